From an optimization exercise on the open Yosys and OpenROAD flow, aimed at small area; shortcuts taken in it are not production practice. Where RTL was checked, it was by simulation tests only, not by an equivalence proof against the original. The runs stand in the order in which they began. Some may have run side by side, so a run need not build on the results above it, and the first need not be the original design. Not every run is shown, and edits may drop behaviour that the tests do not exercise. The RTL of runs 6 to 8, 11 and 13 to 15 was laid out without a check of its function. The clock cells of runs 10 to 17 and 19 come from the design's own scripts or RTL, not from TritonCTS. The clock input has no modelled driver; a real chip could not lean on it and would need a root buffer or a full tree.

==> design/flow/run.sh <==
#!/bin/bash
# synth_recipe.tcl (not shown) runs the flow's synth.tcl, then flattens the netlist and writes it again
# the make line also repeats each setting of config.mk as NAME=value (left out here)
make -C /OpenROAD-flow-scripts/flow DESIGN_CONFIG=/design/flow/config.mk WORK_HOME=/design/flow/orfs CLKGATE_MAP_FILE= SYNTH_SCRIPT=/design/flow/synth_recipe.tcl finish
==> design/flow/config.mk <==
export PLATFORM = sky130hd
export DESIGN_NAME = servo_driver
export DESIGN_NICKNAME = servo_driver
export VERILOG_FILES = /design/flow/design.v
export SDC_FILE = /design/flow/constraint.sdc
export NUM_CORES = 4
export LEC_CHECK = 0
export CAP_MARGIN = 20
export CORE_MARGIN = 2
export CORE_UTILIZATION = 40
export SLEW_MARGIN = 20
==> design/flow/constraint.sdc <==
create_clock -name core_clock -period 25.0 [get_ports {clk}]
set_input_delay 5.0000 -clock core_clock [delete_from_list [all_inputs] [get_ports {clk}]]
set_output_delay 5.0000 -clock core_clock [all_outputs]
set_load 0.01 [all_outputs]
==> design/flow/design.v <==
module bit_scaler(
clk,
rst,
rdy_in,
akn_out,
rdy_out,
akn_in,
request,
time_output
);
input       clk               ;
input       rst               ; 
input       rdy_in            ;
input       akn_in            ;
input       [7:0]request      ; 
output reg  rdy_out           ;
output reg  akn_out           ;
output reg  [31:0]time_output ; 
reg         [1:0] state       ; 
reg         [31:0]data        ;
localparam WAIT = 2'b00, SAVE = 2'b01, MULTIPLY = 2'b10, SEND = 2'b11;
parameter NUMERATOR = 32'HABE0, DENOMINATOR = 32'hFF, OFFSET = 32'HD0FC;
always@(posedge clk)begin
  if(rst)begin
    state <= WAIT               ;
    data <= 32'b0              ;
    rdy_out <= 1'b0            ;
    akn_out <= 1'b0            ;
    time_output <= 32'b0       ;
  end else begin
  case(state)
    WAIT: begin
      if(rdy_in)begin
        data[7:0] <= request;
        state <= SAVE;
        time_output <= 32'b0;
        akn_out <= 1'b1; 
      end
    end
    SAVE: begin
       akn_out <= 1'b1;
      if(~rdy_in)begin
        akn_out <= 1'b0;
        state <= MULTIPLY;
      end
    end
    MULTIPLY: begin
      time_output <= NUMERATOR * data / DENOMINATOR  + OFFSET;
      state <= SEND;
    end
    SEND: begin
      rdy_out <= 1'b1;
      if(akn_in)begin
        rdy_out <= 1'b0;
        state <= WAIT;
      end
    end
    default begin
      state <= WAIT;
    end
  endcase
  end
end
endmodule
module pwm_signal(
clk,
rst,
pulse_request,
pwm_out,
new_data_ready,
data_recieved,
tap
);
input           clk                       ; 
input           rst                       ; 
input     [31:0]pulse_request             ; 
input           new_data_ready            ; 
output reg      pwm_out                   ; 
output reg      data_recieved             ; 
output reg      [7:0]tap                  ;
reg       [31:0]pulse_length              ;
reg       [31:0]_time                     ; 
wire      [31:0]_time_next                ; 
parameter MIN_PULSE_LENGTH = 32'HD0FC, MAX_PULSE_LENGTH = 32'h17CDC,  FRAME = 32'h10C8E0; 
always@(posedge clk)begin
  if(rst)begin
    pulse_length      <= MIN_PULSE_LENGTH    ;
    data_recieved     <= 1'b0                ;
    tap               <= MIN_PULSE_LENGTH    ;
  end else if(new_data_ready)begin
    if(pulse_request >= MAX_PULSE_LENGTH) begin
      pulse_length <= MAX_PULSE_LENGTH;	
    end else if(pulse_request < MIN_PULSE_LENGTH) begin
      pulse_length <= MIN_PULSE_LENGTH;	
    end else begin
      pulse_length <= pulse_request;	
    end
    data_recieved  <= 1'b1;
	 tap            <= pulse_length[7:0];
  end else begin
    data_recieved  <= 1'b0; 
  end
end
assign _time_next = _time + 1'b1;
always@(posedge clk)begin
  if(rst)begin
    pwm_out           <= 1'b0                ; 
    _time             <= 32'h0               ; 
  end else if(_time_next >= FRAME)begin
    _time    <= 31'h0;
    pwm_out  <= 1'b1;
  end else begin
    _time    <= _time_next;
    if(_time_next >= pulse_length) begin
      pwm_out <= 1'b0;
    end
  end
end
endmodule
module servo_driver(
clk,
rst,
pulse_request,
pwm_out,
rdy_in,
akn_in_out,
addr,
tap
);
input           clk                          ; 
input           rst                          ; 
input      [7:0]pulse_request                ; 
input           rdy_in                       ; 
input      [7:0]addr                         ;
output          pwm_out                      ; 
output          akn_in_out                   ; 
output     [7:0]tap                          ;
reg               go                         ;
reg               bs_rdy                     ;
wire              bs_akn                     ;
reg          [1:0]state                      ;
reg               local_akn                  ;
wire              pwm_rdy                    ;
wire              pwm_akn                    ;
wire        [31:0]data                       ;
localparam WAIT = 2'H0, SEND_DATA = 2'H1, SEND_AKN = 2'H2;
parameter LOCAL_ADDR = 8'H1          ;
parameter MIN_PULSE_LENGTH = 32'HD0FC, MAX_PULSE_LENGTH = 32'h17CDC,  FRAME = 32'h10C8E0;
parameter NUMERATOR = (MAX_PULSE_LENGTH - MIN_PULSE_LENGTH), DENOMINATOR = 32'hFF, OFFSET = MIN_PULSE_LENGTH;
assign akn_in_out = local_akn;
bit_scaler #(.NUMERATOR(NUMERATOR),.DENOMINATOR(DENOMINATOR),.OFFSET(OFFSET)) bs (
clk,
rst,
bs_rdy, 	
bs_akn,	
pwm_rdy,        
pwm_akn,         
pulse_request,        
data    
);
pwm_signal #(.MIN_PULSE_LENGTH(MIN_PULSE_LENGTH), .MAX_PULSE_LENGTH(MAX_PULSE_LENGTH), .FRAME(FRAME)) PWM1(
clk,
rst,
data,  
pwm_out,        
pwm_rdy, 
pwm_akn,
tap  
);
always@(posedge clk)begin
  if(rst)begin
    local_akn      <= 1'B0                    ;
    bs_rdy         <= 1'B0                    ;
    state          <= WAIT;
  end else
  case(state)
    WAIT:begin
      if(rdy_in && (addr == LOCAL_ADDR))begin
        bs_rdy <= 1'B1;
        state <= SEND_DATA;
      end
    end SEND_DATA: begin
      if(bs_akn && ~ local_akn)begin
        bs_rdy <= 1'B0;
        local_akn <= 1'B1;
        state <= SEND_AKN;
      end
    end SEND_AKN: begin
      if(~rdy_in && local_akn)begin
        state <= WAIT;
        local_akn <= 1'B0;
      end
    end default begin
      state <= WAIT;
    end
  endcase
end
endmodule 
==> results of run 1 <==
-- cell usage in the layout, fill, tap and decap left out, drive strengths merged, types with 13 or more instances in the layout --
cell	count
a211oi	42
or3	23
or2	17
a21o	25
nor3	59
inv	119
o31ai	22
and4	13
o211ai	22
nor2	173
xor2	31
a211o	21
o21a	15
nand2b	29
a22oi	14
nand3	81
ha	80
xnor2	61
a31o	14
nor4	34
fa	25
o21ai	98
nand4	26
clkdlybuf4s50	27
nand2	143
nor2b	19
mux2i	22
a21oi	117
and3	28
and2	34
a31oi	36
dfxtp	94
-- state kept, by name, summed over array words and instances, names as in the netlist --
name / count
PWM1._time: 32
PWM1.pulse_length: 18
bs.time_output: 18
PWM1.tap: 8
bs.data: 8
bs.state: 2
state: 2
PWM1.data_recieved: 1
PWM1.pwm_out: 1
bs.akn_out: 1
bs.rdy_out: 1
bs_rdy: 1
local_akn: 1
-- through the flow --
| stage | area, sq um | setup slack (ns) | util, % | hold WS [ns] | cells |
|---|---|---|---|---|---|
| 6_report | 14400 | 3.11 | 43.1 | 0.452 | 2238 |
| 5_1_grt | 14400 | 1.57 | 43.1 | 0.466 | 2238 |
| 4_1_cts | 14400 | 3.49 | 43.1 | 0.454 | 2238 |
| 3_5_place_dp | 14100 | 3.59 | 42.2 | 0.444 | 2222 |
| 3_3_place_gp | 14100 | 3.88 | 42.2 | 0.437 | 2222 |
| 2_1_floorplan | 13600 | 6.84 | - | 0.422 | 1800 |
-- cells by family (layout without fill, tap and decap cells) --
family / count (synthesis) / count (layout) / synth area share (%)
adder cells (fa/ha/maj): 106 / 106 / 11.2
flip-flops: 94 / 94 / 13.9
buffers and inverters: 178 / 168 / 5.72
multiplexers: 29 / 29 / 2.24
other: 1 / 11 / 0.0277
AO/OA/AOI/OAI: 577 / 577 / 32.5
XOR/XNOR: 94 / 94 / 6.40
AND/OR/NAND/NOR: 711 / 711 / 28.0
-- area by class of cell --
cell class | count | area [sq um]
Fill cell | 3445 | 19000
Multi-Input combinational cell | 1528 | 10900
Sequential cell | 94 | 1880
Tap cell | 448 | 561
Inverter | 117 | 439
Timing Repair Buffer | 35 | 328
Clock buffer | 9 | 225
Clock inverter | 7 | 78.8
-- worst min-delay path by stage --
stage	to
2_1_floorplan	PWM1.pulse_length[17]
3_5_place_dp	PWM1.pulse_length[17]
4_1_cts	bs.time_output[1]
3_3_place_gp	PWM1.pulse_length[17]
6_report	PWM1.pulse_length[17]
5_1_grt	bs.time_output[1]
-- critical path: cells and delay by family (launching register included) --
family	cells	cell delay (ns)
AOI/OAI and AO/OA	29	8.99
DFF	1	0.79
muxes	3	1.47
adders and majority gates	8	2.81
buffers and inverters	4	0.44
and+or+nand+nor	21	6.95
xor gates and xnor gates	1	0.27
-- metal layers --
metal | vias up | GRT usage [%] | routed length, um
met2 | 462 | 38.5 | 19000
li1 | 6711 | - | -
met3 | 107 | 2.43 | 2000
met5 | - | 0 | 0
met1 | 6617 | 32.4 | 19800
met4 | 0 | 8.18 | 1390
==> reports/results.ini, run 1 <==
[clocking]
cts_tree=built
postCtsResizedCells=0
clk_pin_slew_ns=0.07
clock-sinks=94
clockBufferDepth=2
cts_root_buffer=clkbuf_16
post_cts_buffers=0
clkLatencyLatePin_ns=0.36
cts_buffers=9
cts.hold.buffers_added=0
htree_levels=3

[synthesis]
avgSynthCellArea_sq_um=7.56
mappedNetlistArea_sq_um=13500
ys_warn_count=3
ys_async_sr_fraction_pct=0
ys_ff_latch=94
yosysTopAreaCell=dfxtp_1
synth_cells=1790
yosysSeqAreaShare_pct=13.9
synthDistinctLibCells=128
ys.flop_type=dfxtp_1
synth_edf_count=0
synth.most_common_cell=nor2_1
synthTopCellsByArea=dfxtp_1, ha_1, nor2_1, a21oi_1, xnor2_1
synth_top_cells_by_count=nor2_1, nand2_1, inv_1
synth.top_cell.area_share_pct=13.9

[run_status]
status=timing/DRC/antenna clean

[timing]
relSlewSlack_pct=24.8
final_hold_viol_count=0
setup_viol_count_final=0
skew_ns=0.00915
worst_slew_pin_slew_ns=1.12
max_freq_mhz=45.7
fin_crit_sh_pct=87.5
rsz0062_at_grt=no
finalSetupTns_ns=0
slew_violations=0
finalCriticalPeriod_ns=21.89

[critical_path]
rr_worst_depth=66
critPathKind=register to register
slowest_delay_ns=0.84
r2r_start=bs.data[0]
cp.arrival_ns=22.11
r2r_end=bs.time_output[16]
worstPathRequired_ns=25.22
cp_slowest_cell=a221oi_1
regToRegSetupSlack_ns=3.11
cp-end-kind=register
crit_start=bs.data[0]
path_max_fanout=19
startpoint_type=register
path_common_cell=ha_1
critical_path.endpoint=bs.time_output[16]

[final_layout]
drive_gt1_share_pct=8.10
synthToLayoutAreaGrowth_pct=6.62
nets=1909
antenna_cells=0

[detailed_routing]
routed_wirelength_um=42200
drt_iter0_drc=1113
vias=13900
first_pass_iters=5
routed_via_density=6.21
drcViolationCount=0
ant_nets=0
wl_per_cell_um=18.8

[floorplan]
die_x_um=188
pin_count=29
initial_utilization_pct=40.4
core_area_sq_um=33400
die_area_sq_um=35300
fp.dieH_um=188
placementRows=67

[flow_run]
cap_violations=0

[placed_design]
hpwl_um=33900
portBuffers=28
gp_congestion=0.978

[global_routing]
grt_start_max_net_pins=51
grt_pass1_vias=13000
grt_pass1_wl_um=69400
track_usage_pct=23.6
grt.overflow.total=0
antenna_found_initial=0

[min_path]
hold_class=register to register
hold_depth=2
min-delay-start=PWM1.pulse_length[17]

Power of run 1 is not shown: the default activity estimate is doubtful for this run.
==> inputs of run 2 (changes only) <==
==> design/flow/design.v (replaced) <==
module bit_scaler(
d,
y
);
input      [7:0]d;
output    [16:0]y;
wire      [27:0]p = d * 20'd706761;
assign y = p[27:12] + 17'd53500;
endmodule
module pwm_signal(
clk,
rst,
position,
load,
pwm_out,
tap
);
input           clk;
input           rst;
input      [7:0]position;
input           load;
output reg      pwm_out;
output reg [7:0]tap;
localparam [20:0] FRAME_LAST = 21'h10C8DF;  
reg        [7:0]pos;             
reg       [20:0]_time;           
wire      [21:0]_time_next = _time + 1'b1;
wire      [16:0]pulse_length;
wire            wrap = &(_time | ~FRAME_LAST);
bit_scaler bs(.d(pos), .y(pulse_length));
always @(posedge clk) begin
  if (rst) begin
    pos <= 8'd0;
    tap <= 8'hFC;
  end else begin
    if (load) pos <= position;
    tap <= pulse_length[7:0];
  end
end
always @(posedge clk) begin
  if (rst || wrap) _time <= 21'd0;
  else             _time <= _time_next[20:0];
end
always @(posedge clk) begin
  if (rst)                                pwm_out <= 1'b0;
  else if (wrap)                          pwm_out <= 1'b1;
  else if (_time_next >= pulse_length)    pwm_out <= 1'b0;
end
endmodule
module servo_driver(
clk,
rst,
pulse_request,
pwm_out,
rdy_in,
akn_in_out,
addr,
tap
);
input           clk;
input           rst;             
input      [7:0]pulse_request;
input           rdy_in;
input      [7:0]addr;
output          pwm_out;
output          akn_in_out;
output     [7:0]tap;
parameter LOCAL_ADDR = 8'H1;
localparam WAIT = 2'd0, SEND_DATA = 2'd1, SEND_AKN = 2'd2;
reg        [1:0]state;           
reg        [2:0]seq;             
reg        [7:0]data;            
wire            take = (seq == 3'd0) && (state == SEND_DATA);
assign akn_in_out = (state == SEND_AKN);
always @(posedge clk) begin
  if (rst) begin
    state <= WAIT;
    seq   <= 3'd0;
  end else begin
    case (state)
      WAIT:      if (rdy_in && (addr == LOCAL_ADDR)) state <= SEND_DATA;
      SEND_DATA: if (seq == 3'd1) state <= SEND_AKN;
      default:   if (~rdy_in) state <= WAIT;
    endcase
    if (seq == 3'd0) begin
      if (state == SEND_DATA) seq <= 3'd1;
    end else if (seq == 3'd6) begin
      seq <= 3'd0;
    end else begin
      seq <= seq + 3'd1;
    end
  end
end
always @(posedge clk) begin
  if (take) data <= pulse_request;
end
pwm_signal PWM1(
  .clk(clk),
  .rst(rst),
  .position(data),
  .load(seq == 3'd5),
  .pwm_out(pwm_out),
  .tap(tap)
);
endmodule
==> reports/results.ini, run 2 <==
[run_status]
status=timing/DRC/antenna clean

[clocking]
htree_levels=2  ; -1
clkLatencyLatePin_ns=0.30  ; -0.06 ns
cts_tree=built
cts.hold.buffers_added=0  ; unchanged
post_cts_buffers=0  ; unchanged
cts_buffers=5  ; -4
cts_root_buffer=clkbuf_16
clock-sinks=51  ; -46%
clockBufferDepth=2  ; unchanged
clk_pin_slew_ns=0.06  ; about the same
postCtsResizedCells=0  ; unchanged

[synthesis]
yosysSeqAreaShare_pct=22.1  ; +8.2 points
synthTopCellsByArea=ha_1, dfxtp_1, fa_1, edfxtp_1, inv_1
synth_cells=556  ; -69%
synth.most_common_cell=ha_1
ys_warn_count=2  ; -1
ys_ff_latch=51  ; -46%
synth_top_cells_by_count=ha_1, inv_1, nand2_1
avgSynthCellArea_sq_um=8.96  ; +19%
mappedNetlistArea_sq_um=4980  ; -63%
synth_edf_count=8  ; +8
yosysTopAreaCell=ha_1
synth.top_cell.area_share_pct=20.1  ; +6.2 points
ys.flop_type=dfxtp_1
ys_async_sr_fraction_pct=0  ; unchanged
synthDistinctLibCells=72  ; -44%

[final_layout]
top_register=PWM1._time
final_common_cell=ha_1
largest_register_ffs=21  ; -34%
synthToLayoutAreaGrowth_pct=11.4
drive_gt1_share_pct=6.22  ; -1.9 points
final_cell_mix=ha_1, inv_1, nand2_1
antenna_cells=0  ; unchanged
nets=700  ; -63%

[floorplan]
fp.dieH_um=116  ; -38%
initial_utilization_pct=41.3  ; +0.87 points
die_x_um=116  ; -38%
placementRows=40  ; -40%
die_area_sq_um=13400  ; -62%
pin_count=29  ; unchanged
core_area_sq_um=12100  ; -64%

[timing]
skew_ns=0.00443  ; -0.00472 ns
setup_viol_count_final=0  ; unchanged
max_freq_mhz=156  ; +240%
finalCriticalPeriod_ns=6.41  ; -15.48 ns
holdWs_ns=0.480  ; +0.0282 ns
worst_slack_ns=18.59  ; +15.48 ns
final_hold_viol_count=0  ; unchanged
finalSetupTns_ns=0  ; unchanged
relSlewSlack_pct=52.0  ; +27 points
slew_violations=0  ; unchanged
rsz0062_at_grt=no
worst_slew_pin_slew_ns=0.720  ; -0.399 ns
fin_crit_sh_pct=25.6  ; -62 points

[placed_design]
gp_congestion=0.842  ; -14%
hpwl_um=8070  ; -76%
dp_slack_ns=18.38  ; +14.78 ns
portBuffers=28  ; unchanged

[critical_path]
path_max_fanout=5  ; -14
r2r_start=PWM1.pos[4]
worstPathRequired_ns=20.00  ; -5.22 ns
crit_start=state[1]
cp-end-kind=output port
cp.arrival_ns=1.41  ; -20.70 ns
critPathKind=register to output port
startpoint_type=register

[min_path]
min-delay-start=seq[0]
hold_class=register to register

[flow_run]
cap_violations=0  ; unchanged

[global_routing]
antenna_found_initial=0  ; unchanged
grt.overflow.total=0  ; unchanged
grt_pass1_vias=3917  ; -70%
grt_pass1_wl_um=17400  ; -75%
track_usage_pct=15.9  ; -7.7 points
grt_start_max_net_pins=26  ; -49%

[detailed_routing]
routed_wirelength_um=9770  ; -77%
vias=3842  ; -72%
routed_via_density=5.14  ; -17%
drt_iter0_drc=131  ; -88%
first_pass_iters=4  ; -1
ant_nets=0  ; unchanged
wl_per_cell_um=13.1  ; -31%
drcViolationCount=0  ; unchanged

-- run 2: changes by cell type after synthesis, sizes merged, moves of 49 or more --
cell / before / now
nor3: 59 / 10
nor2: 173 / 32
dfxtp: 94 / 43
nand3: 81 / 28
o21ai: 98 / 16
inv: 116 / 50
a21oi: 117 / 32
nand2: 143 / 49
-- run 2: worst paths after layout --
check                  to  slack [ns]  cells past startpoint
min reg2reg        seq[0]        0.48                      1
max reg2reg  PWM1.pwm_out       19.05                     21
max            akn_in_out       18.59                      2
min                seq[0]        0.48                      1
-- run 2: cell families after synthesis --
kind of cell / after synthesis / share of synthesized area [%]
compound gates: 86 / 11.7
mux: 5 / 1.08
simple gates: 205 / 22.9
fa+ha+maj: 103 / 29.3
xor+xnor: 42 / 7.68
flops: 51 / 22.1
buf+inv: 64 / 5.20
-- run 2: final cells by class --
class	instances	area [sq um]
timing repair buffer	29	288
multi-input combinational	441	3620
clock buffer	5	125
tap	168	210
sequential	51	1100
inverter	50	188
fill	1195	6510
clock inverter	3	17.5
-- run 2: per-layer routing --
| layer | global-route usage, % | routed length, um |
|---|---|---|
| met5 | 0 | 0 |
| met4 | 4.02 | 144 |
| met3 | 3.03 | 290 |
| met2 | 27.8 | 4690 |
| met1 | 20.1 | 4650 |
-- run 2: per-stage QoR --
step / area, sq um / std cells / util, %
3_3_place_gp: 5410 / 739 / 44.8
6_report: 5550 / 747 / 46.0
5_1_grt: 5550 / 747 / 46.0
2_1_floorplan: 4980 / 556 / -
3_5_place_dp: 5410 / 739 / 44.8
4_1_cts: 5550 / 747 / 46.0
-- run 2: worst max-delay path, cell delays in order (launching register included) --
cell	delay, ns
dfxtp_1	0.38
nor2b_1	0.17
clkdlybuf4s50_1	0.56
Power of run 2 is not shown: the default activity estimate is doubtful for this run.
==> inputs of run 3 (changes only) <==
--- a/design/flow/design.v
+++ b/design/flow/design.v
@@ -6,4 +6,15 @@
 output    [16:0]y;
-wire      [27:0]p = d * 20'd706761;
-assign y = p[27:12] + 17'd53500;
+wire     [335:0]ta = {21'd662586, 21'd618413, 21'd574242, 21'd530069, 21'd485896, 21'd441723, 21'd397553, 21'd353379, 21'd309206, 21'd265033, 21'd220860, 21'd176689, 21'd132516, 21'd88343, 21'd44170, 21'd0};
+wire     [335:0]tb = {21'd897414, 21'd894652, 21'd891892, 21'd889131, 21'd886371, 21'd883609, 21'd880847, 21'd878088, 21'd875326, 21'd872567, 21'd869805, 21'd867045, 21'd864284, 21'd861524, 21'd858762, 21'd856000};
+wire      [20:0]a = ta[d[7:4]*21 +: 21];
+wire      [20:0]b = tb[d[3:0]*21 +: 21];
+wire      [21:0]c;
+wire      [20:0]s;
+assign c[0] = 1'b0;
+genvar i;
+generate for (i = 0; i < 21; i = i + 1) begin : rc
+  assign s[i]   = a[i] ^ b[i] ^ c[i];
+  assign c[i+1] = (a[i] & b[i]) | (c[i] & (a[i] ^ b[i]));
+end endgenerate
+assign y = s[20:4];
 endmodule
==> design/flow/flow/run.sh (new file) <==
#!/bin/bash
# Layout flow: the standard synthesis, then the combinational logic of its
# netlist is mapped again for area (the registers are kept as they are), then
# the standard ORFS flow from floorplan to finish.
set -euo pipefail
WORK=$(pwd)
FLOW=$WORK/flow
R=$WORK/orfs/results/$FLOW_PLATFORM/servo_driver/base

bash standard.sh synth > $WORK/std_synth.log 2>&1

cp $R/1_2_yosys.v $WORK/std_netlist.v
bash $FLOW/resynth.sh $WORK/std_netlist.v $WORK/resynth.v > $WORK/resynth.log 2>&1

cp $WORK/resynth.v $R/1_2_yosys.v
touch $R/1_2_yosys.v $R/1_2_yosys.sdc
rm -f $R/1_synth.odb $R/1_synth.sdc

bash standard.sh \
  "BUFFER_PORTS_ARGS=-buffer_cell sky130_fd_sc_hd__buf_1" \
  "CTS_ARGS=$(cat $FLOW/cts_args.txt)" \
  finish > $WORK/std_finish.log 2>&1
==> design/flow/flow/abc_1.script (new file) <==
strash; dc2; dch -f; amap; topo
==> design/flow/flow/abc_2.script (new file) <==
strash; dch -f; amap; strash; dch -f; amap; topo
==> design/flow/flow/abc_3.script (new file) <==
strash
&get -n
&deepsyn -T 60 -S 1
&put
dch -f
amap
topo
==> design/flow/flow/cts_args.txt (new file) <==
-sink_clustering_enable -repair_clock_nets -buf_list sky130_fd_sc_hd__clkbuf_8 -root_buf sky130_fd_sc_hd__clkbuf_8 -dont_use_dummy_load
==> design/flow/flow/resynth.sh (new file) <==
#!/bin/bash
# usage: resynth.sh in.v out.v
# Maps the combinational logic of a mapped netlist again for area with a few
# ABC scripts and keeps the smallest result. Flip-flop cells are kept as
# black boxes, so every register keeps its instance name and cell type.
set -euo pipefail
IN=$1; OUT=$2
FLOW=$(cd $(dirname $0) && pwd)
LIB=$FLOW_HOME/platforms/sky130hd/lib/sky130_fd_sc_hd__tt_025C_1v80.lib
TMP=$(dirname $OUT)/resynth_tmp
mkdir -p $TMP
best=""; besta=""
for s in $FLOW/abc_*.script; do
  n=$(basename $s .script)
  cat > $TMP/$n.ys <<EOT
read_liberty -ignore_miss_func $LIB
read_verilog $IN
blackbox sky130_fd_sc_hd__df* sky130_fd_sc_hd__edf* sky130_fd_sc_hd__sdf* sky130_fd_sc_hd__sedf* sky130_fd_sc_hd__dl*
hierarchy -top $FLOW_TOP
flatten
opt_clean
techmap
opt -fast -purge
abc -liberty $LIB -dont_use *probe* -dont_use *lpflow* -script $s
opt_clean -purge
hilomap -singleton -hicell sky130_fd_sc_hd__conb_1 HI -locell sky130_fd_sc_hd__conb_1 LO
splitnets
opt_clean -purge
tee -o $TMP/$n.stat stat -liberty $LIB
write_verilog -noattr -noexpr -nohex -nodec $TMP/$n.v
EOT
  if yosys -l $TMP/$n.log -q $TMP/$n.ys > /dev/null 2>&1; then
    a=$(grep "Chip area for module" $TMP/$n.stat | tail -1 | awk '{print $NF}')
    echo "$n: $a"
    if [[ -z "$besta" ]] || python3 -c "import sys; sys.exit(0 if $a < $besta else 1)"; then
      best=$n; besta=$a
    fi
  else
    echo "$n: failed"
  fi
done
echo "best: $best $besta"
cp $TMP/$best.v $OUT
==> design/flow/standard.sh (new file) <==
#!/bin/bash
# synth_recipe.tcl (not shown) runs the flow's synth.tcl, then flattens the netlist and writes it again
# the make line also repeats each setting of config.mk as NAME=value (left out here)
make -C /OpenROAD-flow-scripts/flow DESIGN_CONFIG=/design/flow/config.mk WORK_HOME=/design/flow/orfs CLKGATE_MAP_FILE= SYNTH_SCRIPT=/design/flow/synth_recipe.tcl "${@:-finish}"
removed: design/flow/run.sh
==> reports/results.ini, run 3 <==
[placed_design]
portBuffers=28  ; unchanged
hpwl_um=4900  ; -39%
gp_congestion=0.962  ; +14%
dp_cells=500  ; -32%

[clocking]
post_cts_buffers=0  ; unchanged
htree_levels=2  ; unchanged
cts_tree=built
clkLatencyLatePin_ns=0.30  ; about the same
clk_pin_slew_ns=0.09  ; +0.03 ns
cts.hold.buffers_added=0  ; unchanged
cts_root_buffer=clkbuf_8
cts_buffers=5  ; unchanged
clockBufferDepth=2  ; unchanged
clock-sinks=51  ; unchanged
postCtsResizedCells=0  ; unchanged

[global_routing]
grt_pass1_vias=2365  ; -40%
track_usage_pct=18.2  ; +2.3 points
grt_pass1_wl_um=11000  ; -37%
antenna_found_initial=0  ; unchanged
grt_start_max_net_pins=16  ; -38%
grt.overflow.total=0  ; unchanged

[timing]
slew_violations=0  ; unchanged
worst_slew_pin_slew_ns=0.650  ; -0.0695 ns
final_hold_viol_count=0  ; unchanged
skew_ns=0.0175  ; +0.0131 ns
setup_viol_count_final=0  ; unchanged
finalCriticalPeriod_ns=7.05  ; +0.644 ns
max_freq_mhz=142  ; -9.1%
finalSetupTns_ns=0  ; unchanged
holdWs_ns=0.459  ; -0.0210 ns
fin_crit_sh_pct=28.2  ; +2.6 points
relSlewSlack_pct=55.5  ; +3.5 points
rsz0062_at_grt=no

[floorplan]
die_x_um=86.7  ; -25%
die_area_sq_um=7510  ; -44%
placementRows=30  ; -25%
fp.dieH_um=86.7  ; -25%
initial_utilization_pct=40.7  ; -0.64 points
pin_count=29  ; unchanged
core_area_sq_um=6720  ; -44%

[detailed_routing]
wl_per_cell_um=12.4  ; -5.4%
first_pass_iters=5  ; +1
vias=2677  ; -30%
ant_nets=0  ; unchanged
drt_iter0_drc=216  ; +65%
drcViolationCount=0  ; unchanged
routed_wirelength_um=6250  ; -36%
routed_via_density=5.30  ; +3.1%

[final_layout]
largest_register_ffs=21  ; unchanged
final-seq-area_sq_um=1100  ; unchanged
final_cells=505  ; -32%
multi_input_area_sq_um=1450  ; -60%
top_register=PWM1._time
final_cell_mix=nor2_1, clkinv_1, nand2_1
fill_cells=670  ; -44%
antenna_cells=0  ; unchanged
synthToLayoutAreaGrowth_pct=10.0
drive_gt1_share_pct=1.18  ; -5.0 points
nets=446  ; -36%
final_common_cell=nor2_1

[critical_path]
r2r_start=PWM1.pos[7]
slowest_delay_ns=0.64  ; +0.08 ns
critPathKind=register to register
cp-end-kind=register
r2r_end=PWM1.pwm_out
cp_slowest_cell=a2111oi_0
cp_num_buf_inv=4  ; +3
worstSetupPathDepth=38  ; +36
critical_path.endpoint=PWM1.pwm_out
cp.arrival_ns=7.27  ; +5.86 ns
regToRegSetupSlack_ns=17.95  ; -1.10 ns
crit_start=PWM1.pos[7]
path_common_cell=nor2_1
path_delay_family=compound AO/OA/AOI/OAI gates
worstPathRequired_ns=25.21  ; +5.21 ns
startpoint_type=register
rr_worst_depth=38  ; +81%
path_max_fanout=11  ; +6

[min_path]
hold_class=register to register

[synthesis]
ys_warn_count=2  ; unchanged
mappedNetlistArea_sq_um=2730  ; -45%
synth_cells=392  ; -29%
avgSynthCellArea_sq_um=6.97  ; -22%

[run_status]
status=timing/DRC/antenna clean

[flow_run]
cap_violations=0  ; unchanged

==> run 3: cell type report <==
cell class / instances / share of cell area, %
Multi-Input combinational cell: 292 / 48.1
Sequential cell: 51 / 36.6
Inverter: 49 / 6.12
Timing Repair Buffer: 28 / 3.50
Tap cell: 80 / 3.33
Clock buffer: 5 / 2.29
==> run 3: routing by layer <==
layer	vias up	share of wire (%)	global-route usage [%]
met5	-	0	0
met4	0	1.1	5.11
met3	7	5.2	3.43
met2	60	43	27.8
met1	1176	51	26.3
li1	1434	-	-
==> run 3: stage by stage <==
| step | utilization, % | cell area [sq um] | setup WS (ns) |
|---|---|---|---|
| final | 44.7 | 3010 | 17.95 |
| after global routing | 44.7 | 3010 | 16.95 |
| after CTS | 44.7 | 3010 | 18.06 |
| after detailed placement | 43.7 | 2940 | 18.14 |
| after global placement | 43.7 | 2940 | 18.11 |
| after floorplan | - | 2730 | 19.18 |
==> run 3: how the worst min path moves through the flow <==
stage | start | to | slack (ns) | depth (start not counted)
after floorplan | PWM1._time[0] | PWM1._time[0] | 0.42 | 1
final | PWM1._time[0] | PWM1._time[0] | 0.46 | 1
after global placement | PWM1._time[0] | PWM1._time[0] | 0.44 | 1
after detailed placement | PWM1._time[0] | PWM1._time[0] | 0.45 | 1
after global routing | PWM1._time[0] | PWM1._time[0] | 0.51 | 1
after CTS | PWM1._time[0] | PWM1._time[0] | 0.47 | 1
Power of run 3 is not shown: the default activity estimate is doubtful for this run.
==> inputs of run 4 (changes only) <==
==> design/flow/flow/cts_args.txt (replaced) <==
-sink_clustering_enable -sink_clustering_size 60 -sink_clustering_max_diameter 500 -repair_clock_nets -buf_list sky130_fd_sc_hd__clkbuf_16 -root_buf sky130_fd_sc_hd__clkbuf_16 -dont_use_dummy_load
==> reports/results.ini, run 4 <==
[clocking]
clkLatencyLatePin_ns=0.29  ; about the same
cts_root_buffer=clkbuf_16
post_cts_buffers=0  ; unchanged
clockBufferDepth=2  ; unchanged
clock-sinks=51  ; unchanged
cts_buffers=5  ; unchanged
clk_pin_slew_ns=0.06  ; -0.03 ns
htree_levels=2  ; unchanged
cts.hold.buffers_added=0  ; unchanged
postCtsResizedCells=0  ; unchanged
cts_tree=built

[placed_design]
gp_congestion=0.902  ; -6.2%
portBuffers=28  ; unchanged
dpl_cell_area_sq_um=2950  ; +0.43%
hpwl_um=4910  ; about the same
dp_slack_ns=18.31  ; +0.170 ns

[timing]
finalSetupTns_ns=0  ; unchanged
relSlewSlack_pct=53.3  ; -2.2 points
setup_viol_count_final=0  ; unchanged
worst_slew_pin_slew_ns=0.701  ; +0.0501 ns
worst_slack_ns=18.22  ; +0.278 ns
slew_violations=0  ; unchanged
holdWs_ns=0.453  ; -0.00623 ns
skew_ns=0.00920  ; -0.00828 ns
final_hold_viol_count=0  ; unchanged
rsz0062_at_grt=no
fin_crit_sh_pct=27.1  ; -1.1 points
max_freq_mhz=148  ; +4.1%
finalCriticalPeriod_ns=6.78  ; -0.278 ns

[global_routing]
grt_pass1_wl_um=11100  ; +0.69%
track_usage_pct=18.5  ; +0.29 points
grt_pass1_vias=2397  ; +1.4%
antenna_found_initial=0  ; unchanged
grt.overflow.total=0  ; unchanged
grt_start_max_net_pins=20  ; +4

[detailed_routing]
drt_iter0_drc=274  ; +27%
first_pass_iters=5  ; unchanged
vias=2590  ; -3.2%
routed.top_layer=met4
route.met2.wl_um=2720  ; +1.6%
ant_nets=0  ; unchanged
met3WireLength_um=278  ; -14%
routed_wirelength_um=6270  ; +0.42%
wl_per_cell_um=12.5  ; +0.82%
routed_via_density=5.15  ; -2.9%
drt-met1-wl_um=3190  ; +0.22%
drcViolationCount=0  ; unchanged

[final_layout]
drive_gt1_share_pct=1.18  ; +0.0056 points
postLayoutCellArea_sq_um=3080  ; +2.3%
largest_register_ffs=21  ; unchanged
synthToLayoutAreaGrowth_pct=12.0
top_register=PWM1._time
antenna_cells=0  ; unchanged
final_cell_mix=nor2_1, nand2_1, clkinv_1
nets=444  ; -0.45%
final_common_cell=nor2_1

[synthesis]
mappedNetlistArea_sq_um=2750  ; +0.46%
avgSynthCellArea_sq_um=7.04  ; +0.97%
ys_warn_count=2  ; unchanged
synth_cells=390  ; -0.51%

[min_path]
hold_class=register to register

[critical_path]
cp-end-kind=register
path_max_fanout=7  ; -4
critPathKind=register to register
cp.arrival_ns=7.01  ; -0.26 ns
cp_slowest_cell=dfxtp_1
slowest_delay_ns=0.44  ; -0.20 ns
worstPathRequired_ns=25.23  ; +0.02 ns
startpoint_type=register

[floorplan]
placementRows=30  ; unchanged
pin_count=29  ; unchanged
fp.dieH_um=86.8  ; +0.21%
initial_utilization_pct=40.9  ; +0.19 points
die_x_um=86.8  ; +0.21%
die_area_sq_um=7540  ; +0.43%
core_area_sq_um=6720  ; unchanged

[run_status]
status=timing/DRC/antenna clean

[flow_run]
cap_violations=0  ; unchanged

## run 4: through the flow
step / util [%] / std cells
final: 45.8 / 503
after global routing: 45.8 / 503
after CTS: 45.8 / 503
after detailed placement: 43.9 / 498
after global placement: 43.9 / 498
after floorplan: - / 390
## run 4: routing by layer
layer  up-vias  global-route usage, %
met4         0                   6.11
met2        57                   28.0
met3         7                   4.00
met1      1121                   26.2
met5         -                      0
li1       1405                      -
## run 4: worst max-delay path: cells and delay by family (launching register included)
| kind | cells | cell delay (ns) |
|---|---|---|
| AOI/OAI and AO/OA | 19 | 3.22 |
| buffers and inverters | 4 | 0.52 |
| DFF | 1 | 0.44 |
| and+or+nand+nor | 23 | 2.51 |
## run 4: cell type report
type / count / area [sq um]
Fill cell: 687 / 3640
Multi-Input combinational cell: 290 / 1460
Sequential cell: 51 / 1100
Inverter: 49 / 184
Clock buffer: 5 / 125
Timing Repair Buffer: 28 / 105
Tap cell: 80 / 100
## run 4: final timing paths
path	endpoint	slack, ns	from	cells after the start
hold / removal	PWM1._time[0]	0.45	PWM1._time[0]	1
hold reg to reg	PWM1._time[0]	0.45	PWM1._time[0]	1
setup / recovery	PWM1.pwm_out	18.22	PWM1.pos[4]	46
setup reg to reg	PWM1.pwm_out	18.22	PWM1.pos[4]	46
Power of run 4 is not shown: the default activity estimate is doubtful for this run.
==> inputs of run 5 (changes only) <==
==> design/flow/flow/abc_1.script (replaced) <==
strash; dc2; dch -f; amap; strash; dch -f; amap; topo
==> design/flow/flow/abc_2.script (replaced) <==
strash; balance -l; resub -K 6 -l; rewrite -l; resub -K 6 -N 2 -l; refactor -l; resub -K 8 -l; balance -l; resub -K 8 -N 2 -l; rewrite -l; resub -K 10 -l; rewrite -z -l; resub -K 10 -N 2 -l; balance -l; resub -K 12 -l; refactor -z -l; resub -K 12 -N 2 -l; rewrite -z -l; balance -l; balance -l; resub -K 6 -l; rewrite -l; resub -K 6 -N 2 -l; refactor -l; resub -K 8 -l; balance -l; resub -K 8 -N 2 -l; rewrite -l; resub -K 10 -l; rewrite -z -l; resub -K 10 -N 2 -l; balance -l; resub -K 12 -l; refactor -z -l; resub -K 12 -N 2 -l; rewrite -z -l; balance -l; balance -l; resub -K 6 -l; rewrite -l; resub -K 6 -N 2 -l; refactor -l; resub -K 8 -l; balance -l; resub -K 8 -N 2 -l; rewrite -l; resub -K 10 -l; rewrite -z -l; resub -K 10 -N 2 -l; balance -l; resub -K 12 -l; refactor -z -l; resub -K 12 -N 2 -l; rewrite -z -l; balance -l; dch -f; amap; strash; dch -f; amap; topo
==> design/flow/flow/abc_ds1.script (new file) <==
strash; &get -n; &deepsyn -T 120 -S 1; &put; dch -f; amap; strash; dch -f; amap; topo
==> design/flow/flow/abc_ds2.script (new file) <==
strash; &get -n; &deepsyn -T 120 -S 2; &put; dch -f; amap; strash; dch -f; amap; topo
==> design/flow/flow/abc_ds3.script (new file) <==
strash; &get -n; &deepsyn -T 120 -S 3; &put; dch -f; amap; strash; dch -f; amap; topo
==> design/flow/flow/abc_ds4.script (new file) <==
strash; &get -n; &deepsyn -T 120 -S 4; &put; dch -f; amap; strash; dch -f; amap; topo
==> design/flow/flow/cts_args.txt (replaced) <==
-sink_clustering_enable -repair_clock_nets -buf_list sky130_fd_sc_hd__clkbuf_8 -root_buf sky130_fd_sc_hd__clkbuf_8 -dont_use_dummy_load
--- a/design/flow/flow/resynth.sh
+++ b/design/flow/flow/resynth.sh
@@ -3,5 +3,6 @@
 # Maps the combinational logic of a mapped netlist again for area with a few
-# ABC scripts and keeps the smallest result. Flip-flop cells are kept as
-# black boxes, so every register keeps its instance name and cell type.
-set -euo pipefail
+# ABC scripts (run side by side) and keeps the smallest result. Flip-flop
+# cells are kept as black boxes, so every register keeps its instance name
+# and cell type.
+set -uo pipefail
 IN=$1; OUT=$2
@@ -11,3 +12,2 @@
 mkdir -p $TMP
-best=""; besta=""
 for s in $FLOW/abc_*.script; do
@@ -31,3 +31,9 @@
 EOT
-  if yosys -l $TMP/$n.log -q $TMP/$n.ys > /dev/null 2>&1; then
+  yosys -l $TMP/$n.log -q $TMP/$n.ys > /dev/null 2>&1 &
+done
+wait
+best=""; besta=""
+for s in $FLOW/abc_*.script; do
+  n=$(basename $s .script)
+  if [[ -f $TMP/$n.stat && -f $TMP/$n.v ]]; then
     a=$(grep "Chip area for module" $TMP/$n.stat | tail -1 | awk '{print $NF}')
removed: design/flow/flow/abc_3.script
==> reports/results.ini, run 5 <==
[critical_path]
cp-end-kind=register
regToRegSetupSlack_ns=18.44  ; +0.22 ns
path_max_fanout=7  ; unchanged
slowest_delay_ns=0.44  ; about the same
critPathKind=register to register
worstPathRequired_ns=25.15  ; -0.08 ns
startpoint_type=register
cp_slowest_cell=dfxtp_1
path_common_cell=o21ai_0
cp.arrival_ns=6.72  ; -0.29 ns
rr_worst_depth=45  ; -2.2%

[detailed_routing]
drt_iter0_drc=172  ; -37%
routed_via_density=5.24  ; +1.8%
first_pass_iters=4  ; -1
routed_wirelength_um=6250  ; -0.32%
drcViolationCount=0  ; unchanged
ant_nets=0  ; unchanged
wl_per_cell_um=12.4  ; -0.91%
vias=2653  ; +2.4%

[final_layout]
largest_register_ffs=21  ; unchanged
top_register=PWM1._time
final_cell_mix=nor2_1, nand2_1, o21ai_0
antenna_cells=0  ; unchanged
fill_cells=702  ; +2.2%
postLayoutCellArea_sq_um=2990  ; -2.7%
final_common_cell=nor2_1
nets=447  ; +0.68%
synthToLayoutAreaGrowth_pct=10.1
drive_gt1_share_pct=1.17  ; -0.0083 points

[global_routing]
track_usage_pct=18.1  ; -0.39 points
grt_pass1_wl_um=10800  ; -2.4%
grt_start_max_net_pins=21  ; +5.0%
antenna_found_initial=0  ; unchanged
grt_pass1_vias=2421  ; +1.0%
grt.overflow.total=0  ; unchanged

[clocking]
cts_buffers=5  ; unchanged
clockBufferDepth=2  ; unchanged
clk_pin_slew_ns=0.09  ; +0.03 ns
clock-sinks=51  ; unchanged
post_cts_buffers=0  ; unchanged
postCtsResizedCells=0  ; unchanged
htree_levels=2  ; unchanged
cts.hold.buffers_added=0  ; unchanged
cts_root_buffer=clkbuf_8
clkLatencyLatePin_ns=0.30  ; about the same
cts_tree=built

[placed_design]
hpwl_um=4960  ; +1.1%
portBuffers=28  ; unchanged
gp_congestion=0.902  ; about the same
dpl_cell_area_sq_um=2920  ; -0.89%

[synthesis]
mappedNetlistArea_sq_um=2720  ; -0.96%
synth_cells=393  ; +0.77%
avgSynthCellArea_sq_um=6.92  ; -1.7%
ys_warn_count=2  ; unchanged

[floorplan]
die_area_sq_um=7470  ; -0.91%
pin_count=29  ; unchanged
initial_utilization_pct=40.7  ; -0.16 points
core_area_sq_um=6680  ; -0.56%
placementRows=30  ; unchanged
die_x_um=86.4  ; -0.45%
fp.dieH_um=86.4  ; -0.45%

[timing]
max_freq_mhz=152  ; +3.3%
rsz0062_at_grt=no
skew_ns=0.0191  ; +0.00993 ns
final_hold_viol_count=0  ; unchanged
finalCriticalPeriod_ns=6.56  ; -0.216 ns
slew_violations=0  ; unchanged
fin_crit_sh_pct=26.2  ; -0.86 points
finalSetupTns_ns=0  ; unchanged
setup_viol_count_final=0  ; unchanged
relSlewSlack_pct=49.8  ; -3.5 points
worst_slew_pin_slew_ns=0.745  ; +0.0443 ns

[min_path]
hold_depth=2  ; +1
hold_class=register to register

[flow_run]
cap_violations=0  ; unchanged

[run_status]
status=timing/DRC/antenna clean

==> run 5: final cells by class <==
type / count / area [sq um] / share of cell area, %
clock buffers: 5 / 68.8 / 2.30
inverters: 39 / 146 / 4.89
repair buffers: 28 / 105 / 3.51
flip-flops and latches: 51 / 1100 / 36.8
multi-input cells: 303 / 1470 / 49.2
well taps: 80 / 100 / 3.34
==> run 5: per-stage QoR <==
stage	hold WS, ns	cells	setup WS (ns)	util (%)
after floorplan	0.417	393	19.11	-
after global placement	0.432	501	18.29	43.8
after detailed placement	0.433	501	18.27	43.8
after CTS	0.457	506	18.50	44.8
after global routing	0.473	506	17.35	44.8
final	0.449	506	18.44	44.8
==> run 5: worst max-delay path, delay by kind of cell (launching register included) <==
family                 cells  cell delay (ns)
DFF                        1             0.44
AOI/OAI and AO/OA         23             3.43
and+or+nand+nor           19             2.05
buffers and inverters      3             0.51
==> run 5: routing by layer <==
layer	wire length (um)	up-vias	part of all wire (%)	global-route usage (%)
met5	0	-	0	0
met4	74	0	1.2	4.69
met3	198	6	3.2	2.86
met2	2830	38	45	29.6
met1	3150	1183	50	25.1
li1	-	1426	-	-
==> run 5: worst paths after layout <==
kind / start / endpoint
hold / removal: data[4] / PWM1.pos[4]
setup / recovery: PWM1.pos[7] / PWM1.pwm_out
hold reg to reg: data[4] / PWM1.pos[4]
setup reg to reg: PWM1.pos[7] / PWM1.pwm_out
Power of run 5 is not shown: the default activity estimate is doubtful for this run.
==> inputs of run 6 (changes only) <==
--- a/design/flow/design.v
+++ b/design/flow/design.v
@@ -79,25 +79,28 @@
 parameter LOCAL_ADDR = 8'H1;
-localparam WAIT = 2'd0, SEND_DATA = 2'd1, SEND_AKN = 2'd2;
-reg        [1:0]state;           
+reg             send_data;       
+reg             send_akn;        
 reg        [2:0]seq;             
 reg        [7:0]data;            
-wire            take = (seq == 3'd0) && (state == SEND_DATA);
-assign akn_in_out = (state == SEND_AKN);
+wire            idle  = ~seq[2] & ~seq[0];
+wire            save  = ~seq[1] &  seq[0];
+wire            send2 =  seq[1] & ~seq[0];
+wire            step  = idle ? send_data : (save ? send_akn : 1'b1);
+assign akn_in_out = send_akn;
 always @(posedge clk) begin
   if (rst) begin
-    state <= WAIT;
-    seq   <= 3'd0;
+    send_data <= 1'b0;
+    send_akn  <= 1'b0;
+    seq       <= 3'b000;
   end else begin
-    case (state)
-      WAIT:      if (rdy_in && (addr == LOCAL_ADDR)) state <= SEND_DATA;
-      SEND_DATA: if (seq == 3'd1) state <= SEND_AKN;
-      default:   if (~rdy_in) state <= WAIT;
-    endcase
-    if (seq == 3'd0) begin
-      if (state == SEND_DATA) seq <= 3'd1;
-    end else if (seq == 3'd6) begin
-      seq <= 3'd0;
-    end else begin
-      seq <= seq + 3'd1;
+    if (send_data) begin
+      if (save) begin
+        send_data <= 1'b0;
+        send_akn  <= 1'b1;
+      end
+    end else if (send_akn) begin
+      if (~rdy_in) send_akn <= 1'b0;
+    end else if (rdy_in && (addr == LOCAL_ADDR)) begin
+      send_data <= 1'b1;
     end
+    if (step) seq <= {seq[1:0], ~seq[2]};
   end
@@ -105,3 +108,3 @@
 always @(posedge clk) begin
-  if (take) data <= pulse_request;
+  if (idle) data <= pulse_request;
 end
@@ -111,3 +114,3 @@
   .position(data),
-  .load(seq == 3'd5),
+  .load(send2),
   .pwm_out(pwm_out),
==> design/flow/flow/abc_ds1.script (replaced) <==
strash; &get -n; &deepsyn -I 1 -J 200 -S 1; &put; dch -f; amap; strash; dch -f; amap; strash; dch -f; amap; topo
==> design/flow/flow/abc_ds2.script (replaced) <==
strash; &get -n; &deepsyn -I 1 -J 200 -S 2; &put; dch -f; amap; strash; dch -f; amap; strash; dch -f; amap; topo
==> design/flow/flow/abc_ds3.script (replaced) <==
strash; &get -n; &deepsyn -I 1 -J 200 -S 3; &put; dch -f; amap; strash; dch -f; amap; strash; dch -f; amap; topo
==> design/flow/flow/abc_ds4.script (replaced) <==
strash; &get -n; &deepsyn -I 1 -J 200 -S 4; &put; dch -f; amap; strash; dch -f; amap; strash; dch -f; amap; topo
==> reports/results.ini, run 6 <==
[critical_path]
cp-end-kind=register
worstPathRequired_ns=25.25  ; +0.10 ns
cp_slowest_cell=o21ai_0
critPathKind=register to register
regToRegSetupSlack_ns=18.46  ; +0.02 ns
path_common_cell=nand2_1
startpoint_type=register
path_max_fanout=7  ; unchanged
cp_num_buf_inv=4  ; +1
path_delay_family=compound AO/OA/AOI/OAI gates
cp.arrival_ns=6.80  ; +0.08 ns
slowest_delay_ns=0.65  ; +0.21 ns

[final_layout]
drive_gt1_share_pct=1.18  ; +0.011 points
largest_register_ffs=21  ; unchanged
final_cell_mix=nor2_1, nand2_1, o21ai_0
synthToLayoutAreaGrowth_pct=10.0  ; about the same
top_register=PWM1._time
final_common_cell=nor2_1
antenna_cells=0  ; unchanged
multi_input_area_sq_um=1460  ; -1.0%
fill_cells=663  ; -5.6%
nets=443  ; -0.89%
final-seq-area_sq_um=1100  ; unchanged

[global_routing]
grt_pass1_wl_um=10100  ; -7.1%
grt_start_max_net_pins=20  ; -4.8%
antenna_found_initial=0  ; unchanged
grt_pass1_vias=2210  ; -8.7%
track_usage_pct=16.8  ; -1.3 points
grt.overflow.total=0  ; unchanged

[floorplan]
fp.dieH_um=86.2  ; -0.33%
die_x_um=86.2  ; -0.33%
initial_utilization_pct=42.0  ; +1.3 points
placementRows=29  ; -3.3%
core_area_sq_um=6420  ; -3.9%
die_area_sq_um=7420  ; -0.66%
pin_count=29  ; unchanged

[synthesis]
mappedNetlistArea_sq_um=2700  ; -0.69%
ys_warn_count=2  ; unchanged
avgSynthCellArea_sq_um=6.94  ; +0.33%
synth_cells=389  ; -1.0%

[detailed_routing]
first_pass_iters=4  ; unchanged
wl_per_cell_um=12.2  ; -1.3%
routed_wirelength_um=6090  ; -2.7%
drt_iter0_drc=186  ; +8.1%
drcViolationCount=0  ; unchanged
ant_nets=0  ; unchanged
vias=2613  ; -1.5%
routed_via_density=5.24  ; -0.13%

[timing]
max_freq_mhz=153  ; +0.24%
worst_slew_pin_slew_ns=1.03  ; +0.286 ns
final_hold_viol_count=0  ; unchanged
relSlewSlack_pct=31.3  ; -19 points
rsz0062_at_grt=no
finalCriticalPeriod_ns=6.54  ; -0.0158 ns
skew_ns=0.0267  ; +0.00762 ns
setup_viol_count_final=0  ; unchanged
finalSetupTns_ns=0  ; unchanged
slew_violations=0  ; unchanged
fin_crit_sh_pct=26.2  ; -0.063 points

[min_path]
hold_class=register to register

[clocking]
clk_pin_slew_ns=0.10  ; about the same
post_cts_buffers=0  ; unchanged
clkLatencyLatePin_ns=0.31  ; about the same
clockBufferDepth=2  ; unchanged
clock-sinks=51  ; unchanged
cts_buffers=5  ; unchanged
cts.hold.buffers_added=0  ; unchanged
cts_tree=built
postCtsResizedCells=0  ; unchanged
cts_root_buffer=clkbuf_8
htree_levels=2  ; unchanged

[placed_design]
gp_congestion=0.957  ; +6.2%
hpwl_um=4720  ; -4.8%
portBuffers=28  ; unchanged

[run_status]
status=timing/DRC/antenna clean

[flow_run]
cap_violations=0  ; unchanged

[run 6: final cells by class]
type                    count  share of cell area, %
clock buffers               5                   2.32
flip-flops and latches     51                   37.1
repair buffers             28                   3.54
multi-input cells         300                   49.0
inverters                  38                   4.80
well taps                  77                   3.24
[run 6: path summary, 6_finish.rpt]
check,depth (start not counted),to,from
max reg2reg,39,PWM1.pwm_out,PWM1.pos[6]
max,39,PWM1.pwm_out,PWM1.pos[6]
min reg2reg,2,PWM1.pos[5],data[5]
min,2,PWM1.pos[5],data[5]
[run 6: metal layers]
layer	share of wire (%)	track usage [%]	vias to the layer above	wire length, um
li1	-	-	1422	-
met3	4.3	3.18	6	261
met5	0	0	-	0
met2	43	25.7	63	2650
met1	51	23.9	1122	3110
met4	1.2	5.05	0	72
[run 6: worst register-to-register path, delay by kind of cell, from the launching register on]
family | cells | cell delay, ns
compound gates | 16 | 3.11
buf+inv | 4 | 0.67
flops | 1 | 0.38
simple gates | 19 | 2.36
[run 6: stage by stage]
stage	hold slack (ns)	setup WS [ns]	cell area [sq um]	cells	util, %
after floorplan	0.417	19.14	2700	389	-
after global placement	0.431	18.52	2900	494	45.2
after detailed placement	0.432	18.46	2900	494	45.2
after CTS	0.453	18.52	2970	499	46.2
after global routing	0.468	17.70	2970	499	46.2
final	0.446	18.46	2970	499	46.2
Power of run 6 is not shown: the default activity estimate is doubtful for this run.
==> inputs of run 7 (changes only) <==
--- a/design/flow/design.v
+++ b/design/flow/design.v
@@ -26,3 +26,3 @@
 pwm_out,
-tap
+low_byte
 );
@@ -33,3 +33,3 @@
 output reg      pwm_out;
-output reg [7:0]tap;
+output     [7:0]low_byte;        
 localparam [20:0] FRAME_LAST = 21'h10C8DF;  
@@ -41,10 +41,6 @@
 bit_scaler bs(.d(pos), .y(pulse_length));
+assign low_byte = pulse_length[7:0];
 always @(posedge clk) begin
-  if (rst) begin
-    pos <= 8'd0;
-    tap <= 8'hFC;
-  end else begin
-    if (load) pos <= position;
-    tap <= pulse_length[7:0];
-  end
+  if (rst)       pos <= 8'd0;
+  else if (load) pos <= position;
 end
@@ -79,32 +75,30 @@
 parameter LOCAL_ADDR = 8'H1;
-reg             send_data;       
-reg             send_akn;        
+localparam WAIT = 2'd0, SEND_DATA = 2'd1, SEND_AKN = 2'd2;
+reg        [1:0]state;           
 reg        [2:0]seq;             
 reg        [7:0]data;            
-wire            idle  = ~seq[2] & ~seq[0];
-wire            save  = ~seq[1] &  seq[0];
-wire            send2 =  seq[1] & ~seq[0];
-wire            step  = idle ? send_data : (save ? send_akn : 1'b1);
-assign akn_in_out = send_akn;
+assign akn_in_out = (state == SEND_AKN);
 always @(posedge clk) begin
   if (rst) begin
-    send_data <= 1'b0;
-    send_akn  <= 1'b0;
-    seq       <= 3'b000;
+    state <= WAIT;
+    seq   <= 3'd0;
   end else begin
-    if (send_data) begin
-      if (save) begin
-        send_data <= 1'b0;
-        send_akn  <= 1'b1;
-      end
-    end else if (send_akn) begin
-      if (~rdy_in) send_akn <= 1'b0;
-    end else if (rdy_in && (addr == LOCAL_ADDR)) begin
-      send_data <= 1'b1;
+    case (state)
+      WAIT:      if (rdy_in && (addr == LOCAL_ADDR)) state <= SEND_DATA;
+      SEND_DATA: if (seq == 3'd1) state <= SEND_AKN;
+      default:   if (~rdy_in) state <= WAIT;
+    endcase
+    if (seq == 3'd0) begin
+      if (state == SEND_DATA) seq <= 3'd1;
+    end else if (seq == 3'd6) begin
+      seq <= 3'd0;
+    end else begin
+      seq <= seq + 3'd1;
     end
-    if (step) seq <= {seq[1:0], ~seq[2]};
   end
 end
+wire       [7:0]low_byte;
 always @(posedge clk) begin
-  if (idle) data <= pulse_request;
+  if (seq == 3'd0)      data <= pulse_request;
+  else if (seq == 3'd5) data <= low_byte;
 end
@@ -114,6 +108,7 @@
   .position(data),
-  .load(send2),
+  .load(seq == 3'd5),
   .pwm_out(pwm_out),
-  .tap(tap)
+  .low_byte(low_byte)
 );
+assign tap = (seq == 3'd6) ? data : low_byte;
 endmodule
==> reports/results.ini, run 7 <==
[clocking]
post_cts_buffers=0  ; unchanged
postCtsResizedCells=0  ; unchanged
clk_pin_slew_ns=0.08  ; -0.02 ns
clkLatencyLatePin_ns=0.30  ; about the same
cts.hold.buffers_added=0  ; unchanged
htree_levels=2  ; unchanged
cts_tree=built
cts_buffers=5  ; unchanged
cts_root_buffer=clkbuf_8
clock-sinks=43  ; -16%
clockBufferDepth=2  ; unchanged

[critical_path]
r2r_start=PWM1.pos[4]
cp-end-kind=output port
r2r_end=PWM1.pwm_out
cp.arrival_ns=5.50  ; -1.30 ns
critPathKind=register to output port
rr_worst_depth=44  ; +13%
worstPathRequired_ns=20.00  ; -5.25 ns
regToRegSetupSlack_ns=17.45  ; -1.01 ns
slowest_delay_ns=0.49  ; -0.16 ns
cp_slowest_cell=dfxtp_1
startpoint_type=register
path_max_fanout=9  ; +2

[detailed_routing]
wl_per_cell_um=13.6  ; +11%
routed_wirelength_um=7000  ; +15%
routed_via_density=5.52  ; +5.5%
drcViolationCount=0  ; unchanged
drt_iter0_drc=172  ; -7.5%
first_pass_iters=4  ; unchanged
vias=2845  ; +8.9%
ant_nets=0  ; unchanged

[final_layout]
largest_register_ffs=21  ; unchanged
final_cell_mix=nor2_1, clkinv_1, o21ai_0
final_common_cell=nor2_1
reg_top3=PWM1._time x21, PWM1.pos x8, data x8
top_register=PWM1._time
fill_cells=685  ; +3.3%
drive_gt1_share_pct=1.14  ; -0.043 points
nets=459  ; +3.6%
antenna_cells=0  ; unchanged
synthToLayoutAreaGrowth_pct=10.1  ; about the same

[global_routing]
grt_pass1_wl_um=11800  ; +18%
grt_pass1_vias=2595  ; +17%
grt.overflow.total=0  ; unchanged
track_usage_pct=20.1  ; +3.3 points
antenna_found_initial=0  ; unchanged
grt_start_max_net_pins=20  ; unchanged

[synthesis]
mappedNetlistArea_sq_um=2670  ; -1.1%
synth_cells=405  ; +4.1%
ys_warn_count=2  ; unchanged
avgSynthCellArea_sq_um=6.60  ; -5.0%

[min_path]
min-delay-start=PWM1._time[10]
hold_depth=2  ; unchanged
hold_class=register to register
hold_end=PWM1._time[10]

[timing]
relSlewSlack_pct=51.4  ; +20 points
rsz0062_at_grt=no
fin_crit_sh_pct=42.0  ; +16 points
finalCriticalPeriod_ns=10.50  ; +3.96 ns
max_freq_mhz=95.2  ; -38%
final_hold_viol_count=0  ; unchanged
skew_ns=0.0123  ; -0.0144 ns
worst_slack_ns=14.50  ; -3.96 ns
slew_violations=0  ; unchanged
setup_viol_count_final=0  ; unchanged
worst_slew_pin_slew_ns=0.726  ; -0.305 ns
finalSetupTns_ns=0  ; unchanged

[floorplan]
placementRows=29  ; unchanged
die_x_um=85.7  ; -0.51%
initial_utilization_pct=41.6  ; -0.45 points
core_area_sq_um=6420  ; unchanged
fp.dieH_um=85.7  ; -0.51%
die_area_sq_um=7350  ; -1.0%
pin_count=29  ; unchanged

[flow_run]
cap_violations=0  ; unchanged

[placed_design]
gp_congestion=0.871  ; -9.0%
portBuffers=28  ; unchanged
hpwl_um=5460  ; +16%
dp_slack_ns=14.93  ; -3.53 ns

[run_status]
status=timing/DRC/antenna clean

## run 7: worst max path at each step
| stage | from | end | slack, ns |
|---|---|---|---|
| 2_1_floorplan | PWM1.pos[4] | tap[7] | 15.70 |
| 3_3_place_gp | PWM1.pos[4] | tap[7] | 15.15 |
| 3_5_place_dp | PWM1.pos[4] | tap[7] | 14.93 |
| 4_1_cts | PWM1.pos[4] | tap[7] | 14.57 |
| 5_1_grt | PWM1.pos[4] | tap[7] | 13.80 |
| 6_report | PWM1.pos[4] | tap[7] | 14.50 |
## run 7: worst max-delay path, delay by kind of cell, from the launching register on
kind / cells / cell delay (ns)
AND/OR/NAND/NOR: 9 / 1.27
flip-flops: 1 / 0.49
AO/OA/AOI/OAI: 14 / 2.64
buffers and inverters: 5 / 0.79
## run 7: area by class of cell
class / instances / area (sq um) / area share, %
clock buffers: 5 / 68.8 / 2.34
inverters: 48 / 180 / 6.13
multi-input cells: 314 / 1550 / 52.7
flip-flops and latches: 43 / 941 / 32.0
well taps: 77 / 96.3 / 3.28
repair buffers: 28 / 105 / 3.57
## run 7: per-layer routing
layer	GRT usage [%]	wire length, um	vias up
li1	-	-	1502
met1	27.3	3510	1258
met2	33.1	3090	77
met3	2.89	288	8
met4	6.06	106	0
met5	0	0	-
## run 7: per-stage QoR
stage	cells	utilization (%)	cell area (sq um)	hold slack (ns)
after floorplan	405	-	2670	0.435
after global placement	510	44.7	2870	0.457
after CTS	515	45.8	2940	0.474
after global routing	515	45.8	2940	0.490
after detailed placement	510	44.7	2870	0.459
final	515	45.8	2940	0.467
Power of run 7 is not shown: the default activity estimate is doubtful for this run.
==> inputs of run 8 (changes only) <==
--- a/design/flow/design.v
+++ b/design/flow/design.v
@@ -26,3 +26,3 @@
 pwm_out,
-low_byte
+tap
 );
@@ -33,3 +33,3 @@
 output reg      pwm_out;
-output     [7:0]low_byte;        
+output reg [7:0]tap;
 localparam [20:0] FRAME_LAST = 21'h10C8DF;  
@@ -41,6 +41,10 @@
 bit_scaler bs(.d(pos), .y(pulse_length));
-assign low_byte = pulse_length[7:0];
 always @(posedge clk) begin
-  if (rst)       pos <= 8'd0;
-  else if (load) pos <= position;
+  if (rst) begin
+    pos <= 8'd0;
+    tap <= 8'hFC;
+  end else begin
+    if (load) pos <= position;
+    tap <= pulse_length[7:0];
+  end
 end
@@ -75,30 +79,32 @@
 parameter LOCAL_ADDR = 8'H1;
-localparam WAIT = 2'd0, SEND_DATA = 2'd1, SEND_AKN = 2'd2;
-reg        [1:0]state;           
+reg             send_data;       
+reg             send_akn;        
 reg        [2:0]seq;             
 reg        [7:0]data;            
-assign akn_in_out = (state == SEND_AKN);
+wire            idle  = ~seq[2] & ~seq[0];
+wire            save  = ~seq[1] &  seq[0];
+wire            send2 =  seq[1] & ~seq[0];
+wire            step  = idle ? send_data : (save ? send_akn : 1'b1);
+assign akn_in_out = send_akn;
 always @(posedge clk) begin
   if (rst) begin
-    state <= WAIT;
-    seq   <= 3'd0;
+    send_data <= 1'b0;
+    send_akn  <= 1'b0;
+    seq       <= 3'b000;
   end else begin
-    case (state)
-      WAIT:      if (rdy_in && (addr == LOCAL_ADDR)) state <= SEND_DATA;
-      SEND_DATA: if (seq == 3'd1) state <= SEND_AKN;
-      default:   if (~rdy_in) state <= WAIT;
-    endcase
-    if (seq == 3'd0) begin
-      if (state == SEND_DATA) seq <= 3'd1;
-    end else if (seq == 3'd6) begin
-      seq <= 3'd0;
-    end else begin
-      seq <= seq + 3'd1;
+    if (send_data) begin
+      if (save) begin
+        send_data <= 1'b0;
+        send_akn  <= 1'b1;
+      end
+    end else if (send_akn) begin
+      if (~rdy_in) send_akn <= 1'b0;
+    end else if (rdy_in && (addr == LOCAL_ADDR)) begin
+      send_data <= 1'b1;
     end
+    if (step) seq <= {seq[1:0], ~seq[2]};
   end
 end
-wire       [7:0]low_byte;
 always @(posedge clk) begin
-  if (seq == 3'd0)      data <= pulse_request;
-  else if (seq == 3'd5) data <= low_byte;
+  if (idle) data <= pulse_request;
 end
@@ -108,7 +114,6 @@
   .position(data),
-  .load(seq == 3'd5),
+  .load(send2),
   .pwm_out(pwm_out),
-  .low_byte(low_byte)
+  .tap(tap)
 );
-assign tap = (seq == 3'd6) ? data : low_byte;
 endmodule
==> design/flow/flow/abc_p1_a.script (new file) <==
strash; dc2; dch -f; amap; strash; dch -f; amap; topo
==> design/flow/flow/abc_p1_b.script (new file) <==
strash; balance -l; resub -K 6 -l; rewrite -l; resub -K 6 -N 2 -l; refactor -l; resub -K 8 -l; balance -l; resub -K 8 -N 2 -l; rewrite -l; resub -K 10 -l; rewrite -z -l; resub -K 10 -N 2 -l; balance -l; resub -K 12 -l; refactor -z -l; resub -K 12 -N 2 -l; rewrite -z -l; balance -l; balance -l; resub -K 6 -l; rewrite -l; resub -K 6 -N 2 -l; refactor -l; resub -K 8 -l; balance -l; resub -K 8 -N 2 -l; rewrite -l; resub -K 10 -l; rewrite -z -l; resub -K 10 -N 2 -l; balance -l; resub -K 12 -l; refactor -z -l; resub -K 12 -N 2 -l; rewrite -z -l; balance -l; balance -l; resub -K 6 -l; rewrite -l; resub -K 6 -N 2 -l; refactor -l; resub -K 8 -l; balance -l; resub -K 8 -N 2 -l; rewrite -l; resub -K 10 -l; rewrite -z -l; resub -K 10 -N 2 -l; balance -l; resub -K 12 -l; refactor -z -l; resub -K 12 -N 2 -l; rewrite -z -l; balance -l; dch -f; amap; strash; dch -f; amap; topo
==> design/flow/flow/abc_p1_ds1.script (new file) <==
strash; &get -n; &deepsyn -I 1 -J 200 -S 1; &put; dch -f; amap; strash; dch -f; amap; strash; dch -f; amap; topo
==> design/flow/flow/abc_p1_ds2.script (new file) <==
strash; &get -n; &deepsyn -I 1 -J 200 -S 2; &put; dch -f; amap; strash; dch -f; amap; strash; dch -f; amap; topo
==> design/flow/flow/abc_p1_ds3.script (new file) <==
strash; &get -n; &deepsyn -I 1 -J 200 -S 3; &put; dch -f; amap; strash; dch -f; amap; strash; dch -f; amap; topo
==> design/flow/flow/abc_p1_ds4.script (new file) <==
strash; &get -n; &deepsyn -I 1 -J 200 -S 4; &put; dch -f; amap; strash; dch -f; amap; strash; dch -f; amap; topo
==> design/flow/flow/abc_p2_ds5.script (new file) <==
strash; &get -n; &deepsyn -I 1 -J 200 -S 5; &put; dch -f; amap; strash; dch -f; amap; strash; dch -f; amap; topo
==> design/flow/flow/abc_p2_ds6.script (new file) <==
strash; &get -n; &deepsyn -I 1 -J 200 -S 6; &put; dch -f; amap; strash; dch -f; amap; strash; dch -f; amap; topo
==> design/flow/flow/abc_p2_ds7.script (new file) <==
strash; &get -n; &deepsyn -I 1 -J 200 -S 7; &put; dch -f; amap; strash; dch -f; amap; strash; dch -f; amap; topo
==> design/flow/flow/abc_p2_ds8.script (new file) <==
strash; &get -n; &deepsyn -I 1 -J 200 -S 8; &put; dch -f; amap; strash; dch -f; amap; strash; dch -f; amap; topo
==> design/flow/flow/abc_p3_ds10.script (new file) <==
strash; &get -n; &deepsyn -I 1 -J 200 -S 10; &put; dch -f; amap; strash; dch -f; amap; strash; dch -f; amap; topo
==> design/flow/flow/abc_p3_ds11.script (new file) <==
strash; &get -n; &deepsyn -I 1 -J 200 -S 11; &put; dch -f; amap; strash; dch -f; amap; strash; dch -f; amap; topo
==> design/flow/flow/abc_p3_ds12.script (new file) <==
strash; &get -n; &deepsyn -I 1 -J 200 -S 12; &put; dch -f; amap; strash; dch -f; amap; strash; dch -f; amap; topo
==> design/flow/flow/abc_p3_ds9.script (new file) <==
strash; &get -n; &deepsyn -I 1 -J 200 -S 9; &put; dch -f; amap; strash; dch -f; amap; strash; dch -f; amap; topo
==> design/flow/flow/resynth.sh (replaced) <==
#!/bin/bash
# usage: resynth.sh in.v out.v
# Maps the combinational logic of a mapped netlist again for area. Each pass
# runs its ABC scripts (abc_pN_*.script) side by side on the best netlist so
# far and keeps the smallest result. Flip-flop cells are kept as black
# boxes, so every register keeps its instance name and cell type.
set -uo pipefail
IN=$1; OUT=$2
FLOW=$(cd $(dirname $0) && pwd)
LIB=$FLOW_HOME/platforms/sky130hd/lib/sky130_fd_sc_hd__tt_025C_1v80.lib
TMP=$(dirname $OUT)/resynth_tmp
mkdir -p $TMP
cur=$IN; cura=""
for pass in 1 2 3; do
  for s in $FLOW/abc_p${pass}_*.script; do
    n=$(basename $s .script)
    cat > $TMP/$n.ys <<EOT
read_liberty -ignore_miss_func $LIB
read_verilog $cur
blackbox sky130_fd_sc_hd__df* sky130_fd_sc_hd__edf* sky130_fd_sc_hd__sdf* sky130_fd_sc_hd__sedf* sky130_fd_sc_hd__dl*
hierarchy -top $FLOW_TOP
flatten
opt_clean
techmap
opt -fast -purge
abc -liberty $LIB -dont_use *probe* -dont_use *lpflow* -script $s
opt_clean -purge
hilomap -singleton -hicell sky130_fd_sc_hd__conb_1 HI -locell sky130_fd_sc_hd__conb_1 LO
splitnets
opt_clean -purge
tee -o $TMP/$n.stat stat -liberty $LIB
write_verilog -noattr -noexpr -nohex -nodec $TMP/$n.v
EOT
    yosys -l $TMP/$n.log -q $TMP/$n.ys > /dev/null 2>&1 &
  done
  wait
  for s in $FLOW/abc_p${pass}_*.script; do
    n=$(basename $s .script)
    if [[ -f $TMP/$n.stat && -f $TMP/$n.v ]]; then
      a=$(grep "Chip area for module" $TMP/$n.stat | tail -1 | awk '{print $NF}')
      echo "pass $pass $n: $a"
      if [[ -z "$cura" ]] || python3 -c "import sys; sys.exit(0 if $a < $cura else 1)"; then
        cur=$TMP/$n.v; cura=$a
      fi
    else
      echo "pass $pass $n: failed"
    fi
  done
  echo "after pass $pass: $cur $cura"
done
cp $cur $OUT
removed: design/flow/flow/abc_1.script
removed: design/flow/flow/abc_2.script
removed: design/flow/flow/abc_ds1.script
removed: design/flow/flow/abc_ds2.script
removed: design/flow/flow/abc_ds3.script
removed: design/flow/flow/abc_ds4.script
==> reports/results.ini, run 8 <==
[run_status]
status=timing/DRC/antenna clean

[floorplan]
placementRows=29  ; unchanged
core_area_sq_um=6390  ; -0.57%
initial_utilization_pct=41.5  ; -0.097 points
die_x_um=85.4  ; -0.38%
pin_count=29  ; unchanged
fp.dieH_um=85.4  ; -0.38%
die_area_sq_um=7290  ; -0.76%

[global_routing]
track_usage_pct=17.8  ; -2.3 points
grt_pass1_vias=2335  ; -10%
grt_pass1_wl_um=10500  ; -11%
antenna_found_initial=0  ; unchanged
grt_start_max_net_pins=17  ; -15%
grt.overflow.total=0  ; unchanged

[final_layout]
antenna_cells=0  ; unchanged
largest_register_ffs=21  ; unchanged
nets=434  ; -5.4%
final_cell_mix=nor2_1, nand2_1, o21ai_0
top_register=PWM1._time
drive_gt1_share_pct=1.21  ; +0.069 points
final_common_cell=nor2_1
synthToLayoutAreaGrowth_pct=10.2  ; about the same

[detailed_routing]
ant_nets=0  ; unchanged
wl_per_cell_um=12.4  ; -8.7%
drt_iter0_drc=144  ; -16%
routed_wirelength_um=6080  ; -13%
drcViolationCount=0  ; unchanged
first_pass_iters=4  ; unchanged
vias=2638  ; -7.3%
routed_via_density=5.38  ; -2.5%

[timing]
worst_slew_pin_slew_ns=0.673  ; -0.0529 ns
setup_viol_count_final=0  ; unchanged
finalSetupTns_ns=0  ; unchanged
final_hold_viol_count=0  ; unchanged
slew_violations=0  ; unchanged
skew_ns=0.00331  ; -0.00902 ns
relSlewSlack_pct=54.7  ; +3.3 points
fin_crit_sh_pct=24.8  ; -17 points
finalCriticalPeriod_ns=6.19  ; -4.32 ns
rsz0062_at_grt=no
max_freq_mhz=162  ; +70%

[clocking]
clkLatencyLatePin_ns=0.29  ; about the same
cts_root_buffer=clkbuf_8
postCtsResizedCells=0  ; unchanged
cts_buffers=5  ; unchanged
post_cts_buffers=0  ; unchanged
clockBufferDepth=2  ; unchanged
cts_tree=built
clock-sinks=51  ; +19%
cts.hold.buffers_added=0  ; unchanged
clk_pin_slew_ns=0.08  ; about the same
htree_levels=2  ; unchanged

[placed_design]
gp_congestion=0.923  ; +5.9%
hpwl_um=4740  ; -13%
portBuffers=28  ; unchanged

[synthesis]
ys_warn_count=2  ; unchanged
mappedNetlistArea_sq_um=2650  ; -0.80%
avgSynthCellArea_sq_um=6.97  ; +5.7%
synth_cells=380  ; -6.2%

[critical_path]
path_max_fanout=11  ; +2
startpoint_type=input port
cp.arrival_ns=6.41  ; +0.91 ns
critPathKind=input port to register
worstPathRequired_ns=25.22  ; +5.22 ns
rr_worst_depth=38  ; -14%
cp-end-kind=register

[min_path]
hold_depth=2  ; unchanged
hold_class=register to register

[flow_run]
cap_violations=0  ; unchanged

-- run 8: final timing paths --
| check | start | end | slack [ns] |
|---|---|---|---|
| worst max-delay path | rst | PWM1.pos[2] | 18.81 |
| worst min-delay path | data[5] | PWM1.pos[5] | 0.45 |
| worst max register to register | PWM1.pos[3] | PWM1.pwm_out | 19.00 |
| worst min register to register | data[5] | PWM1.pos[5] | 0.45 |
-- run 8: stage by stage --
| step | setup WS, ns | util [%] | cell area, sq um | std cells | hold slack, ns |
|---|---|---|---|---|---|
| finish | 18.81 | 45.7 | 2920 | 490 | 0.454 |
| global route | 18.19 | 45.7 | 2920 | 490 | 0.480 |
| CTS | 18.77 | 45.7 | 2920 | 490 | 0.460 |
| detailed placement | 18.45 | 44.7 | 2850 | 485 | 0.437 |
| global placement | 18.59 | 44.7 | 2850 | 485 | 0.436 |
| floorplan | 19.14 | - | 2650 | 380 | 0.418 |
-- run 8: critical path, cell delays in order --
cell and delay, ns:
buf_1 0.30, clkinv_1 0.36, nand2_1 0.23, o21ai_0 0.26, o21ai_0 0.25
-- run 8: layout make-up --
class                      instances  area [sq um]
sequential                        51          1100
tap                               77          96.3
fill                             648          3470
timing repair buffer              28           105
multi-input combinational        296          1430
inverter                          33           124
clock buffer                       5          68.8
-- run 8: routing by layer --
metal / vias to the layer above / track usage [%] / routed length [um]
met3: 9 / 3.02 / 357
met5: - / 0 / 0
li1: 1393 / - / -
met4: 0 / 6.20 / 89
met2: 74 / 27.3 / 2600
met1: 1162 / 25.1 / 3030
Power of run 8 is not shown: the default activity estimate is doubtful for this run.
==> inputs of run 9 (changes only) <==
--- a/design/flow/design.v
+++ b/design/flow/design.v
@@ -26,3 +26,3 @@
 pwm_out,
-tap
+low_byte
 );
@@ -33,3 +33,3 @@
 output reg      pwm_out;
-output reg [7:0]tap;
+output     [7:0]low_byte;        
 localparam [20:0] FRAME_LAST = 21'h10C8DF;  
@@ -41,10 +41,6 @@
 bit_scaler bs(.d(pos), .y(pulse_length));
+assign low_byte = pulse_length[7:0];
 always @(posedge clk) begin
-  if (rst) begin
-    pos <= 8'd0;
-    tap <= 8'hFC;
-  end else begin
-    if (load) pos <= position;
-    tap <= pulse_length[7:0];
-  end
+  if (rst)       pos <= 8'd0;
+  else if (load) pos <= position;
 end
@@ -86,2 +82,3 @@
 wire            send2 =  seq[1] & ~seq[0];
+wire            send3 =  seq[2] & ~seq[1];
 wire            step  = idle ? send_data : (save ? send_akn : 1'b1);
@@ -107,4 +104,6 @@
 end
+wire       [7:0]low_byte;
 always @(posedge clk) begin
-  if (idle) data <= pulse_request;
+  if (idle)       data <= pulse_request;
+  else if (send2) data <= low_byte;
 end
@@ -116,4 +115,5 @@
   .pwm_out(pwm_out),
-  .tap(tap)
+  .low_byte(low_byte)
 );
+assign tap = send3 ? data : low_byte;
 endmodule
==> reports/results.ini, run 9 <==
[run_status]
status=timing/DRC/antenna clean

[floorplan]
die_x_um=85.0  ; -0.50%
fp.dieH_um=85.0  ; -0.50%
core_area_sq_um=6350  ; -0.57%
initial_utilization_pct=41.3  ; -0.20 points
die_area_sq_um=7220  ; -0.99%
pin_count=29  ; unchanged
placementRows=29  ; unchanged

[min_path]
hold_class=register to register
min-delay-start=PWM1._time[0]

[clocking]
cts_buffers=5  ; unchanged
clk_pin_slew_ns=0.09  ; about the same
clkLatencyLatePin_ns=0.29  ; about the same
post_cts_buffers=0  ; unchanged
clock-sinks=43  ; -16%
clockBufferDepth=2  ; unchanged
cts.hold.buffers_added=0  ; unchanged
postCtsResizedCells=0  ; unchanged
htree_levels=2  ; unchanged
cts_root_buffer=clkbuf_8
cts_tree=built

[synthesis]
mappedNetlistArea_sq_um=2620  ; -1.0%
avgSynthCellArea_sq_um=6.64  ; -4.8%
synth_cells=395  ; +3.9%
ys_warn_count=2  ; unchanged

[detailed_routing]
ant_nets=0  ; unchanged
routed_wirelength_um=6690  ; +10%
drcViolationCount=0  ; unchanged
vias=2723  ; +3.2%
first_pass_iters=4  ; unchanged
drt_iter0_drc=137  ; -4.9%
wl_per_cell_um=13.3  ; +6.8%
routed_via_density=5.39  ; +0.16%

[final_layout]
synthToLayoutAreaGrowth_pct=10.3  ; about the same
final_cell_mix=nor2_1, clkinv_1, a21oi_1
drive_gt1_share_pct=1.17  ; -0.042 points
final_cells=505  ; +3.1%
nets=449  ; +3.5%
top_register=PWM1._time
antenna_cells=0  ; unchanged
reg_top3=PWM1._time x21, PWM1.pos x8, data x8
final_core_util_pct=45.6  ; -0.17 points
final_common_cell=nor2_1
largest_register_ffs=21  ; unchanged

[timing]
slew_violations=0  ; unchanged
finalSetupTns_ns=0  ; unchanged
final_hold_viol_count=0  ; unchanged
max_freq_mhz=103  ; -36%
skew_ns=0.0165  ; +0.0132 ns
worst_slew_pin_slew_ns=0.681  ; +0.00839 ns
fin_crit_sh_pct=38.8  ; +14 points
rsz0062_at_grt=no
relSlewSlack_pct=54.4  ; -0.25 points
finalCriticalPeriod_ns=9.71  ; +3.52 ns
setup_viol_count_final=0  ; unchanged

[flow_run]
cap_violations=0  ; unchanged

[critical_path]
regToRegSetupSlack_ns=18.31  ; -0.69 ns
crit_start=PWM1.pos[4]
r2r_start=PWM1.pos[4]
path_max_fanout=7  ; -4
cp-end-kind=output port
critPathKind=register to output port
cp.arrival_ns=4.71  ; -1.70 ns
startpoint_type=register
worstPathRequired_ns=20.00  ; -5.22 ns

[global_routing]
grt_pass1_wl_um=11600  ; +11%
track_usage_pct=19.5  ; +1.8 points
antenna_found_initial=0  ; unchanged
grt_pass1_vias=2464  ; +5.5%
grt.overflow.total=0  ; unchanged
grt_start_max_net_pins=16  ; -1

[placed_design]
portBuffers=28  ; unchanged
gp_congestion=0.932  ; +1.0%
hpwl_um=5230  ; +10%
dp_cells=500  ; +3.1%

==> run 9: layout make-up <==
cell class | count | area [sq um]
Fill cell | 652 | 3460
Multi-Input combinational cell | 299 | 1480
Sequential cell | 43 | 941
Inverter | 53 | 199
Timing Repair Buffer | 28 | 105
Tap cell | 77 | 96.3
Clock buffer | 5 | 68.8
==> run 9: routing by layer <==
layer | global-route usage [%] | vias to the layer above | wire [um]
met3 | 3.11 | 4 | 257
met1 | 27.2 | 1207 | 3370
met5 | 0 | - | 0
met2 | 31.3 | 59 | 3020
li1 | - | 1453 | -
met4 | 5.77 | 0 | 45
==> run 9: path summary, 6_finish.rpt <==
kind                                 endpoint  cells after the start
worst min-delay path            PWM1._time[0]                      1
worst min register to register  PWM1._time[0]                      1
worst max register to register   PWM1.pwm_out                     47
worst max-delay path                   tap[7]                     27
==> run 9: metrics by stage <==
stage	hold slack (ns)	instance area, sq um	setup WS, ns
after floorplan	0.418	2620	16.42
after global placement	0.441	2820	15.76
after detailed placement	0.450	2820	15.78
after CTS	0.469	2890	15.41
after global routing	0.492	2890	14.68
final	0.461	2890	15.29
==> run 9: critical path, cell delays in order (launching register included) <==
cell	delay (ns)
dfxtp_1	0.48
clkinv_1	0.24
o21ai_0	0.44
nor2_1	0.11
a21oi_1	0.18
o22ai_1	0.14
nor2_1	0.18
clkinv_1	0.11
o22ai_1	0.12
nand2_1	0.07
o221ai_1	0.10
nor2_1	0.09
a21oi_1	0.16
nor2_1	0.07
a21oi_1	0.17
nor2_1	0.07
a21oi_1	0.21
o21ai_0	0.16
nor2_1	0.12
nor2_1	0.06
nand2_1	0.07
o21ai_0	0.10
nand2_1	0.10
o21ai_0	0.10
o21ai_0	0.32
clkinv_1	0.15
o22ai_1	0.14
buf_1	0.19
Power of run 9 is not shown: the default activity estimate is doubtful for this run.
==> inputs of run 10 (changes only) <==
--- a/design/flow/flow/run.sh
+++ b/design/flow/flow/run.sh
@@ -20,3 +20,3 @@
   "BUFFER_PORTS_ARGS=-buffer_cell sky130_fd_sc_hd__buf_1" \
-  "CTS_ARGS=$(cat $FLOW/cts_args.txt)" \
+  "PRE_CTS_TCL=$FLOW/clock_leaves.tcl" \
   finish > $WORK/std_finish.log 2>&1
==> design/flow/flow/clock_leaves.tcl (new file) <==
# PRE_CTS_TCL hook: a one-level clock tree. The clock port drives K leaf
# clock buffers, each placed at the centre of a group of flip-flops (k-means
# on their positions). K is the smallest from 2 to 4 whose worst estimated
# flip-flop clock slew stays under SLEW_LIMIT. TritonCTS is then not run
# (clock_tree_synthesis becomes a no-op); the rest of cts.tcl (placement
# legalisation, timing repair) runs as usual.

set leaf_cell sky130_fd_sc_hd__clkbuf_8
set slew_limit 0.110

proc leaves_kmeans { sinks k } {
  set n [llength $sinks]
  set cs {}
  for {set i 0} {$i < $k} {incr i} {
    set s [lindex $sinks [expr {int(($i + 0.5) * $n / $k)}]]
    lappend cs [list [lindex $s 1] [lindex $s 2]]
  }
  set asg {}
  for {set iter 0} {$iter < 50} {incr iter} {
    set sx {}; set sy {}; set cnt {}
    for {set i 0} {$i < $k} {incr i} { lappend sx 0; lappend sy 0; lappend cnt 0 }
    set asg {}
    foreach s $sinks {
      set best 0; set bd 1e30
      for {set i 0} {$i < $k} {incr i} {
        set c [lindex $cs $i]
        set d [expr {abs([lindex $s 1]-[lindex $c 0]) + abs([lindex $s 2]-[lindex $c 1])}]
        if {$d < $bd} { set bd $d; set best $i }
      }
      lappend asg $best
      lset sx $best [expr {[lindex $sx $best] + [lindex $s 1]}]
      lset sy $best [expr {[lindex $sy $best] + [lindex $s 2]}]
      lset cnt $best [expr {[lindex $cnt $best] + 1}]
    }
    for {set i 0} {$i < $k} {incr i} {
      if {[lindex $cnt $i] > 0} {
        lset cs $i [list [expr {[lindex $sx $i] / [lindex $cnt $i]}] [expr {[lindex $sy $i] / [lindex $cnt $i]}]]
      }
    }
  }
  return [list $cs $asg]
}

proc leaves_insert { cell k } {
  set block [ord::get_db_block]
  set master [[ord::get_db] findMaster $cell]
  set clknet [$block findNet clk]
  set sinks {}
  foreach it [$clknet getITerms] {
    set b [[$it getInst] getBBox]
    lappend sinks [list $it [expr {([$b xMin]+[$b xMax])/2.0}] [expr {([$b yMin]+[$b yMax])/2.0}]]
  }
  set sinks [lsort -real -index 1 $sinks]
  lassign [leaves_kmeans $sinks $k] cs asg
  set made {}
  for {set i 0} {$i < $k} {incr i} {
    set inst [odb::dbInst_create $block $master clkleaf_$i]
    set net [odb::dbNet_create $block clk_leaf_$i]
    $net setSigType CLOCK
    [$inst findITerm A] connect $clknet
    [$inst findITerm X] connect $net
    set c [lindex $cs $i]
    $inst setLocation [expr {int([lindex $c 0])}] [expr {int([lindex $c 1])}]
    $inst setPlacementStatus PLACED
    set leafnet($i) $net
    lappend made [list $inst $net]
  }
  foreach s $sinks a $asg {
    set it [lindex $s 0]
    $it disconnect
    $it connect $leafnet($a)
  }
  return [list $made $sinks]
}

proc leaves_remove { made sinks } {
  set block [ord::get_db_block]
  set clknet [$block findNet clk]
  foreach s $sinks {
    set it [lindex $s 0]
    $it disconnect
    $it connect $clknet
  }
  foreach m $made {
    lassign $m inst net
    odb::dbInst_destroy $inst
    odb::dbNet_destroy $net
  }
}

proc leaves_worst_slew { } {
  set worst 0
  foreach p [get_pins -hierarchical */CLK] {
    set s [get_property $p slew_max]
    if {$s > $worst} { set worst $s }
  }
  return $worst
}

set_propagated_clock [all_clocks]
for {set k 2} {$k <= 4} {incr k} {
  lassign [leaves_insert $leaf_cell $k] made sinks
  estimate_parasitics -placement
  set w [leaves_worst_slew]
  puts "clock leaves: $k x $leaf_cell, worst estimated clock pin slew $w"
  if {$w <= $slew_limit || $k == 4} { break }
  leaves_remove $made $sinks
}

rename clock_tree_synthesis my_flow_unused_clock_tree_synthesis
proc clock_tree_synthesis { args } {
  puts "clock tree already built by the PRE_CTS_TCL hook"
  set_propagated_clock [all_clocks]
}
removed: design/flow/flow/cts_args.txt
==> reports/results.ini, run 10 <==
[run_status]
status=timing/DRC/antenna clean

[detailed_routing]
drcViolationCount=0  ; unchanged
ant_nets=0  ; unchanged
drt_iter0_drc=157  ; +15%
vias=2695  ; -1.0%
routed_via_density=5.35  ; -0.83%
wl_per_cell_um=13.1  ; -1.1%
routed_wirelength_um=6610  ; -1.3%
first_pass_iters=4  ; unchanged

[min_path]
min-delay-start=PWM1._time[0]
hold_class=register to register
hold_depth=1  ; unchanged
hold_end=PWM1._time[0]

[critical_path]
startpoint_type=register
cp-end-kind=output port
r2r_end=PWM1.pwm_out
path_max_fanout=8  ; +1
critPathKind=register to output port
path_delay_family=compound AO/OA/AOI/OAI gates
slowest_delay_ns=0.46  ; -0.02 ns
path_common_cell=nor2_1
rr_worst_depth=47  ; unchanged
cp.arrival_ns=4.52  ; -0.19 ns
cp_num_buf_inv=4  ; unchanged
r2r_start=PWM1.pos[6]
worstPathRequired_ns=20.00  ; about the same
cp_slowest_cell=dfxtp_1
regToRegSetupSlack_ns=18.34  ; +0.03 ns

[global_routing]
track_usage_pct=18.7  ; -0.85 points
grt_pass1_vias=2448  ; -0.65%
grt.overflow.total=0  ; unchanged
antenna_found_initial=0  ; unchanged
grt_pass1_wl_um=11600  ; -0.24%
grt_start_max_net_pins=18  ; +2

[timing]
relSlewSlack_pct=54.7  ; +0.26 points
rsz0062_at_grt=no
finalSetupTns_ns=0  ; unchanged
worst_slew_pin_slew_ns=0.677  ; -0.00394 ns
fin_crit_sh_pct=38.1  ; -0.76 points
slew_violations=0  ; unchanged
skew_ns=0.0431  ; +0.0266 ns
setup_viol_count_final=0  ; unchanged
max_freq_mhz=105  ; +2.0%
finalCriticalPeriod_ns=9.52  ; -0.190 ns
final_hold_viol_count=0  ; unchanged

[final_layout]
nets=448  ; -0.22%
reg_top3=PWM1._time x21, PWM1.pos x8, data x8
final_common_cell=nor2_1
antenna_cells=0  ; unchanged
synthToLayoutAreaGrowth_pct=9.78
largest_register_ffs=21  ; unchanged
final_cell_mix=nor2_1, clkinv_1, a21oi_1
drive_gt1_share_pct=0.937  ; -0.23 points
top_register=PWM1._time

[flow_run]
cap_violations=0  ; unchanged

[synthesis]
avgSynthCellArea_sq_um=6.64  ; unchanged
synth_cells=395  ; unchanged
ys_warn_count=2  ; unchanged
mappedNetlistArea_sq_um=2620  ; unchanged

[placed_design]
hpwl_um=5230  ; unchanged
gp_congestion=0.932  ; unchanged
portBuffers=28  ; unchanged

[floorplan]
core_area_sq_um=6350  ; unchanged
die_x_um=85.0  ; unchanged
die_area_sq_um=7220  ; unchanged
initial_utilization_pct=41.3  ; unchanged
fp.dieH_um=85.0  ; unchanged
placementRows=29  ; unchanged
pin_count=29  ; unchanged

[clocking]
cts.hold.buffers_added=0  ; unchanged
post_cts_buffers=0  ; unchanged
postCtsResizedCells=0  ; unchanged
clkLatencyLatePin_ns=0.17  ; -0.12 ns
clk_pin_slew_ns=0.11  ; +0.02 ns

run 10: cell count changes in the layout (fill, tap and decap cells not counted), sizes merged:
cell and change:
clkbuf -1
run 10: through the flow:
stage               hold WS [ns]  std cells  area (sq um)  util [%]  setup WS, ns
floorplan                  0.418        395          2620         -         16.42
global placement           0.441        500          2820      44.5         15.76
detailed placement         0.450        500          2820      44.5         15.78
CTS                        0.468        504          2880      45.3         15.56
global route               0.491        504          2880      45.3         14.77
finish                     0.460        504          2880      45.3         15.48
run 10: area by class of cell:
| class | instances | area, sq um |
|---|---|---|
| plain buffers | 4 | 55.1 |
| fillers | 652 | 3470 |
| inverters | 53 | 199 |
| multi-input cells | 299 | 1480 |
| flip-flops and latches | 43 | 941 |
| well taps | 77 | 96.3 |
| repair buffers | 28 | 105 |
run 10: how the worst max path moves through the flow:
stage	startpoint	endpoint	slack [ns]	cells past startpoint
2_1_floorplan	PWM1.pos[6]	tap[7]	16.42	26
3_3_place_gp	PWM1.pos[7]	tap[7]	15.76	27
3_5_place_dp	PWM1.pos[6]	tap[7]	15.78	27
4_1_cts	PWM1.pos[6]	tap[7]	15.56	27
5_1_grt	PWM1.pos[6]	tap[7]	14.77	27
6_report	PWM1.pos[6]	tap[7]	15.48	27
run 10: per-layer routing:
metal / global-route usage, % / vias up / wire length, um / share of wire [%]
li1: - / 1451 / - / -
met1: 27.4 / 1190 / 3390 / 51
met2: 30.9 / 46 / 2920 / 44
met3: 1.46 / 8 / 197 / 3.0
met4: 2.31 / 0 / 95 / 1.4
met5: 0 / - / 0 / 0
Power of run 10 is not shown: the default activity estimate is doubtful for this run.
==> inputs of run 11 (changes only) <==
--- a/design/flow/design.v
+++ b/design/flow/design.v
@@ -6,11 +6,11 @@
 output    [16:0]y;
-wire     [335:0]ta = {21'd662586, 21'd618413, 21'd574242, 21'd530069, 21'd485896, 21'd441723, 21'd397553, 21'd353379, 21'd309206, 21'd265033, 21'd220860, 21'd176689, 21'd132516, 21'd88343, 21'd44170, 21'd0};
-wire     [335:0]tb = {21'd897414, 21'd894652, 21'd891892, 21'd889131, 21'd886371, 21'd883609, 21'd880847, 21'd878088, 21'd875326, 21'd872567, 21'd869805, 21'd867045, 21'd864284, 21'd861524, 21'd858762, 21'd856000};
-wire      [20:0]a = ta[d[7:4]*21 +: 21];
-wire      [20:0]b = tb[d[3:0]*21 +: 21];
-wire      [21:0]c;
-wire      [20:0]s;
+wire     [351:0]ta = {22'd3037162, 22'd2948813, 22'd2860482, 22'd2772133, 22'd2683784, 22'd2595435, 22'd2507105, 22'd2418755, 22'd2330406, 22'd2242057, 22'd2153708, 22'd2065377, 22'd1977028, 22'd1888679, 22'd1800330, 22'd1712000};
+wire     [351:0]tb = {22'd82838, 22'd77308, 22'd71796, 22'd66267, 22'd60755, 22'd55225, 22'd49695, 22'd44184, 22'd38654, 22'd33143, 22'd27613, 22'd22101, 22'd16572, 22'd11060, 22'd5530, 22'd0};
+wire      [21:0]a = ta[d[7:4]*22 +: 22];
+wire      [21:0]b = tb[d[3:0]*22 +: 22];
+wire      [22:0]c;
+wire      [21:0]s;
 assign c[0] = 1'b0;
 genvar i;
-generate for (i = 0; i < 21; i = i + 1) begin : rc
+generate for (i = 0; i < 22; i = i + 1) begin : rc
   assign s[i]   = a[i] ^ b[i] ^ c[i];
@@ -18,3 +18,3 @@
 end endgenerate
-assign y = s[20:4];
+assign y = s[21:5];
 endmodule
@@ -78,3 +78,3 @@
 reg        [2:0]seq;             
-reg        [7:0]data;            
+reg        [7:0]data_n;          
 wire            idle  = ~seq[2] & ~seq[0];
@@ -106,4 +106,4 @@
 always @(posedge clk) begin
-  if (idle)       data <= pulse_request;
-  else if (send2) data <= low_byte;
+  if (idle)       data_n <= ~pulse_request;
+  else if (send2) data_n <= ~low_byte;
 end
@@ -112,3 +112,3 @@
   .rst(rst),
-  .position(data),
+  .position(~data_n),
   .load(send2),
@@ -117,3 +117,3 @@
 );
-assign tap = send3 ? data : low_byte;
+assign tap = send3 ? ~data_n : low_byte;
 endmodule
==> reports/results.ini, run 11 <==
[run_status]
status=timing/DRC/antenna clean

[synthesis]
ys_warn_count=2  ; unchanged
avgSynthCellArea_sq_um=6.48  ; -2.3%
synth_cells=405  ; +2.5%
mappedNetlistArea_sq_um=2630  ; +0.14%

[timing]
worst_slack_ns=15.43  ; -0.0526 ns
fin_crit_sh_pct=38.3  ; +0.21 points
finalSetupTns_ns=0  ; unchanged
setup_viol_count_final=0  ; unchanged
slew_violations=0  ; unchanged
final_hold_viol_count=0  ; unchanged
finalCriticalPeriod_ns=9.57  ; +0.0526 ns
relSlewSlack_pct=51.7  ; -3.0 points
rsz0062_at_grt=no
worst_slew_pin_slew_ns=0.707  ; +0.0295 ns
skew_ns=0.0231  ; -0.0200 ns
max_freq_mhz=104  ; -0.55%

[detailed_routing]
drcViolationCount=0  ; unchanged
routed_wirelength_um=6530  ; -1.1%
first_pass_iters=5  ; +1
wl_per_cell_um=12.7  ; -3.4%
routed_via_density=5.31  ; -0.66%
vias=2741  ; +1.7%
ant_nets=0  ; unchanged
drt_iter0_drc=166  ; +5.7%

[min_path]
hold_depth=1  ; unchanged
hold_end=PWM1._time[0]
hold_class=register to register
min-delay-start=PWM1._time[0]

[clocking]
clkLatencyLatePin_ns=0.15  ; -0.02 ns
clk_pin_slew_ns=0.09  ; -0.02 ns
postCtsResizedCells=0  ; unchanged
cts.hold.buffers_added=0  ; unchanged
post_cts_buffers=0  ; unchanged

[floorplan]
die_area_sq_um=7230  ; +0.14%
die_x_um=85.0  ; about the same
pin_count=29  ; unchanged
core_area_sq_um=6350  ; unchanged
fp.dieH_um=85.0  ; about the same
initial_utilization_pct=41.4  ; +0.059 points
placementRows=29  ; unchanged

[critical_path]
slowest_delay_ns=0.69  ; +0.23 ns
rr_worst_depth=44  ; -6.4%
path_common_cell=nor2_1
cp.arrival_ns=4.57  ; +0.05 ns
cp_slowest_cell=a2111oi_0
startpoint_type=register
cp-end-kind=output port
r2r_start=PWM1.pos[1]
regToRegSetupSlack_ns=18.31  ; -0.03 ns
critPathKind=register to output port
r2r_end=PWM1.pwm_out
worstPathRequired_ns=20.00  ; about the same
path_max_fanout=7  ; -1
cp_num_buf_inv=2  ; -2
path_cells=clkinv_1, nor2_1, nor2_1, a2111oi_0, a21oi_1, a2111oi_0, o21ai_0, a222oi_1, nor2_1, nor2_1, a21oi_1, nor2_1, a21oi_1, o22ai_1, nand2_1, nand2_1, o21ai_0, o21ai_0, nand2_1, nand2_1, o21ai_0, o22ai_1, buf_1
path_delay_family=compound AO/OA/AOI/OAI gates

[final_layout]
top_register=PWM1._time
final_common_cell=nor2_1
fill_cells=658  ; +0.92%
reg_top3=PWM1._time x21, PWM1.pos x8, data_n x8
final_cell_mix=nor2_1, clkinv_1, o21ai_0
nets=460  ; +2.7%
drive_gt1_share_pct=1.37  ; +0.43 points
antenna_cells=0  ; unchanged
postLayoutCellArea_sq_um=2900  ; +0.65%
synthToLayoutAreaGrowth_pct=10.3
largest_register_ffs=21  ; unchanged

[global_routing]
grt_start_max_net_pins=17  ; -1
grt_pass1_vias=2511  ; +2.6%
grt.overflow.total=0  ; unchanged
antenna_found_initial=0  ; unchanged
track_usage_pct=18.7  ; +0.062 points
grt_pass1_wl_um=11500  ; -0.89%

[flow_run]
cap_violations=0  ; unchanged

[placed_design]
hpwl_um=5260  ; +0.49%
portBuffers=28  ; unchanged
gp_congestion=0.950  ; +1.9%
dp_slack_ns=15.69  ; -0.0887 ns
dpl_cell_area_sq_um=2840  ; +0.66%

==> run 11: stage by stage <==
stage,util [%],cells,hold slack (ns)
after floorplan,-,405,0.417
after global placement,44.5,510,0.432
after detailed placement,44.8,512,0.437
after CTS,45.6,516,0.452
after global routing,45.6,516,0.477
final,45.6,516,0.445
==> run 11: how the worst max path moves through the flow <==
stage / startpoint / endpoint / slack, ns / cells after the start
after detailed placement: PWM1.pos[1] / tap[7] / 15.69 / 23
after global placement: PWM1.pos[1] / tap[7] / 15.86 / 23
after CTS: PWM1.pos[1] / tap[7] / 15.52 / 23
after global routing: PWM1.pos[1] / tap[7] / 14.90 / 23
after floorplan: PWM1.pos[1] / tap[7] / 16.32 / 22
final: PWM1.pos[1] / tap[7] / 15.43 / 23
==> run 11: area by class of cell <==
class | instances | area [sq um] | area share (%)
Buffer | 4 | 55.1 | 1.90
Inverter | 48 | 180 | 6.22
Multi-Input combinational cell | 314 | 1510 | 51.9
Sequential cell | 43 | 941 | 32.5
Tap cell | 77 | 96.3 | 3.32
Timing Repair Buffer | 30 | 120 | 4.15
==> run 11: per-layer routing <==
metal	vias to the layer above	routed length, um	track usage (%)
met5	-	0	0
met4	0	98	2.60
met3	10	329	1.26
met2	67	2830	30.6
met1	1177	3280	27.8
li1	1487	-	-
Power of run 11 is not shown: the default activity estimate is doubtful for this run.
==> inputs of run 12 (changes only) <==
--- a/design/flow/design.v
+++ b/design/flow/design.v
@@ -6,11 +6,11 @@
 output    [16:0]y;
-wire     [351:0]ta = {22'd3037162, 22'd2948813, 22'd2860482, 22'd2772133, 22'd2683784, 22'd2595435, 22'd2507105, 22'd2418755, 22'd2330406, 22'd2242057, 22'd2153708, 22'd2065377, 22'd1977028, 22'd1888679, 22'd1800330, 22'd1712000};
-wire     [351:0]tb = {22'd82838, 22'd77308, 22'd71796, 22'd66267, 22'd60755, 22'd55225, 22'd49695, 22'd44184, 22'd38654, 22'd33143, 22'd27613, 22'd22101, 22'd16572, 22'd11060, 22'd5530, 22'd0};
-wire      [21:0]a = ta[d[7:4]*22 +: 22];
-wire      [21:0]b = tb[d[3:0]*22 +: 22];
-wire      [22:0]c;
-wire      [21:0]s;
+wire     [335:0]ta = {21'd662586, 21'd618413, 21'd574242, 21'd530069, 21'd485896, 21'd441723, 21'd397553, 21'd353379, 21'd309206, 21'd265033, 21'd220860, 21'd176689, 21'd132516, 21'd88343, 21'd44170, 21'd0};
+wire     [335:0]tb = {21'd897414, 21'd894652, 21'd891892, 21'd889131, 21'd886371, 21'd883609, 21'd880847, 21'd878088, 21'd875326, 21'd872567, 21'd869805, 21'd867045, 21'd864284, 21'd861524, 21'd858762, 21'd856000};
+wire      [20:0]a = ta[d[7:4]*21 +: 21];
+wire      [20:0]b = tb[d[3:0]*21 +: 21];
+wire      [21:0]c;
+wire      [20:0]s;
 assign c[0] = 1'b0;
 genvar i;
-generate for (i = 0; i < 22; i = i + 1) begin : rc
+generate for (i = 0; i < 21; i = i + 1) begin : rc
   assign s[i]   = a[i] ^ b[i] ^ c[i];
@@ -18,3 +18,3 @@
 end endgenerate
-assign y = s[21:5];
+assign y = s[20:4];
 endmodule
==> reports/results.ini, run 12 <==
[run_status]
status=timing/DRC/antenna clean

[synthesis]
ys_warn_count=2  ; unchanged
synth_cells=382  ; -5.7%
avgSynthCellArea_sq_um=6.75  ; +4.2%
mappedNetlistArea_sq_um=2580  ; -1.8%

[placed_design]
portBuffers=28  ; unchanged
hpwl_um=5370  ; +2.1%
gp_congestion=0.874  ; -7.9%
dpl_cell_area_sq_um=2780  ; -2.2%
dp_slack_ns=16.07  ; +0.377 ns

[detailed_routing]
routed_via_density=5.58  ; +5.0%
vias=2732  ; -0.33%
wl_per_cell_um=13.8  ; +8.6%
ant_nets=0  ; unchanged
first_pass_iters=5  ; unchanged
drt_iter0_drc=137  ; -17%
routed_wirelength_um=6740  ; +3.2%
drcViolationCount=0  ; unchanged

[critical_path]
r2r_end=PWM1.pwm_out
rr_worst_depth=39  ; -11%
path_common_cell=o21ai_0
critical_path.endpoint=tap[7]
crit_start=PWM1.pos[5]
path_cells=clkinv_1, nor2_1, nor2_1, o21ai_0, a31oi_1, o21ai_0, o21ai_0, o21ai_0, o22ai_1, o21ai_0, nand2_1, nand2_1, nand2_1, nand2_1, nand2_1, o21ai_0, nand2_1, o21ai_0, nand2_1, o21ai_0, clkinv_1, o22ai_1, buf_1
cp.arrival_ns=4.18  ; -0.39 ns
cp_slowest_cell=dfxtp_1
regToRegSetupSlack_ns=18.79  ; +0.48 ns
startpoint_type=register
r2r_start=PWM1.pos[5]
slowest_delay_ns=0.48  ; -0.21 ns
cp-end-kind=output port
path_max_fanout=9  ; +2
worstPathRequired_ns=20.00  ; about the same
critPathKind=register to output port

[timing]
finalCriticalPeriod_ns=9.18  ; -0.394 ns
skew_ns=0.0171  ; -0.00605 ns
worst_slack_ns=15.82  ; +0.394 ns
fin_crit_sh_pct=36.7  ; -1.6 points
slew_violations=0  ; unchanged
finalSetupTns_ns=0  ; unchanged
relSlewSlack_pct=54.6  ; +2.9 points
worst_slew_pin_slew_ns=0.679  ; -0.0282 ns
rsz0062_at_grt=no
final_hold_viol_count=0  ; unchanged
setup_viol_count_final=0  ; unchanged
max_freq_mhz=109  ; +4.3%

[floorplan]
die_x_um=84.3  ; -0.85%
pin_count=29  ; unchanged
fp.dieH_um=84.3  ; -0.85%
core_area_sq_um=6280  ; -1.1%
placementRows=29  ; unchanged
initial_utilization_pct=41.1  ; -0.26 points
die_area_sq_um=7110  ; -1.7%

[final_layout]
final_cell_mix=nor2_1, nand2_1, o21ai_0
nets=434  ; -5.7%
synthToLayoutAreaGrowth_pct=9.41
final_common_cell=nor2_1
postLayoutCellArea_sq_um=2820  ; -2.6%
antenna_cells=0  ; unchanged
drive_gt1_share_pct=0.726  ; -0.64 points
reg_top3=PWM1._time x21, PWM1.pos x8, data_n x8
final_core_util_pct=45.0  ; -0.67 points
largest_register_ffs=21  ; unchanged
top_register=PWM1._time

[global_routing]
track_usage_pct=18.7  ; -0.044 points
antenna_found_initial=0  ; unchanged
grt_pass1_vias=2432  ; -3.1%
grt_pass1_wl_um=11300  ; -1.8%
grt_start_max_net_pins=16  ; -1
grt.overflow.total=0  ; unchanged

[min_path]
hold_class=register to register

[clocking]
postCtsResizedCells=0  ; unchanged
clk_pin_slew_ns=0.11  ; +0.02 ns
clkLatencyLatePin_ns=0.16  ; about the same
cts.hold.buffers_added=0  ; unchanged
post_cts_buffers=0  ; unchanged

[flow_run]
cap_violations=0  ; unchanged

-- run 12: metal layers --
| metal | share of wire [%] | up-vias | wire, um | GRT usage [%] |
|---|---|---|---|---|
| li1 | - | 1443 | - | - |
| met2 | 44 | 84 | 2990 | 31.3 |
| met5 | 0 | - | 0 | 0 |
| met1 | 49 | 1188 | 3280 | 26.5 |
| met4 | 2.8 | 0 | 191 | 4.11 |
| met3 | 4.1 | 17 | 278 | 1.28 |
-- run 12: per-stage QoR --
step	std cells	hold WS, ns
finish	490	0.424
global route	490	0.456
CTS	490	0.428
detailed placement	487	0.414
global placement	487	0.408
floorplan	382	0.401
-- run 12: final cells by class --
cell class,count,area [sq um]
flip-flops and latches,43,941
fillers,660,3450
inverters,44,165
multi-input cells,295,1470
repair buffers,28,105
well taps,77,96.3
plain buffers,3,41.3
-- run 12: how the worst min path moves through the flow --
| stage | start | endpoint | depth (start not counted) |
|---|---|---|---|
| after floorplan | PWM1._time[0] | PWM1._time[0] | 1 |
| after global placement | PWM1._time[0] | PWM1._time[0] | 1 |
| after detailed placement | PWM1._time[0] | PWM1._time[0] | 1 |
| after CTS | PWM1._time[0] | PWM1._time[0] | 1 |
| after global routing | PWM1._time[0] | PWM1._time[0] | 1 |
| final | PWM1._time[0] | PWM1._time[0] | 1 |
-- run 12: critical path: cells and delay by family (launching register included) --
| kind | cells | cell delay [ns] |
|---|---|---|
| simple gates | 9 | 0.84 |
| flops | 1 | 0.48 |
| buf+inv | 3 | 0.61 |
| compound gates | 11 | 2.08 |
Power of run 12 is not shown: the default activity estimate is doubtful for this run.
==> inputs of run 13 (changes only) <==
--- a/design/flow/design.v
+++ b/design/flow/design.v
@@ -37,4 +37,19 @@
 reg       [20:0]_time;           
-wire      [21:0]_time_next = _time + 1'b1;
+wire      [20:0]_time_next;       
+wire      [21:0]inc_c;
+wire            pulse_end;         
 wire      [16:0]pulse_length;
+assign inc_c[0] = 1'b1;
+genvar i;
+generate for (i = 0; i < 21; i = i + 1) begin : inc
+  assign _time_next[i] = _time[i] ^ inc_c[i];
+  assign inc_c[i+1]    = _time[i] & inc_c[i];
+end endgenerate
+wire      [17:0]ge;
+assign ge[0] = 1'b1;
+generate for (i = 0; i < 17; i = i + 1) begin : cmp
+  assign ge[i+1] = (_time_next[i] & ~pulse_length[i]) |
+                   (~(_time_next[i] ^ pulse_length[i]) & ge[i]);
+end endgenerate
+assign pulse_end = ge[17] | (|_time_next[20:17]) | inc_c[21];
 wire            wrap = &(_time | ~FRAME_LAST);
@@ -48,3 +63,3 @@
   if (rst || wrap) _time <= 21'd0;
-  else             _time <= _time_next[20:0];
+  else             _time <= _time_next;
 end
@@ -53,3 +68,3 @@
   else if (wrap)                          pwm_out <= 1'b1;
-  else if (_time_next >= pulse_length)    pwm_out <= 1'b0;
+  else if (pulse_end)                     pwm_out <= 1'b0;
 end
==> reports/results.ini, run 13 <==
[detailed_routing]
drcViolationCount=0  ; unchanged
vias=2743  ; +0.40%
routed_via_density=5.55  ; -0.41%
ant_nets=0  ; unchanged
wl_per_cell_um=13.4  ; -2.6%
drt_iter0_drc=180  ; +31%
routed_wirelength_um=6620  ; -1.8%
first_pass_iters=5  ; unchanged

[synthesis]
avgSynthCellArea_sq_um=6.70  ; -0.83%
ys_warn_count=2  ; unchanged
mappedNetlistArea_sq_um=2580  ; about the same
synth_cells=385  ; +0.79%

[timing]
slew_violations=0  ; unchanged
skew_ns=0.00276  ; -0.0143 ns
setup_viol_count_final=0  ; unchanged
max_freq_mhz=104  ; -4.1%
finalSetupTns_ns=0  ; unchanged
rsz0062_at_grt=no
worst_slew_pin_slew_ns=0.673  ; -0.00548 ns
finalCriticalPeriod_ns=9.57  ; +0.394 ns
relSlewSlack_pct=54.9  ; +0.37 points
fin_crit_sh_pct=38.3  ; +1.6 points
final_hold_viol_count=0  ; unchanged

[floorplan]
core_area_sq_um=6280  ; unchanged
initial_utilization_pct=41.1  ; about the same
placementRows=29  ; unchanged
die_area_sq_um=7100  ; about the same
fp.dieH_um=84.3  ; about the same
pin_count=29  ; unchanged
die_x_um=84.3  ; about the same

[global_routing]
grt_most_used_layer=met2
antenna_found_initial=0  ; unchanged
grt.overflow.total=0  ; unchanged
grt_start_max_net_pins=17  ; +1
grt_use_met2_pct=30.6  ; -0.72 points
track_usage_pct=18.4  ; -0.33 points
grt_pass1_wl_um=11200  ; -0.67%
grt_pass1_vias=2362  ; -2.9%
use_met1_pct=27.0  ; +0.53 points
use_met3_pct=0.885  ; -0.39 points

[final_layout]
synthToLayoutAreaGrowth_pct=9.70
final_common_cell=nor2_1
reg_top3=PWM1._time x21, PWM1.pos x8, data_n x8
final_cells=494  ; +0.82%
nets=438  ; +0.92%
final_cell_mix=nor2_1, o21ai_0, clkinv_1, a21oi_1, nand2_1
top_register=PWM1._time
drive_gt1_share_pct=0.959  ; +0.23 points
largest_register_ffs=21  ; unchanged
postLayoutCellArea_sq_um=2830  ; +0.22%
antenna_cells=0  ; unchanged

[placed_design]
hpwl_um=5270  ; -1.8%
dpl_cell_area_sq_um=2790  ; +0.22%
dp_cells=491  ; +0.82%
portBuffers=28  ; unchanged
gp_congestion=0.919  ; +5.1%

[critical_path]
cp.arrival_ns=4.57  ; +0.39 ns
critPathKind=register to output port
startpoint_type=register
cp-end-kind=output port
path_max_fanout=10  ; +1
worstPathRequired_ns=20.00  ; about the same

[clocking]
clk_pin_slew_ns=0.09  ; -0.02 ns
postCtsResizedCells=0  ; unchanged
cts.hold.buffers_added=0  ; unchanged
post_cts_buffers=0  ; unchanged
clkLatencyLatePin_ns=0.15  ; about the same

[min_path]
hold_class=register to register

[flow_run]
cap_violations=0  ; unchanged

[run_status]
status=timing/DRC/antenna clean

## run 13: layer usage
metal | wire length, um | share of wire [%]
met1 | 3240 | 49
met3 | 246 | 3.7
met2 | 3060 | 46
met4 | 65 | 0.98
met5 | 0 | 0
## run 13: layout make-up
type / count / area [sq um]
Fill cell: 661 / 3450
Sequential cell: 43 / 941
Tap cell: 77 / 96.3
Buffer: 3 / 41.3
Multi-Input combinational cell: 301 / 1480
Timing Repair Buffer: 29 / 113
Inverter: 41 / 154
## run 13: final timing paths
path	start	to	slack (ns)	cells after the start
worst max-delay path	PWM1.pos[4]	tap[7]	15.43	27
worst min-delay path	PWM1._time[0]	PWM1._time[0]	0.42	1
worst max register to register	PWM1.pos[4]	PWM1.pwm_out	18.32	43
worst min register to register	PWM1._time[0]	PWM1._time[0]	0.42	1
## run 13: worst max-delay path, cell delays in order (launching register included)
cell and delay [ns]:
dfxtp_1 0.43, clkinv_1 0.27, nor2_1 0.23, o21ai_0 0.14
nor2b_1 0.17, nor2_1 0.15, clkinv_1 0.17, a221oi_1 0.39
nor2_1 0.08, o21ai_0 0.13, o21ai_0 0.12, nor2_1 0.16
a21oi_1 0.07, nor2_1 0.15, a21oi_1 0.08, o22ai_1 0.18
nand2_1 0.09, nand2_1 0.08, nor2_1 0.05, a21oi_1 0.15
nor2_1 0.07, a21oi_1 0.17, nor2_1 0.07, a21oi_1 0.22
nor2_1 0.08, a21oi_1 0.23, o22ai_1 0.13, buf_1 0.14
## run 13: stage by stage
step	setup WS (ns)	hold WS, ns	util [%]
5_1_grt	14.64	0.425	45.1
3_5_place_dp	15.63	0.405	44.4
6_report	15.43	0.417	45.1
2_1_floorplan	16.31	0.389	-
4_1_cts	15.43	0.419	45.1
3_3_place_gp	15.79	0.400	44.4
Power of run 13 is not shown: the default activity estimate is doubtful for this run.
==> inputs of run 14 (changes only) <==
--- a/design/flow/design.v
+++ b/design/flow/design.v
@@ -6,6 +6,48 @@
 output    [16:0]y;
-wire     [335:0]ta = {21'd662586, 21'd618413, 21'd574242, 21'd530069, 21'd485896, 21'd441723, 21'd397553, 21'd353379, 21'd309206, 21'd265033, 21'd220860, 21'd176689, 21'd132516, 21'd88343, 21'd44170, 21'd0};
-wire     [335:0]tb = {21'd897414, 21'd894652, 21'd891892, 21'd889131, 21'd886371, 21'd883609, 21'd880847, 21'd878088, 21'd875326, 21'd872567, 21'd869805, 21'd867045, 21'd864284, 21'd861524, 21'd858762, 21'd856000};
-wire      [20:0]a = ta[d[7:4]*21 +: 21];
-wire      [20:0]b = tb[d[3:0]*21 +: 21];
+wire      [15:0]hsel = 16'd1 << d[7:4];
+wire      [15:0]lsel = 16'd1 << d[3:0];
+wire      [20:0]a;
+wire      [20:0]b;
+assign a[0] = |(hsel & 16'h5754);
+assign a[1] = |(hsel & 16'hA586);
+assign a[2] = |(hsel & 16'h50AC);
+assign a[3] = |(hsel & 16'hCC62);
+assign a[4] = |(hsel & 16'h96B4);
+assign a[5] = |(hsel & 16'hE738);
+assign a[6] = |(hsel & 16'h07C0);
+assign a[7] = |(hsel & 16'h52AA);
+assign a[8] = |(hsel & 16'h64CC);
+assign a[9] = |(hsel & 16'h78F0);
+assign a[10] = |(hsel & 16'hD5AA);
+assign a[11] = |(hsel & 16'hCC66);
+assign a[12] = |(hsel & 16'h96B4);
+assign a[13] = |(hsel & 16'h4D92);
+assign a[14] = |(hsel & 16'h6924);
+assign a[15] = |(hsel & 16'h2492);
+assign a[16] = |(hsel & 16'h4924);
+assign a[17] = |(hsel & 16'h8E38);
+assign a[18] = |(hsel & 16'h0FC0);
+assign a[19] = |(hsel & 16'hF000);
+assign a[20] = |(hsel & 16'h0000);
+assign b[0] = |(lsel & 16'h1E70);
+assign b[1] = |(lsel & 16'h9AC2);
+assign b[2] = |(lsel & 16'hE2FC);
+assign b[3] = |(lsel & 16'h57AA);
+assign b[4] = |(lsel & 16'h64CC);
+assign b[5] = |(lsel & 16'h78F0);
+assign b[6] = |(lsel & 16'h2A55);
+assign b[7] = |(lsel & 16'hE633);
+assign b[8] = |(lsel & 16'hB4A5);
+assign b[9] = |(lsel & 16'h6D93);
+assign b[10] = |(lsel & 16'h4925);
+assign b[11] = |(lsel & 16'h2493);
+assign b[12] = |(lsel & 16'hB6DA);
+assign b[13] = |(lsel & 16'hC71C);
+assign b[14] = |(lsel & 16'h07E0);
+assign b[15] = |(lsel & 16'hF800);
+assign b[16] = |(lsel & 16'hFFFF);
+assign b[17] = |(lsel & 16'h0000);
+assign b[18] = |(lsel & 16'hFFFF);
+assign b[19] = |(lsel & 16'hFFFF);
+assign b[20] = |(lsel & 16'h0000);
 wire      [21:0]c;
==> reports/results.ini, run 14 <==
[synthesis]
mappedNetlistArea_sq_um=2580  ; about the same
ys_warn_count=2  ; unchanged
avgSynthCellArea_sq_um=6.64  ; -0.87%
synth_cells=388  ; +0.78%

[critical_path]
startpoint_type=register
r2r_end=PWM1.pwm_out
critPathKind=register to output port
r2r_start=PWM1.pos[6]
regToRegSetupSlack_ns=18.30  ; -0.02 ns
rr_worst_depth=41  ; -4.7%
cp-end-kind=output port
cp.arrival_ns=4.75  ; +0.18 ns
path_max_fanout=9  ; -1
worstPathRequired_ns=20.00  ; about the same

[global_routing]
use_met1_pct=26.0  ; -0.99 points
track_usage_pct=18.5  ; +0.12 points
grt_pass1_wl_um=11200  ; +0.19%
grt_pass1_vias=2436  ; +3.1%
grt_use_met2_pct=31.8  ; +1.2 points
antenna_found_initial=0  ; unchanged
grt_start_max_net_pins=20  ; +3
grt.overflow.total=0  ; unchanged
use_met3_pct=1.18  ; +0.29 points
grt_most_used_layer=met2

[run_status]
status=timing/DRC/antenna clean

[placed_design]
portBuffers=28  ; unchanged
dp_cells=493  ; +0.41%
hpwl_um=5310  ; +0.71%
gp_congestion=0.880  ; -4.2%

[detailed_routing]
drcViolationCount=0  ; unchanged
first_pass_iters=4  ; -1
routed_via_density=5.34  ; -3.9%
vias=2653  ; -3.3%
wl_per_cell_um=13.2  ; -1.3%
ant_nets=0  ; unchanged
routed_wirelength_um=6580  ; -0.68%
drt_iter0_drc=181  ; +0.56%

[floorplan]
die_area_sq_um=7100  ; about the same
initial_utilization_pct=41.0  ; about the same
pin_count=29  ; unchanged
core_area_sq_um=6280  ; unchanged
fp.dieH_um=84.3  ; about the same
placementRows=29  ; unchanged
die_x_um=84.3  ; about the same

[final_layout]
drive_gt1_share_pct=0.952  ; -0.0069 points
largest_register_ffs=21  ; unchanged
nets=441  ; +0.68%
antenna_cells=0  ; unchanged
final_cells=497  ; +0.61%
synthToLayoutAreaGrowth_pct=9.96
final_cell_mix=nor2_1, clkinv_1, o21ai_0, nand2_1, dfxtp_1
top_register=PWM1._time
reg_top3=PWM1._time x21, PWM1.pos x8, data_n x8
final_common_cell=nor2_1
fill_cells=659  ; -0.30%

[timing]
skew_ns=0.0594  ; +0.0567 ns
holdWs_ns=0.476  ; +0.0589 ns
final_hold_viol_count=0  ; unchanged
relSlewSlack_pct=31.1  ; -24 points
max_freq_mhz=103  ; -1.9%
rsz0062_at_grt=no
setup_viol_count_final=0  ; unchanged
worst_slew_pin_slew_ns=1.02  ; +0.350 ns
finalSetupTns_ns=0  ; unchanged
slew_violations=0  ; unchanged
finalCriticalPeriod_ns=9.75  ; +0.183 ns
fin_crit_sh_pct=39.0  ; +0.73 points

[min_path]
min-delay-start=PWM1._time[0]
hold_end=PWM1._time[0]
hold_depth=1  ; unchanged
hold_class=register to register

[clocking]
clkLatencyLatePin_ns=0.17  ; +0.02 ns
clk_pin_slew_ns=0.12  ; +0.03 ns
cts.hold.buffers_added=0  ; unchanged
post_cts_buffers=0  ; unchanged
postCtsResizedCells=0  ; unchanged

[flow_run]
cap_violations=0  ; unchanged

[run 14: per-stage QoR]
stage / utilization (%) / worst slack (ns) / cell area, sq um
final: 45.1 / 15.25 / 2830
after CTS: 45.1 / 15.30 / 2830
after global placement: 44.2 / 15.54 / 2780
after detailed placement: 44.2 / 15.47 / 2780
after global routing: 45.1 / 14.56 / 2830
after floorplan: - / 16.22 / 2580
[run 14: per-layer routing]
layer  routed length, um  vias to the layer above  part of all wire [%]
met2                2980                       48                    45
met1                3290                     1154                    50
li1                    -                     1443                     -
met3                 203                        8                   3.1
met5                   0                        -                     0
met4                 106                        0                   1.6
[run 14: worst max path at each step]
| stage | from | end | slack (ns) | cells past startpoint |
|---|---|---|---|---|
| detailed placement | PWM1.pos[6] | tap[7] | 15.47 | 23 |
| global placement | PWM1.pos[6] | tap[7] | 15.54 | 23 |
| global route | PWM1.pos[7] | tap[7] | 14.56 | 25 |
| finish | PWM1.pos[6] | tap[7] | 15.25 | 23 |
| floorplan | PWM1.pos[6] | tap[7] | 16.22 | 22 |
| CTS | PWM1.pos[6] | tap[7] | 15.30 | 23 |
[run 14: cell type report]
type | count | area (sq um) | share of cell area (%)
Multi-Input combinational cell | 302 | 1470 | 52.0
Inverter | 43 | 161 | 5.70
Buffer | 4 | 55.1 | 1.94
Sequential cell | 43 | 941 | 33.2
Tap cell | 77 | 96.3 | 3.40
Timing Repair Buffer | 28 | 105 | 3.71
[run 14: critical path: stages, from the launching register on]
cell and delay (ns):
dfxtp_1 0.48, clkinv_1 0.18, nor2_1 0.28, nor2_1 0.16
a221oi_1 0.41, or2_0 0.18, o211ai_1 0.13, o21ai_0 0.37
o21ai_0 0.20, o22ai_1 0.18, nand2_1 0.09, nand2_1 0.09
nand2_1 0.06, and2_0 0.18, a21oi_1 0.21, a21oi_1 0.13
o21ai_0 0.22, nor2_1 0.08, a21oi_1 0.21, nor2_1 0.06
a21oi_1 0.32, nor2_1 0.07, a21oi_1 0.14, buf_1 0.17
Power of run 14 is not shown: the default activity estimate is doubtful for this run.
==> inputs of run 15 (changes only) <==
--- a/design/flow/design.v
+++ b/design/flow/design.v
@@ -30,3 +30,3 @@
 assign a[19] = |(hsel & 16'hF000);
-assign a[20] = |(hsel & 16'h0000);
+assign a[20] = 1'b0;
 assign b[0] = |(lsel & 16'h1E70);
@@ -47,7 +47,7 @@
 assign b[15] = |(lsel & 16'hF800);
-assign b[16] = |(lsel & 16'hFFFF);
-assign b[17] = |(lsel & 16'h0000);
-assign b[18] = |(lsel & 16'hFFFF);
-assign b[19] = |(lsel & 16'hFFFF);
-assign b[20] = |(lsel & 16'h0000);
+assign b[16] = 1'b1;
+assign b[17] = 1'b0;
+assign b[18] = 1'b1;
+assign b[19] = 1'b1;
+assign b[20] = 1'b0;
 wire      [21:0]c;
==> design/flow/flow/abc_p4_ds13.script (new file) <==
strash; &get -n; &deepsyn -I 1 -J 200 -S 13; &put; dch -f; amap; strash; dch -f; amap; strash; dch -f; amap; topo
==> design/flow/flow/abc_p4_ds14.script (new file) <==
strash; &get -n; &deepsyn -I 1 -J 200 -S 14; &put; dch -f; amap; strash; dch -f; amap; strash; dch -f; amap; topo
==> design/flow/flow/abc_p4_ds15.script (new file) <==
strash; &get -n; &deepsyn -I 1 -J 200 -S 15; &put; dch -f; amap; strash; dch -f; amap; strash; dch -f; amap; topo
==> design/flow/flow/abc_p4_ds16.script (new file) <==
strash; &get -n; &deepsyn -I 1 -J 200 -S 16; &put; dch -f; amap; strash; dch -f; amap; strash; dch -f; amap; topo
==> design/flow/flow/abc_p5_ds17.script (new file) <==
strash; &get -n; &deepsyn -I 1 -J 200 -S 17; &put; dch -f; amap; strash; dch -f; amap; strash; dch -f; amap; topo
==> design/flow/flow/abc_p5_ds18.script (new file) <==
strash; &get -n; &deepsyn -I 1 -J 200 -S 18; &put; dch -f; amap; strash; dch -f; amap; strash; dch -f; amap; topo
==> design/flow/flow/abc_p5_ds19.script (new file) <==
strash; &get -n; &deepsyn -I 1 -J 200 -S 19; &put; dch -f; amap; strash; dch -f; amap; strash; dch -f; amap; topo
==> design/flow/flow/abc_p5_ds20.script (new file) <==
strash; &get -n; &deepsyn -I 1 -J 200 -S 20; &put; dch -f; amap; strash; dch -f; amap; strash; dch -f; amap; topo
--- a/design/flow/flow/resynth.sh
+++ b/design/flow/flow/resynth.sh
@@ -13,3 +13,3 @@
 cur=$IN; cura=""
-for pass in 1 2 3; do
+for pass in 1 2 3 4 5; do
   for s in $FLOW/abc_p${pass}_*.script; do
==> reports/results.ini, run 15 <==
[run_status]
status=timing/DRC/antenna clean

[timing]
slew_violations=0  ; unchanged
holdWs_ns=0.456  ; -0.0200 ns
final_hold_viol_count=0  ; unchanged
finalCriticalPeriod_ns=9.72  ; -0.0310 ns
worst_slew_pin_slew_ns=0.778  ; -0.246 ns
rsz0062_at_grt=no
skew_ns=0.0301  ; -0.0294 ns
finalSetupTns_ns=0  ; unchanged
fin_crit_sh_pct=38.9  ; -0.12 points
setup_viol_count_final=0  ; unchanged
relSlewSlack_pct=47.6  ; +17 points
max_freq_mhz=103  ; +0.32%

[final_layout]
antenna_cells=0  ; unchanged
drive_gt1_share_pct=1.19  ; +0.24 points
top_register=PWM1._time
final_common_cell=nor2_1
final_cells=496  ; -0.20%
final_cell_mix=nor2_1, o21ai_0, nand2_1
fill_cells=709  ; +7.6%
reg_top3=PWM1._time x21, PWM1.pos x8, data_n x8
nets=440  ; -0.23%
largest_register_ffs=21  ; unchanged
synthToLayoutAreaGrowth_pct=10.1

[critical_path]
rr_worst_depth=42  ; +2.4%
path_delay_family=compound AO/OA/AOI/OAI gates
crit_start=PWM1.pos[2]
worstPathRequired_ns=20.00  ; about the same
critPathKind=register to output port
path_max_fanout=9  ; unchanged
cp-end-kind=output port
r2r_end=PWM1.pwm_out
r2r_start=PWM1.pos[2]
cp_slowest_cell=dfxtp_1
regToRegSetupSlack_ns=18.02  ; -0.28 ns
worstSetupPathDepth=28  ; +22%
slowest_delay_ns=0.40  ; -0.08 ns
startpoint_type=register
critical_path.endpoint=tap[7]
cp_num_buf_inv=4  ; +2
cp.arrival_ns=4.72  ; -0.03 ns

[floorplan]
die_x_um=84.4  ; +0.21%
fp.dieH_um=84.4  ; +0.21%
die_area_sq_um=7130  ; +0.42%
initial_utilization_pct=41.0  ; -0.058 points
pin_count=29  ; unchanged
core_area_sq_um=6310  ; +0.58%
placementRows=29  ; unchanged

[detailed_routing]
first_pass_iters=4  ; unchanged
routed.top_layer=met4
routed_wirelength_um=6730  ; +2.3%
routed_via_density=5.47  ; +2.5%
drt_iter0_drc=143  ; -21%
ant_nets=0  ; unchanged
drcViolationCount=0  ; unchanged
vias=2713  ; +2.3%
wl_per_cell_um=13.6  ; +2.5%
drt-met1-wl_um=3380  ; +2.9%
route.met2.wl_um=3020  ; +1.5%
met3WireLength_um=198  ; -2.5%

[clocking]
clkLatencyLatePin_ns=0.15  ; -0.02 ns
postCtsResizedCells=0  ; unchanged
post_cts_buffers=0  ; unchanged
clk_pin_slew_ns=0.08  ; -0.04 ns
cts.hold.buffers_added=0  ; unchanged

[placed_design]
portBuffers=28  ; unchanged
dp_cells=491  ; -0.41%
hpwl_um=5370  ; +1.3%
gp_congestion=0.912  ; +3.6%

[global_routing]
grt_pass1_wl_um=11000  ; -1.7%
grt_pass1_vias=2370  ; -2.7%
antenna_found_initial=0  ; unchanged
grt_start_max_net_pins=18  ; -10%
track_usage_pct=18.3  ; -0.18 points
grt.overflow.total=0  ; unchanged

[synthesis]
mappedNetlistArea_sq_um=2590  ; +0.44%
avgSynthCellArea_sq_um=6.70  ; +0.96%
synth_cells=386  ; -0.52%
ys_warn_count=2  ; unchanged

[min_path]
hold_depth=1  ; unchanged
hold_class=register to register

[flow_run]
cap_violations=0  ; unchanged

-- run 15: per-layer routing --
metal	global-route usage, %	vias to the layer above
met5	0	-
met4	3.46	0
met3	1.67	10
met2	30.7	41
met1	26.0	1209
li1	-	1453
-- run 15: area by class of cell --
| cell class | instances | area, sq um | share of cell area, % |
|---|---|---|---|
| Inverter | 38 | 143 | 5.01 |
| Multi-Input combinational cell | 305 | 1500 | 52.8 |
| Sequential cell | 43 | 941 | 33.0 |
| Buffer | 4 | 55.1 | 1.93 |
| Timing Repair Buffer | 29 | 110 | 3.86 |
| Tap cell | 77 | 96.3 | 3.38 |
-- run 15: how the worst min path moves through the flow --
| stage | from | to | slack [ns] |
|---|---|---|---|
| after floorplan | PWM1._time[0] | PWM1._time[0] | 0.42 |
| after global placement | PWM1._time[0] | PWM1._time[0] | 0.44 |
| after detailed placement | PWM1._time[0] | PWM1._time[0] | 0.44 |
| after CTS | PWM1._time[0] | PWM1._time[0] | 0.46 |
| after global routing | data_n[4] | PWM1.pos[4] | 0.49 |
| final | PWM1._time[0] | PWM1._time[0] | 0.46 |
-- run 15: metrics by stage --
stage          util (%)  area (sq um)  setup WS [ns]
3_3_place_gp       44.2          2790          15.66
2_1_floorplan         -          2590          16.14
6_report           45.1          2850          15.28
3_5_place_dp       44.2          2790          15.51
4_1_cts            45.0          2840          15.33
5_1_grt            45.1          2850          14.56
Power of run 15 is not shown: the default activity estimate is doubtful for this run.
==> inputs of run 16 (changes only) <==
==> design/flow/design.v: back to that of run 12 <==
--- a/design/flow/flow/run.sh
+++ b/design/flow/flow/run.sh
@@ -3,3 +3,5 @@
 # netlist is mapped again for area (the registers are kept as they are), then
-# the standard ORFS flow from floorplan to finish.
+# the standard ORFS flow from floorplan to finish, with minimum-size port
+# buffers and a one-level clock tree (flow/clock_leaves.tcl; TritonCTS with
+# flow/cts_args.txt if that tree cannot meet the slew limit).
 set -euo pipefail
@@ -21,2 +23,3 @@
   "PRE_CTS_TCL=$FLOW/clock_leaves.tcl" \
+  "CTS_ARGS=$(cat $FLOW/cts_args.txt)" \
   finish > $WORK/std_finish.log 2>&1
--- a/design/flow/flow/clock_leaves.tcl
+++ b/design/flow/flow/clock_leaves.tcl
@@ -3,5 +3,6 @@
 # on their positions). K is the smallest from 2 to 4 whose worst estimated
-# flip-flop clock slew stays under SLEW_LIMIT. TritonCTS is then not run
+# flip-flop clock slew stays under slew_limit. TritonCTS is then not run
 # (clock_tree_synthesis becomes a no-op); the rest of cts.tcl (placement
-# legalisation, timing repair) runs as usual.
+# legalisation, timing repair) runs as usual. If no K meets the limit, the
+# leaves are taken out again and TritonCTS builds the tree as usual.
 
@@ -100,2 +101,3 @@
 set_propagated_clock [all_clocks]
+set leaves_done 0
 for {set k 2} {$k <= 4} {incr k} {
@@ -105,3 +107,3 @@
   puts "clock leaves: $k x $leaf_cell, worst estimated clock pin slew $w"
-  if {$w <= $slew_limit || $k == 4} { break }
+  if {$w <= $slew_limit} { set leaves_done 1; break }
   leaves_remove $made $sinks
@@ -109,6 +111,12 @@
 
-rename clock_tree_synthesis my_flow_unused_clock_tree_synthesis
-proc clock_tree_synthesis { args } {
-  puts "clock tree already built by the PRE_CTS_TCL hook"
+if {$leaves_done} {
   set_propagated_clock [all_clocks]
+  rename clock_tree_synthesis my_flow_unused_clock_tree_synthesis
+  proc clock_tree_synthesis { args } {
+    puts "clock tree already built by the PRE_CTS_TCL hook"
+    set_propagated_clock [all_clocks]
+  }
+} else {
+  unset_propagated_clock [all_clocks]
+  puts "clock leaves: no leaf count meets the slew limit, TritonCTS builds the tree"
 }
==> design/flow/flow/cts_args.txt (new file) <==
-sink_clustering_enable -repair_clock_nets -buf_list sky130_fd_sc_hd__clkbuf_8 -root_buf sky130_fd_sc_hd__clkbuf_8 -dont_use_dummy_load
==> reports/results.ini, run 16 <==
[detailed_routing]
drt_iter0_drc=126  ; -12%
ant_nets=0  ; unchanged
vias=2787  ; +2.7%
routed_wirelength_um=6660  ; -1.0%
wl_per_cell_um=13.6  ; +0.38%
first_pass_iters=5  ; +1
drcViolationCount=0  ; unchanged
routed_via_density=5.70  ; +4.2%

[final_layout]
largest_register_ffs=21  ; unchanged
fill_cells=665  ; -6.2%
final_cell_mix=nor2_1, clkinv_1, nand2_1, o21ai_0, dfxtp_1
multi_input_area_sq_um=1470  ; -2.2%
drive_gt1_share_pct=0.971  ; -0.22 points
postLayoutCellArea_sq_um=2830  ; -0.79%
final-seq-area_sq_um=941  ; unchanged
final_common_cell=nor2_1
top_register=PWM1._time
nets=433  ; -1.6%
reg_top3=PWM1._time x21, PWM1.pos x8, data_n x8
synthToLayoutAreaGrowth_pct=9.71
antenna_cells=0  ; unchanged

[global_routing]
grt_start_max_net_pins=16  ; -2
track_usage_pct=19.1  ; +0.76 points
antenna_found_initial=0  ; unchanged
grt.overflow.total=0  ; unchanged
grt_pass1_wl_um=11700  ; +5.6%
grt_pass1_vias=2589  ; +9.2%

[run_status]
status=timing/DRC/antenna clean

[critical_path]
slowest_delay_ns=0.44  ; +0.04 ns
path_common_cell=nor2_1
cp_slowest_cell=dfxtp_1
path_max_fanout=9  ; unchanged
worstPathRequired_ns=20.00  ; about the same
cp.arrival_ns=4.41  ; -0.31 ns
cp-end-kind=output port
critPathKind=register to output port
startpoint_type=register

[floorplan]
pin_count=29  ; unchanged
die_x_um=84.3  ; -0.21%
fp.dieH_um=84.3  ; -0.21%
initial_utilization_pct=41.0  ; +0.058 points
die_area_sq_um=7100  ; -0.41%
core_area_sq_um=6280  ; -0.57%
placementRows=29  ; unchanged

[timing]
max_freq_mhz=106  ; +3.3%
worst_slew_pin_slew_ns=0.858  ; +0.0809 ns
rsz0062_at_grt=no
skew_ns=0.0105  ; -0.0196 ns
finalCriticalPeriod_ns=9.41  ; -0.313 ns
relSlewSlack_pct=42.6  ; -5.0 points
final_hold_viol_count=0  ; unchanged
setup_viol_count_final=0  ; unchanged
slew_violations=0  ; unchanged
finalSetupTns_ns=0  ; unchanged
fin_crit_sh_pct=37.6  ; -1.3 points

[clocking]
clk_pin_slew_ns=0.10  ; +0.02 ns
post_cts_buffers=0  ; unchanged
cts.hold.buffers_added=0  ; unchanged
postCtsResizedCells=0  ; unchanged
clkLatencyLatePin_ns=0.15  ; about the same

[placed_design]
portBuffers=28  ; unchanged
hpwl_um=5330  ; -0.79%
gp_congestion=0.967  ; +6.0%
dpl_cell_area_sq_um=2790  ; -0.13%

[synthesis]
mappedNetlistArea_sq_um=2580  ; -0.44%
ys_warn_count=2  ; unchanged
synth_cells=380  ; -1.6%
avgSynthCellArea_sq_um=6.78  ; +1.1%

[flow_run]
cap_violations=0  ; unchanged

[min_path]
hold_class=register to register

## run 16: final cells by class
cell class                      count  area share [%]
Multi-Input combinational cell    293            52.0
Tap cell                           77            3.41
Timing Repair Buffer               29            3.98
Buffer                              3            1.46
Inverter                           44            5.84
Sequential cell                    43            33.3
## run 16: critical path: cells and delay by family (launching register included)
kind,cells,cell delay (ns)
simple gates,11,1.23
compound gates,11,1.89
flops,1,0.44
buf+inv,4,0.67
## run 16: worst paths after layout
kind / startpoint / end / slack [ns] / cells past startpoint
worst min-delay path: PWM1._time[0] / PWM1._time[0] / 0.42 / 1
worst min register to register: PWM1._time[0] / PWM1._time[0] / 0.42 / 1
worst max-delay path: PWM1.pos[1] / tap[7] / 15.59 / 26
worst max register to register: PWM1.pos[4] / PWM1.pwm_out / 18.92 / 39
## run 16: layer usage
metal | part of all wire, % | global-route usage [%]
met1 | 47 | 25.9
met5 | 0 | 0
met3 | 5.4 | 1.28
met4 | 2.9 | 4.55
met2 | 44 | 33.1
## run 16: metrics by stage
step,std cells,utilization [%],setup WS (ns),hold WS [ns]
final,489,45.0,15.59,0.423
after CTS,489,45.0,15.65,0.430
after global routing,489,45.0,14.93,0.441
after global placement,486,44.4,15.90,0.408
after detailed placement,486,44.4,15.87,0.417
after floorplan,380,-,16.62,0.401
Power of run 16 is not shown: the default activity estimate is doubtful for this run.
==> inputs of run 17 (changes only) <==
--- a/design/flow/config.mk
+++ b/design/flow/config.mk
@@ -9,3 +9,4 @@
 export CORE_MARGIN = 2
-export CORE_UTILIZATION = 40
+export CORE_UTILIZATION = 65
+export PLACE_DENSITY = 0.75
 export SLEW_MARGIN = 20
==> reports/results.ini, run 17 <==
[placed_design]
hpwl_um=4990  ; -6.3%
portBuffers=28  ; unchanged
gp_congestion=0.918  ; -5.0%

[critical_path]
startpoint_type=register
cp.arrival_ns=4.48  ; +0.07 ns
cp-end-kind=output port
critPathKind=register to output port
path_max_fanout=10  ; +1
worstPathRequired_ns=20.00  ; about the same

[floorplan]
placementRows=22  ; -24%
die_area_sq_um=4480  ; -37%
fp.dieH_um=67.0  ; -21%
initial_utilization_pct=68.8  ; +28 points
core_area_sq_um=3740  ; -40%
die_x_um=67.0  ; -21%
pin_count=29  ; unchanged

[final_layout]
final-seq-area_sq_um=941  ; unchanged
synthToLayoutAreaGrowth_pct=8.01
fill_cells=315  ; -53%
multi_input_area_sq_um=1470  ; unchanged
top_register=PWM1._time
largest_register_ffs=21  ; unchanged
antenna_cells=0  ; unchanged
final_cell_mix=nor2_1, clkinv_1, nand2_1, o21ai_0, dfxtp_1
drive_gt1_share_pct=0.730  ; -0.24 points
nets=432  ; -0.23%
reg_top3=PWM1._time x21, PWM1.pos x8, data_n x8
final_common_cell=nor2_1

[timing]
max_freq_mhz=106  ; -0.71%
relSlewSlack_pct=43.1  ; +0.52 points
skew_ns=0.0156  ; +0.00508 ns
setup_viol_count_final=0  ; unchanged
final_hold_viol_count=0  ; unchanged
worst_slew_pin_slew_ns=0.851  ; -0.00783 ns
finalSetupTns_ns=0  ; unchanged
slew_violations=0  ; unchanged
finalCriticalPeriod_ns=9.48  ; +0.0676 ns
fin_crit_sh_pct=37.9  ; +0.27 points
rsz0062_at_grt=no

[global_routing]
grt_pass1_wl_um=10500  ; -9.9%
grt.overflow.total=0  ; unchanged
antenna_found_initial=0  ; unchanged
grt_pass1_vias=2426  ; -6.3%
grt_start_max_net_pins=18  ; +2
track_usage_pct=29.7  ; +11 points

[detailed_routing]
route.met2.wl_um=3090  ; +4.9%
met3WireLength_um=429  ; +19%
first_pass_iters=7  ; +2
drt_iter0_drc=253  ; +100%
routed.top_layer=met4
routed_wirelength_um=6460  ; -2.9%
routed_via_density=6.17  ; +8.3%
vias=2833  ; +1.7%
wl_per_cell_um=14.1  ; +3.4%
drcViolationCount=0  ; unchanged
drt-met1-wl_um=2820  ; -11%
ant_nets=0  ; unchanged

[clocking]
post_cts_buffers=0  ; unchanged
clk_pin_slew_ns=0.10  ; about the same
clkLatencyLatePin_ns=0.16  ; about the same
cts.hold.buffers_added=0  ; unchanged
postCtsResizedCells=0  ; unchanged

[synthesis]
ys_warn_count=2  ; unchanged
avgSynthCellArea_sq_um=6.78  ; unchanged
mappedNetlistArea_sq_um=2580  ; unchanged
synth_cells=380  ; unchanged

[flow_run]
cap_violations=0  ; unchanged

[min_path]
hold_class=register to register

[run_status]
status=timing/DRC/antenna clean

[run 17: layout make-up]
type | count | share of cell area (%)
Sequential cell | 43 | 33.8
Timing Repair Buffer | 28 | 3.78
Tap cell | 48 | 2.16
Inverter | 44 | 5.94
Buffer | 3 | 1.48
Multi-Input combinational cell | 293 | 52.8
[run 17: routing by layer]
| layer | vias up | track usage [%] |
|---|---|---|
| li1 | 1437 | - |
| met1 | 1263 | 39.8 |
| met2 | 118 | 52.6 |
| met3 | 15 | 1.69 |
| met4 | 0 | 6.63 |
| met5 | - | 0 |
[run 17: final timing paths]
kind              slack (ns)       endpoint  cells past startpoint           from
setup / recovery       15.52         tap[7]                     26    PWM1.pos[3]
hold / removal          0.45  PWM1._time[0]                      1  PWM1._time[0]
setup reg to reg       18.96   PWM1.pwm_out                     39    PWM1.pos[4]
hold reg to reg         0.45  PWM1._time[0]                      1  PWM1._time[0]
[run 17: worst max-delay path, stage by stage (launching register included)]
cell and delay, ns:
dfxtp_1 0.43, clkinv_1 0.30, nor2_1 0.27, clkinv_1 0.12, nor2_1 0.17, clkinv_1 0.12, o21ai_0 0.18, o21ai_0 0.18
a221oi_1 0.24, a2111oi_0 0.11, a21oi_1 0.17, nor2_1 0.08, a21oi_1 0.20, o22ai_1 0.11, nand2_1 0.11, nand2_1 0.07
nand2_1 0.07, nand2_1 0.07, nor2_1 0.14, o22ai_1 0.10, nor2_1 0.15, nor2_1 0.07, nand2_1 0.07, o21ai_0 0.10
o21ai_0 0.37, o22ai_1 0.16, buf_1 0.17
[run 17: per-stage QoR]
step | hold WS (ns) | setup slack [ns] | util, % | instances | area [sq um]
3_5_place_dp | 0.428 | 15.85 | 73.2 | 456 | 2740
2_1_floorplan | 0.401 | 16.62 | - | 380 | 2580
5_1_grt | 0.470 | 15.00 | 74.3 | 459 | 2780
6_report | 0.447 | 15.52 | 74.3 | 459 | 2780
4_1_cts | 0.451 | 15.66 | 74.3 | 459 | 2780
3_3_place_gp | 0.409 | 15.98 | 73.2 | 456 | 2740
Power of run 17 is not shown: the default activity estimate is doubtful for this run.
==> inputs of run 18 (changes only) <==
--- a/design/flow/config.mk
+++ b/design/flow/config.mk
@@ -9,4 +9,4 @@
 export CORE_MARGIN = 2
-export CORE_UTILIZATION = 65
-export PLACE_DENSITY = 0.75
+export CORE_UTILIZATION = 80
+export PLACE_DENSITY = 0.88
 export SLEW_MARGIN = 20
==> reports/results.ini, run 18 <==
[run_status]
status=stopped before the end
haltStage=global placement without I/O
tool.error=[ERROR GPL-0301] Utilization 101.531 % exceeds 100%.

[synthesis]
mappedNetlistArea_sq_um=2580  ; unchanged
avgSynthCellArea_sq_um=6.78  ; unchanged
ys_warn_count=2  ; unchanged
synth_cells=380  ; unchanged

[floorplan]
initial_utilization_pct=84.4  ; +16 points
die_x_um=60.7  ; -9.3%
placementRows=20  ; -9.1%
fp.dieH_um=60.7  ; -9.3%

==> inputs of run 19 (changes only) <==
--- a/design/flow/config.mk
+++ b/design/flow/config.mk
@@ -9,4 +9,4 @@
 export CORE_MARGIN = 2
-export CORE_UTILIZATION = 80
-export PLACE_DENSITY = 0.88
+export CORE_UTILIZATION = 72
+export PLACE_DENSITY = 0.82
 export SLEW_MARGIN = 20
==> reports/results.ini, run 19 <==
[run_status]
status=timing/DRC/antenna clean

[detailed_routing]
drcViolationCount=0
vias=2935
routed_via_density=6.42
drt_iter0_drc=498
ant_nets=0
routed_wirelength_um=6750
first_pass_iters=5
wl_per_cell_um=14.8

[critical_path]
startpoint_type=register
cp.arrival_ns=4.46
path_max_fanout=9
critPathKind=register to output port
worstPathRequired_ns=20.00
cp-end-kind=output port

[final_layout]
antenna_cells=0
postLayoutCellArea_sq_um=2780
reg_top3=PWM1._time x21, PWM1.pos x8, data_n x8
nets=432
drive_gt1_share_pct=0.730
top_register=PWM1._time
final_common_cell=nor2_1
final_cells=457
largest_register_ffs=21
synthToLayoutAreaGrowth_pct=7.92
final_cell_mix=nor2_1, clkinv_1, nand2_1, o21ai_0, dfxtp_1

[global_routing]
antenna_found_initial=0
grt_pass1_vias=2701
track_usage_pct=34.9
grt_pass1_wl_um=11700
grt_start_max_net_pins=20
grt.overflow.total=0

[timing]
final_hold_viol_count=0
max_freq_mhz=106
finalCriticalPeriod_ns=9.46
slew_violations=0
relSlewSlack_pct=45.8
finalSetupTns_ns=0
setup_viol_count_final=0
rsz0062_at_grt=no
worst_slew_pin_slew_ns=0.811
fin_crit_sh_pct=37.8
skew_ns=0.0215

[synthesis]
ys_warn_count=2  ; unchanged
synth_cells=380  ; unchanged
avgSynthCellArea_sq_um=6.78  ; unchanged
mappedNetlistArea_sq_um=2580  ; unchanged

[placed_design]
gp_congestion=1.02
dp_cells=454
dpl_cell_area_sq_um=2740
hpwl_um=5220
portBuffers=28

[clocking]
clkLatencyLatePin_ns=0.16
clk_pin_slew_ns=0.10
cts.hold.buffers_added=0
postCtsResizedCells=0
post_cts_buffers=0

[floorplan]
die_x_um=63.8  ; +5.1%
placementRows=21  ; +5.0%
initial_utilization_pct=76.0  ; -8.4 points
die_area_sq_um=4070
pin_count=29
core_area_sq_um=3390
fp.dieH_um=63.8  ; +5.1%

[min_path]
hold_class=register to register

[flow_run]
cap_violations=0

run 19: layer usage:
layer	track usage [%]	part of all wire [%]
met3	2.29	6.8
met5	0	0
met4	9.51	2.8
met1	44.6	42
met2	63.4	49
run 19: final cells by class:
class / instances / area [sq um]
plain buffers: 3 / 41.3
fillers: 254 / 609
inverters: 44 / 165
multi-input cells: 293 / 1470
flip-flops and latches: 43 / 941
well taps: 46 / 57.6
repair buffers: 28 / 105
run 19: worst paths after layout:
check	startpoint	to	slack, ns	depth (start not counted)
worst min register to register	PWM1._time[0]	PWM1._time[0]	0.42	1
worst min-delay path	PWM1._time[0]	PWM1._time[0]	0.42	1
worst max register to register	PWM1.pos[4]	PWM1.pwm_out	18.79	39
worst max-delay path	PWM1.pos[1]	tap[7]	15.54	26
run 19: through the flow:
step,utilization [%],worst slack [ns],hold WS (ns)
floorplan,-,16.62,0.401
global route,82.0,15.04,0.439
detailed placement,80.8,15.87,0.410
finish,82.0,15.54,0.424
global placement,80.8,16.05,0.409
CTS,82.0,15.71,0.425
run 19: worst max-delay path, cell delays in order, from the launching register on:
cell and delay, ns:
dfxtp_1 0.43, clkinv_1 0.27, nor2_1 0.25, clkinv_1 0.12, nor2_1 0.14, clkinv_1 0.13, o21ai_0 0.18, o21ai_0 0.16
a221oi_1 0.23, a2111oi_0 0.10, a21oi_1 0.18, nor2_1 0.08, a21oi_1 0.21, o22ai_1 0.12, nand2_1 0.11, nand2_1 0.07
nand2_1 0.08, nand2_1 0.07, nor2_1 0.14, o22ai_1 0.10, nor2_1 0.15, nor2_1 0.07, nand2_1 0.07, o21ai_0 0.11
o21ai_0 0.38, o22ai_1 0.19, buf_1 0.18
Power of run 19 is not shown: the default activity estimate is doubtful for this run.

re-timing with driven ports:
In the flow no input, the clock included, has a driving cell. The finished layouts below were timed again as built, in two steps. Step 1 (the two cells are an assumption about what drives the block):
set clk [get_ports {clk}]
set_driving_cell -lib_cell sky130_fd_sc_hd__clkbuf_16 $clk
set_driving_cell -lib_cell sky130_fd_sc_hd__buf_2 [delete_from_list [all_inputs] $clk]
Step 2, shift: input delay + t, output delay - t, t = (earliest + latest rising clock arrival at the registers) / 2. This alone moves slack from input paths to output paths. Slacks: ideal / step 1 / step 2; pairs: ideal / step 1.
run | shift t [ns] | setup slack, ns | worst setup path after step 2
run 1 | 0.394 | 3.114 / 3.114 / 3.114 | register to register
run 2 | 0.327 | 18.590 / 18.556 / 18.394 | input to register
run 3 | 0.316 | 17.946 / 17.946 / 17.946 | register to register
run 4 | 0.319 | 18.224 / 18.224 / 18.224 | register to register
run 5 | 0.322 | 18.440 / 18.440 / 18.258 | input to register
run 6 | 0.326 | 18.456 / 18.456 / 18.456 | register to register
run 7 | 0.319 | 14.495 / 14.466 / 14.785 | register to output
run 8 | 0.322 | 18.812 / 18.819 / 18.497 | input to register
run 9 | 0.315 | 15.292 / 15.264 / 15.579 | register to output
run 10 | 0.198 | 15.481 / 15.426 / 15.624 | register to output
run 11 | 0.200 | 15.429 / 15.370 / 15.569 | register to output
run 12 | 0.202 | 15.823 / 15.776 / 15.977 | register to output
run 13 | 0.197 | 15.430 / 15.382 / 15.579 | register to output
run 14 | 0.197 | 15.247 / 15.194 / 15.390 | register to output
run 15 | 0.199 | 15.278 / 15.216 / 15.415 | register to output
run 16 | 0.198 | 15.591 / 15.542 / 15.739 | register to output
run 17 | 0.195 | 15.523 / 15.476 / 15.671 | register to output
run 19 | 0.194 | 15.538 / 15.491 / 15.685 | register to output
After both steps setup and hold are still met in every run listed. For run 8, which loses most, drivers alone change the setup slack by +0.007 ns; drivers and shift together by -0.315 ns.
